This design comes from an exercise in tuning for small area, a short achievable clock period and few clock cycles per item on the open sky130 flow, not from production work.
RTL that was checked went through simulation tests only; none was proved equivalent to the original.
The runs stand in the order in which they began. Some may have run side by side, so a run need not build on the results above it, and the first need not be the original design.
Not every run is shown, and edits may drop behaviour that the tests do not exercise.
The RTL of runs 3, 4, 8, 19, 20 and 22 was laid out without a check of its function.

File: design.v
module matrix_mul(
    input wire clk,
    input wire reset,
    input wire start,
    input wire [8:0][7:0] matrix_a,
    input wire [8:0][7:0] matrix_b,
    output reg [8:0][15:0] result,
    output reg done
);
reg [3:0] state;
reg [3:0] i, j, k;
reg [15:0] sum;
localparam IDLE = 4'd0, MULTIPLY = 4'd1, DONE = 4'd2;
always @(posedge clk or posedge reset) begin
    if (reset) begin
        state <= IDLE;
        done <= 0;
        i <= 0;
        j <= 0;
        k <= 0;
        sum <= 0;
    end else begin
        case (state)
            IDLE: begin
                if (start) begin
                    state <= MULTIPLY;
                    i <= 0;
                    j <= 0;
                    k <= 0;
                    sum <= 0;
                    done <= 0;
                end
            end
            MULTIPLY: begin
                if (k == 3) begin
                    result[i*3 + j] <= sum;
                    sum <= 0;
                    k <= 0;
                    if (j == 2) begin
                        j <= 0;
                        if (i == 2) begin
                            state <= DONE;
                        end else begin
                            i <= i + 1;
                        end
                    end else begin
                        j <= j + 1;
                    end
                end else begin
                    sum <= sum + matrix_a[i*3 + k] * matrix_b[k*3 + j];
                    k <= k + 1;
                end
            end
            DONE: begin
                done <= 1;
                state <= IDLE;
            end
        endcase
    end
end
endmodule
File: run.sh
#!/bin/bash
# synth_recipe.tcl (not shown) runs the flow's synth.tcl, then flattens the netlist and writes it again
# the make line also repeats each setting of config.mk as NAME=value (left out here)
make -C /OpenROAD-flow-scripts/flow DESIGN_CONFIG=/design/flow/config.mk WORK_HOME=/design/flow/orfs CLKGATE_MAP_FILE= SYNTH_SCRIPT=/design/flow/synth_recipe.tcl finish
File: config.mk
export PLATFORM = sky130hd
export DESIGN_NAME = matrix_mul
export DESIGN_NICKNAME = matrix_mul
export VERILOG_FILES = /design/flow/design.v
export SDC_FILE = /design/flow/constraint.sdc
export NUM_CORES = 4
export LEC_CHECK = 0
export CAP_MARGIN = 20
export CORE_MARGIN = 2
export CORE_UTILIZATION = 40
export PLACE_DENSITY = 0.6
export SLEW_MARGIN = 20
File: constraint.sdc
create_clock -name core_clock -period 10.0 [get_ports {clk}]
set_input_delay 2.0000 -clock core_clock [delete_from_list [all_inputs] [get_ports {clk}]]
set_output_delay 2.0000 -clock core_clock [all_outputs]
set_load 0.01 [all_outputs]
==> results of run 1 <==
registers in the layout, summed over array words and instances (netlist names):
name,cells
result,144
sum,16
i,4
j,4
k,4
state,2
done,1
metrics by stage:
step	worst slack, ns	std cells
final	2.31	1633
after detailed placement	2.24	1601
after CTS	2.29	1633
after global placement	2.42	1601
after floorplan	1.89	960
after global routing	1.72	1633
logic make-up after synthesis:
| family | Yosys count | synth area share, % |
|---|---|---|
| AND/OR/NAND/NOR | 192 | 7.82 |
| multiplexers | 197 | 21.0 |
| adder cells (fa/ha/maj) | 122 | 16.0 |
| flip-flops | 175 | 41.8 |
| XOR/XNOR | 27 | 1.94 |
| buffers and inverters | 142 | 4.62 |
| AO/OA/AOI/OAI | 105 | 6.74 |
metal layers:
metal | routed length, um | track usage, % | up-vias
met5 | 0 | 0 | -
met4 | 868 | 7.22 | 0
met3 | 1700 | 3.24 | 34
met2 | 15600 | 35.4 | 301
met1 | 14200 | 26.9 | 4278
li1 | - | - | 4025
critical path, stage by stage (launching register included):
cell	delay (ns)
dfrtp_1	0.48
inv_1	0.07
ha_1	0.38
fa_1	1.06
nor3b_1	0.81
nand3_1	0.14
o21ai_0	0.19
and2_1	0.32
nand2_1	0.12
fa_1	0.55
inv_1	0.05
fa_1	0.50
fa_1	0.51
fa_1	0.49
ha_1	0.36
a2111oi_0	0.45
o21ai_0	0.22
a41oi_1	0.36
a21oi_1	0.13
xor2_1	0.15
a22o_1	0.20
Yosys cell counts, types with 3 or more instances:
cell | count | area, um2
a22oi_1 | 8 | 60.1
o21ai_0 | 23 | 115
xor2_1 | 6 | 52.6
mux2_1 | 21 | 236
mux2i_1 | 11 | 110
nand2b_1 | 6 | 37.5
and2_0 | 14 | 87.6
edfxtp_1 | 144 | 4320
ha_1 | 65 | 813
nor2b_1 | 6 | 37.5
a21oi_1 | 16 | 80.1
buf_2 | 9 | 45.0
and2_1 | 10 | 62.6
clkbuf_1 | 39 | 146
o211ai_1 | 3 | 22.5
fa_1 | 57 | 1140
nand2_1 | 58 | 218
a22o_1 | 17 | 149
nor2_1 | 33 | 124
inv_1 | 91 | 342
or3_1 | 3 | 18.8
a2111oi_0 | 3 | 26.3
and3_1 | 10 | 62.6
mux4_2 | 32 | 721
o21ai_2 | 4 | 35.0
nor3_1 | 18 | 90.1
mux2_2 | 133 | 1500
o21a_1 | 5 | 37.5
a21o_1 | 8 | 60.1
nand3_1 | 20 | 100
xnor2_1 | 21 | 184
dfrtp_1 | 31 | 776
layout by cell type (no fill, tap or decap), types with 10 or more instances in the layout:
cell	n
nor3_1	18
inv_1	91
dfrtp_1	31
a21oi_1	16
nor2_1	33
ha_1	63
mux2_1	21
fa_1	57
o21ai_0	23
clkbuf_16	17
nand3_1	20
and2_0	14
mux2_2	133
a22o_1	17
and3_1	10
xnor2_1	20
edfxtp_1	144
nand2_1	58
buf_4	11
mux2i_1	11
clkdlybuf4s50_1	291
and2_1	10
mux4_2	32
worst min path at each step:
stage	startpoint	to	slack (ns)
floorplan	state[0]$_DFFE_PP0P_	state[0]$_DFFE_PP0P_	0.50
global placement	state[0]$_DFFE_PP0P_	state[0]$_DFFE_PP0P_	0.53
detailed placement	sum[4]$_DFFE_PP0P_	sum[4]$_DFFE_PP0P_	0.55
CTS	sum[4]$_DFFE_PP0P_	sum[4]$_DFFE_PP0P_	0.57
global route	result[25]$_DFFE_PP_	result[25]$_DFFE_PP_	0.59
finish	sum[4]$_DFFE_PP0P_	sum[4]$_DFFE_PP0P_	0.56
cell type report:
class	instances	area (um2)	share of cell area, %
sequential	175	5100	31.7
inverter	91	342	2.12
clock inverter	15	170	1.06
clock buffer	17	425	2.64
multi-input combinational	643	6570	40.8
timing repair buffer	302	3000	18.6
tap	390	488	3.03
==> results.py, run 1 <==
metrics = {
    "status": {
        "status": "finished clean",
    },
    "critical_path": {
        "reg2reg_setup_slack_ns": 2.31,
        "cp-end-kind": "register",
        "reg2regPathDepth": 20,
        "crit_path_end": "sum[14]$_DFFE_PP0P_",
        "worstSetupPathType": "reg2reg",
        "startpoint_type": "register",
        "setup.worst_path.start": "i[0]$_DFFE_PP0P_",
        "cp.arrival_ns": 8.01,
        "cp_max_fo": 17,
        "worstPathRequired_ns": 10.33,
        "r2r-start": "i[0]$_DFFE_PP0P_",
        "timing.rr.end": "sum[14]$_DFFE_PP0P_",
    },
    "finish": {
        "layout-drive-gt1-share_pct": 18.3,
        "n_fill_cell": 2574,
        "final_nets": 1499,
        "syn_to_final_growth_pct": 31.9,
        "diodes": 0,
        "fin_util_pct": 54.0,
        "stdcell_area_mm2": 0.0161,
    },
    "placed_design": {
        "port_buffers": 291,
        "post-dp-hpwl_mm": 25.9,
        "gp_congestion": 0.888,
        "dpl_cell_area_mm2": 0.0155,
    },
    "drt": {
        "drt-vias-per-instance": 5.29,
        "drt_wl_total_mm": 32.4,
        "first_pass_iters": 5,
        "drt_iter0_drc": 556,
        "wire_per_inst_um": 19.8,
        "drc_errors": 0,
        "ant_nets": 0,
        "vias": 8638,
    },
    "synthesis": {
        "synthFlopType": "edfxtp_1",
        "synth_edf_count": 144,
        "yosysUniqueCellTypes": 56,
        "ys_seq_area_share_pct": 41.8,
        "ys_ff_latch": 175,
        "syn_nets": 1229,
        "synth_cells": 960,
        "yosysWarnings": 1,
        "async_flop_share_pct": 17.7,
        "syn_area_mm2": 0.0122,
        "avgSynthCellArea_um2": 12.7,
    },
    "grt": {
        "antenna_found_initial": 0,
        "grt_pass1_vias": 8792,
        "grt_use_total_pct": 20.8,
        "grt_start_max_net_pins": 84,
        "grt_first_pass_wirelength_mm": 50.0,
        "overflow": 0,
    },
    "floorplanning": {
        "start_util_pct": 40.9,
        "num_rows": 63,
        "num_io_pins": 292,
        "die_area_mm2": 0.0319,
        "fp.dieW_um": 179,
        "die_h_um": 179,
        "core_area_mm2": 0.0298,
    },
    "sta": {
        "slew_headroom_pct": 27.9,
        "fmax_ghz": 0.130,
        "hold_violations": 0,
        "worst_slew_pin_slew_ns": 1.08,
        "holdWs_ns": 0.561,
        "setup_viol": 0,
        "period_needed_ns": 7.69,
        "drv_slew": 0,
        "rsz0062_at_grt": "no",
        "fin_setup_tns_ns": 0,
        "finalClockSkew_ns": 0.0128,
        "fin_crit_sh_pct": 76.9,
    },
    "clock_network": {
        "cts.clk_slew.worst_paths_ns": 0.08,
        "cts_tree": "done",
        "cts_buffer_depth": 2,
        "clock-sinks": 175,
        "cts_setup_buffers": 0,
        "holdBufCountCts": 0,
        "cts_buffers": 17,
        "root_buffer": "clkbuf_16",
        "clock_latency_ns": 0.43,
        "post_cts_resized": 0,
        "htree_levels": 4,
    },
    "run": {
        "drv_cap": 0,
    },
    "min_path": {
        "hp-class": "reg2reg",
        "hold_depth": 1,
    },
}
Testbench counts, summed over its fixed seeds: cycles 19,456, items 512.
Power of run 1 is not shown: default switching activity piles up to over one toggle a cycle in this logic, so the estimate is an artifact.
==> run 2: changes to the inputs <==
==> design.v (replaced) <==
module matrix_mul(
    input wire clk,
    input wire reset,
    input wire start,
    input wire [8:0][7:0] matrix_a,
    input wire [8:0][7:0] matrix_b,
    output reg [8:0][15:0] result,
    output reg done
);
reg phase;
always @(posedge clk or posedge reset) begin
    if (reset) begin
        phase <= 1'b0;
        done  <= 1'b0;
    end else begin
        phase <= start & ~phase;
        if (phase)
            done <= 1'b1;
        else if (start)
            done <= 1'b0;
    end
end
wire [8:0][3:0] nib;
genvar e, i, j;
generate
    for (e = 0; e < 9; e = e + 1) begin : g_nib
        assign nib[e] = phase ? matrix_b[e][3:0] : matrix_b[e][7:4];
    end
    for (i = 0; i < 3; i = i + 1) begin : g_row
        for (j = 0; j < 3; j = j + 1) begin : g_col
            wire [15:0] acc = phase ? {result[i*3+j][11:0], 4'b0} : 16'd0;
            wire [15:0] s = acc
                          + matrix_a[i*3+0] * nib[0*3+j]
                          + matrix_a[i*3+1] * nib[1*3+j]
                          + matrix_a[i*3+2] * nib[2*3+j];
            always @(posedge clk)
                if (phase | start)
                    result[i*3+j] <= s;
        end
    end
endgenerate
endmodule
==> results.py, run 2 <==
metrics = {
    "status": {
        "status": "finished clean",
    },
    "floorplanning": {
        "die_h_um": 302,
        "die_area_mm2": 0.0912,
        "core_area_mm2": 0.0882,
        "fp.dieW_um": 302,
        "num_io_pins": 292,
        "num_rows": 109,
        "start_util_pct": 40.2,
    },
    "drt": {
        "drt_wl_total_mm": 95.0,
        "wire_per_inst_um": 18.7,
        "drt-vias-per-instance": 4.93,
        "drt_iter0_drc": 1139,
        "drc_errors": 0,
        "vias": 25116,
        "ant_nets": 0,
        "first_pass_iters": 5,
    },
    "critical_path": {
        "slowest_delay_ns": 0.55,
        "cp-end-kind": "register",
        "path_common_cell": "fa_1",
        "crit_slowest_cell": "fa_1",
        "worstPathRequired_ns": 10.27,
        "reg2regPathDepth": 19,
        "cp.arrival_ns": 7.47,
        "worstSetupPathType": "in2reg",
        "crit_chain": "clkdlybuf4s50_1, mux2_2, and2_1, fa_1, inv_1, fa_1, inv_1, fa_1, inv_1, fa_1, inv_1, ha_1, fa_1, a211oi_1, o21ai_0, a31oi_1, o21bai_1, a21oi_1, xnor2_1",
        "cp_max_fo": 24,
        "startpoint_type": "primary input",
    },
    "run": {
        "drv_cap": 0,
    },
    "finish": {
        "largest_register": "result",
        "n_fill_cell": 8551,
        "instances_no_fill": 5094,
        "largest_reg_flops": 144,
        "syn_to_final_growth_pct": 12.4,
        "layout-drive-gt1-share_pct": 2.37,
        "stdcell_area_mm2": 0.0399,
        "layout.cells.most_common": "inv_1",
        "final_nets": 5104,
        "reg_top3": "result x144, done x1, phase x1",
        "final_cell_mix": "909 x inv_1, 729 x fa_1, 473 x and2_1, 466 x nand2_1, 315 x ha_1",
    },
    "synthesis": {
        "synth_cells": 3753,
        "syn_nets": 4944,
        "synth_area_leader_cell": "fa_1",
        "synthFlopType": "edfxtp_1",
        "avgSynthCellArea_um2": 9.46,
        "synth_edf_count": 144,
        "synth_top_area_share_pct": 41.1,
        "syn_area_mm2": 0.0355,
        "async_flop_share_pct": 1.37,
        "post-synth-top-count-cell": "inv_1",
        "ys_seq_area_share_pct": 12.3,
        "synth_top_cells_by_count": "909 x inv_1, 729 x fa_1, 473 x and2_1",
        "ys_ff_latch": 146,
        "yosysUniqueCellTypes": 59,
        "synthTopCellsByArea": "fa_1 41%, edfxtp_1 12%, ha_1 11%, inv_1 9.6%, and2_1 8.3%",
        "yosysWarnings": 1,
    },
    "sta": {
        "rsz0062_at_grt": "no",
        "worst_slew_pin_slew_ns": 0.899,
        "setup_viol": 0,
        "fin_ws_ns": 2.80,
        "fmax_ghz": 0.139,
        "hold_violations": 0,
        "finalClockSkew_ns": 0.0293,
        "fin_crit_sh_pct": 72.0,
        "drv_slew": 0,
        "period_needed_ns": 7.20,
        "slew_headroom_pct": 40.1,
        "fin_setup_tns_ns": 0,
    },
    "clock_network": {
        "htree_levels": 4,
        "cts_tree": "done",
        "holdBufCountCts": 0,
        "cts_buffer_depth": 2,
        "clock_latency_ns": 0.55,
        "cts.clk_slew.worst_paths_ns": 0.07,
        "clock-sinks": 146,
        "cts_setup_buffers": 0,
        "root_buffer": "clkbuf_16",
        "post_cts_resized": 0,
        "cts_buffers": 17,
    },
    "min_path": {
        "hold_depth": 1,
        "hp-class": "reg2reg",
    },
    "grt": {
        "grt_use_total_pct": 22.1,
        "grt_pass1_vias": 27492,
        "antenna_found_initial": 10,
        "grt_start_max_net_pins": 59,
        "overflow": 0,
        "grt_first_pass_wirelength_mm": 152,
    },
    "placed_design": {
        "gp_congestion": 0.835,
        "dpl_cell_area_mm2": 0.0393,
        "placed_cells": 5059,
        "post-dp-hpwl_mm": 77.6,
        "port_buffers": 291,
        "pre_cts_slack_ns": 2.28,
    },
}
-- run 2: cell count changes after synthesis, sizes merged, moves of 43 or more --
cell    before  now
fa          57  729
nor2b        6   69
ha          65  315
a21oi       16   59
and2        24  475
inv         91  909
mux2       154   33
xnor2       21   66
clkbuf      39  154
nand2       58  466
-- run 2: logic make-up after synthesis --
family / share of synthesized area (%)
fa+ha+maj: 52.2
xor+xnor: 2.32
compound gates: 4.31
mux: 1.24
buf+inv: 11.4
flops: 12.3
simple gates: 16.2
-- run 2: routing by layer --
metal	GRT usage [%]	wire length (um)	part of all wire [%]	up-vias
li1	-	-	-	11446
met1	27.3	39000	41	13067
met2	39.4	49200	52	449
met3	3.49	3830	4.0	138
met4	7.33	2900	3.0	16
met5	0	97	0.10	-
-- run 2: per-stage QoR --
stage / hold slack (ns) / util (%)
finish: 0.483 / 45.2
global route: 0.518 / 45.2
CTS: 0.487 / 45.2
detailed placement: 0.469 / 44.6
global placement: 0.463 / 44.6
floorplan: 0.518 / -
-- run 2: final timing paths --
kind / start / slack, ns / end
worst max-delay path: matrix_b[42] / 2.80 / result[92]$_DFFE_PP_
worst min-delay path: done$_DFFE_PP0P_ / 0.48 / done$_DFFE_PP0P_
worst max register to register: phase$_DFF_PP0_ / 3.36 / result[62]$_DFFE_PP_
min in group asynchronous: reset / 1.61 / phase$_DFF_PP0_
max in group asynchronous: reset / 8.27 / phase$_DFF_PP0_
worst min register to register: done$_DFFE_PP0P_ / 0.48 / done$_DFFE_PP0P_
-- run 2: worst max-delay path: cells and delay by family --
| family | cells | cell delay (ns) |
|---|---|---|
| buffers and inverters | 5 | 0.62 |
| AND/OR/NAND/NOR | 1 | 0.28 |
| XOR/XNOR | 1 | 0.10 |
| AO/OA/AOI/OAI | 5 | 1.19 |
| adder cells (fa/ha/maj) | 6 | 2.76 |
| multiplexers | 1 | 0.49 |
-- run 2: final cells by class --
type | instances | area, um2 | share of cell area [%]
timing repair buffer | 302 | 3000 | 7.50
clock inverter | 13 | 129 | 0.323
inverter | 909 | 3410 | 8.55
antenna | 3 | 7.51 | 0.0188
clock buffer | 19 | 443 | 1.11
multi-input combinational | 2537 | 27100 | 67.9
tap | 1165 | 1460 | 3.65
sequential | 146 | 4380 | 11.0
Testbench counts for the RTL of run 2, summed over its fixed seeds: cycles 1,024, items 512.
Power of run 2 is not shown: the default activity estimate is doubtful for this run.
--- run 3: outline of the changes from run 2 ---
design.v: 42 -> 1619 lines; modules unchanged: 0
  matrix_mul: edited, 42 -> 1615 lines, shown in part
  fa: new, 4 lines
==> module matrix_mul, changes in run 3, first 70 of 1610 lines <==
@@ -20,23 +20,1596 @@
             done <= 1'b0;
     end
 end
+wire load = start | phase;
 wire [8:0][3:0] nib;
-genvar e, i, j;
+genvar e;
 generate
     for (e = 0; e < 9; e = e + 1) begin : g_nib
         assign nib[e] = phase ? matrix_b[e][3:0] : matrix_b[e][7:4];
     end
-    for (i = 0; i < 3; i = i + 1) begin : g_row
-        for (j = 0; j < 3; j = j + 1) begin : g_col
-            wire [15:0] acc = phase ? {result[i*3+j][11:0], 4'b0} : 16'd0;
-            wire [15:0] s = acc
-                          + matrix_a[i*3+0] * nib[0*3+j]
-                          + matrix_a[i*3+1] * nib[1*3+j]
-                          + matrix_a[i*3+2] * nib[2*3+j];
-            always @(posedge clk)
-                if (phase | start)
-                    result[i*3+j] <= s;
-        end
-    end
 endgenerate
+wire e0_s1, e0_c2;
+wire e0_s3, e0_c4;
+wire e0_s5, e0_c6;
+wire e0_s7, e0_c8;
+wire e0_s9, e0_c10;
+wire e0_s11, e0_c12;
+wire e0_s13, e0_c14;
+wire e0_s15, e0_c16;
+wire e0_s17, e0_c18;
+wire e0_s19, e0_c20;
+wire e0_s21, e0_c22;
+wire e0_s23, e0_c24;
+wire e0_s25, e0_c26;
+wire e0_s27, e0_c28;
+wire e0_s29, e0_c30;
+wire e0_s31, e0_c32;
+wire e0_s33, e0_c34;
+wire e0_s35, e0_c36;
+wire e0_s37, e0_c38;
+wire e0_s39, e0_c40;
+wire e0_s41, e0_c42;
+wire e0_s43, e0_c44;
+wire e0_s45, e0_c46;
+wire e0_s47, e0_c48;
+wire e0_s49, e0_c50;
+wire e0_s51, e0_c52;
+wire e0_s53, e0_c54;
+wire e0_s55, e0_c56;
+wire e0_s57, e0_c58;
+wire e0_s59, e0_c60;
+wire e0_s61, e0_c62;
+wire e0_s63, e0_c64;
+wire e0_s65, e0_c66;
+wire e0_s67, e0_c68;
+wire e0_s69, e0_c70;
+wire e0_s71, e0_c72;
+wire e0_s73, e0_c74;
+wire e0_s75, e0_c76;
+wire e0_s77, e0_c78;
+wire e0_s79, e0_c80;
+wire e0_s81, e0_c82;
+wire e0_s83, e0_c84;
+wire e0_s85, e0_c86;
+wire e0_s87, e0_c88;
+wire e0_s89, e0_c90;
==> module fa as of run 3 <==
module fa(input wire a, input wire b, input wire c, output wire s, output wire co);
    assign s = a ^ b ^ c;
    assign co = (a & b) | (a & c) | (b & c);
endmodule
--- a/config.mk
+++ b/config.mk
@@ -10,3 +10,4 @@
 export CORE_UTILIZATION = 40
 export PLACE_DENSITY = 0.6
 export SLEW_MARGIN = 20
+export SYNTH_HIERARCHICAL = 1
==> results.py, run 3 <==
metrics = {
    "synthesis": {
        "synth_top_area_share_pct": 55.0,
        "synth_cells": 2592,
        "async_flop_share_pct": 1.37,
        "synth_area_leader_cell": "fa_1",
        "synthFlopType": "edfxtp_1",
        "yosysWarnings": 7,
        "synthTopCellsByArea": "fa_1 55%, edfxtp_1 15%, nand2_1 13%, ha_1 2.8%, xnor2_1 2.2%",
        "synth_top_cells_by_count": "1005 x nand2_1, 774 x fa_1, 156 x clkbuf_1",
        "ys_seq_area_share_pct": 15.5,
        "ys_ff_latch": 146,
        "yosysUniqueCellTypes": 40,
        "synth_edf_count": 144,
        "avgSynthCellArea_um2": 10.9,
        "syn_nets": 3576,
        "post-synth-top-count-cell": "nand2_1",
        "syn_area_mm2": 0.0282,
    },
    "finish": {
        "diodes": 0,
        "largest_register": "result",
        "syn_to_final_growth_pct": 14.7,
        "layout-drive-gt1-share_pct": 3.33,
        "largest_reg_flops": 144,
        "reg_top3": "result x144, done x1, phase x1",
        "final_nets": 3734,
        "stdcell_area_mm2": 0.0323,
        "fin_util_pct": 46.3,
        "layout.cells.most_common": "nand2_1",
        "final_cell_mix": "1004 x nand2_1, 774 x fa_1, 291 x clkdlybuf4s50_1, 144 x edfxtp_1, 72 x xnor2_1",
    },
    "placed_design": {
        "gp_congestion": 0.897,
        "dpl_cell_area_mm2": 0.0317,
        "port_buffers": 291,
        "post-dp-hpwl_mm": 70.4,
    },
    "critical_path": {
        "cp-end-kind": "register",
        "worstPathRequired_ns": 10.34,
        "cp_max_fo": 24,
        "worstSetupPathType": "in2reg",
        "cp.arrival_ns": 8.05,
        "reg2reg_setup_slack_ns": 2.97,
        "timing.rr.end": "result[79]$_DFFE_PP_",
        "r2r-start": "phase$_DFF_PP0_",
        "startpoint_type": "primary input",
        "reg2regPathDepth": 15,
    },
    "drt": {
        "drt_iter0_drc": 1809,
        "ant_nets": 0,
        "wire_per_inst_um": 24.8,
        "drc_errors": 0,
        "drt_wl_total_mm": 91.8,
        "first_pass_iters": 5,
        "vias": 21073,
        "drt-vias-per-instance": 5.69,
    },
    "clock_network": {
        "htree_levels": 4,
        "post_cts_resized": 0,
        "holdBufCountCts": 0,
        "cts_buffers": 17,
        "root_buffer": "clkbuf_16",
        "cts.clk_slew.worst_paths_ns": 0.06,
        "clock_latency_ns": 0.50,
        "cts_tree": "done",
        "cts_setup_buffers": 0,
        "cts_buffer_depth": 2,
        "clock-sinks": 146,
    },
    "min_path": {
        "hold_path_startpoint": "done$_DFFE_PP0P_",
        "hold_depth": 1,
        "min_to": "done$_DFFE_PP0P_",
        "hp-class": "reg2reg",
    },
    "sta": {
        "worst_slew_pin_slew_ns": 0.972,
        "rsz0062_at_grt": "no",
        "setup_viol": 0,
        "holdWs_ns": 0.488,
        "fmax_ghz": 0.130,
        "slew_headroom_pct": 35.0,
        "hold_violations": 0,
        "finalClockSkew_ns": 0.0112,
        "fin_setup_tns_ns": 0,
        "drv_slew": 0,
        "fin_crit_sh_pct": 77.1,
        "period_needed_ns": 7.71,
    },
    "grt": {
        "grt_use_total_pct": 26.0,
        "antenna_found_initial": 0,
        "grt_first_pass_wirelength_mm": 144,
        "grt_start_max_net_pins": 62,
        "overflow": 0,
        "grt_pass1_vias": 24136,
    },
    "run": {
        "drv_cap": 0,
    },
    "floorplanning": {
        "die_area_mm2": 0.0726,
        "start_util_pct": 40.3,
        "core_area_mm2": 0.0699,
        "num_rows": 97,
        "fp.dieW_um": 269,
        "num_io_pins": 292,
        "die_h_um": 269,
    },
    "status": {
        "status": "finished clean",
    },
}
-- run 3: kinds of logic (layout without fill, tap and decap cells) --
logic type	Yosys count	in the layout	share of synthesized area, %
AO/OA/AOI/OAI	132	132	3.30
XOR/XNOR	106	106	3.29
adder cells (fa/ha/maj)	837	837	57.8
buffers and inverters	219	390	2.93
flip-flops	146	146	15.5
multiplexers	36	36	1.44
AND/OR/NAND/NOR	1116	1116	15.7
-- run 3: critical path, stage by stage --
cell	delay [ns]
clkdlybuf4s50_1	0.45
mux2_2	0.71
nand2_1	0.19
fa_1	0.57
fa_1	0.45
fa_1	0.45
fa_1	0.48
fa_1	0.40
fa_1	0.43
fa_1	0.41
ha_1	0.25
a211oi_1	0.31
o21ai_0	0.20
or4_1	0.53
a41oi_1	0.16
-- run 3: area by class of cell --
cell class                 count  area (um2)
clock buffer                  20         437
clock inverter                12         159
fill                        6427       37600
inverter                      59         221
multi-input combinational   2227       23000
sequential                   146        4380
tap                          940        1180
timing repair buffer         299        2970
-- run 3: stage by stage --
step                instances  setup WS [ns]
floorplan                2592           2.96
global placement         3671           1.94
detailed placement       3671           1.86
CTS                      3703           2.35
global route             3703           2.04
finish                   3703           2.29
-- run 3: modules after synthesis, one instance, submodules excluded --
module	cells inside	cell area, um2	copies in the design	flip-flops and latches
fa	1	20.0	774	0
matrix_mul	1818	12700	1	146
-- run 3: worst max-delay path by stage --
stage	cells past startpoint	slack (ns)	start	endpoint
5_1_grt	15	2.04	matrix_b[11]	result[79]$_DFFE_PP_
3_3_place_gp	14	1.94	matrix_b[11]	result[31]$_DFFE_PP_
3_5_place_dp	15	1.86	matrix_b[15]	result[79]$_DFFE_PP_
2_1_floorplan	15	2.96	matrix_b[34]	result[79]$_DFFE_PP_
4_1_cts	15	2.35	matrix_b[15]	result[79]$_DFFE_PP_
6_report	15	2.29	matrix_b[15]	result[79]$_DFFE_PP_
-- run 3: metal layers --
| layer | share of wire, % | GRT usage, % | up-vias |
|---|---|---|---|
| met3 | 10 | 7.38 | 220 |
| li1 | - | - | 8446 |
| met5 | 0 | 0 | - |
| met2 | 47 | 41.6 | 1249 |
| met1 | 39 | 34.0 | 11158 |
| met4 | 3.2 | 9.17 | 0 |
Power of run 3 is not shown: the default activity estimate is doubtful for this run.
==> run 4: changes to the inputs <==
--- a/config.mk
+++ b/config.mk
@@ -9,5 +9,6 @@
 export CORE_MARGIN = 2
 export CORE_UTILIZATION = 40
 export PLACE_DENSITY = 0.6
+export SETUP_SLACK_MARGIN = 4
 export SLEW_MARGIN = 20
 export SYNTH_HIERARCHICAL = 1
==> results.py, run 4 <==
metrics = {
    "status": {
        "status": "finished clean",
    },
    "synthesis": {
        "synth_top_area_share_pct": 55.0,
        "synth_top_cells_by_count": "1005 x nand2_1, 774 x fa_1, 156 x clkbuf_1",
        "async_flop_share_pct": 1.37,
        "syn_nets": 3576,
        "avgSynthCellArea_um2": 10.9,
        "synth_area_leader_cell": "fa_1",
        "syn_area_mm2": 0.0282,
        "synthTopCellsByArea": "fa_1 55%, edfxtp_1 15%, nand2_1 13%, ha_1 2.8%, xnor2_1 2.2%",
        "synth_cells": 2592,
        "yosysUniqueCellTypes": 40,
        "synth_edf_count": 144,
        "ys_seq_area_share_pct": 15.5,
        "yosysWarnings": 7,
        "ys_ff_latch": 146,
        "synthFlopType": "edfxtp_1",
        "post-synth-top-count-cell": "nand2_1",
    },
    "clock_network": {
        "cts.clk_slew.worst_paths_ns": 0.08,
        "cts_buffers": 17,
        "cts_tree": "done",
        "root_buffer": "clkbuf_16",
        "cts_buffer_depth": 2,
        "holdBufCountCts": 0,
        "clock_latency_ns": 0.51,
        "clock-sinks": 146,
        "htree_levels": 4,
    },
    "critical_path": {
        "path_common_cell": "fa_2",
        "crit_slowest_cell": "fa_2",
        "cp_max_fo": 12,
        "worstSetupPathType": "in2reg",
        "cp-end-kind": "register",
        "crit_chain": "buf_2, nand2_1, fa_1, fa_2, fa_2, fa_1, fa_2, fa_2, fa_2, or3_4, buf_4, buf_6, o41ai_4, xnor2_1",
        "cp.arrival_ns": 6.83,
        "worstPathRequired_ns": 10.25,
        "reg2reg_setup_slack_ns": 3.77,
        "startpoint_type": "primary input",
        "slowest_delay_ns": 0.56,
    },
    "drt": {
        "drt_iter0_drc": 3148,
        "ant_nets": 0,
        "drt_wl_total_mm": 118,
        "vias": 24036,
        "drt-vias-per-instance": 6.01,
        "drc_errors": 0,
        "wire_per_inst_um": 29.6,
        "first_pass_iters": 8,
    },
    "sta": {
        "worst_slew_pin_slew_ns": 0.965,
        "rsz0062_at_grt": "yes",
        "period_needed_ns": 6.58,
        "hold_violations": 0,
        "fmax_ghz": 0.152,
        "drv_slew": 0,
        "fin_setup_tns_ns": 0,
        "setup_viol": 0,
        "slew_headroom_pct": 35.7,
        "finalClockSkew_ns": 0.00708,
        "fin_crit_sh_pct": 65.8,
    },
    "finish": {
        "layout-drive-gt1-share_pct": 30.8,
        "layout.cells.most_common": "nand2_1",
        "reg_top3": "result x144, done x1, phase x1",
        "final_cell_mix": "906 x nand2_1, 550 x fa_1, 224 x fa_2, 160 x buf_4, 148 x clkdlybuf4s50_1",
        "largest_reg_flops": 144,
        "final_nets": 4020,
        "largest_register": "result",
        "syn_to_final_growth_pct": 33.0,
    },
    "placed_design": {
        "gp_congestion": 0.901,
        "port_buffers": 291,
        "post-dp-hpwl_mm": 69.8,
    },
    "floorplanning": {
        "num_rows": 97,
        "fp.dieW_um": 269,
        "start_util_pct": 40.3,
        "core_area_mm2": 0.0699,
        "die_area_mm2": 0.0726,
        "num_io_pins": 292,
        "die_h_um": 269,
    },
    "grt": {
        "grt_pass1_vias": 26579,
        "grt_use_total_pct": 32.8,
        "grt_first_pass_wirelength_mm": 172,
        "overflow": 0,
        "grt_start_max_net_pins": 80,
        "antenna_found_initial": 14,
    },
    "min_path": {
        "hp-class": "reg2reg",
    },
    "run": {
        "drv_cap": 0,
    },
}
run 4: cell types whose count changed in the layout (fill, tap and decap cells not counted), moves of 43 or more:
cell             previous run  this run
mux2_4                      0        88
buf_6                       0        73
fa_1                      774       550
nand2_2                     0        58
fa_2                        0       224
clkdlybuf4s50_1           291       148
buf_4                       8       160
buf_2                       0        43
nand2_1                  1004       906
run 4: worst paths after layout:
check,to,depth (start not counted),from
min in group asynchronous,phase$_DFF_PP0_,2,reset
worst max register to register,result[12]$_DFFE_PP_,16,phase$_DFF_PP0_
worst min-delay path,done$_DFFE_PP0P_,1,done$_DFFE_PP0P_
worst max-delay path,result[12]$_DFFE_PP_,14,matrix_a[21]
worst min register to register,done$_DFFE_PP0P_,1,done$_DFFE_PP0P_
max in group asynchronous,phase$_DFF_PP0_,2,reset
run 4: layout make-up:
class / instances / area, um2
inverters: 59 / 221
diodes: 11 / 27.5
repair buffers: 527 / 5320
well taps: 940 / 1180
fillers: 5912 / 32400
clock inverters: 15 / 161
multi-input cells: 2285 / 25800
flip-flops and latches: 146 / 4380
clock buffers: 17 / 425
run 4: cell families (layout without fill, tap and decap cells):
logic type	Yosys count	count (layout)	share of synthesized area [%]
and+or+nand+nor	1116	1116	15.7
adders and majority gates	837	837	57.8
buffers and inverters	219	618	2.93
DFF	146	146	15.5
AOI/OAI and AO/OA	132	132	3.30
xor gates and xnor gates	106	106	3.29
muxes	36	94	1.44
other	0	11	0
run 4: modules after synthesis, one instance, submodules excluded:
module	cells inside	flip-flops and latches	copies in the design	cell area (um2)
fa	1	0	774	20.0
matrix_mul	1818	146	1	12700
run 4: through the flow:
step | std cells | util [%] | instance area [um2] | setup slack (ns) | hold WS, ns
global route | 3996 | 53.6 | 37500 | 3.33 | 0.509
global placement | 3669 | 46.4 | 32500 | 2.27 | 0.468
finish | 4000 | 53.6 | 37500 | 3.42 | 0.476
detailed placement | 3669 | 46.4 | 32500 | 2.14 | 0.465
floorplan | 2592 | - | 29500 | 3.16 | 0.518
CTS | 3934 | 52.0 | 36300 | 3.48 | 0.484
run 4: what timing repair did:
item | CTS | global route
cloned | 54 | 4
resized for setup | 956 | 194
pin swaps | 203 | 132
setup endpoints to repair | 91 | 72
buffers inserted | 179 | 51
run 4: worst max-delay path: cells and delay by family:
kind	cells	cell delay (ns)
adder cells (fa/ha/maj)	7	3.12
buffers and inverters	3	0.62
AND/OR/NAND/NOR	2	0.56
AO/OA/AOI/OAI	1	0.37
XOR/XNOR	1	0.13
run 4: layer usage:
metal,vias up,routed length (um),GRT usage [%]
met4,12,7420,18.1
met3,535,18100,15.0
met2,2026,52700,49.7
met5,-,132,0.592
li1,9147,-,-
met1,12316,40000,38.8
Power of run 4 is not shown: default switching activity piles up to over one toggle a cycle in this logic, so the estimate is an artifact.
==> run 5: too many edits to list; what changed since run 4 <==
design.v: 1619 -> 1748 lines; modules unchanged: 1
  matrix_mul: edited, 1615 -> 1741 lines, shown in part
  xnr: new, 3 lines
==> module matrix_mul as of run 5, first 82 of 1741 lines <==
module matrix_mul(
    input wire clk,
    input wire reset,
    input wire start,
    input wire [8:0][7:0] matrix_a,
    input wire [8:0][7:0] matrix_b,
    output reg [8:0][15:0] result,
    output reg done
);
reg phase;
always @(posedge clk or posedge reset) begin
    if (reset) begin
        phase <= 1'b0;
        done  <= 1'b0;
    end else begin
        phase <= start & ~phase;
        if (phase)
            done <= 1'b1;
        else if (start)
            done <= 1'b0;
    end
end
wire load = start | phase;
wire [8:0][3:0] nib;
genvar e;
generate
    for (e = 0; e < 9; e = e + 1) begin : g_nib
        assign nib[e] = phase ? matrix_b[e][3:0] : matrix_b[e][7:4];
    end
endgenerate
wire e0_s1, e0_c2;
wire e0_s3, e0_c4;
wire e0_s5, e0_c6;
wire e0_s7, e0_c8;
wire e0_s9, e0_c10;
wire e0_s11, e0_c12;
wire e0_s13, e0_c14;
wire e0_s15, e0_c16;
wire e0_s17, e0_c18;
wire e0_s19, e0_c20;
wire e0_s21, e0_c22;
wire e0_s23, e0_c24;
wire e0_s25, e0_c26;
wire e0_s27, e0_c28;
wire e0_s29, e0_c30;
wire e0_s31, e0_c32;
wire e0_s33, e0_c34;
wire e0_s35, e0_c36;
wire e0_s37, e0_c38;
wire e0_s39, e0_c40;
wire e0_s41, e0_c42;
wire e0_s43, e0_c44;
wire e0_s45, e0_c46;
wire e0_s47, e0_c48;
wire e0_s49, e0_c50;
wire e0_s51, e0_c52;
wire e0_s53, e0_c54;
wire e0_s55, e0_c56;
wire e0_s57, e0_c58;
wire e0_s59, e0_c60;
wire e0_s61, e0_c62;
wire e0_s63, e0_c64;
wire e0_s65, e0_c66;
wire e0_s67, e0_c68;
wire e0_s69, e0_c70;
wire e0_s71, e0_c72;
wire e0_s73, e0_c74;
wire e0_s75, e0_c76;
wire e0_s77, e0_c78;
wire e0_s79, e0_c80;
wire e0_s81, e0_c82;
wire e0_s83, e0_c84;
wire e0_s85, e0_c86;
wire e0_s87, e0_c88;
wire e0_s89, e0_c90;
wire e0_s91, e0_c92;
wire e0_s93, e0_c94;
wire e0_s95, e0_c96;
wire e0_s97, e0_c98;
wire e0_s99, e0_c100;
wire e0_s101, e0_c102;
wire e0_s103, e0_c104;
==> module xnr as of run 5 <==
module xnr(input wire a, input wire b, output wire y);
    assign y = ~(a ^ b);
endmodule
--- a/config.mk
+++ b/config.mk
@@ -9,6 +9,6 @@
 export CORE_MARGIN = 2
 export CORE_UTILIZATION = 40
 export PLACE_DENSITY = 0.6
-export SETUP_SLACK_MARGIN = 4
+export SETUP_SLACK_MARGIN = 3
 export SLEW_MARGIN = 20
 export SYNTH_HIERARCHICAL = 1
==> results.py, run 5 <==
metrics = {
    "status": {
        "status": "finished clean",
    },
    "synthesis": {
        "yosysWarnings": 7,
        "synth_top_family_by_area": "adder cells",
        "synthAdderAreaFrac_pct": 52.1,
        "synth_top_area_share_pct": 46.9,
        "synth_xor_area_share_pct": 5.77,
        "muxShareOfSynthArea_pct": 1.43,
        "post-synth-top-count-cell": "nand2_1",
        "synthTopCellsByArea": "fa_1 47%, edfxtp_1 14%, nand2_1 12%, ha_1 5.2%, xnor2_1 4.1%",
        "synth_cells": 2998,
        "yosys.area_share.simple_pct": 17.3,
        "syn_area_mm2": 0.0303,
        "synthFlopType": "edfxtp_1",
        "ys_ff_latch": 146,
        "async_flop_share_pct": 1.37,
        "synth_compound_area_share_pct": 5.93,
        "ys_seq_area_share_pct": 14.4,
        "syn_nets": 3982,
        "yosysUniqueCellTypes": 63,
        "synth_top_cells_by_count": "1009 x nand2_1, 711 x fa_1, 148 x clkbuf_1",
        "synth_edf_count": 144,
        "avgSynthCellArea_um2": 10.1,
        "synth_area_leader_cell": "fa_1",
    },
    "drt": {
        "vias": 24349,
        "first_pass_iters": 6,
        "drt_wl_total_mm": 108,
        "drt-vias-per-instance": 5.78,
        "drt_iter0_drc": 2422,
        "wire_per_inst_um": 25.7,
        "drc_errors": 0,
        "ant_nets": 0,
    },
    "finish": {
        "multiInputGateArea_mm2": 0.0255,
        "layout-drive-gt1-share_pct": 6.75,
        "syn_to_final_growth_pct": 17.5,
        "layout.cells.most_common": "nand2_1",
        "n_fill_cell": 7051,
        "seqCellArea_mm2": 0.00438,
        "largest_register": "result",
        "final_nets": 4202,
        "reg_top3": "result x144, done x1, phase x1",
        "final_cell_mix": "1009 x nand2_1, 711 x fa_1, 234 x clkdlybuf4s50_1, 144 x edfxtp_1, 142 x xnor2_1",
        "largest_reg_flops": 144,
    },
    "run": {
        "drv_cap": 0,
    },
    "grt": {
        "overflow": 0,
        "antenna_found_initial": 3,
        "grt_first_pass_wirelength_mm": 156,
        "grt_start_max_net_pins": 60,
        "grt_use_total_pct": 26.9,
        "grt_pass1_vias": 25626,
    },
    "critical_path": {
        "crit_chain": "clkdlybuf4s50_1, mux2_2, nand2_1, fa_1, fa_1, fa_1, fa_1, fa_1, ha_1, nand4_1, o21a_1, o211ai_2, a31oi_2, o311a_1",
        "worstPathRequired_ns": 10.27,
        "worstSetupPathType": "in2reg",
        "r2r-start": "phase$_DFF_PP0_",
        "cp_max_fo": 12,
        "cp-end-kind": "register",
        "crit_slowest_cell": "clkdlybuf4s50_1",
        "timing.rr.end": "result[15]$_DFFE_PP_",
        "cp.arrival_ns": 7.21,
        "reg2reg_setup_slack_ns": 3.33,
        "reg2regPathDepth": 16,
        "startpoint_type": "primary input",
        "path_common_cell": "fa_1",
        "slowest_delay_ns": 0.65,
    },
    "sta": {
        "period_needed_ns": 6.94,
        "fin_setup_tns_ns": 0,
        "slew_headroom_pct": 26.5,
        "setup_viol": 0,
        "fin_crit_sh_pct": 69.4,
        "hold_violations": 0,
        "fmax_ghz": 0.144,
        "finalClockSkew_ns": 0.0172,
        "worst_slew_pin_slew_ns": 1.10,
        "drv_slew": 0,
        "rsz0062_at_grt": "yes",
    },
    "floorplanning": {
        "die_area_mm2": 0.0781,
        "num_io_pins": 292,
        "fp.dieW_um": 279,
        "start_util_pct": 40.2,
        "die_h_um": 279,
        "num_rows": 101,
        "core_area_mm2": 0.0756,
    },
    "min_path": {
        "min_to": "done$_DFFE_PP0P_",
        "hold_path_startpoint": "done$_DFFE_PP0P_",
        "hold_depth": 1,
        "hp-class": "reg2reg",
    },
    "clock_network": {
        "cts_buffers": 17,
        "holdBufCountCts": 0,
        "cts_tree": "done",
        "cts_buffer_depth": 2,
        "cts.clk_slew.worst_paths_ns": 0.07,
        "clock-sinks": 146,
        "htree_levels": 4,
        "root_buffer": "clkbuf_16",
        "clock_latency_ns": 0.52,
    },
    "placed_design": {
        "port_buffers": 291,
        "post-dp-hpwl_mm": 75.1,
        "gp_congestion": 0.865,
    },
}
==> run 5: cell types whose count changed after synthesis, moves of 18 or more <==
cell and change:
xnor2_1 +70, nand4_1 +67, fa_1 -63, ha_1 +63, a21oi_1 +56, buf_1 +26, or2_2 +25, o21a_1 +24
o21ai_1 +24, xor2_1 +24, a21o_1 +23, nand3_1 +18, nor2b_1 +18
==> run 5: worst max path at each step <==
stage                       endpoint  cells after the start  slack (ns)         start
2_1_floorplan  result[126]$_DFFE_PP_                     16        3.33  matrix_b[34]
3_3_place_gp    result[15]$_DFFE_PP_                     16        2.05   matrix_b[3]
3_5_place_dp    result[62]$_DFFE_PP_                     15        1.98   matrix_b[3]
4_1_cts        result[126]$_DFFE_PP_                     15        3.01  matrix_a[51]
5_1_grt         result[61]$_DFFE_PP_                     17        2.91   matrix_b[7]
6_report        result[63]$_DFFE_PP_                     14        3.06   matrix_b[7]
==> run 5: layer usage <==
layer	global-route usage [%]	vias to the layer above	wire, um	part of all wire (%)
met4	9.60	0	4230	3.9
met3	6.01	251	12500	12
met5	0	-	0	0
met2	42.9	1402	49200	45
li1	-	10121	-	-
met1	36.1	12575	42500	39
==> run 5: cell families after synthesis <==
logic type	after synthesis
mux	39
flops	146
fa+ha+maj	837
buf+inv	241
xor+xnor	200
simple gates	1269
compound gates	266
==> run 5: layout make-up <==
| class | count | share of cell area (%) |
|---|---|---|
| antenna | 1 | 0.00702 |
| clock buffer | 19 | 1.21 |
| clock inverter | 13 | 0.246 |
| inverter | 59 | 0.621 |
| multi-input combinational | 2625 | 71.6 |
| sequential | 146 | 12.3 |
| tap | 978 | 3.43 |
| timing repair buffer | 369 | 10.6 |
==> run 5: modules after synthesis, one instance, submodules excluded <==
module      flops+latches  cell area [um2]  times used
fa                      0             20.0         702
xnr                     0             8.76          90
matrix_mul            146            15500           1
==> run 5: timing repair <==
item                       4_1_cts  5_1_grt
setup endpoints to repair       48       32
buffers inserted                 0       53
gates resized for setup         36       85
gates cloned                     3       11
pin swaps                        0        3
==> run 5: critical path: cells and delay by family <==
kind                     cells  cell delay [ns]
AO/OA/AOI/OAI                4             0.98
AND/OR/NAND/NOR              2             0.25
adder cells (fa/ha/maj)      6             2.76
buffers and inverters        1             0.65
multiplexers                 1             0.57
==> run 5: stage by stage <==
step	instances	setup WS, ns	cell area (um2)	hold slack, ns	util [%]
2_1_floorplan	2998	3.33	30300	0.518	-
6_report	4210	3.06	35700	0.484	47.2
3_5_place_dp	4110	1.98	34000	0.471	45.0
4_1_cts	4145	3.01	34700	0.486	45.9
5_1_grt	4209	2.91	35700	0.502	47.2
3_3_place_gp	4110	2.05	34000	0.470	45.0
Testbench counts for the RTL of run 5, summed over its fixed seeds: cycles 1,024, items 512.
Power of run 5 is not shown: the default activity estimate is doubtful for this run.
==> run 6: changes to the inputs <==
==> flow/run.sh (new file) <==
#!/bin/bash
# Standard ORFS layout; the only change: ports are buffered with buf_1 cells
# instead of the default delay buffers. Full tool output goes to standard.log.
bash standard.sh finish "BUFFER_PORTS_ARGS=-buffer_cell sky130_fd_sc_hd__buf_1" > standard.log 2>&1
==> standard.sh (new file) <==
#!/bin/bash
# synth_recipe.tcl (not shown) runs the flow's synth.tcl, then flattens the netlist and writes it again
# the make line also repeats each setting of config.mk as NAME=value (left out here)
make -C /OpenROAD-flow-scripts/flow DESIGN_CONFIG=/design/flow/config.mk WORK_HOME=/design/flow/orfs CLKGATE_MAP_FILE= SYNTH_SCRIPT=/design/flow/synth_recipe.tcl "${@:-finish}"
removed: run.sh
==> results.py, run 6 <==
metrics = {
    "status": {
        "status": "finished clean",
    },
    "finish": {
        "n_fill_cell": 7333,
        "instances_no_fill": 4161,
        "final_nets": 4152,
        "syn_to_final_growth_pct": 8.84,
        "final_cell_mix": "1009 x nand2_1, 711 x fa_1, 288 x buf_1, 144 x edfxtp_1, 142 x xnor2_1",
        "largest_reg_flops": 144,
        "layout.cells.most_common": "nand2_1",
        "largest_register": "result",
        "reg_top3": "result x144, done x1, phase x1",
        "layout-drive-gt1-share_pct": 5.03,
    },
    "critical_path": {
        "r2r-start": "phase$_DFF_PP0_",
        "worstPathRequired_ns": 10.25,
        "timing.rr.end": "result[62]$_DFFE_PP_",
        "crit_slowest_cell": "mux2_2",
        "critPathTopFamily": "adder cells",
        "startpoint_type": "primary input",
        "worstSetupPathType": "in2reg",
        "cp_max_fo": 27,
        "crit_chain": "buf_1, mux2_2, nand2_1, fa_1, fa_1, fa_1, fa_1, fa_1, ha_1, a2111oi_2, o21ai_1, a41o_1, a21oi_2, o21ai_1, a21oi_1, xnor2_1",
        "slowest_delay_ns": 0.76,
        "reg2regPathDepth": 16,
        "cp.arrival_ns": 7.04,
        "cp-end-kind": "register",
        "path_common_cell": "fa_1",
        "path_buf_inv": 1,
        "path_depth": 16,
        "reg2reg_setup_slack_ns": 3.37,
    },
    "synthesis": {
        "synthTopCellsByArea": "fa_1 47%, edfxtp_1 14%, nand2_1 12%, ha_1 5.2%, xnor2_1 4.1%",
        "synth_area_leader_cell": "fa_1",
        "synthFlopType": "edfxtp_1",
        "avgSynthCellArea_um2": 10.1,
        "synth_edf_count": 144,
        "post-synth-top-count-cell": "nand2_1",
        "synth_top_cells_by_count": "1009 x nand2_1, 711 x fa_1, 148 x clkbuf_1",
        "syn_area_mm2": 0.0303,
        "async_flop_share_pct": 1.37,
        "syn_nets": 3982,
        "synth_top_area_share_pct": 46.9,
        "yosysWarnings": 7,
        "yosysUniqueCellTypes": 63,
        "ys_ff_latch": 146,
        "ys_seq_area_share_pct": 14.4,
        "synth_cells": 2998,
    },
    "drt": {
        "ant_nets": 0,
        "first_pass_iters": 5,
        "drc_errors": 0,
        "vias": 23870,
        "drt_wl_total_mm": 102,
        "drt_iter0_drc": 1965,
        "drt-vias-per-instance": 5.74,
        "wire_per_inst_um": 24.5,
    },
    "min_path": {
        "min_to": "done$_DFFE_PP0P_",
        "hp-class": "reg2reg",
        "hold_depth": 1,
        "hold_path_startpoint": "done$_DFFE_PP0P_",
    },
    "sta": {
        "rsz0062_at_grt": "yes",
        "finalClockSkew_ns": 0.0189,
        "slew_headroom_pct": 29.9,
        "fmax_ghz": 0.147,
        "hold_violations": 0,
        "fin_setup_tns_ns": 0,
        "drv_slew": 0,
        "fin_crit_sh_pct": 67.9,
        "setup_viol": 0,
        "period_needed_ns": 6.79,
        "worst_slew_pin_slew_ns": 1.05,
    },
    "floorplanning": {
        "core_area_mm2": 0.0756,
        "num_io_pins": 292,
        "die_h_um": 279,
        "start_util_pct": 40.2,
        "die_area_mm2": 0.0781,
        "num_rows": 101,
        "fp.dieW_um": 279,
    },
    "placed_design": {
        "post-dp-hpwl_mm": 74.6,
        "port_buffers": 291,
        "gp_congestion": 0.878,
        "placed_cells": 4125,
    },
    "grt": {
        "grt_first_pass_wirelength_mm": 155,
        "grt_use_total_pct": 26.6,
        "overflow": 0,
        "grt_pass1_vias": 25048,
        "grt_start_max_net_pins": 145,
        "antenna_found_initial": 2,
    },
    "clock_network": {
        "cts_tree": "done",
        "root_buffer": "clkbuf_16",
        "htree_levels": 4,
        "cts_buffers": 17,
        "holdBufCountCts": 0,
        "clock-sinks": 146,
        "cts.clk_slew.worst_paths_ns": 0.07,
        "clock_latency_ns": 0.52,
        "cts_buffer_depth": 2,
    },
    "run": {
        "drv_cap": 0,
    },
}
## run 6: cell counts after synthesis
No cell type changed its count.
## run 6: per-module statistics from Yosys (local to each module, per instance)
module	cells	flops+latches
xnr	1	0
matrix_mul	2206	146
fa	1	0
## run 6: cell type report
class	count	area, um2	area share, %
repair buffers	331	1420	4.29
clock inverters	14	180	0.545
well taps	978	1220	3.70
diodes	2	5.00	0.0152
flip-flops and latches	146	4380	13.3
multi-input cells	2613	25200	76.2
inverters	59	221	0.670
clock buffers	18	429	1.30
## run 6: worst max path at each step
stage | slack [ns] | endpoint | start
CTS | 3.08 | result[78]$_DFFE_PP_ | matrix_b[11]
detailed placement | 2.34 | result[62]$_DFFE_PP_ | matrix_b[3]
global route | 2.96 | result[94]$_DFFE_PP_ | matrix_b[70]
finish | 3.21 | result[94]$_DFFE_PP_ | matrix_b[65]
floorplan | 3.33 | result[126]$_DFFE_PP_ | matrix_b[34]
global placement | 2.43 | result[78]$_DFFE_PP_ | matrix_b[11]
## run 6: timing repair
action | 4_1_cts | 5_1_grt
resized for setup | 2 | 26
cloned | 0 | 2
endpoints found under the setup margin | 11 | 17
buffers inserted | 0 | 0
## run 6: logic make-up (layout without fill, tap and decap cells)
logic type | after synthesis | count (layout) | synth area share [%]
compound gates | 266 | 266 | 5.93
xor+xnor | 200 | 200 | 5.77
fa+ha+maj | 837 | 837 | 52.1
buf+inv | 241 | 422 | 3.01
flops | 146 | 146 | 14.4
mux | 39 | 41 | 1.43
other cells | 0 | 2 | 0
simple gates | 1269 | 1269 | 17.3
## run 6: worst reg2reg max path: cells and delay by family, from the launching register on
kind                     cells  cell delay [ns]
adder cells (fa/ha/maj)      6             2.72
flip-flops                   1             0.79
AO/OA/AOI/OAI                5             1.24
multiplexers                 1             0.49
AND/OR/NAND/NOR              1             0.12
XOR/XNOR                     1             0.10
buffers and inverters        2             0.91
## run 6: routing by layer
metal	GRT usage, %	share of wire [%]
met5	0	0
met4	8.75	2.8
met3	5.56	9.3
met2	43.2	48
met1	35.6	40
## run 6: per-stage QoR
| stage | instance area, um2 | hold WS, ns | utilization (%) | worst slack (ns) |
|---|---|---|---|---|
| after global routing | 33000 | 0.499 | 43.7 | 2.96 |
| after detailed placement | 32300 | 0.467 | 42.7 | 2.34 |
| final | 33000 | 0.482 | 43.7 | 3.21 |
| after global placement | 32300 | 0.467 | 42.7 | 2.43 |
| after floorplan | 30300 | 0.518 | - | 3.33 |
| after CTS | 32900 | 0.485 | 43.5 | 3.08 |
Power of run 6 is not shown: the default activity estimate is doubtful for this run.
==> run 7: changes to the inputs <==
--- a/config.mk
+++ b/config.mk
@@ -7,8 +7,8 @@
 export LEC_CHECK = 0
 export CAP_MARGIN = 20
 export CORE_MARGIN = 2
-export CORE_UTILIZATION = 40
-export PLACE_DENSITY = 0.6
+export CORE_UTILIZATION = 65
+export PLACE_DENSITY = 0.8
 export SETUP_SLACK_MARGIN = 3
 export SLEW_MARGIN = 20
 export SYNTH_HIERARCHICAL = 1
==> results.py, run 7 <==
metrics = {
    "clock_network": {
        "clock_latency_ns": 0.53,
        "cts_buffers": 17,
        "clock-sinks": 146,
        "root_buffer": "clkbuf_16",
        "cts.clk_slew.worst_paths_ns": 0.06,
        "cts_setup_buffers": 0,
        "cts_buffer_depth": 2,
        "cts_tree": "done",
        "htree_levels": 4,
    },
    "drt": {
        "wire_per_inst_um": 25.2,
        "drt-vias-per-instance": 6.65,
        "drt_wl_total_mm": 94.8,
        "ant_nets": 0,
        "vias": 25047,
        "drt_iter0_drc": 2994,
        "drc_errors": 0,
        "first_pass_iters": 7,
    },
    "finish": {
        "n_fill_cell": 3413,
        "largest_reg_flops": 144,
        "final_nets": 4126,
        "final_cell_mix": "1009 x nand2_1, 711 x fa_1, 289 x buf_1, 144 x edfxtp_1, 142 x xnor2_1",
        "syn_to_final_growth_pct": 6.49,
        "layout.cells.most_common": "nand2_1",
        "multiInputGateArea_mm2": 0.0251,
        "seqCellArea_mm2": 0.00438,
        "reg_top3": "result x144, done x1, phase x1",
        "largest_register": "result",
        "layout-drive-gt1-share_pct": 4.31,
    },
    "grt": {
        "grt_use_total_pct": 40.9,
        "overflow": 0,
        "antenna_found_initial": 6,
        "grt_pass1_vias": 27170,
        "grt_start_max_net_pins": 111,
        "grt_first_pass_wirelength_mm": 147,
    },
    "synthesis": {
        "async_flop_share_pct": 1.37,
        "yosysWarnings": 7,
        "muxShareOfSynthArea_pct": 1.43,
        "synthFlopType": "edfxtp_1",
        "yosysUniqueCellTypes": 63,
        "ys_ff_latch": 146,
        "ys_seq_area_share_pct": 14.4,
        "synthTopCellsByArea": "fa_1 47%, edfxtp_1 14%, nand2_1 12%, ha_1 5.2%, xnor2_1 4.1%",
        "post-synth-top-count-cell": "nand2_1",
        "synth_compound_area_share_pct": 5.93,
        "synth_area_leader_cell": "fa_1",
        "synth_top_area_share_pct": 46.9,
        "synth_cells": 2998,
        "synth_top_family_by_area": "adder cells",
        "synthAdderAreaFrac_pct": 52.1,
        "synth_top_cells_by_count": "1009 x nand2_1, 711 x fa_1, 148 x clkbuf_1",
        "avgSynthCellArea_um2": 10.1,
        "syn_area_mm2": 0.0303,
        "yosys.area_share.simple_pct": 17.3,
        "synth_edf_count": 144,
        "synth_xor_area_share_pct": 5.77,
        "syn_nets": 3982,
    },
    "placed_design": {
        "port_buffers": 291,
        "gp_congestion": 0.974,
        "post-dp-hpwl_mm": 69.4,
    },
    "floorplanning": {
        "core_area_mm2": 0.0464,
        "die_h_um": 220,
        "fp.dieW_um": 220,
        "num_io_pins": 292,
        "die_area_mm2": 0.0484,
        "start_util_pct": 65.5,
        "num_rows": 79,
    },
    "critical_path": {
        "worstPathRequired_ns": 10.27,
        "cp.arrival_ns": 7.13,
        "cp-end-kind": "register",
        "cp_max_fo": 27,
        "reg2regPathDepth": 16,
        "startpoint_type": "primary input",
        "worstSetupPathType": "in2reg",
    },
    "sta": {
        "slew_headroom_pct": 27.3,
        "fmax_ghz": 0.146,
        "rsz0062_at_grt": "yes",
        "period_needed_ns": 6.86,
        "finalClockSkew_ns": 0.0122,
        "worst_slew_pin_slew_ns": 1.09,
        "drv_slew": 0,
        "holdWs_ns": 0.490,
        "hold_violations": 0,
        "fin_setup_tns_ns": 0,
        "fin_crit_sh_pct": 68.6,
        "setup_viol": 0,
    },
    "min_path": {
        "hold_depth": 1,
        "hp-class": "reg2reg",
    },
    "run": {
        "drv_cap": 0,
    },
    "status": {
        "status": "finished clean",
    },
}
[run 7: kinds of logic (layout without fill, tap and decap cells)]
kind of cell | Yosys count | count (layout)
adder cells (fa/ha/maj) | 837 | 837
buffers and inverters | 241 | 397
multiplexers | 39 | 40
AO/OA/AOI/OAI | 266 | 266
other | 0 | 6
flip-flops | 146 | 146
XOR/XNOR | 200 | 200
AND/OR/NAND/NOR | 1269 | 1269
[run 7: what timing repair did]
item                       in CTS  in global routing
gates cloned                    0                  1
hold buffers                    0                  0
pin swaps                       0                  0
setup endpoints to repair      17                 26
resized for setup               3                 15
[run 7: final timing paths]
check / slack, ns / endpoint / from
worst max-delay path: 3.14 / result[126]$_DFFE_PP_ / matrix_b[38]
worst min-delay path: 0.49 / done$_DFFE_PP0P_ / done$_DFFE_PP0P_
worst max register to register: 3.26 / result[126]$_DFFE_PP_ / phase$_DFF_PP0_
worst min register to register: 0.49 / done$_DFFE_PP0P_ / done$_DFFE_PP0P_
max in group asynchronous: 8.58 / phase$_DFF_PP0_ / reset
min in group asynchronous: 1.30 / phase$_DFF_PP0_ / reset
[run 7: cell type report]
cell class                      count  share of cell area, %
Multi-Input combinational cell   2612                   77.8
Sequential cell                   146                   13.5
Timing Repair Buffer              306                   3.77
Tap cell                          607                   2.35
Clock buffer                       17                   1.32
Inverter                           59                  0.685
Clock inverter                     15                  0.496
Antenna cell                        6                 0.0465
[run 7: routing by layer]
metal / part of all wire (%) / vias to the layer above / wire [um] / track usage (%)
met5: 0.043 / - / 41 / 0
met3: 14 / 510 / 13500 / 15.3
li1: - / 9967 / - / -
met1: 34 / 12439 / 32400 / 50.6
met2: 45 / 2125 / 42700 / 61.5
met4: 6.6 / 6 / 6250 / 24.8
[run 7: through the flow]
stage / setup WS [ns] / std cells / cell area (um2) / utilization (%)
floorplan: 3.33 / 2998 / 30300 / -
global placement: 2.41 / 3729 / 31600 / 68.2
detailed placement: 2.26 / 3729 / 31600 / 68.2
CTS: 3.02 / 3761 / 32200 / 69.5
global route: 2.96 / 3762 / 32300 / 69.7
finish: 3.14 / 3768 / 32300 / 69.7
[run 7: Yosys stat by module, one instance, submodules excluded]
module      cells inside  cell area (um2)
xnr                    1             8.76
fa                     1             20.0
matrix_mul          2206            15500
[run 7: worst max-delay path, cell delays in order]
cell,delay (ns)
buf_1,0.06
mux2_2,0.70
nand2_1,0.21
fa_1,0.61
fa_1,0.44
fa_1,0.41
fa_1,0.53
fa_1,0.41
ha_1,0.38
a2111oi_2,0.31
o21ai_1,0.15
a41o_1,0.29
a21oi_1,0.22
o21ai_1,0.12
a21oi_2,0.17
xnor2_1,0.07
Power of run 7 is left out: the tool's default activity adds up to more than one toggle a clock period on the data nets, which glitch-free logic cannot reach.
## Run 8: large edit since run 7, in outline
design.v: 1748 -> 1798 lines; modules unchanged: 2
  matrix_mul: edited, 1741 -> 1788 lines, shown in part
  nmux: new, 3 lines
==> module matrix_mul as of run 8, first 83 of 1788 lines <==
module matrix_mul(
    input wire clk,
    input wire reset,
    input wire start,
    input wire [8:0][7:0] matrix_a,
    input wire [8:0][7:0] matrix_b,
    output reg [8:0][15:0] result,
    output reg done
);
reg phase;
always @(posedge clk or posedge reset) begin
    if (reset) begin
        phase <= 1'b0;
        done  <= 1'b0;
    end else begin
        phase <= start & ~phase;
        if (phase)
            done <= 1'b1;
        else if (start)
            done <= 1'b0;
    end
end
wire load = start | phase;
wire [3:0] e0_n0;
wire [3:0] e0_n1;
wire [3:0] e0_n2;
wire e0_s1, e0_c2;
wire e0_s3, e0_c4;
wire e0_s5, e0_c6;
wire e0_s7, e0_c8;
wire e0_s9, e0_c10;
wire e0_s11, e0_c12;
wire e0_s13, e0_c14;
wire e0_s15, e0_c16;
wire e0_s17, e0_c18;
wire e0_s19, e0_c20;
wire e0_s21, e0_c22;
wire e0_s23, e0_c24;
wire e0_s25, e0_c26;
wire e0_s27, e0_c28;
wire e0_s29, e0_c30;
wire e0_s31, e0_c32;
wire e0_s33, e0_c34;
wire e0_s35, e0_c36;
wire e0_s37, e0_c38;
wire e0_s39, e0_c40;
wire e0_s41, e0_c42;
wire e0_s43, e0_c44;
wire e0_s45, e0_c46;
wire e0_s47, e0_c48;
wire e0_s49, e0_c50;
wire e0_s51, e0_c52;
wire e0_s53, e0_c54;
wire e0_s55, e0_c56;
wire e0_s57, e0_c58;
wire e0_s59, e0_c60;
wire e0_s61, e0_c62;
wire e0_s63, e0_c64;
wire e0_s65, e0_c66;
wire e0_s67, e0_c68;
wire e0_s69, e0_c70;
wire e0_s71, e0_c72;
wire e0_s73, e0_c74;
wire e0_s75, e0_c76;
wire e0_s77, e0_c78;
wire e0_s79, e0_c80;
wire e0_s81, e0_c82;
wire e0_s83, e0_c84;
wire e0_s85, e0_c86;
wire e0_s87, e0_c88;
wire e0_s89, e0_c90;
wire e0_s91, e0_c92;
wire e0_s93, e0_c94;
wire e0_s95, e0_c96;
wire e0_s97, e0_c98;
wire e0_s99, e0_c100;
wire e0_s101, e0_c102;
wire e0_s103, e0_c104;
wire e0_s105, e0_c106;
wire e0_s107, e0_c108;
wire e0_s109, e0_c110;
wire e0_s111, e0_c112;
wire e0_s113, e0_c114;
==> module nmux as of run 8 <==
module nmux(input wire [7:0] b, input wire lo, output wire [3:0] n);
    assign n = lo ? b[3:0] : b[7:4];
endmodule
--- a/config.mk
+++ b/config.mk
@@ -7,8 +7,8 @@
 export LEC_CHECK = 0
 export CAP_MARGIN = 20
 export CORE_MARGIN = 2
-export CORE_UTILIZATION = 65
-export PLACE_DENSITY = 0.8
+export CORE_UTILIZATION = 40
+export PLACE_DENSITY = 0.6
 export SETUP_SLACK_MARGIN = 3
 export SLEW_MARGIN = 20
 export SYNTH_HIERARCHICAL = 1
==> results.py, run 8 <==
metrics = {
    "status": {
        "status": "finished clean",
    },
    "placed_design": {
        "post-dp-hpwl_mm": 82.5,
        "port_buffers": 291,
        "gp_congestion": 0.918,
        "placed_cells": 4274,
    },
    "floorplanning": {
        "die_area_mm2": 0.0807,
        "num_io_pins": 292,
        "num_rows": 102,
        "fp.dieW_um": 284,
        "die_h_um": 284,
        "core_area_mm2": 0.0776,
        "start_util_pct": 40.5,
    },
    "sta": {
        "drv_slew": 0,
        "fin_setup_tns_ns": 0,
        "fmax_ghz": 0.147,
        "fin_crit_sh_pct": 68.2,
        "rsz0062_at_grt": "no",
        "finalClockSkew_ns": 0.0152,
        "period_needed_ns": 6.82,
        "worst_slew_pin_slew_ns": 1.08,
        "slew_headroom_pct": 28.1,
        "hold_violations": 0,
        "setup_viol": 0,
    },
    "grt": {
        "grt_start_max_net_pins": 106,
        "grt_use_total_pct": 26.0,
        "antenna_found_initial": 7,
        "grt_pass1_vias": 25775,
        "overflow": 0,
        "grt_first_pass_wirelength_mm": 158,
    },
    "synthesis": {
        "synthFlopType": "edfxtp_1",
        "synth_top_area_share_pct": 45.3,
        "ys_seq_area_share_pct": 13.9,
        "yosysWarnings": 7,
        "avgSynthCellArea_um2": 10.0,
        "async_flop_share_pct": 1.37,
        "post-synth-top-count-cell": "nand2_1",
        "synth_area_leader_cell": "fa_1",
        "yosysUniqueCellTypes": 62,
        "syn_nets": 4112,
        "synthTopCellsByArea": "fa_1 45%, edfxtp_1 14%, nand2_1 12%, ha_1 5.0%, xnor2_1 4.0%",
        "synth_cells": 3128,
        "syn_area_mm2": 0.0314,
        "synth_edf_count": 144,
        "synth_top_cells_by_count": "1006 x nand2_1, 711 x fa_1, 197 x clkbuf_1",
        "ys_ff_latch": 146,
    },
    "min_path": {
        "hold_depth": 1,
        "hp-class": "reg2reg",
        "min_to": "done$_DFFE_PP0P_",
        "hold_path_startpoint": "done$_DFFE_PP0P_",
    },
    "clock_network": {
        "root_buffer": "clkbuf_16",
        "holdBufCountCts": 0,
        "cts.clk_slew.worst_paths_ns": 0.08,
        "clock-sinks": 146,
        "cts_buffer_depth": 2,
        "cts_buffers": 17,
        "cts_tree": "done",
        "htree_levels": 4,
        "clock_latency_ns": 0.50,
    },
    "drt": {
        "ant_nets": 0,
        "drt-vias-per-instance": 5.66,
        "vias": 24375,
        "drt_wl_total_mm": 103,
        "wire_per_inst_um": 24.0,
        "first_pass_iters": 6,
        "drc_errors": 0,
        "drt_iter0_drc": 2201,
    },
    "critical_path": {
        "startpoint_type": "primary input",
        "worstSetupPathType": "in2reg",
        "path_common_cell": "fa_1",
        "cp-end-kind": "register",
        "timing.rr.end": "result[125]$_DFFE_PP_",
        "worstPathRequired_ns": 10.24,
        "critPathTopFamily": "adder cells",
        "crit_slowest_cell": "buf_1",
        "slowest_delay_ns": 0.77,
        "reg2reg_setup_slack_ns": 3.58,
        "reg2regPathDepth": 15,
        "cp.arrival_ns": 7.06,
        "r2r-start": "phase$_DFF_PP0_",
        "cp_max_fo": 15,
        "path_buf_inv": 1,
        "crit_chain": "buf_1, nand2_1, fa_1, fa_1, fa_1, fa_1, fa_1, ha_1, a211o_1, a211oi_1, a211oi_1, o22ai_1, o21ai_0, xor2_1",
    },
    "run": {
        "drv_cap": 0,
    },
    "finish": {
        "syn_to_final_growth_pct": 7.72,
        "final_nets": 4238,
        "largest_reg_flops": 144,
        "instances_no_fill": 4308,
        "layout.cells.most_common": "nand2_1",
        "n_fill_cell": 7578,
        "reg_top3": "result x144, done x1, phase x1",
        "layout-drive-gt1-share_pct": 6.37,
        "largest_register": "result",
        "fin_util_pct": 43.6,
        "final_cell_mix": "1006 x nand2_1, 711 x fa_1, 290 x buf_1, 144 x xnor2_1, 144 x edfxtp_1",
    },
}
## run 8: through the flow
stage	hold WS [ns]	setup WS, ns	area [um2]
after floorplan	0.518	3.21	31400
after global placement	0.475	2.82	33200
after detailed placement	0.494	2.69	33200
after CTS	0.514	3.26	33800
after global routing	0.533	3.00	33800
final	0.509	3.18	33800
## run 8: worst max path at each step
stage,from,depth (start not counted),to
global placement,matrix_a[4],13,result[31]$_DFFE_PP_
global route,matrix_a[19],14,result[30]$_DFFE_PP_
finish,matrix_a[19],14,result[30]$_DFFE_PP_
CTS,matrix_a[27],14,result[77]$_DFFE_PP_
floorplan,phase$_DFF_PP0_,17,result[123]$_DFFE_PP_
detailed placement,matrix_a[27],14,result[77]$_DFFE_PP_
## run 8: cells by family (layout without fill, tap and decap cells)
| kind of cell | Yosys count | in the layout | share of synthesized area [%] |
|---|---|---|---|
| xor gates and xnor gates | 200 | 200 | 5.58 |
| DFF | 146 | 146 | 13.9 |
| AOI/OAI and AO/OA | 294 | 294 | 6.11 |
| muxes | 110 | 110 | 3.94 |
| buffers and inverters | 271 | 410 | 3.24 |
| other | 0 | 1 | 0 |
| adders and majority gates | 837 | 837 | 50.4 |
| and+or+nand+nor | 1270 | 1270 | 16.8 |
## run 8: cell type report
type                            instances  area, um2  area share (%)
Antenna cell                            1       2.50         0.00740
Clock buffer                           17        425            1.26
Clock inverter                         15        164           0.485
Inverter                               64        240           0.710
Multi-Input combinational cell       2711      26000            76.9
Sequential cell                       146       4380            12.9
Tap cell                             1040       1300            3.85
Timing Repair Buffer                  314       1300            3.83
## run 8: Yosys stat by module (local to each module, per instance)
| module | cell area (um2) | flip-flops and latches | cells inside |
|---|---|---|---|
| matrix_mul | 15300 | 146 | 2228 |
| fa | 20.0 | 0 | 1 |
| xnr | 8.76 | 0 | 1 |
| nmux | 45.0 | 0 | 4 |
## run 8: repair_timing
item | in CTS | in global routing
resized for setup | 0 | 3
endpoints found under the setup margin | 0 | 5
buffers inserted | 0 | 1
## run 8: per-layer routing
metal | track usage (%) | vias to the layer above | wire, um
li1 | - | 10459 | -
met1 | 36.2 | 12632 | 44100
met2 | 40.9 | 1148 | 47900
met3 | 6.09 | 124 | 9160
met4 | 6.82 | 12 | 2040
met5 | 0 | - | 76
Power of run 8 is not shown: the default activity estimate is doubtful for this run.
==> run 9: changes to the inputs <==
==> design.v: back to that of run 5 <==
--- a/config.mk
+++ b/config.mk
@@ -9,6 +9,6 @@
 export CORE_MARGIN = 2
 export CORE_UTILIZATION = 40
 export PLACE_DENSITY = 0.6
-export SETUP_SLACK_MARGIN = 3
+export SETUP_SLACK_MARGIN = 4
 export SLEW_MARGIN = 20
 export SYNTH_HIERARCHICAL = 1
==> results.py, run 9 <==
metrics = {
    "status": {
        "status": "finished clean",
    },
    "drt": {
        "wire_per_inst_um": 29.6,
        "drt-vias-per-instance": 6.01,
        "drc_errors": 0,
        "ant_nets": 0,
        "drt_iter0_drc": 3023,
        "first_pass_iters": 8,
        "drt_wl_total_mm": 132,
        "vias": 26767,
    },
    "critical_path": {
        "crit_chain": "buf_6, buf_8, mux2_4, buf_4, buf_12, nand2_1, fa_1, fa_2, fa_1, fa_1, fa_1, ha_4, nand4_1, o21a_1, o211ai_2, a31oi_4, o311a_1",
        "r2r-start": "phase$_DFF_PP0_",
        "reg2reg_setup_slack_ns": 3.87,
        "timing.rr.end": "result[126]$_DFFE_PP_",
        "worstSetupPathType": "in2reg",
        "startpoint_type": "primary input",
        "reg2regPathDepth": 18,
        "worstPathRequired_ns": 10.26,
        "cp-end-kind": "register",
        "slowest_delay_ns": 0.52,
        "cp_max_fo": 5,
        "path_common_cell": "fa_1",
        "cp.arrival_ns": 6.50,
        "crit_slowest_cell": "fa_1",
    },
    "finish": {
        "n_fill_cell": 6588,
        "layout-drive-gt1-share_pct": 26.5,
        "seqCellArea_mm2": 0.00438,
        "multiInputGateArea_mm2": 0.0279,
        "layout.cells.most_common": "nand2_1",
        "largest_register": "result",
        "final_cell_mix": "910 x nand2_1, 591 x fa_1, 199 x buf_4, 190 x buf_1, 144 x edfxtp_1",
        "largest_reg_flops": 144,
        "stdcell_area_mm2": 0.0392,
        "syn_to_final_growth_pct": 29.3,
        "final_nets": 4442,
        "reg_top3": "result x144, done x1, phase x1",
    },
    "grt": {
        "grt_pass1_vias": 27717,
        "grt_start_max_net_pins": 97,
        "grt_use_total_pct": 33.0,
        "antenna_found_initial": 11,
        "overflow": 0,
        "grt_first_pass_wirelength_mm": 184,
    },
    "synthesis": {
        "ys_seq_area_share_pct": 14.4,
        "synth_edf_count": 144,
        "post-synth-top-count-cell": "nand2_1",
        "syn_area_mm2": 0.0303,
        "yosysWarnings": 7,
        "synth_top_area_share_pct": 46.9,
        "avgSynthCellArea_um2": 10.1,
        "synthFlopType": "edfxtp_1",
        "syn_nets": 3982,
        "async_flop_share_pct": 1.37,
        "ys_ff_latch": 146,
        "synth_area_leader_cell": "fa_1",
        "yosysUniqueCellTypes": 63,
        "synth_cells": 2998,
        "synth_top_cells_by_count": "1009 x nand2_1, 711 x fa_1, 148 x clkbuf_1",
        "synthTopCellsByArea": "fa_1 47%, edfxtp_1 14%, nand2_1 12%, ha_1 5.2%, xnor2_1 4.1%",
    },
    "floorplanning": {
        "core_area_mm2": 0.0756,
        "num_rows": 101,
        "fp.dieW_um": 279,
        "die_area_mm2": 0.0781,
        "start_util_pct": 40.2,
        "num_io_pins": 292,
        "die_h_um": 279,
    },
    "placed_design": {
        "gp_congestion": 0.887,
        "post-dp-hpwl_mm": 74.2,
        "pre_cts_slack_ns": 2.47,
        "dpl_cell_area_mm2": 0.0331,
        "port_buffers": 291,
    },
    "sta": {
        "worst_slew_pin_slew_ns": 1.05,
        "hold_violations": 0,
        "slew_headroom_pct": 30.1,
        "holdWs_ns": 0.497,
        "fin_ws_ns": 3.77,
        "fin_crit_sh_pct": 62.3,
        "drv_slew": 0,
        "setup_viol": 0,
        "finalClockSkew_ns": 0.0127,
        "fin_setup_tns_ns": 0,
        "fmax_ghz": 0.160,
        "period_needed_ns": 6.23,
        "rsz0062_at_grt": "yes",
    },
    "min_path": {
        "hold_path_startpoint": "done$_DFFE_PP0P_",
        "min_to": "done$_DFFE_PP0P_",
        "hp-class": "reg2reg",
        "hold_depth": 1,
    },
    "clock_network": {
        "cts_buffer_depth": 2,
        "clock-sinks": 146,
        "cts_buffers": 17,
        "holdBufCountCts": 0,
        "htree_levels": 4,
        "clock_latency_ns": 0.51,
        "cts_tree": "done",
        "root_buffer": "clkbuf_16",
        "cts.clk_slew.worst_paths_ns": 0.07,
    },
    "run": {
        "drv_cap": 0,
    },
}
-- run 9: changes by cell type after synthesis, sizes merged, moves of 8 or more --
cell,change
a21oi,-16
buf,+24
clkbuf,-49
mux2,-72
nor2b,+8
o211ai,+12
o21a,+11
or3,-9
-- run 9: cell families after synthesis --
family                   synth area share (%)
AO/OA/AOI/OAI                            5.93
XOR/XNOR                                 5.77
adder cells (fa/ha/maj)                  52.1
buffers and inverters                    3.01
flip-flops                               14.4
multiplexers                             1.43
AND/OR/NAND/NOR                          17.3
-- run 9: repair_timing --
| action | 4_1_cts | 5_1_grt |
|---|---|---|
| pin swaps | 154 | 201 |
| setup endpoints to repair | 81 | 61 |
| resized for setup | 383 | 283 |
| cloned | 35 | 6 |
| setup buffers | 164 | 90 |
-- run 9: area by class of cell --
type	count	area share, %
multi-input combinational	2649	71.0
timing repair buffer	585	12.6
sequential	146	11.2
tap	978	3.12
clock buffer	18	1.09
inverter	59	0.571
clock inverter	14	0.386
antenna	8	0.0510
-- run 9: per-stage QoR --
stage               std cells  utilization [%]
finish                   4457             51.9
CTS                      4353             49.4
floorplan                2998                -
detailed placement       4122             43.8
global placement         4122             43.8
global route             4451             51.9
-- run 9: worst max path at each step --
| stage | slack, ns | cells past startpoint | end | start |
|---|---|---|---|---|
| after CTS | 3.86 | 18 | result[126]$_DFFE_PP_ | matrix_b[11] |
| after global routing | 3.67 | 18 | result[63]$_DFFE_PP_ | matrix_b[6] |
| after global placement | 2.49 | 15 | result[62]$_DFFE_PP_ | matrix_b[3] |
| final | 3.77 | 17 | result[79]$_DFFE_PP_ | matrix_b[11] |
| after floorplan | 3.61 | 16 | result[94]$_DFFE_PP_ | matrix_b[69] |
| after detailed placement | 2.47 | 15 | result[62]$_DFFE_PP_ | matrix_b[3] |
-- run 9: per-module statistics from Yosys, one instance, submodules excluded --
module | cell area (um2) | cells
xnr | 8.76 | 1
matrix_mul | 15500 | 2206
fa | 20.0 | 1
-- run 9: worst max-delay path: cells and delay by family --
kind	cells	cell delay (ns)
and+or+nand+nor	2	0.18
buffers and inverters	4	0.50
adders and majority gates	6	2.56
AOI/OAI and AO/OA	4	0.95
muxes	1	0.30
-- run 9: per-layer routing --
layer | routed length (um) | GRT usage (%)
met2 | 55500 | 48.4
met4 | 8890 | 17.8
met5 | 210 | 0
met1 | 47300 | 40.9
met3 | 20000 | 14.4
Testbench counts for the RTL of run 9, summed over its fixed seeds: cycles 1,024, items 512.
Power of run 9 is not shown: the default activity estimate is doubtful for this run.
==> run 10: changes to the inputs <==
--- a/config.mk
+++ b/config.mk
@@ -9,6 +9,7 @@
 export CORE_MARGIN = 2
 export CORE_UTILIZATION = 40
 export PLACE_DENSITY = 0.6
-export SETUP_SLACK_MARGIN = 4
+export SETUP_SLACK_MARGIN = 3.5
 export SLEW_MARGIN = 20
 export SYNTH_HIERARCHICAL = 1
+export TNS_END_PERCENT = 5
==> results.py, run 10 <==
metrics = {
    "sta": {
        "holdWs_ns": 0.489,
        "slew_headroom_pct": 31.0,
        "setup_viol": 0,
        "worst_slew_pin_slew_ns": 1.03,
        "fin_setup_tns_ns": 0,
        "hold_violations": 0,
        "period_needed_ns": 6.49,
        "fmax_ghz": 0.154,
        "drv_slew": 0,
        "rsz0062_at_grt": "yes",
        "finalClockSkew_ns": 0.0128,
        "fin_crit_sh_pct": 64.9,
    },
    "finish": {
        "layout.cells.most_common": "nand2_1",
        "final_cell_mix": "1009 x nand2_1, 710 x fa_1, 242 x buf_1, 144 x edfxtp_1, 142 x xnor2_1",
        "layout-drive-gt1-share_pct": 7.91,
        "fin_util_pct": 44.5,
        "final_nets": 4183,
        "syn_to_final_growth_pct": 10.9,
        "largest_register": "result",
        "reg_top3": "result x144, done x1, phase x1",
        "largest_reg_flops": 144,
    },
    "synthesis": {
        "synth_top_area_share_pct": 46.9,
        "synth_cells": 2998,
        "synth_top_cells_by_count": "1009 x nand2_1, 711 x fa_1, 148 x clkbuf_1",
        "syn_area_mm2": 0.0303,
        "synthFlopType": "edfxtp_1",
        "yosysWarnings": 7,
        "synthAdderAreaFrac_pct": 52.1,
        "avgSynthCellArea_um2": 10.1,
        "yosys.area_share.simple_pct": 17.3,
        "yosysUniqueCellTypes": 63,
        "synthTopCellsByArea": "fa_1 47%, edfxtp_1 14%, nand2_1 12%, ha_1 5.2%, xnor2_1 4.1%",
        "async_flop_share_pct": 1.37,
        "syn_nets": 3982,
        "muxShareOfSynthArea_pct": 1.43,
        "synth_area_leader_cell": "fa_1",
        "synth_xor_area_share_pct": 5.77,
        "post-synth-top-count-cell": "nand2_1",
        "ys_seq_area_share_pct": 14.4,
        "synth_top_family_by_area": "adder cells",
        "synth_compound_area_share_pct": 5.93,
        "ys_ff_latch": 146,
        "synth_edf_count": 144,
    },
    "drt": {
        "drt_iter0_drc": 2447,
        "wire_per_inst_um": 25.1,
        "drt_wl_total_mm": 105,
        "ant_nets": 0,
        "first_pass_iters": 6,
        "drc_errors": 0,
        "vias": 24191,
        "drt-vias-per-instance": 5.77,
    },
    "grt": {
        "grt_start_max_net_pins": 63,
        "overflow": 0,
        "antenna_found_initial": 2,
        "grt_first_pass_wirelength_mm": 155,
        "grt_pass1_vias": 25134,
        "grt_use_total_pct": 26.7,
    },
    "clock_network": {
        "holdBufCountCts": 0,
        "htree_levels": 4,
        "root_buffer": "clkbuf_16",
        "cts_buffers": 17,
        "cts.clk_slew.worst_paths_ns": 0.07,
        "clock-sinks": 146,
        "cts_tree": "done",
        "cts_buffer_depth": 2,
        "clock_latency_ns": 0.51,
    },
    "critical_path": {
        "reg2reg_setup_slack_ns": 3.62,
        "cp-end-kind": "register",
        "cp.arrival_ns": 6.75,
        "timing.rr.end": "result[30]$_DFFE_PP_",
        "r2r-start": "phase$_DFF_PP0_",
        "cp_max_fo": 6,
        "reg2regPathDepth": 17,
        "startpoint_type": "primary input",
        "worstPathRequired_ns": 10.26,
        "worstSetupPathType": "in2reg",
    },
    "run": {
        "drv_cap": 0,
    },
    "min_path": {
        "hp-class": "reg2reg",
        "hold_path_startpoint": "done$_DFFE_PP0P_",
        "min_to": "done$_DFFE_PP0P_",
        "hold_depth": 1,
    },
    "floorplanning": {
        "num_io_pins": 292,
        "start_util_pct": 40.2,
        "fp.dieW_um": 279,
        "die_area_mm2": 0.0781,
        "num_rows": 101,
        "die_h_um": 279,
        "core_area_mm2": 0.0756,
    },
    "placed_design": {
        "port_buffers": 291,
        "post-dp-hpwl_mm": 74.3,
        "gp_congestion": 0.877,
    },
    "status": {
        "status": "finished clean",
    },
}
==> run 10: logic make-up (layout without fill, tap and decap cells) <==
group / Yosys count / in the layout
flops: 146 / 146
xor+xnor: 200 / 200
mux: 39 / 47
compound gates: 266 / 266
fa+ha+maj: 837 / 837
other cells: 0 / 1
buf+inv: 241 / 446
simple gates: 1269 / 1269
==> run 10: modules after synthesis, one instance, submodules excluded <==
module	area, um2	flip-flops and latches	copies in the design
matrix_mul	15500	146	1
fa	20.0	0	702
xnr	8.76	0	90
==> run 10: worst max-delay path, cell delays in order <==
cell and delay [ns]:
clkbuf_4 0.21, mux2_4 0.36, buf_4 0.16, nand2_1 0.08, fa_1 0.46, fa_1 0.51
fa_1 0.40, fa_1 0.52, fa_1 0.41, ha_1 0.35, nand3_1 0.11, o211ai_1 0.10
buf_4 0.16, o41ai_2 0.34, nand2b_1 0.19, nor3_1 0.05, o22ai_1 0.22, xnor2_1 0.11
==> run 10: layer usage <==
| metal | vias up | routed length (um) | track usage (%) |
|---|---|---|---|
| met2 | 1363 | 49400 | 42.7 |
| met5 | - | 113 | 0 |
| met1 | 12547 | 41700 | 35.8 |
| met3 | 187 | 11200 | 6.01 |
| li1 | 10090 | - | - |
| met4 | 4 | 2930 | 9.12 |
==> run 10: layout make-up <==
| type | count | area, um2 |
|---|---|---|
| Timing Repair Buffer | 356 | 1820 |
| Clock inverter | 14 | 115 |
| Sequential cell | 146 | 4380 |
| Fill cell | 7283 | 41900 |
| Antenna cell | 1 | 2.50 |
| Tap cell | 978 | 1220 |
| Multi-Input combinational cell | 2619 | 25500 |
| Inverter | 59 | 221 |
| Clock buffer | 17 | 425 |
==> run 10: how the worst max path moves through the flow <==
stage / from / endpoint / slack (ns)
floorplan: matrix_b[34] / result[78]$_DFFE_PP_ / 3.48
global placement: matrix_b[11] / result[78]$_DFFE_PP_ / 2.20
CTS: matrix_b[43] / result[94]$_DFFE_PP_ / 3.38
finish: matrix_b[11] / result[30]$_DFFE_PP_ / 3.51
detailed placement: matrix_b[11] / result[78]$_DFFE_PP_ / 2.21
global route: matrix_b[11] / result[126]$_DFFE_PP_ / 3.39
==> run 10: timing repair <==
item | in CTS | in global routing
pin swaps | 0 | 10
endpoints found under the setup margin | 64 | 50
gates resized for setup | 45 | 107
setup buffers | 2 | 24
cloned | 2 | 6
==> run 10: metrics by stage <==
step           worst slack (ns)  instances  area, um2
2_1_floorplan              3.48       2998      30400
3_3_place_gp               2.20       4124      32300
3_5_place_dp               2.21       4124      32300
4_1_cts                    3.38       4159      33100
5_1_grt                    3.39       4190      33700
6_report                   3.51       4190      33700
Power of run 10 is not shown: the default activity estimate is doubtful for this run.
==> run 11: changes to the inputs <==
--- a/config.mk
+++ b/config.mk
@@ -9,7 +9,7 @@
 export CORE_MARGIN = 2
 export CORE_UTILIZATION = 40
 export PLACE_DENSITY = 0.6
-export SETUP_SLACK_MARGIN = 3.5
+export SETUP_SLACK_MARGIN = 3
 export SLEW_MARGIN = 20
 export SYNTH_HIERARCHICAL = 1
 export TNS_END_PERCENT = 5
==> results.py, run 11 <==
metrics = {
    "status": {
        "status": "finished clean",
    },
    "clock_network": {
        "htree_levels": 4,
        "cts.clk_slew.worst_paths_ns": 0.08,
        "holdBufCountCts": 0,
        "cts_buffer_depth": 2,
        "clock_latency_ns": 0.52,
        "cts_tree": "done",
        "cts_buffers": 17,
        "clock-sinks": 146,
        "root_buffer": "clkbuf_16",
    },
    "critical_path": {
        "slowest_delay_ns": 0.78,
        "path_common_cell": "fa_1",
        "startpoint_type": "primary input",
        "cp-end-kind": "register",
        "worstSetupPathType": "in2reg",
        "worstPathRequired_ns": 10.26,
        "path_buf_inv": 1,
        "crit_chain": "buf_1, mux2_2, nand2_1, fa_1, fa_1, fa_1, fa_1, fa_1, ha_1, a21oi_1, o211ai_1, a31oi_1, o21ai_1, a211oi_2, xnor2_1",
        "crit_slowest_cell": "mux2_2",
        "cp.arrival_ns": 7.16,
        "critPathTopFamily": "adder cells",
        "cp_max_fo": 27,
    },
    "floorplanning": {
        "num_rows": 101,
        "fp.dieW_um": 279,
        "num_io_pins": 292,
        "start_util_pct": 40.2,
        "die_h_um": 279,
        "core_area_mm2": 0.0756,
        "die_area_mm2": 0.0781,
    },
    "placed_design": {
        "gp_congestion": 0.878,
        "port_buffers": 291,
        "post-dp-hpwl_mm": 74.6,
    },
    "synthesis": {
        "synth_edf_count": 144,
        "synth_cells": 2998,
        "synth_top_area_share_pct": 46.9,
        "yosysUniqueCellTypes": 63,
        "synthTopCellsByArea": "fa_1 47%, edfxtp_1 14%, nand2_1 12%, ha_1 5.2%, xnor2_1 4.1%",
        "post-synth-top-count-cell": "nand2_1",
        "synth_area_leader_cell": "fa_1",
        "synthFlopType": "edfxtp_1",
        "syn_nets": 3982,
        "async_flop_share_pct": 1.37,
        "syn_area_mm2": 0.0303,
        "synth_top_cells_by_count": "1009 x nand2_1, 711 x fa_1, 148 x clkbuf_1",
        "avgSynthCellArea_um2": 10.1,
        "ys_seq_area_share_pct": 14.4,
        "yosysWarnings": 7,
        "ys_ff_latch": 146,
    },
    "drt": {
        "drt-vias-per-instance": 5.73,
        "drt_wl_total_mm": 102,
        "vias": 23824,
        "wire_per_inst_um": 24.6,
        "first_pass_iters": 6,
        "ant_nets": 0,
        "drt_iter0_drc": 2053,
        "drc_errors": 0,
    },
    "sta": {
        "fmax_ghz": 0.145,
        "hold_violations": 0,
        "period_needed_ns": 6.89,
        "rsz0062_at_grt": "yes",
        "worst_slew_pin_slew_ns": 1.05,
        "fin_setup_tns_ns": 0,
        "slew_headroom_pct": 29.8,
        "fin_crit_sh_pct": 68.9,
        "finalClockSkew_ns": 0.0195,
        "drv_slew": 0,
        "setup_viol": 0,
    },
    "grt": {
        "grt_use_total_pct": 26.6,
        "overflow": 0,
        "grt_first_pass_wirelength_mm": 155,
        "grt_start_max_net_pins": 145,
        "antenna_found_initial": 2,
        "grt_pass1_vias": 25048,
    },
    "finish": {
        "n_fill_cell": 7331,
        "final_cell_mix": "1009 x nand2_1, 711 x fa_1, 289 x buf_1, 144 x edfxtp_1, 142 x xnor2_1",
        "final_nets": 4152,
        "layout-drive-gt1-share_pct": 5.03,
        "layout.cells.most_common": "nand2_1",
        "syn_to_final_growth_pct": 8.77,
        "largest_register": "result",
        "reg_top3": "result x144, done x1, phase x1",
        "largest_reg_flops": 144,
        "fin_util_pct": 43.7,
    },
    "run": {
        "drv_cap": 0,
    },
    "min_path": {
        "hp-class": "reg2reg",
    },
}
## run 11: cell counts after synthesis
Identical to the previous run, type by type.
## run 11: final timing paths
path / slack (ns) / startpoint / depth (start not counted) / end
setup reg to reg: 3.38 / phase$_DFF_PP0_ / 16 / result[62]$_DFFE_PP_
hold reg to reg: 0.48 / done$_DFFE_PP0P_ / 1 / done$_DFFE_PP0P_
max in group asynchronous: 8.57 / reset / 2 / phase$_DFF_PP0_
setup / recovery: 3.11 / matrix_b[54] / 15 / result[62]$_DFFE_PP_
min in group asynchronous: 1.30 / reset / 2 / phase$_DFF_PP0_
hold / removal: 0.48 / done$_DFFE_PP0P_ / 1 / done$_DFFE_PP0P_
## run 11: per-layer routing
| metal | GRT usage (%) | vias to the layer above | wire, um | part of all wire, % |
|---|---|---|---|---|
| met5 | 0 | - | 0 | 0 |
| met4 | 8.75 | 0 | 2790 | 2.7 |
| met3 | 5.56 | 162 | 9560 | 9.4 |
| met2 | 43.2 | 1256 | 48600 | 48 |
| met1 | 35.6 | 12390 | 41200 | 40 |
| li1 | - | 10016 | - | - |
## run 11: Yosys stat by module (local to each module, per instance)
module	area (um2)	times used	flip-flops and latches
fa	20.0	702	0
xnr	8.76	90	0
matrix_mul	15500	1	146
## run 11: final cells by class
cell class | count | area, um2 | share of cell area (%)
clock inverters | 14 | 180 | 0.546
inverters | 59 | 221 | 0.671
well taps | 978 | 1220 | 3.71
repair buffers | 331 | 1410 | 4.26
multi-input cells | 2613 | 25200 | 76.2
diodes | 2 | 5.00 | 0.0152
clock buffers | 18 | 429 | 1.30
flip-flops and latches | 146 | 4380 | 13.3
## run 11: timing repair
item,CTS,global route
gates resized for setup,1,22
setup buffers,0,0
cloned,0,2
setup endpoints to repair,11,24
## run 11: cells by family after synthesis
group / synth area share, %
flip-flops: 14.4
XOR/XNOR: 5.77
buffers and inverters: 3.01
AO/OA/AOI/OAI: 5.93
multiplexers: 1.43
adder cells (fa/ha/maj): 52.1
AND/OR/NAND/NOR: 17.3
## run 11: worst reg2reg max path, cell delays in order (launching register included)
cell	delay, ns
dfrtp_4	0.78
buf_4	0.60
mux2_4	0.50
buf_4	0.31
nand2_1	0.11
fa_1	0.48
fa_1	0.51
fa_1	0.42
fa_1	0.54
fa_1	0.41
ha_1	0.35
a21oi_1	0.26
o211ai_1	0.16
a31oi_1	0.42
o21ai_1	0.18
a211oi_2	0.25
xnor2_1	0.10
## run 11: metrics by stage
step	std cells	worst slack [ns]	hold slack [ns]	instance area, um2
finish	4161	3.11	0.482	33000
global route	4161	2.96	0.499	33000
CTS	4157	2.89	0.485	32900
detailed placement	4125	2.34	0.467	32300
global placement	4125	2.43	0.467	32300
floorplan	2998	3.33	0.518	30300
Power of run 11 is not shown: the default activity estimate is doubtful for this run.
==> run 12: changes to the inputs <==
--- a/config.mk
+++ b/config.mk
@@ -9,7 +9,7 @@
 export CORE_MARGIN = 2
 export CORE_UTILIZATION = 40
 export PLACE_DENSITY = 0.6
-export SETUP_SLACK_MARGIN = 3
+export SETUP_SLACK_MARGIN = 4
 export SLEW_MARGIN = 20
 export SYNTH_HIERARCHICAL = 1
 export TNS_END_PERCENT = 5
==> results.py, run 12 <==
metrics = {
    "min_path": {
        "hp-class": "reg2reg",
        "hold_path_startpoint": "done$_DFFE_PP0P_",
        "hold_depth": 1,
    },
    "synthesis": {
        "syn_area_mm2": 0.0303,
        "async_flop_share_pct": 1.37,
        "post-synth-top-count-cell": "nand2_1",
        "ys_ff_latch": 146,
        "synth_top_cells_by_count": "1009 x nand2_1, 711 x fa_1, 148 x clkbuf_1",
        "ys_seq_area_share_pct": 14.4,
        "synth_cells": 2998,
        "synth_area_leader_cell": "fa_1",
        "avgSynthCellArea_um2": 10.1,
        "synth_edf_count": 144,
        "yosysWarnings": 7,
        "synthTopCellsByArea": "fa_1 47%, edfxtp_1 14%, nand2_1 12%, ha_1 5.2%, xnor2_1 4.1%",
        "yosysUniqueCellTypes": 63,
        "synthFlopType": "edfxtp_1",
        "syn_nets": 3982,
        "synth_top_area_share_pct": 46.9,
    },
    "drt": {
        "drt_iter0_drc": 2546,
        "drc_errors": 0,
        "ant_nets": 0,
        "first_pass_iters": 6,
        "drt-vias-per-instance": 5.92,
        "vias": 25424,
        "drt_wl_total_mm": 120,
        "wire_per_inst_um": 27.9,
    },
    "sta": {
        "worst_slew_pin_slew_ns": 1.00,
        "setup_viol": 0,
        "fmax_ghz": 0.159,
        "hold_violations": 0,
        "finalClockSkew_ns": 0.0163,
        "drv_slew": 0,
        "period_needed_ns": 6.30,
        "fin_setup_tns_ns": 0,
        "fin_crit_sh_pct": 63.0,
        "slew_headroom_pct": 33.1,
        "rsz0062_at_grt": "yes",
    },
    "grt": {
        "overflow": 0,
        "met1_usage_pct": 38.0,
        "met3_usage_pct": 10.0,
        "grt_start_max_net_pins": 63,
        "grt_first_pass_wirelength_mm": 173,
        "busiest_layer": "met2",
        "grt_pass1_vias": 26652,
        "grt_use_total_pct": 30.4,
        "antenna_found_initial": 2,
        "use_met2_pct": 47.4,
    },
    "placed_design": {
        "post-dp-hpwl_mm": 74.8,
        "gp_congestion": 0.877,
        "port_buffers": 291,
    },
    "critical_path": {
        "r2r-start": "phase$_DFF_PP0_",
        "critPathTopFamily": "adder cells",
        "worstSetupPathType": "in2reg",
        "cp.arrival_ns": 6.56,
        "crit_slowest_cell": "fa_1",
        "cp-end-kind": "register",
        "cp_max_fo": 7,
        "path_depth": 17,
        "reg2regPathDepth": 17,
        "path_common_cell": "fa_1",
        "reg2reg_setup_slack_ns": 3.87,
        "slowest_delay_ns": 0.53,
        "worstPathRequired_ns": 10.26,
        "crit_chain": "clkbuf_4, mux2_8, buf_12, buf_12, buf_4, nand2_1, fa_1, fa_1, fa_2, fa_1, fa_1, ha_4, nand4_1, o21a_2, o211ai_2, a31oi_2, o311a_1",
        "path_buf_inv": 4,
        "setup.worst_path.start": "matrix_b[30]",
        "crit_path_end": "result[63]$_DFFE_PP_",
        "startpoint_type": "primary input",
        "timing.rr.end": "result[126]$_DFFE_PP_",
    },
    "finish": {
        "final_cell_mix": "1002 x nand2_1, 681 x fa_1, 204 x buf_1, 144 x edfxtp_1, 141 x xnor2_1",
        "final_nets": 4285,
        "largest_register": "result",
        "reg_top3": "result x144, done x1, phase x1",
        "layout-drive-gt1-share_pct": 14.4,
        "syn_to_final_growth_pct": 17.3,
        "layout.cells.most_common": "nand2_1",
        "largest_reg_flops": 144,
    },
    "run": {
        "drv_cap": 0,
    },
    "floorplanning": {
        "die_area_mm2": 0.0781,
        "num_io_pins": 292,
        "start_util_pct": 40.2,
        "die_h_um": 279,
        "core_area_mm2": 0.0756,
        "fp.dieW_um": 279,
        "num_rows": 101,
    },
    "clock_network": {
        "root_buffer": "clkbuf_16",
        "htree_levels": 4,
        "holdBufCountCts": 0,
        "cts.clk_slew.worst_paths_ns": 0.07,
        "clock-sinks": 146,
        "cts_buffers": 17,
        "clock_latency_ns": 0.52,
        "cts_tree": "done",
        "cts_buffer_depth": 2,
    },
    "status": {
        "status": "finished clean",
    },
}
-- run 12: per-layer routing --
layer,vias to the layer above,routed length [um]
li1,10299,-
met1,13053,43500
met2,1691,53400
met3,381,15700
met4,0,7250
met5,-,0
-- run 12: area by class of cell --
type,count,area [um2]
fillers,7032,40000
multi-input cells,2637,26300
flip-flops and latches,146,4380
repair buffers,440,2880
well taps,978,1220
clock buffers,17,425
inverters,59,221
clock inverters,15,171
diodes,2,5.00
-- run 12: kinds of logic (layout without fill, tap and decap cells) --
logic type	count (synthesis)	in the layout	synth area share [%]
AO/OA/AOI/OAI	266	266	5.93
other	0	2	0
flip-flops	146	146	14.4
adder cells (fa/ha/maj)	837	837	52.1
multiplexers	39	65	1.43
buffers and inverters	241	531	3.01
XOR/XNOR	200	200	5.77
AND/OR/NAND/NOR	1269	1269	17.3
-- run 12: worst min-delay path by stage --
| stage | to | slack (ns) |
|---|---|---|
| final | done$_DFFE_PP0P_ | 0.49 |
| after detailed placement | done$_DFFE_PP0P_ | 0.47 |
| after floorplan | done$_DFFE_PP0P_ | 0.52 |
| after CTS | done$_DFFE_PP0P_ | 0.49 |
| after global routing | done$_DFFE_PP0P_ | 0.52 |
| after global placement | done$_DFFE_PP0P_ | 0.47 |
-- run 12: Yosys stat by module, one instance, submodules excluded --
| module | cell area [um2] | copies in the design |
|---|---|---|
| matrix_mul | 15500 | 1 |
| xnr | 8.76 | 90 |
| fa | 20.0 | 702 |
-- run 12: stage by stage --
step | util [%] | setup WS, ns | hold WS (ns) | std cells | area (um2)
after floorplan | - | 3.61 | 0.518 | 2998 | 30600
after global routing | 47.1 | 3.59 | 0.523 | 4292 | 35600
after global placement | 42.8 | 2.11 | 0.468 | 4123 | 32400
final | 47.1 | 3.70 | 0.487 | 4294 | 35600
after CTS | 46.4 | 3.81 | 0.491 | 4269 | 35100
after detailed placement | 42.8 | 2.09 | 0.472 | 4123 | 32400
-- run 12: what timing repair did --
item | CTS | global route
cloned | 24 | 3
setup endpoints to repair | 87 | 66
gates resized for setup | 247 | 56
setup buffers | 90 | 20
pin swaps | 55 | 45
Power of run 12 is not shown: the default activity estimate is doubtful for this run.
==> run 13: changes to the inputs <==
--- a/config.mk
+++ b/config.mk
@@ -9,7 +9,7 @@
 export CORE_MARGIN = 2
 export CORE_UTILIZATION = 40
 export PLACE_DENSITY = 0.6
-export SETUP_SLACK_MARGIN = 4
+export SETUP_SLACK_MARGIN = 4.5
 export SLEW_MARGIN = 20
 export SYNTH_HIERARCHICAL = 1
 export TNS_END_PERCENT = 5
==> results.py, run 13 <==
metrics = {
    "critical_path": {
        "cp.arrival_ns": 6.57,
        "startpoint_type": "primary input",
        "reg2regPathDepth": 16,
        "cp_max_fo": 7,
        "path_common_cell": "fa_1",
        "reg2reg_setup_slack_ns": 3.81,
        "timing.rr.end": "result[31]$_DFFE_PP_",
        "crit_chain": "buf_2, mux2_4, buf_6, nand2_1, fa_1, fa_1, fa_2, fa_2, fa_1, ha_4, nand3_1, nor2_2, inv_1, a211oi_2, o31ai_1, xor2_1, and2_1",
        "worstPathRequired_ns": 10.27,
        "crit_slowest_cell": "fa_2",
        "slowest_delay_ns": 0.55,
        "cp-end-kind": "register",
        "worstSetupPathType": "in2reg",
        "r2r-start": "phase$_DFF_PP0_",
    },
    "sta": {
        "finalClockSkew_ns": 0.0186,
        "drv_slew": 0,
        "rsz0062_at_grt": "yes",
        "setup_viol": 0,
        "period_needed_ns": 6.30,
        "fin_crit_sh_pct": 63.0,
        "fmax_ghz": 0.159,
        "slew_headroom_pct": 28.3,
        "worst_slew_pin_slew_ns": 1.08,
        "fin_setup_tns_ns": 0,
        "hold_violations": 0,
    },
    "synthesis": {
        "synth_cells": 2998,
        "async_flop_share_pct": 1.37,
        "syn_area_mm2": 0.0303,
        "synth_edf_count": 144,
        "syn_nets": 3982,
        "synthFlopType": "edfxtp_1",
        "ys_ff_latch": 146,
        "synthTopCellsByArea": "fa_1 47%, edfxtp_1 14%, nand2_1 12%, ha_1 5.2%, xnor2_1 4.1%",
        "ys_seq_area_share_pct": 14.4,
        "yosysWarnings": 7,
        "synth_top_area_share_pct": 46.9,
        "synth_area_leader_cell": "fa_1",
        "post-synth-top-count-cell": "nand2_1",
        "yosysUniqueCellTypes": 63,
        "avgSynthCellArea_um2": 10.1,
        "synth_top_cells_by_count": "1009 x nand2_1, 711 x fa_1, 148 x clkbuf_1",
    },
    "placed_design": {
        "post-dp-hpwl_mm": 74.7,
        "gp_congestion": 0.869,
        "port_buffers": 291,
    },
    "drt": {
        "drt_iter0_drc": 2803,
        "first_pass_iters": 6,
        "wire_per_inst_um": 28.8,
        "drt_wl_total_mm": 124,
        "ant_nets": 0,
        "drt-vias-per-instance": 5.99,
        "drc_errors": 0,
        "vias": 25788,
    },
    "floorplanning": {
        "die_h_um": 279,
        "core_area_mm2": 0.0756,
        "num_rows": 101,
        "start_util_pct": 40.2,
        "num_io_pins": 292,
        "die_area_mm2": 0.0781,
        "fp.dieW_um": 279,
    },
    "finish": {
        "reg_top3": "result x144, done x1, phase x1",
        "largest_reg_flops": 144,
        "layout-drive-gt1-share_pct": 15.3,
        "largest_register": "result",
        "syn_to_final_growth_pct": 18.4,
        "n_fill_cell": 6971,
        "final_nets": 4296,
        "fin_util_pct": 47.5,
        "layout.cells.most_common": "nand2_1",
        "final_cell_mix": "1001 x nand2_1, 669 x fa_1, 200 x buf_1, 144 x edfxtp_1, 142 x xnor2_1",
    },
    "clock_network": {
        "clock-sinks": 146,
        "cts_buffers": 17,
        "cts_buffer_depth": 2,
        "cts.clk_slew.worst_paths_ns": 0.07,
        "htree_levels": 4,
        "holdBufCountCts": 0,
        "root_buffer": "clkbuf_16",
        "clock_latency_ns": 0.52,
        "cts_tree": "done",
    },
    "grt": {
        "overflow": 0,
        "grt_use_total_pct": 30.9,
        "grt_pass1_vias": 26530,
        "grt_start_max_net_pins": 90,
        "grt_first_pass_wirelength_mm": 174,
        "antenna_found_initial": 7,
    },
    "run": {
        "drv_cap": 0,
    },
    "min_path": {
        "hold_depth": 1,
        "hp-class": "reg2reg",
        "min_to": "done$_DFFE_PP0P_",
        "hold_path_startpoint": "done$_DFFE_PP0P_",
    },
    "status": {
        "status": "finished clean",
    },
}
==> run 13: worst max-delay path by stage <==
stage	from	to	slack, ns	cells past startpoint
after floorplan	matrix_b[69]	result[94]$_DFFE_PP_	3.61	16
after global placement	matrix_b[3]	result[62]$_DFFE_PP_	2.09	15
after detailed placement	matrix_b[3]	result[62]$_DFFE_PP_	2.09	15
after CTS	matrix_b[11]	result[30]$_DFFE_PP_	3.79	17
after global routing	matrix_b[11]	result[79]$_DFFE_PP_	3.62	18
final	matrix_b[42]	result[47]$_DFFE_PP_	3.70	17
==> run 13: per-layer routing <==
| metal | global-route usage (%) | part of all wire, % | up-vias |
|---|---|---|---|
| li1 | - | - | 10346 |
| met1 | 39.1 | 36 | 13182 |
| met4 | 14.0 | 5.7 | 14 |
| met3 | 11.1 | 15 | 391 |
| met5 | 0.813 | 0.17 | - |
| met2 | 47.4 | 43 | 1855 |
==> run 13: stage by stage <==
step	cell area [um2]	setup slack [ns]	instances	hold slack, ns
final	35900	3.70	4303	0.543
after global routing	35900	3.62	4302	0.565
after CTS	35000	3.79	4258	0.487
after detailed placement	32400	2.09	4120	0.473
after global placement	32400	2.09	4120	0.469
after floorplan	30600	3.61	2998	0.518
==> run 13: kinds of logic (layout without fill, tap and decap cells) <==
group / count (synthesis) / in the layout / share of synthesized area, %
AO/OA/AOI/OAI: 266 / 266 / 5.93
AND/OR/NAND/NOR: 1269 / 1269 / 17.3
flip-flops: 146 / 146 / 14.4
other: 0 / 1 / 0
multiplexers: 39 / 66 / 1.43
buffers and inverters: 241 / 540 / 3.01
XOR/XNOR: 200 / 200 / 5.77
adder cells (fa/ha/maj): 837 / 837 / 52.1
==> run 13: worst max-delay path, delay by kind of cell <==
family | cells | cell delay (ns)
buffers and inverters | 3 | 0.47
adders and majority gates | 6 | 2.75
and+or+nand+nor | 4 | 0.57
muxes | 1 | 0.22
AOI/OAI and AO/OA | 2 | 0.38
xor gates and xnor gates | 1 | 0.15
==> run 13: modules after synthesis, one instance, submodules excluded <==
module,cell area [um2],cells inside,times used,flops+latches
xnr,8.76,1,90,0
matrix_mul,15500,2206,1,146
fa,20.0,1,702,0
==> run 13: layout make-up <==
class	instances	area [um2]	share of cell area, %
Multi-Input combinational cell	2638	26300	73.3
Sequential cell	146	4380	12.2
Timing Repair Buffer	450	3190	8.88
Tap cell	978	1220	3.41
Clock buffer	18	429	1.19
Inverter	59	221	0.616
Clock inverter	13	161	0.449
Antenna cell	1	2.50	0.00697
==> run 13: timing repair <==
action                                  in CTS  in global routing
pin swaps                                   38                 55
buffers inserted                            83                 38
gates resized for setup                    226                126
cloned                                      24                  6
endpoints found under the setup margin     104                 96
Power of run 13 is not shown: the default activity estimate is doubtful for this run.
--- run 14: outline of the changes from run 13 ---
design.v: 1748 -> 3917 lines; modules unchanged: 2
  matrix_mul: edited, 1741 -> 3883 lines, shown in part
  g_inv: new, 3 lines
  g_nand: new, 3 lines
  g_nor: new, 3 lines
  g_xor: new, 3 lines
  g_xnor: new, 3 lines
  g_aoi21b: new, 3 lines
  g_oai21b: new, 3 lines
  g_aoi21: new, 3 lines
  g_oai21: new, 3 lines
==> module matrix_mul, changes in run 14, first 117 of 5144 lines <==
@@ -116,6 +116,126 @@
 wire e0_s171, e0_c172;
 wire e0_s173, e0_c174;
 wire e0_s175, e0_c176;
+wire e0_g177;
+wire e0_g178;
+wire e0_g179;
+wire e0_g180;
+wire e0_g181;
+wire e0_g182;
+wire e0_g183;
+wire e0_g184;
+wire e0_g185;
+wire e0_g186;
+wire e0_g187;
+wire e0_g188;
+wire e0_g189;
+wire e0_g190;
+wire e0_g191;
+wire e0_g192;
+wire e0_g193;
+wire e0_g194;
+wire e0_g195;
+wire e0_g196;
+wire e0_g197;
+wire e0_g198;
+wire e0_g199;
+wire e0_g200;
+wire e0_g201;
+wire e0_g202;
+wire e0_g203;
+wire e0_g204;
+wire e0_g205;
+wire e0_g206;
+wire e0_g207;
+wire e0_g208;
+wire e0_g209;
+wire e0_g210;
+wire e0_g211;
+wire e0_g212;
+wire e0_g213;
+wire e0_g214;
+wire e0_g215;
+wire e0_g216;
+wire e0_g217;
+wire e0_g218;
+wire e0_g219;
+wire e0_g220;
+wire e0_g221;
+wire e0_g222;
+wire e0_g223;
+wire e0_g224;
+wire e0_g225;
+wire e0_g226;
+wire e0_g227;
+wire e0_g228;
+wire e0_g229;
+wire e0_g230;
+wire e0_g231;
+wire e0_g232;
+wire e0_g233;
+wire e0_g234;
+wire e0_g235;
+wire e0_g236;
+wire e0_g237;
+wire e0_g238;
+wire e0_g239;
+wire e0_g240;
+wire e0_g241;
+wire e0_g242;
+wire e0_g243;
+wire e0_g244;
+wire e0_g245;
+wire e0_g246;
+wire e0_g247;
+wire e0_g248;
+wire e0_g249;
+wire e0_g250;
+wire e0_g251;
+wire e0_g252;
+wire e0_g253;
+wire e0_g254;
+wire e0_g255;
+wire e0_g256;
+wire e0_g257;
+wire e0_g258;
+wire e0_g259;
+wire e0_g260;
+wire e0_g261;
+wire e0_g262;
+wire e0_g263;
+wire e0_g264;
+wire e0_g265;
+wire e0_g266;
+wire e0_g267;
+wire e0_g268;
+wire e0_g269;
+wire e0_g270;
+wire e0_g271;
+wire e0_g272;
+wire e0_g273;
+wire e0_g274;
+wire e0_g275;
+wire e0_g276;
+wire e0_g277;
+wire e0_g278;
+wire e0_g279;
+wire e0_g280;
+wire e0_g281;
+wire e0_g282;
+wire e0_g283;
+wire e0_g284;
+wire e0_g285;
+wire e0_g286;
+wire e0_g287;
+wire e0_g288;
+wire e0_g289;
==> module g_inv as of run 14 <==
module g_inv(input wire a, output wire y);
    assign y = ~a;
endmodule
==> module g_nand as of run 14 <==
module g_nand(input wire a, input wire b, output wire y);
    assign y = ~(a & b);
endmodule
==> module g_nor as of run 14 <==
module g_nor(input wire a, input wire b, output wire y);
    assign y = ~(a | b);
endmodule
==> module g_xor as of run 14 <==
module g_xor(input wire a, input wire b, output wire y);
    assign y = a ^ b;
endmodule
==> module g_xnor as of run 14 <==
module g_xnor(input wire a, input wire b, output wire y);
    assign y = ~(a ^ b);
endmodule
==> module g_aoi21b as of run 14 <==
module g_aoi21b(input wire a, input wire b, input wire c, output wire y);
    assign y = ~((a & b) | ~c);
endmodule
==> module g_oai21b as of run 14 <==
module g_oai21b(input wire a, input wire b, input wire c, output wire y);
    assign y = ~((a | b) & ~c);
endmodule
==> module g_aoi21 as of run 14 <==
module g_aoi21(input wire a, input wire b, input wire c, output wire y);
    assign y = ~((a & b) | c);
endmodule
==> module g_oai21 as of run 14 <==
module g_oai21(input wire a, input wire b, input wire c, output wire y);
    assign y = ~((a | b) & c);
endmodule
--- a/config.mk
+++ b/config.mk
@@ -9,7 +9,7 @@
 export CORE_MARGIN = 2
 export CORE_UTILIZATION = 40
 export PLACE_DENSITY = 0.6
-export SETUP_SLACK_MARGIN = 4.5
+export SETUP_SLACK_MARGIN = 4
 export SLEW_MARGIN = 20
 export SYNTH_HIERARCHICAL = 1
 export TNS_END_PERCENT = 5
==> results.py, run 14 <==
metrics = {
    "status": {
        "status": "finished clean",
    },
    "sta": {
        "fin_crit_sh_pct": 59.6,
        "fin_setup_tns_ns": 0,
        "drv_slew": 0,
        "fmax_ghz": 0.168,
        "hold_violations": 0,
        "slew_headroom_pct": 28.2,
        "worst_slew_pin_slew_ns": 1.08,
        "finalClockSkew_ns": 0.0152,
        "setup_viol": 0,
        "rsz0062_at_grt": "yes",
        "period_needed_ns": 5.96,
    },
    "synthesis": {
        "synth_area_leader_cell": "fa_1",
        "ys_seq_area_share_pct": 14.2,
        "synth_edf_count": 144,
        "synthFlopType": "edfxtp_1",
        "post-synth-top-count-cell": "nand2_1",
        "synth_top_area_share_pct": 45.8,
        "ys_ff_latch": 146,
        "syn_area_mm2": 0.0307,
        "yosysUniqueCellTypes": 23,
        "yosysWarnings": 7,
        "syn_nets": 4059,
        "synth_cells": 3210,
        "synthTopCellsByArea": "fa_1 46%, nand2_1 15%, edfxtp_1 14%, xor2_1 5.4%, xnor2_1 4.6%",
        "synth_top_cells_by_count": "1188 x nand2_1, 702 x fa_1, 189 x xor2_1",
        "async_flop_share_pct": 1.37,
        "avgSynthCellArea_um2": 9.57,
    },
    "finish": {
        "largest_register": "result",
        "largest_reg_flops": 144,
        "reg_top3": "result x144, done x1, phase x1",
        "final_nets": 4258,
        "syn_to_final_growth_pct": 11.4,
        "fin_util_pct": 45.1,
        "layout-drive-gt1-share_pct": 11.2,
        "final_cell_mix": "1188 x nand2_1, 698 x fa_1, 232 x buf_1, 189 x xor2_1, 162 x xnor2_1",
        "layout.cells.most_common": "nand2_1",
    },
    "critical_path": {
        "crit_slowest_cell": "fa_1",
        "path_common_cell": "fa_1",
        "worstSetupPathType": "in2reg",
        "timing.rr.end": "result[11]$_DFFE_PP_",
        "worstPathRequired_ns": 10.26,
        "cp-end-kind": "register",
        "crit_path_end": "result[75]$_DFFE_PP_",
        "r2r-start": "phase$_DFF_PP0_",
        "path_buf_inv": 2,
        "cp_max_fo": 9,
        "startpoint_type": "primary input",
        "critPathTopFamily": "adder cells",
        "crit_chain": "clkbuf_2, mux2_4, buf_12, nand2_1, fa_1, fa_1, fa_1, fa_1, fa_1, nand2_1, a21oi_2, o21ai_1, a21oi_4, o21ai_1, xor2_1",
        "slowest_delay_ns": 0.58,
        "reg2reg_setup_slack_ns": 4.21,
        "setup.worst_path.start": "matrix_b[13]",
        "reg2regPathDepth": 15,
        "path_depth": 15,
        "cp.arrival_ns": 6.22,
    },
    "clock_network": {
        "cts_tree": "done",
        "cts.clk_slew.worst_paths_ns": 0.07,
        "htree_levels": 4,
        "clock_latency_ns": 0.52,
        "cts_buffers": 17,
        "holdBufCountCts": 0,
        "clock-sinks": 146,
        "cts_buffer_depth": 2,
        "root_buffer": "clkbuf_16",
    },
    "grt": {
        "antenna_found_initial": 14,
        "grt_start_max_net_pins": 93,
        "overflow": 0,
        "grt_first_pass_wirelength_mm": 152,
        "grt_pass1_vias": 24737,
        "grt_use_total_pct": 26.2,
    },
    "placed_design": {
        "gp_congestion": 0.877,
        "port_buffers": 291,
        "post-dp-hpwl_mm": 73.4,
    },
    "floorplanning": {
        "fp.dieW_um": 281,
        "die_h_um": 281,
        "core_area_mm2": 0.0759,
        "num_rows": 101,
        "die_area_mm2": 0.0790,
        "start_util_pct": 40.4,
        "num_io_pins": 292,
    },
    "drt": {
        "drt-vias-per-instance": 5.49,
        "drc_errors": 0,
        "wire_per_inst_um": 24.0,
        "drt_iter0_drc": 2523,
        "vias": 24477,
        "drt_wl_total_mm": 107,
        "ant_nets": 0,
        "first_pass_iters": 7,
    },
    "min_path": {
        "hp-class": "reg2reg",
    },
    "run": {
        "drv_cap": 0,
    },
}
-- run 14: worst min path at each step --
stage	start	end	slack, ns	cells after the start
2_1_floorplan	done$_DFFE_PP0P_	done$_DFFE_PP0P_	0.52	1
3_3_place_gp	done$_DFFE_PP0P_	done$_DFFE_PP0P_	0.46	1
3_5_place_dp	done$_DFFE_PP0P_	done$_DFFE_PP0P_	0.47	1
4_1_cts	done$_DFFE_PP0P_	done$_DFFE_PP0P_	0.49	1
5_1_grt	done$_DFFE_PP0P_	done$_DFFE_PP0P_	0.50	1
6_report	done$_DFFE_PP0P_	done$_DFFE_PP0P_	0.48	1
-- run 14: per-module statistics from Yosys (local to each module, per instance) --
module	flops+latches	cell area [um2]	cells
matrix_mul	146	10000	1437
g_xor	0	8.76	1
xnr	0	8.76	1
g_oai21b	0	7.51	1
g_inv	0	3.75	1
g_oai21	0	5.00	1
g_nor	0	3.75	1
g_nand	0	3.75	1
fa	0	20.0	1
g_xnor	0	8.76	1
g_aoi21	0	8.76	1
-- run 14: kinds of logic (layout without fill, tap and decap cells) --
| logic type | count (synthesis) | in the layout | synth area share [%] |
|---|---|---|---|
| buffers and inverters | 289 | 489 | 4.31 |
| DFF | 146 | 146 | 14.2 |
| AOI/OAI and AO/OA | 244 | 244 | 5.82 |
| adders and majority gates | 702 | 702 | 45.8 |
| xor gates and xnor gates | 351 | 351 | 10.0 |
| other | 0 | 8 | 0 |
| and+or+nand+nor | 1442 | 1442 | 18.4 |
| muxes | 36 | 48 | 1.41 |
-- run 14: area by class of cell --
cell class / count / area (um2)
clock buffer: 19 / 433
multi-input combinational: 2787 / 25600
fill: 7314 / 41700
inverter: 101 / 379
sequential: 146 / 4380
clock inverter: 13 / 151
timing repair buffer: 356 / 1930
antenna: 8 / 20.0
tap: 1030 / 1290
-- run 14: timing repair --
action,in CTS,in global routing
gates cloned,4,8
setup buffers,2,31
endpoints found under the hold margin,0,0
pin swaps,0,12
gates resized for setup,76,115
endpoints found under the setup margin,93,73
-- run 14: through the flow --
| stage | area (um2) | cells | hold slack [ns] | setup WS [ns] |
|---|---|---|---|---|
| finish | 34200 | 4460 | 0.483 | 4.04 |
| floorplan | 30700 | 3210 | 0.518 | 3.96 |
| CTS | 33400 | 4413 | 0.487 | 3.93 |
| global placement | 32400 | 4375 | 0.462 | 2.20 |
| global route | 34200 | 4456 | 0.502 | 3.95 |
| detailed placement | 32400 | 4375 | 0.470 | 2.32 |
-- run 14: layer usage --
metal  global-route usage [%]  up-vias  share of wire, %
met5                        0        -             0.066
met4                     8.62       12               2.6
met3                     7.94      163                12
met2                     40.8     1431                46
met1                     34.9    12503                40
li1                         -    10368                 -
Testbench counts for the RTL of run 14, summed over its fixed seeds: cycles 1,024, items 512.
Power of run 14 is not shown: the default activity estimate is doubtful for this run.
==> run 15: changes to the inputs <==
--- a/config.mk
+++ b/config.mk
@@ -9,7 +9,7 @@
 export CORE_MARGIN = 2
 export CORE_UTILIZATION = 40
 export PLACE_DENSITY = 0.6
-export SETUP_SLACK_MARGIN = 4
+export SETUP_SLACK_MARGIN = 3.5
 export SLEW_MARGIN = 20
 export SYNTH_HIERARCHICAL = 1
 export TNS_END_PERCENT = 5
==> results.py, run 15 <==
metrics = {
    "clock_network": {
        "clock_latency_ns": 0.53,
        "htree_levels": 4,
        "cts_buffer_depth": 2,
        "cts_buffers": 17,
        "cts.clk_slew.worst_paths_ns": 0.09,
        "cts_tree": "done",
        "clock-sinks": 146,
        "root_buffer": "clkbuf_16",
    },
    "drt": {
        "drc_errors": 0,
        "first_pass_iters": 5,
        "drt-vias-per-instance": 5.44,
        "drt_iter0_drc": 2204,
        "drt_wl_total_mm": 101,
        "ant_nets": 0,
        "wire_per_inst_um": 22.9,
        "vias": 23976,
    },
    "placed_design": {
        "port_buffers": 291,
        "post-dp-hpwl_mm": 74.0,
        "dpl_cell_area_mm2": 0.0324,
        "gp_congestion": 0.865,
    },
    "critical_path": {
        "cp_max_fo": 12,
        "path_common_cell": "fa_1",
        "reg2reg_setup_slack_ns": 3.91,
        "cp.arrival_ns": 6.66,
        "crit_slowest_cell": "buf_1",
        "slowest_delay_ns": 0.77,
        "worstPathRequired_ns": 10.28,
        "crit_chain": "buf_1, nand2_1, fa_1, fa_1, fa_1, fa_1, fa_1, nor2_1, a21oi_2, o21ai_1, inv_1, o21ai_1, o21bai_1, xnor2_1",
        "worstSetupPathType": "in2reg",
        "startpoint_type": "primary input",
        "cp-end-kind": "register",
    },
    "synthesis": {
        "ys_ff_latch": 146,
        "syn_nets": 4059,
        "ys_seq_area_share_pct": 14.2,
        "yosysUniqueCellTypes": 23,
        "synth_top_area_share_pct": 45.8,
        "synth_top_cells_by_count": "1188 x nand2_1, 702 x fa_1, 189 x xor2_1",
        "synthTopCellsByArea": "fa_1 46%, nand2_1 15%, edfxtp_1 14%, xor2_1 5.4%, xnor2_1 4.6%",
        "async_flop_share_pct": 1.37,
        "synth_edf_count": 144,
        "synth_area_leader_cell": "fa_1",
        "synth_cells": 3210,
        "post-synth-top-count-cell": "nand2_1",
        "synthFlopType": "edfxtp_1",
        "yosysWarnings": 7,
        "avgSynthCellArea_um2": 9.57,
        "syn_area_mm2": 0.0307,
    },
    "finish": {
        "final_nets": 4213,
        "largest_reg_flops": 144,
        "reg_top3": "result x144, done x1, phase x1",
        "largest_register": "result",
        "fin_util_pct": 43.6,
        "n_fill_cell": 7389,
        "layout.cells.most_common": "nand2_1",
        "stdcell_area_mm2": 0.0331,
        "syn_to_final_growth_pct": 7.89,
        "final_cell_mix": "1188 x nand2_1, 702 x fa_1, 284 x buf_1, 189 x xor2_1, 163 x nor2_1",
        "layout-drive-gt1-share_pct": 7.61,
    },
    "sta": {
        "fin_crit_sh_pct": 63.7,
        "fmax_ghz": 0.157,
        "period_needed_ns": 6.37,
        "fin_setup_tns_ns": 0,
        "finalClockSkew_ns": 0.0317,
        "drv_slew": 0,
        "hold_violations": 0,
        "slew_headroom_pct": 24.9,
        "worst_slew_pin_slew_ns": 1.13,
        "rsz0062_at_grt": "yes",
        "setup_viol": 0,
    },
    "floorplanning": {
        "start_util_pct": 40.4,
        "fp.dieW_um": 281,
        "die_area_mm2": 0.0790,
        "core_area_mm2": 0.0759,
        "num_rows": 101,
        "die_h_um": 281,
        "num_io_pins": 292,
    },
    "grt": {
        "antenna_found_initial": 11,
        "grt_pass1_vias": 24885,
        "grt_use_total_pct": 26.1,
        "grt_start_max_net_pins": 72,
        "overflow": 0,
        "grt_first_pass_wirelength_mm": 153,
    },
    "min_path": {
        "hp-class": "reg2reg",
    },
    "run": {
        "drv_cap": 0,
    },
    "status": {
        "status": "finished clean",
    },
}
==> run 15: cell counts after synthesis <==
No cell type changed its count.
==> run 15: repair_timing <==
action	in CTS	in global routing
hold endpoints to repair	0	0
setup endpoints to repair	24	65
gates resized for setup	1	31
buffers inserted	0	2
cloned	0	1
hold buffers	0	0
==> run 15: worst max-delay path: cells and delay by family <==
family / cells / cell delay (ns)
buffers and inverters: 2 / 0.85
and+or+nand+nor: 2 / 0.42
xor gates and xnor gates: 1 / 0.10
adders and majority gates: 5 / 2.51
AOI/OAI and AO/OA: 4 / 0.76
==> run 15: path summary, 6_finish.rpt <==
kind | from | end | cells after the start
worst min register to register | done$_DFFE_PP0P_ | done$_DFFE_PP0P_ | 1
worst max-delay path | matrix_a[20] | result[30]$_DFFE_PP_ | 14
max in group asynchronous | reset | phase$_DFF_PP0_ | 2
min in group asynchronous | reset | phase$_DFF_PP0_ | 2
worst min-delay path | done$_DFFE_PP0P_ | done$_DFFE_PP0P_ | 1
worst max register to register | phase$_DFF_PP0_ | result[78]$_DFFE_PP_ | 15
==> run 15: cell type report <==
type	instances	area [um2]	share of cell area, %
multi-input cells	2776	25100	75.8
well taps	1030	1290	3.89
diodes	1	2.50	0.00755
clock buffers	17	425	1.28
flip-flops and latches	146	4380	13.2
repair buffers	322	1380	4.15
clock inverters	15	180	0.544
inverters	101	379	1.14
==> run 15: cell families (layout without fill, tap and decap cells) <==
kind of cell    Yosys count  after routing  share of synthesized area (%)
other cells               0              1                              0
simple gates           1442           1442                           18.4
buf+inv                 289            455                           4.31
compound gates          244            244                           5.82
xor+xnor                351            351                           10.0
fa+ha+maj               702            702                           45.8
mux                      36             37                           1.41
flops                   146            146                           14.2
==> run 15: per-module statistics from Yosys, one instance, submodules excluded, excerpt <==
module / flops+latches / cells inside / copies in the design / area [um2]
g_nor: 0 / 1 / 162 / 3.75
g_aoi21: 0 / 1 / 144 / 8.76
g_oai21b: 0 / 1 / 9 / 7.51
g_xor: 0 / 1 / 189 / 8.76
g_oai21: 0 / 1 / 90 / 5.00
g_xnor: 0 / 1 / 72 / 8.76
g_nand: 0 / 1 / 216 / 3.75
matrix_mul: 146 / 1437 / 1 / 10000
g_inv: 0 / 1 / 99 / 3.75
==> run 15: per-stage QoR <==
step / worst slack, ns / hold WS, ns / cells
finish: 3.63 / 0.484 / 4408
global route: 3.45 / 0.509 / 4408
CTS: 3.48 / 0.491 / 4403
detailed placement: 2.77 / 0.475 / 4371
global placement: 2.85 / 0.462 / 4371
floorplan: 3.81 / 0.518 / 3210
==> run 15: per-layer routing <==
| layer | vias up | global-route usage (%) | share of wire, % |
|---|---|---|---|
| met5 | - | 0 | 0.12 |
| met4 | 18 | 7.56 | 2.5 |
| met3 | 163 | 7.52 | 10 |
| met2 | 1236 | 40.7 | 46 |
| met1 | 12286 | 35.5 | 41 |
| li1 | 10273 | - | - |
Power of run 15 is not shown: the default activity estimate is doubtful for this run.
==> run 16: changes to the inputs <==
==> flow/run.sh (replaced) <==
#!/bin/bash
# The standard ORFS layout (standard.sh, unchanged synthesis); the one
# change: ports are buffered with buf_1 cells instead of the default delay
# buffers. The full tool output goes to standard.log in this folder.
bash standard.sh finish "BUFFER_PORTS_ARGS=-buffer_cell sky130_fd_sc_hd__buf_1" > standard.log 2>&1
--- a/config.mk
+++ b/config.mk
@@ -9,7 +9,7 @@
 export CORE_MARGIN = 2
 export CORE_UTILIZATION = 40
 export PLACE_DENSITY = 0.6
-export SETUP_SLACK_MARGIN = 3.5
+export SETUP_SLACK_MARGIN = 4
 export SLEW_MARGIN = 20
 export SYNTH_HIERARCHICAL = 1
 export TNS_END_PERCENT = 5
==> results.py, run 16 <==
metrics = {
    "finish": {
        "final_nets": 4258,
        "reg_top3": "result x144, done x1, phase x1",
        "largest_reg_flops": 144,
        "final_cell_mix": "1188 x nand2_1, 698 x fa_1, 232 x buf_1, 189 x xor2_1, 162 x xnor2_1",
        "n_fill_cell": 7314,
        "layout.cells.most_common": "nand2_1",
        "syn_to_final_growth_pct": 11.4,
        "largest_register": "result",
        "fin_util_pct": 45.1,
        "layout-drive-gt1-share_pct": 11.2,
    },
    "placed_design": {
        "port_buffers": 291,
        "gp_congestion": 0.877,
        "post-dp-hpwl_mm": 73.4,
    },
    "floorplanning": {
        "core_area_mm2": 0.0759,
        "num_io_pins": 292,
        "fp.dieW_um": 281,
        "num_rows": 101,
        "start_util_pct": 40.4,
        "die_h_um": 281,
        "die_area_mm2": 0.0790,
    },
    "synthesis": {
        "synth_top_area_share_pct": 45.8,
        "syn_nets": 4059,
        "synth_top_cells_by_count": "1188 x nand2_1, 702 x fa_1, 189 x xor2_1",
        "yosysWarnings": 7,
        "post-synth-top-count-cell": "nand2_1",
        "syn_area_mm2": 0.0307,
        "ys_ff_latch": 146,
        "avgSynthCellArea_um2": 9.57,
        "synthFlopType": "edfxtp_1",
        "yosysUniqueCellTypes": 23,
        "synth_area_leader_cell": "fa_1",
        "synth_cells": 3210,
        "synthTopCellsByArea": "fa_1 46%, nand2_1 15%, edfxtp_1 14%, xor2_1 5.4%, xnor2_1 4.6%",
        "async_flop_share_pct": 1.37,
        "ys_seq_area_share_pct": 14.2,
        "synth_edf_count": 144,
    },
    "drt": {
        "drt-vias-per-instance": 5.49,
        "first_pass_iters": 7,
        "ant_nets": 0,
        "drt_wl_total_mm": 107,
        "drt_iter0_drc": 2523,
        "drc_errors": 0,
        "wire_per_inst_um": 24.0,
        "vias": 24477,
    },
    "min_path": {
        "hold_path_startpoint": "done$_DFFE_PP0P_",
        "hold_depth": 1,
        "min_to": "done$_DFFE_PP0P_",
        "hp-class": "reg2reg",
    },
    "grt": {
        "grt_start_max_net_pins": 93,
        "grt_use_total_pct": 26.2,
        "grt_first_pass_wirelength_mm": 152,
        "overflow": 0,
        "antenna_found_initial": 14,
        "grt_pass1_vias": 24737,
    },
    "sta": {
        "period_needed_ns": 5.96,
        "fin_crit_sh_pct": 59.6,
        "rsz0062_at_grt": "yes",
        "drv_slew": 0,
        "fin_setup_tns_ns": 0,
        "slew_headroom_pct": 28.2,
        "finalClockSkew_ns": 0.0152,
        "setup_viol": 0,
        "hold_violations": 0,
        "worst_slew_pin_slew_ns": 1.08,
        "fmax_ghz": 0.168,
    },
    "critical_path": {
        "cp_max_fo": 9,
        "cp-end-kind": "register",
        "worstSetupPathType": "in2reg",
        "reg2regPathDepth": 15,
        "timing.rr.end": "result[11]$_DFFE_PP_",
        "reg2reg_setup_slack_ns": 4.21,
        "cp.arrival_ns": 6.22,
        "worstPathRequired_ns": 10.26,
        "r2r-start": "phase$_DFF_PP0_",
        "startpoint_type": "primary input",
        "setup.worst_path.start": "matrix_b[13]",
    },
    "clock_network": {
        "cts_buffer_depth": 2,
        "cts_tree": "done",
        "root_buffer": "clkbuf_16",
        "clock-sinks": 146,
        "htree_levels": 4,
        "cts_buffers": 17,
        "holdBufCountCts": 0,
        "clock_latency_ns": 0.52,
        "cts.clk_slew.worst_paths_ns": 0.07,
    },
    "status": {
        "status": "finished clean",
    },
    "run": {
        "drv_cap": 0,
    },
}
## run 16: final cells by class
type	count	area, um2	share of cell area, %
flip-flops and latches	146	4380	12.8
well taps	1030	1290	3.77
clock buffers	19	433	1.27
repair buffers	356	1930	5.64
multi-input cells	2787	25600	74.9
diodes	8	20.0	0.0585
clock inverters	13	151	0.442
inverters	101	379	1.11
## run 16: through the flow
stage / hold slack (ns) / instances / instance area, um2 / setup WS (ns)
floorplan: 0.518 / 3210 / 30700 / 3.96
global placement: 0.462 / 4375 / 32400 / 2.20
detailed placement: 0.470 / 4375 / 32400 / 2.32
CTS: 0.487 / 4413 / 33400 / 3.93
global route: 0.502 / 4456 / 34200 / 3.95
finish: 0.483 / 4460 / 34200 / 4.04
## run 16: kinds of logic (layout without fill, tap and decap cells)
family | after synthesis | count (layout) | share of synthesized area (%)
other | 0 | 8 | 0
AND/OR/NAND/NOR | 1442 | 1442 | 18.4
flip-flops | 146 | 146 | 14.2
AO/OA/AOI/OAI | 244 | 244 | 5.82
adder cells (fa/ha/maj) | 702 | 702 | 45.8
multiplexers | 36 | 48 | 1.41
XOR/XNOR | 351 | 351 | 10.0
buffers and inverters | 289 | 489 | 4.31
## run 16: how the worst max path moves through the flow
stage                       endpoint  slack [ns]  depth (start not counted)
2_1_floorplan   result[10]$_DFFE_PP_        3.96                         14
3_3_place_gp    result[11]$_DFFE_PP_        2.20                         14
3_5_place_dp    result[13]$_DFFE_PP_        2.32                         14
4_1_cts         result[30]$_DFFE_PP_        3.93                         14
5_1_grt        result[137]$_DFFE_PP_        3.95                         15
6_report        result[75]$_DFFE_PP_        4.04                         15
## run 16: per-module statistics from Yosys, one instance, submodules excluded
module / copies in the design / area, um2 / cells
g_nand: 216 / 3.75 / 1
g_oai21: 90 / 5.00 / 1
g_inv: 99 / 3.75 / 1
g_xnor: 72 / 8.76 / 1
g_xor: 189 / 8.76 / 1
g_aoi21: 144 / 8.76 / 1
g_oai21b: 9 / 7.51 / 1
xnr: 90 / 8.76 / 1
matrix_mul: 1 / 10000 / 1437
fa: 702 / 20.0 / 1
g_nor: 162 / 3.75 / 1
## run 16: critical path, stage by stage
cell	delay [ns]
clkbuf_2	0.18
mux2_4	0.27
buf_12	0.17
nand2_1	0.08
fa_1	0.58
fa_1	0.46
fa_1	0.40
fa_1	0.46
fa_1	0.55
nand2_1	0.10
a21oi_2	0.19
o21ai_1	0.12
a21oi_4	0.31
o21ai_1	0.15
xor2_1	0.18
## run 16: repair_timing
action / in CTS / in global routing
gates cloned: 4 / 8
buffers inserted: 2 / 31
hold endpoints to repair: 0 / 0
setup endpoints to repair: 93 / 73
gates resized for setup: 76 / 115
pin swaps: 0 / 12
## run 16: layer usage
metal	GRT usage, %	vias to the layer above	wire, um	part of all wire [%]
li1	-	10368	-	-
met1	34.9	12503	42300	40
met2	40.8	1431	48900	46
met3	7.94	163	12800	12
met4	8.62	12	2790	2.6
met5	0	-	71	0.066
Power of run 16 is not shown: the default activity estimate is doubtful for this run.
==> run 17: changes to the inputs <==
==> flow/run.sh (replaced) <==
#!/bin/bash
# Standard ORFS layout; the only change: ports are buffered with buf_1 cells
# instead of the default delay buffers. Full tool output goes to standard.log.
bash standard.sh finish "BUFFER_PORTS_ARGS=-buffer_cell sky130_fd_sc_hd__buf_1" > standard.log 2>&1
--- a/config.mk
+++ b/config.mk
@@ -9,7 +9,7 @@
 export CORE_MARGIN = 2
 export CORE_UTILIZATION = 40
 export PLACE_DENSITY = 0.6
-export SETUP_SLACK_MARGIN = 4
+export SETUP_SLACK_MARGIN = 4.5
 export SLEW_MARGIN = 20
 export SYNTH_HIERARCHICAL = 1
 export TNS_END_PERCENT = 5
==> results.py, run 17 <==
metrics = {
    "finish": {
        "largest_reg_flops": 144,
        "largest_register": "result",
        "multiInputGateArea_mm2": 0.0263,
        "reg_top3": "result x144, done x1, phase x1",
        "fin_util_pct": 48.1,
        "layout-drive-gt1-share_pct": 20.3,
        "syn_to_final_growth_pct": 19.1,
        "layout.cells.most_common": "nand2_1",
        "final_cell_mix": "1143 x nand2_1, 613 x fa_1, 209 x buf_1, 189 x xor2_1, 162 x xnor2_1",
        "n_fill_cell": 7068,
        "seqCellArea_mm2": 0.00438,
        "final_nets": 4410,
    },
    "synthesis": {
        "async_flop_share_pct": 1.37,
        "post-synth-top-count-cell": "nand2_1",
        "synth_cells": 3210,
        "muxShareOfSynthArea_pct": 1.41,
        "ys_seq_area_share_pct": 14.2,
        "synth_top_cells_by_count": "1188 x nand2_1, 702 x fa_1, 189 x xor2_1",
        "syn_area_mm2": 0.0307,
        "synthTopCellsByArea": "fa_1 46%, nand2_1 15%, edfxtp_1 14%, xor2_1 5.4%, xnor2_1 4.6%",
        "synthAdderAreaFrac_pct": 45.8,
        "yosysUniqueCellTypes": 23,
        "synth_top_family_by_area": "adder cells",
        "synth_edf_count": 144,
        "synth_area_leader_cell": "fa_1",
        "ys_ff_latch": 146,
        "synthFlopType": "edfxtp_1",
        "yosys.area_share.simple_pct": 18.4,
        "avgSynthCellArea_um2": 9.57,
        "yosysWarnings": 7,
        "synth_top_area_share_pct": 45.8,
        "syn_nets": 4059,
        "synth_compound_area_share_pct": 5.82,
        "synth_xor_area_share_pct": 10.0,
    },
    "floorplanning": {
        "die_area_mm2": 0.0790,
        "fp.dieW_um": 281,
        "num_io_pins": 292,
        "die_h_um": 281,
        "num_rows": 101,
        "core_area_mm2": 0.0759,
        "start_util_pct": 40.4,
    },
    "critical_path": {
        "worstSetupPathType": "in2reg",
        "crit_chain": "buf_2, mux2_4, nand2_1, fa_1, fa_1, fa_1, fa_1, fa_1, nand2_1, a21oi_2, o21ai_2, a21oi_4, buf_12, o21ai_1, xor2_1",
        "slowest_delay_ns": 0.55,
        "reg2reg_setup_slack_ns": 4.26,
        "path_common_cell": "fa_1",
        "worstPathRequired_ns": 10.26,
        "r2r-start": "phase$_DFF_PP0_",
        "cp.arrival_ns": 6.09,
        "cp_max_fo": 12,
        "reg2regPathDepth": 16,
        "cp-end-kind": "register",
        "startpoint_type": "primary input",
        "crit_slowest_cell": "fa_1",
        "timing.rr.end": "result[77]$_DFFE_PP_",
    },
    "drt": {
        "drt_iter0_drc": 2830,
        "drt_wl_total_mm": 123,
        "drt-vias-per-instance": 5.69,
        "first_pass_iters": 6,
        "ant_nets": 0,
        "drc_errors": 0,
        "vias": 26243,
        "wire_per_inst_um": 26.7,
    },
    "clock_network": {
        "holdBufCountCts": 0,
        "clock_latency_ns": 0.51,
        "cts_buffer_depth": 2,
        "cts_tree": "done",
        "clock-sinks": 146,
        "cts_buffers": 17,
        "cts.clk_slew.worst_paths_ns": 0.07,
        "root_buffer": "clkbuf_16",
        "htree_levels": 4,
    },
    "sta": {
        "fin_crit_sh_pct": 58.3,
        "rsz0062_at_grt": "yes",
        "drv_slew": 0,
        "finalClockSkew_ns": 0.0165,
        "period_needed_ns": 5.83,
        "holdWs_ns": 0.486,
        "fmax_ghz": 0.172,
        "setup_viol": 0,
        "slew_headroom_pct": 38.3,
        "fin_setup_tns_ns": 0,
        "worst_slew_pin_slew_ns": 0.925,
        "fin_ws_ns": 4.17,
        "hold_violations": 0,
    },
    "grt": {
        "grt_use_total_pct": 30.8,
        "overflow": 0,
        "antenna_found_initial": 13,
        "grt_first_pass_wirelength_mm": 174,
        "grt_start_max_net_pins": 71,
        "grt_pass1_vias": 26829,
    },
    "min_path": {
        "min_to": "done$_DFFE_PP0P_",
        "hp-class": "reg2reg",
        "hold_path_startpoint": "done$_DFFE_PP0P_",
        "hold_depth": 1,
    },
    "run": {
        "drv_cap": 0,
    },
    "placed_design": {
        "post-dp-hpwl_mm": 74.1,
        "port_buffers": 291,
        "gp_congestion": 0.878,
        "pre_cts_slack_ns": 2.64,
    },
    "status": {
        "status": "finished clean",
    },
}
[run 17: cell counts after synthesis]
Identical to the previous run, type by type.
[run 17: cell type report]
type / count / share of cell area (%)
clock inverter: 13 / 0.308
multi-input combinational: 2805 / 72.0
sequential: 146 / 12.0
timing repair buffer: 490 / 9.87
inverter: 101 / 1.05
tap: 1030 / 3.52
clock buffer: 19 / 1.18
antenna: 8 / 0.0547
[run 17: metal layers]
| metal | part of all wire, % | up-vias | track usage (%) |
|---|---|---|---|
| met5 | 0.21 | - | 1.38 |
| met4 | 6.0 | 20 | 15.5 |
| met1 | 37 | 13208 | 39.6 |
| met2 | 42 | 1855 | 44.8 |
| li1 | - | 10744 | - |
| met3 | 15 | 416 | 12.2 |
[run 17: through the flow]
stage | cell area, um2 | std cells
6_report | 36600 | 4612
5_1_grt | 36600 | 4607
4_1_cts | 35800 | 4570
3_5_place_dp | 32600 | 4385
3_3_place_gp | 32600 | 4384
2_1_floorplan | 31100 | 3210
[run 17: how the worst max path moves through the flow]
| stage | startpoint | end | cells after the start |
|---|---|---|---|
| final | matrix_b[9] | result[77]$_DFFE_PP_ | 15 |
| after global routing | matrix_b[9] | result[78]$_DFFE_PP_ | 15 |
| after CTS | matrix_b[39] | result[30]$_DFFE_PP_ | 17 |
| after detailed placement | matrix_b[3] | result[105]$_DFFE_PP_ | 15 |
| after global placement | matrix_b[3] | result[111]$_DFFE_PP_ | 14 |
| after floorplan | matrix_b[24] | result[105]$_DFFE_PP_ | 15 |
[run 17: worst max-delay path, delay by kind of cell]
kind | cells | cell delay, ns
AND/OR/NAND/NOR | 2 | 0.23
XOR/XNOR | 1 | 0.16
buffers and inverters | 2 | 0.33
AO/OA/AOI/OAI | 4 | 0.56
adder cells (fa/ha/maj) | 5 | 2.40
multiplexers | 1 | 0.39
[run 17: per-module statistics from Yosys (local to each module, per instance), a selection]
module      flip-flops and latches  copies in the design  area, um2  cells inside
g_xnor                           0                    72       8.76             1
g_oai21                          0                    90       5.00             1
g_xor                            0                   189       8.76             1
g_nand                           0                   216       3.75             1
matrix_mul                     146                     1      10000          1437
xnr                              0                    90       8.76             1
[run 17: what timing repair did]
action | in CTS | in global routing
pin swaps | 135 | 72
gates cloned | 31 | 8
setup endpoints to repair | 98 | 100
gates resized for setup | 307 | 115
setup buffers | 122 | 25
[run 17: cells by family after synthesis]
kind of cell    Yosys count
mux                      36
simple gates           1442
fa+ha+maj               702
compound gates          244
flops                   146
xor+xnor                351
buf+inv                 289
Power of run 17 is not shown: the default activity estimate is doubtful for this run.
==> run 18: changes to the inputs <==
--- a/config.mk
+++ b/config.mk
@@ -7,9 +7,9 @@
 export LEC_CHECK = 0
 export CAP_MARGIN = 20
 export CORE_MARGIN = 2
-export CORE_UTILIZATION = 40
-export PLACE_DENSITY = 0.6
-export SETUP_SLACK_MARGIN = 4.5
+export CORE_UTILIZATION = 55
+export PLACE_DENSITY = 0.7
+export SETUP_SLACK_MARGIN = 4
 export SLEW_MARGIN = 20
 export SYNTH_HIERARCHICAL = 1
 export TNS_END_PERCENT = 5
==> results.py, run 18 <==
metrics = {
    "sta": {
        "drv_slew": 0,
        "hold_violations": 0,
        "rsz0062_at_grt": "yes",
        "slew_headroom_pct": 32.1,
        "fin_setup_tns_ns": 0,
        "fmax_ghz": 0.165,
        "period_needed_ns": 6.06,
        "setup_viol": 0,
        "fin_crit_sh_pct": 60.6,
        "worst_slew_pin_slew_ns": 1.02,
        "finalClockSkew_ns": 0.0241,
    },
    "min_path": {
        "min_to": "done$_DFFE_PP0P_",
        "hold_path_startpoint": "done$_DFFE_PP0P_",
        "hp-class": "reg2reg",
        "hold_depth": 1,
    },
    "drt": {
        "wire_per_inst_um": 26.5,
        "first_pass_iters": 6,
        "drc_errors": 0,
        "drt_wl_total_mm": 111,
        "drt-vias-per-instance": 6.23,
        "ant_nets": 0,
        "drt_iter0_drc": 3348,
        "vias": 26168,
    },
    "synthesis": {
        "post-synth-top-count-cell": "nand2_1",
        "async_flop_share_pct": 1.37,
        "avgSynthCellArea_um2": 9.57,
        "synth_top_cells_by_count": "1188 x nand2_1, 702 x fa_1, 189 x xor2_1",
        "yosysUniqueCellTypes": 23,
        "ys_ff_latch": 146,
        "ys_seq_area_share_pct": 14.2,
        "syn_area_mm2": 0.0307,
        "synth_cells": 3210,
        "synthTopCellsByArea": "fa_1 46%, nand2_1 15%, edfxtp_1 14%, xor2_1 5.4%, xnor2_1 4.6%",
        "syn_nets": 4059,
        "yosysWarnings": 7,
        "synth_edf_count": 144,
        "synth_top_area_share_pct": 45.8,
        "synthFlopType": "edfxtp_1",
        "synth_area_leader_cell": "fa_1",
    },
    "clock_network": {
        "cts_buffers": 17,
        "root_buffer": "clkbuf_16",
        "clock_latency_ns": 0.53,
        "htree_levels": 4,
        "cts_tree": "done",
        "cts_buffer_depth": 2,
        "clock-sinks": 146,
        "holdBufCountCts": 0,
        "cts.clk_slew.worst_paths_ns": 0.07,
    },
    "finish": {
        "largest_register": "result",
        "n_fill_cell": 4533,
        "layout.cells.most_common": "nand2_1",
        "syn_to_final_growth_pct": 11.3,
        "reg_top3": "result x144, done x1, phase x1",
        "layout-drive-gt1-share_pct": 12.6,
        "final_nets": 4287,
        "largest_reg_flops": 144,
        "final_cell_mix": "1187 x nand2_1, 695 x fa_1, 210 x buf_1, 189 x xor2_1, 161 x xnor2_1",
    },
    "floorplanning": {
        "die_area_mm2": 0.0577,
        "core_area_mm2": 0.0552,
        "num_rows": 86,
        "num_io_pins": 292,
        "die_h_um": 240,
        "start_util_pct": 55.6,
        "fp.dieW_um": 240,
    },
    "run": {
        "drv_cap": 0,
    },
    "grt": {
        "overflow": 0,
        "grt_pass1_vias": 26891,
        "grt_first_pass_wirelength_mm": 152,
        "grt_start_max_net_pins": 95,
        "grt_use_total_pct": 35.5,
        "antenna_found_initial": 7,
    },
    "critical_path": {
        "cp.arrival_ns": 6.32,
        "reg2reg_setup_slack_ns": 4.20,
        "worstSetupPathType": "in2reg",
        "cp-end-kind": "register",
        "startpoint_type": "primary input",
        "reg2regPathDepth": 15,
        "worstPathRequired_ns": 10.26,
        "r2r-start": "phase$_DFF_PP0_",
        "cp_max_fo": 13,
        "timing.rr.end": "result[12]$_DFFE_PP_",
    },
    "placed_design": {
        "port_buffers": 291,
        "post-dp-hpwl_mm": 71.0,
        "gp_congestion": 0.902,
    },
    "status": {
        "status": "finished clean",
    },
}
run 18: cell count changes in the layout (fill, tap and decap cells not counted), sizes merged, moves of 2 or more:
cell / previous run / this run
buf: 462 / 300
bufbuf: 2 / 0
bufinv: 1 / 3
clkbuf: 32 / 82
clkdlybuf4s15: 11 / 9
clkinvlp: 2 / 0
diode: 8 / 1
mux2: 66 / 61
run 18: through the flow:
stage | cells | worst slack [ns] | hold slack (ns) | area (um2) | util, %
2_1_floorplan | 3210 | 3.96 | 0.518 | 30700 | -
3_5_place_dp | 4080 | 2.32 | 0.493 | 32000 | 57.9
5_1_grt | 4199 | 3.89 | 0.528 | 34200 | 61.9
6_report | 4200 | 3.94 | 0.499 | 34200 | 61.9
4_1_cts | 4116 | 3.92 | 0.507 | 32900 | 59.5
3_3_place_gp | 4080 | 2.38 | 0.482 | 32000 | 57.9
run 18: final cells by class:
cell class	count	area, um2	area share (%)
Clock inverter	12	140	0.410
Timing Repair Buffer	372	2090	6.12
Tap cell	748	936	2.74
Sequential cell	146	4380	12.8
Clock buffer	20	437	1.28
Multi-Input combinational cell	2800	25800	75.5
Inverter	101	379	1.11
Antenna cell	1	2.50	0.00733
run 18: worst max-delay path by stage:
stage / start / end / slack, ns
5_1_grt: matrix_b[5] / result[12]$_DFFE_PP_ / 3.89
6_report: matrix_b[34] / result[26]$_DFFE_PP_ / 3.94
3_5_place_dp: matrix_b[19] / result[45]$_DFFE_PP_ / 2.32
2_1_floorplan: matrix_a[9] / result[10]$_DFFE_PP_ / 3.96
4_1_cts: matrix_a[15] / result[14]$_DFFE_PP_ / 3.92
3_3_place_gp: matrix_b[19] / result[44]$_DFFE_PP_ / 2.38
run 18: Yosys stat by module, one instance, submodules excluded:
module,cells,flip-flops and latches
g_nand,1,0
g_xnor,1,0
g_xor,1,0
g_oai21,1,0
g_inv,1,0
g_aoi21,1,0
xnr,1,0
fa,1,0
g_nor,1,0
g_oai21b,1,0
matrix_mul,1437,146
run 18: repair_timing:
action	CTS	global route
resized for setup	68	159
setup endpoints to repair	92	73
cloned	4	21
pin swaps	0	20
setup buffers	0	62
run 18: critical path: stages:
cell and delay, ns:
clkbuf_2 0.17, mux2_2 0.58, nand2_1 0.19, fa_1 0.59, fa_1 0.44, fa_1 0.53
fa_1 0.48, nand2_1 0.17, nand2_1 0.08, o21ai_1 0.55, a21oi_4 0.21, o21ai_1 0.23
xor2_1 0.09
run 18: cells by family after synthesis:
kind of cell    after synthesis  share of synthesized area (%)
flops                       146                           14.2
fa+ha+maj                   702                           45.8
compound gates              244                           5.82
buf+inv                     289                           4.31
mux                          36                           1.41
xor+xnor                    351                           10.0
simple gates               1442                           18.4
run 18: routing by layer:
metal,wire (um),GRT usage [%],part of all wire [%],vias up
met5,70,0,0.063,-
met4,6730,16.0,6.0,10
met3,17800,10.8,16,433
met2,48400,55.0,44,2150
met1,38300,46.3,34,13106
li1,-,-,-,10469
Power of run 18 is not shown: the default activity estimate is doubtful for this run.
--- run 19: outline of the changes from run 18 ---
design.v: 3917 -> 3845 lines; modules unchanged: 11
  matrix_mul: edited, 3883 -> 3811 lines, shown in part
==> module matrix_mul, changes in run 19, first 32 of 4149 lines <==
@@ -232,10 +232,6 @@
 wire e0_g290;
 wire e0_g291;
 wire e0_g292;
-wire e0_g293;
-wire e0_g294;
-wire e0_g295;
-wire e0_g296;
 fa u_e0_s1 (.a(~(matrix_a[0][0] & nib[0][3])), .b(~(matrix_a[0][1] & nib[0][2])), .c(~(matrix_a[0][2] & nib[0][1])), .s(e0_s1), .co(e0_c2));
 xnr u_e0_s3 (.a(~(matrix_a[0][3] & nib[0][0])), .b(~(matrix_a[1][0] & nib[3][3])), .y(e0_s3));
 assign e0_c4 = ~(matrix_a[0][3] & nib[0][0]) | ~(matrix_a[1][0] & nib[3][3]);
@@ -414,48 +410,46 @@
 g_aoi21 u_e0_g254 (.a(e0_g195), .b(e0_g235), .c(e0_g181), .y(e0_g254));
 g_inv u_e0_g255 (.a(e0_g235), .y(e0_g255));
 g_oai21 u_e0_g256 (.a(e0_g227), .b(e0_g255), .c(e0_g221), .y(e0_g256));
-g_inv u_e0_g257 (.a(e0_g235), .y(e0_g257));
-g_oai21 u_e0_g258 (.a(e0_g246), .b(e0_g257), .c(e0_g237), .y(e0_g258));
-g_aoi21 u_e0_g259 (.a(e0_g247), .b(e0_g235), .c(e0_g238), .y(e0_g259));
-g_aoi21 u_e0_g260 (.a(e0_g203), .b(e0_g241), .c(e0_g189), .y(e0_g260));
-g_inv u_e0_g261 (.a(e0_g241), .y(e0_g261));
-g_oai21 u_e0_g262 (.a(e0_g231), .b(e0_g261), .c(e0_g225), .y(e0_g262));
-g_aoi21 u_e0_g263 (.a(e0_g251), .b(e0_g241), .c(e0_g242), .y(e0_g263));
-g_inv u_e0_g264 (.a(e0_g241), .y(e0_g264));
-g_oai21 u_e0_g265 (.a(e0_g253), .b(e0_g264), .c(e0_g244), .y(e0_g265));
-g_nand u_e0_g266 (.a(e0_g203), .b(e0_g250), .y(e0_g266));
-g_inv u_e0_g267 (.a(e0_g231), .y(e0_g267));
+g_oai21 u_e0_g257 (.a(e0_g246), .b(e0_g255), .c(e0_g237), .y(e0_g257));
+g_aoi21 u_e0_g258 (.a(e0_g247), .b(e0_g235), .c(e0_g238), .y(e0_g258));
+g_aoi21 u_e0_g259 (.a(e0_g203), .b(e0_g241), .c(e0_g189), .y(e0_g259));
+g_inv u_e0_g260 (.a(e0_g241), .y(e0_g260));
+g_oai21 u_e0_g261 (.a(e0_g231), .b(e0_g260), .c(e0_g225), .y(e0_g261));
+g_aoi21 u_e0_g262 (.a(e0_g251), .b(e0_g241), .c(e0_g242), .y(e0_g262));
--- a/config.mk
+++ b/config.mk
@@ -7,8 +7,8 @@
 export LEC_CHECK = 0
 export CAP_MARGIN = 20
 export CORE_MARGIN = 2
-export CORE_UTILIZATION = 55
-export PLACE_DENSITY = 0.7
+export CORE_UTILIZATION = 40
+export PLACE_DENSITY = 0.6
 export SETUP_SLACK_MARGIN = 4
 export SLEW_MARGIN = 20
 export SYNTH_HIERARCHICAL = 1
==> results.py, run 19 <==
metrics = {
    "status": {
        "status": "finished clean",
    },
    "clock_network": {
        "cts_buffer_depth": 2,
        "clock-sinks": 146,
        "cts.clk_slew.worst_paths_ns": 0.07,
        "htree_levels": 4,
        "clock_latency_ns": 0.51,
        "cts_buffers": 17,
        "holdBufCountCts": 0,
        "cts_tree": "done",
        "root_buffer": "clkbuf_16",
    },
    "sta": {
        "period_needed_ns": 5.98,
        "slew_headroom_pct": 35.5,
        "finalClockSkew_ns": 0.0229,
        "fin_crit_sh_pct": 59.8,
        "setup_viol": 0,
        "rsz0062_at_grt": "yes",
        "hold_violations": 0,
        "holdWs_ns": 0.487,
        "worst_slew_pin_slew_ns": 0.968,
        "fmax_ghz": 0.167,
        "fin_setup_tns_ns": 0,
        "drv_slew": 0,
    },
    "placed_design": {
        "gp_congestion": 0.876,
        "port_buffers": 291,
        "dpl_cell_area_mm2": 0.0324,
        "post-dp-hpwl_mm": 74.1,
    },
    "critical_path": {
        "cp.arrival_ns": 6.24,
        "r2r-start": "phase$_DFF_PP0_",
        "cp_max_fo": 12,
        "path_common_cell": "fa_1",
        "crit_slowest_cell": "fa_1",
        "setup.worst_path.start": "matrix_a[35]",
        "startpoint_type": "primary input",
        "worstSetupPathType": "in2reg",
        "worstPathRequired_ns": 10.26,
        "slowest_delay_ns": 0.61,
        "reg2regPathDepth": 15,
        "critPathTopFamily": "adder cells",
        "cp-end-kind": "register",
        "crit_chain": "clkdlybuf4s15_2, nand2_1, fa_1, fa_2, fa_1, fa_1, fa_1, nand2_2, a21oi_2, o21ai_2, a21oi_4, buf_6, o21ai_1, xnor2_1",
        "path_buf_inv": 2,
        "reg2reg_setup_slack_ns": 4.12,
        "path_depth": 14,
    },
    "synthesis": {
        "post-synth-top-count-cell": "nand2_1",
        "yosysWarnings": 7,
        "syn_area_mm2": 0.0306,
        "avgSynthCellArea_um2": 9.60,
        "synth_edf_count": 144,
        "async_flop_share_pct": 1.37,
        "ys_seq_area_share_pct": 14.3,
        "syn_nets": 4041,
        "synth_cells": 3192,
        "synthFlopType": "edfxtp_1",
        "synthTopCellsByArea": "fa_1 46%, nand2_1 15%, edfxtp_1 14%, xor2_1 5.4%, xnor2_1 4.6%",
        "ys_ff_latch": 146,
        "yosysUniqueCellTypes": 23,
        "synth_top_area_share_pct": 45.9,
        "synth_area_leader_cell": "fa_1",
        "synth_top_cells_by_count": "1188 x nand2_1, 702 x fa_1, 189 x xor2_1",
    },
    "finish": {
        "syn_to_final_growth_pct": 12.7,
        "n_fill_cell": 7227,
        "multiInputGateArea_mm2": 0.0257,
        "largest_register": "result",
        "seqCellArea_mm2": 0.00438,
        "final_nets": 4260,
        "largest_reg_flops": 144,
        "final_cell_mix": "1185 x nand2_1, 694 x fa_1, 225 x buf_1, 189 x xor2_1, 162 x xnor2_1",
        "layout.cells.most_common": "nand2_1",
        "stdcell_area_mm2": 0.0345,
        "layout-drive-gt1-share_pct": 12.3,
        "reg_top3": "result x144, done x1, phase x1",
    },
    "drt": {
        "drc_errors": 0,
        "drt_iter0_drc": 2750,
        "ant_nets": 0,
        "drt_wl_total_mm": 111,
        "first_pass_iters": 9,
        "drt-vias-per-instance": 5.56,
        "vias": 24795,
        "wire_per_inst_um": 24.8,
    },
    "floorplanning": {
        "num_rows": 101,
        "core_area_mm2": 0.0759,
        "fp.dieW_um": 281,
        "start_util_pct": 40.3,
        "num_io_pins": 292,
        "die_area_mm2": 0.0788,
        "die_h_um": 281,
    },
    "grt": {
        "overflow": 0,
        "grt_pass1_vias": 25433,
        "grt_start_max_net_pins": 83,
        "antenna_found_initial": 12,
        "grt_use_total_pct": 26.6,
        "grt_first_pass_wirelength_mm": 154,
    },
    "min_path": {
        "hold_path_startpoint": "done$_DFFE_PP0P_",
        "hold_depth": 1,
        "hp-class": "reg2reg",
    },
    "run": {
        "drv_cap": 0,
    },
}
==> run 19: changes by cell type in the layout (fill, tap and decap cells not counted), moves of 8 or more <==
| cell | before | now |
|---|---|---|
| clkbuf_2 | 62 | 32 |
| inv_1 | 99 | 78 |
| mux2_4 | 43 | 26 |
| buf_1 | 210 | 225 |
| clkdlybuf4s15_2 | 9 | 17 |
| mux2_8 | 8 | 16 |
==> run 19: path summary, 6_finish.rpt <==
| path | endpoint |
|---|---|
| worst max-delay path | result[79]$_DFFE_PP_ |
| worst min-delay path | done$_DFFE_PP0P_ |
| worst max register to register | result[57]$_DFFE_PP_ |
| worst min register to register | done$_DFFE_PP0P_ |
| max in group asynchronous | phase$_DFF_PP0_ |
| min in group asynchronous | phase$_DFF_PP0_ |
==> run 19: metrics by stage <==
stage | cells | setup slack (ns) | utilization [%]
2_1_floorplan | 3192 | 3.95 | -
3_3_place_gp | 4358 | 2.44 | 42.6
3_5_place_dp | 4358 | 2.40 | 42.6
4_1_cts | 4399 | 3.94 | 44.0
5_1_grt | 4456 | 3.95 | 45.5
6_report | 4459 | 4.02 | 45.5
==> run 19: routing by layer <==
| layer | share of wire (%) | GRT usage [%] |
|---|---|---|
| met4 | 3.9 | 10.8 |
| met3 | 12 | 6.33 |
| met2 | 45 | 41.7 |
| met5 | 0.14 | 0 |
| met1 | 39 | 35.4 |
==> run 19: Yosys stat by module, one instance, submodules excluded, a selection <==
module,times used,cells,area [um2]
fa,702,1,20.0
g_inv,81,1,3.75
g_nor,162,1,3.75
g_oai21,90,1,5.00
g_oai21b,9,1,7.51
g_xnor,72,1,8.76
g_xor,189,1,8.76
xnr,90,1,8.76
==> run 19: kinds of logic after synthesis <==
group	share of synthesized area, %
AND/OR/NAND/NOR	18.5
multiplexers	1.41
AO/OA/AOI/OAI	5.83
flip-flops	14.3
adder cells (fa/ha/maj)	45.9
buffers and inverters	4.10
XOR/XNOR	10.0
==> run 19: final cells by class <==
| type | count | area share [%] |
|---|---|---|
| clock buffers | 22 | 1.37 |
| clock inverters | 10 | 0.424 |
| multi-input cells | 2790 | 74.4 |
| well taps | 1030 | 3.73 |
| inverters | 83 | 0.902 |
| diodes | 5 | 0.0362 |
| flip-flops and latches | 146 | 12.7 |
| repair buffers | 373 | 6.41 |
==> run 19: timing repair <==
| item | 4_1_cts | 5_1_grt |
|---|---|---|
| pin swaps | 0 | 20 |
| endpoints found under the setup margin | 84 | 64 |
| buffers inserted | 5 | 43 |
| gates resized for setup | 87 | 141 |
| gates cloned | 4 | 11 |
Power of run 19 is not shown: the default activity estimate is doubtful for this run.
==> run 20: changes to the inputs <==
--- a/config.mk
+++ b/config.mk
@@ -7,8 +7,8 @@
 export LEC_CHECK = 0
 export CAP_MARGIN = 20
 export CORE_MARGIN = 2
-export CORE_UTILIZATION = 40
-export PLACE_DENSITY = 0.6
+export CORE_UTILIZATION = 30
+export PLACE_DENSITY = 0.5
 export SETUP_SLACK_MARGIN = 4
 export SLEW_MARGIN = 20
 export SYNTH_HIERARCHICAL = 1
==> results.py, run 20 <==
metrics = {
    "status": {
        "status": "finished clean",
    },
    "min_path": {
        "hp-class": "reg2reg",
    },
    "finish": {
        "largest_register": "result",
        "syn_to_final_growth_pct": 13.4,
        "multiInputGateArea_mm2": 0.0256,
        "stdcell_area_mm2": 0.0347,
        "n_fill_cell": 10518,
        "layout-drive-gt1-share_pct": 11.2,
        "seqCellArea_mm2": 0.00438,
        "largest_reg_flops": 144,
        "layout.cells.most_common": "nand2_1",
        "final_nets": 4255,
        "reg_top3": "result x144, done x1, phase x1",
        "final_cell_mix": "1188 x nand2_1, 695 x fa_1, 245 x buf_1, 189 x xor2_1, 161 x xnor2_1",
    },
    "sta": {
        "slew_headroom_pct": 35.4,
        "fin_crit_sh_pct": 59.3,
        "setup_viol": 0,
        "period_needed_ns": 5.93,
        "hold_violations": 0,
        "rsz0062_at_grt": "yes",
        "fmax_ghz": 0.169,
        "fin_setup_tns_ns": 0,
        "drv_slew": 0,
        "worst_slew_pin_slew_ns": 0.968,
        "finalClockSkew_ns": 0.0154,
        "holdWs_ns": 0.479,
    },
    "grt": {
        "grt_first_pass_wirelength_mm": 167,
        "grt_pass1_vias": 25472,
        "grt_start_max_net_pins": 77,
        "antenna_found_initial": 15,
        "grt_use_total_pct": 21.8,
        "overflow": 0,
    },
    "synthesis": {
        "ys_seq_area_share_pct": 14.3,
        "syn_area_mm2": 0.0306,
        "ys_ff_latch": 146,
        "synth_top_cells_by_count": "1188 x nand2_1, 702 x fa_1, 189 x xor2_1",
        "synthTopCellsByArea": "fa_1 46%, nand2_1 15%, edfxtp_1 14%, xor2_1 5.4%, xnor2_1 4.6%",
        "yosysWarnings": 7,
        "synth_area_leader_cell": "fa_1",
        "synth_edf_count": 144,
        "syn_nets": 4041,
        "synthFlopType": "edfxtp_1",
        "post-synth-top-count-cell": "nand2_1",
        "async_flop_share_pct": 1.37,
        "synth_top_area_share_pct": 45.9,
        "avgSynthCellArea_um2": 9.60,
        "synth_cells": 3192,
        "yosysUniqueCellTypes": 23,
    },
    "drt": {
        "drt_wl_total_mm": 115,
        "drc_errors": 0,
        "ant_nets": 0,
        "drt_iter0_drc": 1822,
        "vias": 24419,
        "wire_per_inst_um": 24.0,
        "first_pass_iters": 8,
        "drt-vias-per-instance": 5.10,
    },
    "critical_path": {
        "worstPathRequired_ns": 10.28,
        "cp_max_fo": 30,
        "startpoint_type": "primary input",
        "worstSetupPathType": "in2reg",
        "cp.arrival_ns": 6.21,
        "cp-end-kind": "register",
    },
    "run": {
        "drv_cap": 0,
    },
    "clock_network": {
        "htree_levels": 4,
        "root_buffer": "clkbuf_16",
        "clock-sinks": 146,
        "clock_latency_ns": 0.53,
        "cts_buffer_depth": 2,
        "cts.clk_slew.worst_paths_ns": 0.07,
        "cts_tree": "done",
        "cts_buffers": 17,
    },
    "floorplanning": {
        "core_area_mm2": 0.102,
        "start_util_pct": 30.2,
        "num_rows": 117,
        "num_io_pins": 292,
        "die_area_mm2": 0.105,
        "fp.dieW_um": 324,
        "die_h_um": 324,
    },
    "placed_design": {
        "dpl_cell_area_mm2": 0.0329,
        "gp_congestion": 0.851,
        "port_buffers": 291,
        "post-dp-hpwl_mm": 81.5,
    },
}
[run 20: changes by cell type in the layout (fill, tap and decap cells not counted), moves of 4 or more]
| cell | change |
|---|---|
| buf_1 | +20 |
| clkbuf_2 | -14 |
| buf_12 | -7 |
| buf_2 | -7 |
| buf_4 | +6 |
| mux2_4 | -6 |
| clkbuf_8 | -4 |
| o21ai_2 | -4 |
[run 20: path summary, 6_finish.rpt]
check	slack (ns)	start	endpoint	depth (start not counted)
max	4.07	matrix_b[33]	result[78]$_DFFE_PP_	16
max reg2reg	4.16	phase$_DFF_PP0_	result[91]$_DFFE_PP_	16
min in group asynchronous	1.30	reset	phase$_DFF_PP0_	2
min reg2reg	0.48	done$_DFFE_PP0P_	done$_DFFE_PP0P_	1
min	0.48	done$_DFFE_PP0P_	done$_DFFE_PP0P_	1
max in group asynchronous	8.57	reset	phase$_DFF_PP0_	2
[run 20: timing repair]
item / 4_1_cts / 5_1_grt
gates resized for setup: 84 / 104
gates cloned: 3 / 7
hold buffers: 0 / 0
endpoints found under the setup margin: 87 / 68
setup buffers: 7 / 28
pin swaps: 0 / 12
[run 20: per-module statistics from Yosys, one instance, submodules excluded]
module | copies in the design | cells inside | flops+latches | cell area [um2]
g_inv | 81 | 1 | 0 | 3.75
xnr | 90 | 1 | 0 | 8.76
g_xor | 189 | 1 | 0 | 8.76
g_nor | 162 | 1 | 0 | 3.75
g_oai21b | 9 | 1 | 0 | 7.51
fa | 702 | 1 | 0 | 20.0
g_oai21 | 90 | 1 | 0 | 5.00
matrix_mul | 1 | 1437 | 146 | 10000
g_xnor | 72 | 1 | 0 | 8.76
g_nand | 216 | 1 | 0 | 3.75
g_aoi21 | 144 | 1 | 0 | 8.76
[run 20: logic make-up (layout without fill, tap and decap cells)]
group | count (synthesis) | after routing | share of synthesized area, %
compound gates | 244 | 244 | 5.83
other cells | 0 | 2 | 0
flops | 146 | 146 | 14.3
buf+inv | 271 | 488 | 4.10
xor+xnor | 351 | 351 | 10.0
mux | 36 | 46 | 1.41
simple gates | 1442 | 1442 | 18.5
fa+ha+maj | 702 | 702 | 45.9
[run 20: critical path, stage by stage]
cell and delay [ns]:
buf_1 0.06, mux2_2 0.26, clkbuf_8 0.25, nand2_1 0.16, fa_1 0.45, fa_1 0.51, fa_1 0.41, fa_1 0.56
fa_1 0.49, nor2_1 0.23, a21oi_2 0.11, o21ai_2 0.28, inv_1 0.07, o21ai_1 0.12, o21bai_1 0.13, xnor2_1 0.09
[run 20: through the flow]
step | util, % | cells | setup WS (ns)
2_1_floorplan | - | 3192 | 3.95
5_1_grt | 34.2 | 4787 | 3.95
6_report | 34.2 | 4789 | 4.07
3_5_place_dp | 32.4 | 4710 | 2.27
4_1_cts | 33.5 | 4752 | 3.92
3_3_place_gp | 32.4 | 4709 | 2.32
[run 20: area by class of cell]
type	instances	area share, %
Multi-Input combinational cell	2785	73.7
Sequential cell	146	12.6
Timing Repair Buffer	373	6.06
Tap cell	1368	4.93
Clock buffer	20	1.26
Inverter	83	0.897
Clock inverter	12	0.522
Antenna cell	2	0.0144
[run 20: routing by layer]
layer / share of wire (%) / global-route usage, %
met1: 42 / 29.6
met4: 2.2 / 5.84
met3: 9.2 / 5.19
met5: 0.15 / 0
met2: 47 / 34.8
Power of run 20 is not shown: the default activity estimate is doubtful for this run.
--- run 21: outline of the changes from run 20 ---
design.v: 3845 -> 4238 lines; modules unchanged: 11
  matrix_mul: edited, 3811 -> 4201 lines, shown in part
  g_a222oi: new, 3 lines
==> module matrix_mul as of run 21, first 94 of 4201 lines <==
module matrix_mul(
    input wire clk,
    input wire reset,
    input wire start,
    input wire [8:0][7:0] matrix_a,
    input wire [8:0][7:0] matrix_b,
    output reg [8:0][15:0] result,
    output reg done
);
reg phase;
always @(posedge clk or posedge reset) begin
    if (reset) begin
        phase <= 1'b0;
        done  <= 1'b0;
    end else begin
        phase <= start & ~phase;
        if (phase)
            done <= 1'b1;
        else if (start)
            done <= 1'b0;
    end
end
wire load = start | phase;
wire [8:0][3:0] nib;
genvar e;
generate
    for (e = 0; e < 9; e = e + 1) begin : g_nib
        assign nib[e] = phase ? matrix_b[e][3:0] : matrix_b[e][7:4];
    end
endgenerate
wire r0_g1;
wire r0_g2;
wire r0_g3;
wire r0_g4;
wire r0_g5;
wire r0_g6;
wire r0_g7;
wire r0_g8;
wire r0_g9;
wire r0_g10;
wire r0_g11;
wire r0_g12;
wire r0_g13;
wire r0_g14;
wire r0_g15;
wire r0_g16;
wire r0_g17;
wire r0_g18;
wire r0_g19;
wire r0_g20;
wire r0_g21;
wire r0_g22;
wire r0_g23;
wire r0_g24;
wire r0_g25;
wire r0_g26;
wire r0_g27;
wire r0_g28;
wire r0_g29;
wire r0_g30;
wire r0_g31;
wire r0_g32;
wire r0_g33;
wire r0_g34;
wire r0_g35;
wire r0_g36;
wire r0_g37;
wire r0_g38;
wire r0_g39;
wire r0_g40;
wire r0_g41;
wire r0_g42;
wire r0_g43;
wire r0_g44;
wire r0_g45;
wire r0_g46;
wire r0_g47;
wire r0_g48;
wire r0_g49;
wire r0_g50;
wire r0_g51;
wire r0_g52;
wire r0_g53;
wire r0_g54;
wire r0_g55;
wire r0_g56;
wire r0_g57;
wire r0_g58;
wire r0_g59;
wire r0_g60;
g_nand u_r0_g1 (.a(matrix_a[0][0]), .b(matrix_a[1][0]), .y(r0_g1));
g_nand u_r0_g2 (.a(matrix_a[0][1]), .b(matrix_a[1][1]), .y(r0_g2));
g_nand u_r0_g3 (.a(matrix_a[0][2]), .b(matrix_a[1][2]), .y(r0_g3));
g_nand u_r0_g4 (.a(matrix_a[0][3]), .b(matrix_a[1][3]), .y(r0_g4));
==> module g_a222oi as of run 21 <==
module g_a222oi(input wire a, input wire b, input wire c, input wire d, input wire e, input wire f, output wire y);
    assign y = ~((a & b) | (c & d) | (e & f));
endmodule
--- a/config.mk
+++ b/config.mk
@@ -6,9 +6,11 @@
 export NUM_CORES = 4
 export LEC_CHECK = 0
 export CAP_MARGIN = 20
+export CELL_PAD_IN_SITES_DETAIL_PLACEMENT = 1
+export CELL_PAD_IN_SITES_GLOBAL_PLACEMENT = 1
 export CORE_MARGIN = 2
-export CORE_UTILIZATION = 30
-export PLACE_DENSITY = 0.5
+export CORE_UTILIZATION = 40
+export PLACE_DENSITY = 0.6
 export SETUP_SLACK_MARGIN = 4
 export SLEW_MARGIN = 20
 export SYNTH_HIERARCHICAL = 1
==> results.py, run 21 <==
metrics = {
    "sta": {
        "fmax_ghz": 0.161,
        "rsz0062_at_grt": "yes",
        "slew_headroom_pct": 21.9,
        "fin_crit_sh_pct": 62.2,
        "fin_setup_tns_ns": 0,
        "hold_violations": 0,
        "worst_slew_pin_slew_ns": 1.17,
        "setup_viol": 0,
        "drv_slew": 0,
        "period_needed_ns": 6.22,
        "holdWs_ns": 0.482,
        "finalClockSkew_ns": 0.0204,
    },
    "finish": {
        "layout.cells.most_common": "nand2_1",
        "fin_util_pct": 49.2,
        "final_cell_mix": "640 x nand2_1, 408 x fa_1, 288 x a222oi_1, 252 x buf_1, 205 x xor2_1",
        "n_fill_cell": 7548,
        "final_nets": 3808,
        "stdcell_area_mm2": 0.0331,
        "layout-drive-gt1-share_pct": 22.3,
        "reg_top3": "result x144, done x1, phase x1",
        "syn_to_final_growth_pct": 21.8,
        "seqCellArea_mm2": 0.00438,
        "largest_reg_flops": 144,
        "multiInputGateArea_mm2": 0.0237,
        "largest_register": "result",
    },
    "critical_path": {
        "path_depth": 19,
        "worstPathRequired_ns": 10.27,
        "critPathTopFamily": "adder cells",
        "crit_slowest_cell": "fa_2",
        "crit_chain": "buf_1, buf_6, nor2_4, o21ai_4, a21oi_4, o21ai_4, xor2_4, a222oi_1, fa_1, fa_2, fa_1, fa_2, nand2_2, a21oi_4, o21ai_4, buf_6, buf_4, a21oi_2, xnor2_1",
        "cp.arrival_ns": 6.49,
        "cp_max_fo": 6,
        "slowest_delay_ns": 0.62,
        "cp-end-kind": "register",
        "path_common_cell": "o21ai_4",
        "reg2regPathDepth": 15,
        "worstSetupPathType": "in2reg",
        "path_buf_inv": 4,
        "startpoint_type": "primary input",
    },
    "drt": {
        "drt_iter0_drc": 4197,
        "drt_wl_total_mm": 124,
        "drt-vias-per-instance": 6.41,
        "ant_nets": 0,
        "wire_per_inst_um": 30.4,
        "drc_errors": 0,
        "vias": 26283,
        "first_pass_iters": 15,
    },
    "grt": {
        "grt_first_pass_wirelength_mm": 181,
        "grt_start_max_net_pins": 62,
        "grt_use_total_pct": 34.8,
        "grt_pass1_vias": 28452,
        "overflow": 0,
        "antenna_found_initial": 3,
    },
    "placed_design": {
        "dpl_cell_area_mm2": 0.0297,
        "port_buffers": 291,
        "post-dp-hpwl_mm": 88.1,
        "gp_congestion": 0.893,
    },
    "synthesis": {
        "synthFlopType": "edfxtp_1",
        "post-synth-top-count-cell": "nand2_1",
        "synth_top_cells_by_count": "660 x nand2_1, 450 x fa_1, 288 x a222oi_1",
        "synth_top_area_share_pct": 33.1,
        "synth_cells": 2789,
        "syn_nets": 3386,
        "yosysWarnings": 7,
        "synthTopCellsByArea": "fa_1 33%, edfxtp_1 16%, a222oi_1 11%, nand2_1 9.1%, xor2_1 7.2%",
        "ys_ff_latch": 146,
        "async_flop_share_pct": 1.37,
        "avgSynthCellArea_um2": 9.75,
        "ys_seq_area_share_pct": 16.1,
        "yosysUniqueCellTypes": 28,
        "synth_edf_count": 144,
        "synth_area_leader_cell": "fa_1",
        "syn_area_mm2": 0.0272,
    },
    "floorplanning": {
        "die_area_mm2": 0.0701,
        "start_util_pct": 40.4,
        "die_h_um": 265,
        "num_io_pins": 292,
        "num_rows": 95,
        "core_area_mm2": 0.0673,
        "fp.dieW_um": 265,
    },
    "clock_network": {
        "holdBufCountCts": 0,
        "cts_buffers": 17,
        "htree_levels": 4,
        "cts_tree": "done",
        "cts_buffer_depth": 2,
        "clock-sinks": 146,
        "cts.clk_slew.worst_paths_ns": 0.08,
        "clock_latency_ns": 0.51,
        "root_buffer": "clkbuf_16",
    },
    "min_path": {
        "hp-class": "reg2reg",
        "hold_depth": 1,
    },
    "run": {
        "drv_cap": 0,
    },
    "status": {
        "status": "finished clean",
    },
}
run 21: per-stage QoR:
stage	worst slack [ns]	instances
after floorplan	3.99	2789
after global placement	2.54	3928
after detailed placement	2.40	3928
after CTS	3.93	4040
after global routing	3.61	4099
final	3.78	4099
run 21: modules after synthesis, one instance, submodules excluded:
module / flops+latches / copies in the design / cells
g_oai21b: 0 / 9 / 1
fa: 0 / 450 / 1
g_nor: 0 / 201 / 1
g_a222oi: 0 / 288 / 1
g_nand: 0 / 252 / 1
xnr: 0 / 63 / 1
g_inv: 0 / 87 / 1
matrix_mul: 146 / 1 / 848
g_aoi21: 0 / 162 / 1
g_oai21: 0 / 123 / 1
g_xnor: 0 / 81 / 1
g_xor: 0 / 225 / 1
run 21: kinds of logic after synthesis:
logic type	after synthesis	synth area share [%]
XOR/XNOR	369	11.9
adder cells (fa/ha/maj)	450	33.1
AO/OA/AOI/OAI	652	20.4
buffers and inverters	186	3.44
multiplexers	12	0.621
AND/OR/NAND/NOR	974	14.5
flip-flops	146	16.1
run 21: metal layers:
metal  vias up  global-route usage [%]  part of all wire (%)
met5         -                       0                 0.013
met4         2                    14.9                   4.2
met3       308                    8.35                   9.7
met2      1567                    56.6                    47
met1     13552                    44.4                    39
li1      10854                       -                     -
run 21: layout make-up:
cell class	instances	share of cell area (%)
inverters	113	1.28
diodes	2	0.0151
clock buffers	19	1.31
flip-flops and latches	146	13.2
well taps	873	3.30
multi-input cells	2468	71.5
repair buffers	465	8.94
clock inverters	13	0.453
run 21: final timing paths:
path,start,endpoint,slack (ns)
worst min-delay path,done$_DFFE_PP0P_,done$_DFFE_PP0P_,0.48
worst max register to register,phase$_DFF_PP0_,result[94]$_DFFE_PP_,3.98
worst min register to register,done$_DFFE_PP0P_,done$_DFFE_PP0P_,0.48
max in group asynchronous,reset,phase$_DFF_PP0_,8.56
worst max-delay path,matrix_a[58],result[108]$_DFFE_PP_,3.78
min in group asynchronous,reset,done$_DFFE_PP0P_,1.31
run 21: worst reg2reg max path, delay by kind of cell, from the launching register on:
| family | cells | cell delay, ns |
|---|---|---|
| XOR/XNOR | 1 | 0.13 |
| AO/OA/AOI/OAI | 5 | 1.03 |
| adder cells (fa/ha/maj) | 4 | 2.11 |
| flip-flops | 1 | 0.88 |
| buffers and inverters | 2 | 0.60 |
| AND/OR/NAND/NOR | 3 | 1.05 |
run 21: what timing repair did:
| action | CTS | global route |
|---|---|---|
| setup endpoints to repair | 99 | 79 |
| resized for setup | 312 | 151 |
| buffers inserted | 73 | 53 |
| pin swaps | 117 | 130 |
| gates cloned | 7 | 4 |
Testbench counts for the RTL of run 21, summed over its fixed seeds: cycles 1,024, items 512.
Power of run 21 is not shown: the default activity estimate is doubtful for this run.
==> run 22: changes to the inputs <==
==> design.v: back to that of run 19 <==
==> config.mk (replaced) <==
export PLATFORM = sky130hd
export DESIGN_NAME = matrix_mul
export DESIGN_NICKNAME = matrix_mul
export VERILOG_FILES = /design/flow/design.v
export SDC_FILE = /design/flow/constraint.sdc
export NUM_CORES = 4
export LEC_CHECK = 0
export CAP_MARGIN = 20
export CORE_MARGIN = 2
export CORE_UTILIZATION = 30
export PLACE_DENSITY = 0.5
export SETUP_SLACK_MARGIN = 4.2
export SLEW_MARGIN = 20
export SYNTH_HIERARCHICAL = 1
export TNS_END_PERCENT = 5
==> results.py, run 22 <==
metrics = {
    "floorplanning": {
        "fp.dieW_um": 324,
        "num_rows": 117,
        "die_area_mm2": 0.105,
        "start_util_pct": 30.2,
        "num_io_pins": 292,
        "die_h_um": 324,
        "core_area_mm2": 0.102,
    },
    "critical_path": {
        "reg2reg_setup_slack_ns": 4.26,
        "worstPathRequired_ns": 10.26,
        "cp.arrival_ns": 6.13,
        "startpoint_type": "primary input",
        "r2r-start": "phase$_DFF_PP0_",
        "timing.rr.end": "result[61]$_DFFE_PP_",
        "cp_max_fo": 7,
        "cp-end-kind": "register",
        "worstSetupPathType": "in2reg",
        "reg2regPathDepth": 16,
    },
    "synthesis": {
        "synth_area_leader_cell": "fa_1",
        "post-synth-top-count-cell": "nand2_1",
        "ys_ff_latch": 146,
        "synthFlopType": "edfxtp_1",
        "yosysWarnings": 7,
        "synth_top_area_share_pct": 45.9,
        "synthTopCellsByArea": "fa_1 46%, nand2_1 15%, edfxtp_1 14%, xor2_1 5.4%, xnor2_1 4.6%",
        "async_flop_share_pct": 1.37,
        "syn_area_mm2": 0.0306,
        "yosysUniqueCellTypes": 23,
        "synth_edf_count": 144,
        "synth_cells": 3192,
        "ys_seq_area_share_pct": 14.3,
        "synth_top_cells_by_count": "1188 x nand2_1, 702 x fa_1, 189 x xor2_1",
        "avgSynthCellArea_um2": 9.60,
        "syn_nets": 4041,
    },
    "placed_design": {
        "post-dp-hpwl_mm": 81.2,
        "port_buffers": 291,
        "gp_congestion": 0.836,
    },
    "clock_network": {
        "cts_tree": "done",
        "clock-sinks": 146,
        "clock_latency_ns": 0.53,
        "cts_buffer_depth": 2,
        "cts.clk_slew.worst_paths_ns": 0.07,
        "htree_levels": 4,
        "cts_buffers": 17,
        "root_buffer": "clkbuf_16",
    },
    "drt": {
        "wire_per_inst_um": 24.3,
        "ant_nets": 0,
        "drt-vias-per-instance": 5.08,
        "drt_wl_total_mm": 117,
        "drt_iter0_drc": 1883,
        "drc_errors": 0,
        "first_pass_iters": 5,
        "vias": 24546,
    },
    "finish": {
        "syn_to_final_growth_pct": 16.3,
        "layout.cells.most_common": "nand2_1",
        "reg_top3": "result x144, done x1, phase x1",
        "layout-drive-gt1-share_pct": 15.5,
        "final_cell_mix": "1171 x nand2_1, 645 x fa_1, 239 x buf_1, 189 x xor2_1, 162 x xnor2_1",
        "largest_register": "result",
        "largest_reg_flops": 144,
        "final_nets": 4293,
    },
    "run": {
        "drv_cap": 0,
    },
    "sta": {
        "worst_slew_pin_slew_ns": 1.03,
        "slew_headroom_pct": 31.4,
        "hold_violations": 0,
        "drv_slew": 0,
        "fmax_ghz": 0.170,
        "rsz0062_at_grt": "yes",
        "fin_setup_tns_ns": 0,
        "fin_crit_sh_pct": 58.7,
        "setup_viol": 0,
        "period_needed_ns": 5.87,
        "finalClockSkew_ns": 0.0220,
    },
    "grt": {
        "overflow": 0,
        "grt_first_pass_wirelength_mm": 168,
        "grt_pass1_vias": 25530,
        "grt_start_max_net_pins": 70,
        "antenna_found_initial": 17,
        "grt_use_total_pct": 22.0,
    },
    "min_path": {
        "hold_path_startpoint": "done$_DFFE_PP0P_",
        "hold_depth": 1,
        "hp-class": "reg2reg",
        "min_to": "done$_DFFE_PP0P_",
    },
    "status": {
        "status": "finished clean",
    },
}
==> run 22: changes by cell type after synthesis, moves of 26 or more <==
cell / change
clkbuf_1: +47
or2_2: -42
a222oi_1: -288
o21ai_0: -45
nand4_1: +54
mux2_2: +26
nand2_1: +528
o21ai_1: -33
buf_2: +76
xor2_1: -36
fa_1: +252
inv_1: -30
nor2_1: -51
==> run 22: what timing repair did <==
action                     in CTS  in global routing
cloned                          6                  6
gates resized for setup       146                167
hold buffers                    0                  0
pin swaps                       6                 75
setup buffers                  29                 41
setup endpoints to repair      94                 73
==> run 22: through the flow <==
stage | hold slack, ns | utilization (%) | instances | worst slack (ns) | cell area [um2]
after global routing | 0.534 | 35.1 | 4826 | 4.03 | 35600
after floorplan | 0.518 | - | 3192 | 4.04 | 30800
after detailed placement | 0.472 | 32.5 | 4711 | 2.37 | 33000
after CTS | 0.489 | 34.1 | 4778 | 4.16 | 34600
final | 0.485 | 35.1 | 4828 | 4.13 | 35600
after global placement | 0.469 | 32.5 | 4711 | 2.43 | 33000
==> run 22: how the worst max path moves through the flow <==
| stage | startpoint | end | depth (start not counted) | slack (ns) |
|---|---|---|---|---|
| after detailed placement | matrix_b[3] | result[108]$_DFFE_PP_ | 15 | 2.37 |
| after global placement | matrix_b[3] | result[108]$_DFFE_PP_ | 15 | 2.43 |
| after floorplan | matrix_b[30] | result[108]$_DFFE_PP_ | 15 | 4.04 |
| after global routing | matrix_b[19] | result[89]$_DFFE_PP_ | 18 | 4.03 |
| final | matrix_b[46] | result[45]$_DFFE_PP_ | 15 | 4.13 |
| after CTS | matrix_b[32] | result[124]$_DFFE_PP_ | 16 | 4.16 |
==> run 22: per-layer routing <==
metal	vias to the layer above	wire, um	track usage [%]
met4	22	3510	6.65
met1	12795	50300	30.8
met5	-	142	0
met2	1125	52900	34.2
met3	169	10300	4.53
li1	10435	-	-
==> run 22: logic make-up (layout without fill, tap and decap cells) <==
family / Yosys count / count (layout) / share of synthesized area (%)
fa+ha+maj: 702 / 702 / 45.9
flops: 146 / 146 / 14.3
other cells: 0 / 3 / 0
simple gates: 1442 / 1442 / 18.5
compound gates: 244 / 244 / 5.83
buf+inv: 271 / 525 / 4.10
mux: 36 / 47 / 1.41
xor+xnor: 351 / 351 / 10.0
==> run 22: worst max-delay path, cell delays in order <==
cell,delay (ns)
clkbuf_4,0.20
mux2_8,0.31
nand2_1,0.12
fa_1,0.56
fa_2,0.41
fa_2,0.54
fa_1,0.45
fa_2,0.63
nor2_2,0.07
a21oi_2,0.14
o21ai_2,0.08
a21oi_4,0.21
buf_6,0.14
o21ai_1,0.08
xor2_1,0.16
==> run 22: area by class of cell <==
cell class | count | area [um2]
Inverter | 83 | 312
Clock inverter | 12 | 181
Antenna cell | 3 | 7.51
Clock buffer | 20 | 447
Fill cell | 10402 | 66000
Timing Repair Buffer | 410 | 2570
Sequential cell | 146 | 4380
Tap cell | 1368 | 1710
Multi-Input combinational cell | 2786 | 26000
==> run 22: Yosys stat by module (local to each module, per instance) <==
module      flip-flops and latches  copies in the design
g_nand                           0                   216
g_nor                            0                   162
g_xnor                           0                    72
g_inv                            0                    81
g_aoi21                          0                   144
fa                               0                   702
g_xor                            0                   189
g_oai21                          0                    90
matrix_mul                     146                     1
xnr                              0                    90
g_oai21b                         0                     9
Power of run 22 is not shown: the default activity estimate is doubtful for this run.
==> run 23: changes to the inputs <==
==> design.v: back to that of run 21 <==
--- a/config.mk
+++ b/config.mk
@@ -7,9 +7,9 @@
 export LEC_CHECK = 0
 export CAP_MARGIN = 20
 export CORE_MARGIN = 2
-export CORE_UTILIZATION = 30
-export PLACE_DENSITY = 0.5
-export SETUP_SLACK_MARGIN = 4.2
+export CORE_UTILIZATION = 35
+export PLACE_DENSITY = 0.45
+export SETUP_SLACK_MARGIN = 3.5
 export SLEW_MARGIN = 20
 export SYNTH_HIERARCHICAL = 1
 export TNS_END_PERCENT = 5
==> results.py, run 23 <==
metrics = {
    "min_path": {
        "hp-class": "reg2reg",
    },
    "floorplanning": {
        "core_area_mm2": 0.0772,
        "num_rows": 102,
        "fp.dieW_um": 283,
        "die_area_mm2": 0.0799,
        "start_util_pct": 35.2,
        "die_h_um": 283,
        "num_io_pins": 292,
    },
    "clock_network": {
        "clock-sinks": 146,
        "htree_levels": 4,
        "cts.clk_slew.worst_paths_ns": 0.08,
        "root_buffer": "clkbuf_16",
        "cts_tree": "done",
        "clock_latency_ns": 0.51,
        "cts_buffers": 17,
        "cts_buffer_depth": 2,
    },
    "finish": {
        "largest_reg_flops": 144,
        "final_cell_mix": "657 x nand2_1, 449 x fa_1, 288 x a222oi_1, 262 x buf_1, 215 x xor2_1",
        "layout.cells.most_common": "nand2_1",
        "largest_register": "result",
        "layout-drive-gt1-share_pct": 14.0,
        "syn_to_final_growth_pct": 13.9,
        "final_nets": 3698,
        "seqCellArea_mm2": 0.00438,
        "n_fill_cell": 7614,
        "reg_top3": "result x144, done x1, phase x1",
        "multiInputGateArea_mm2": 0.0225,
    },
    "drt": {
        "drt_wl_total_mm": 110,
        "drc_errors": 0,
        "ant_nets": 0,
        "first_pass_iters": 17,
        "vias": 24553,
        "wire_per_inst_um": 26.4,
        "drt_iter0_drc": 4000,
        "drt-vias-per-instance": 5.90,
    },
    "synthesis": {
        "synth_top_family_by_area": "adder cells",
        "synth_edf_count": 144,
        "synth_top_area_share_pct": 33.1,
        "synthFlopType": "edfxtp_1",
        "post-synth-top-count-cell": "nand2_1",
        "ys_seq_area_share_pct": 16.1,
        "synth_compound_area_share_pct": 20.4,
        "syn_nets": 3386,
        "synth_xor_area_share_pct": 11.9,
        "yosys.area_share.simple_pct": 14.5,
        "avgSynthCellArea_um2": 9.75,
        "synth_cells": 2789,
        "synthTopCellsByArea": "fa_1 33%, edfxtp_1 16%, a222oi_1 11%, nand2_1 9.1%, xor2_1 7.2%",
        "muxShareOfSynthArea_pct": 0.621,
        "synth_area_leader_cell": "fa_1",
        "yosysWarnings": 7,
        "synthAdderAreaFrac_pct": 33.1,
        "async_flop_share_pct": 1.37,
        "ys_ff_latch": 146,
        "synth_top_cells_by_count": "660 x nand2_1, 450 x fa_1, 288 x a222oi_1",
        "syn_area_mm2": 0.0272,
        "yosysUniqueCellTypes": 28,
    },
    "sta": {
        "fmax_ghz": 0.155,
        "hold_violations": 0,
        "worst_slew_pin_slew_ns": 1.24,
        "rsz0062_at_grt": "yes",
        "setup_viol": 0,
        "fin_crit_sh_pct": 64.6,
        "finalClockSkew_ns": 0.0175,
        "drv_slew": 0,
        "period_needed_ns": 6.46,
        "fin_setup_tns_ns": 0,
        "slew_headroom_pct": 16.8,
    },
    "critical_path": {
        "slowest_delay_ns": 0.72,
        "cp_max_fo": 17,
        "crit_chain": "buf_1, inv_1, o32ai_2, buf_4, a222oi_1, fa_1, fa_1, fa_1, fa_1, nand2_1, a21oi_2, o21ai_1, a21oi_4, inv_1, a21oi_2, xnor2_1",
        "cp-end-kind": "register",
        "worstPathRequired_ns": 10.25,
        "cp.arrival_ns": 6.71,
        "path_common_cell": "fa_1",
        "startpoint_type": "primary input",
        "crit_slowest_cell": "o32ai_2",
        "worstSetupPathType": "in2reg",
    },
    "status": {
        "status": "finished clean",
    },
    "placed_design": {
        "post-dp-hpwl_mm": 83.9,
        "gp_congestion": 0.908,
        "port_buffers": 291,
    },
    "grt": {
        "busiest_layer": "met2",
        "overflow": 0,
        "grt_start_max_net_pins": 66,
        "grt_first_pass_wirelength_mm": 160,
        "met3_usage_pct": 6.83,
        "use_met2_pct": 41.7,
        "antenna_found_initial": 13,
        "grt_use_total_pct": 27.2,
        "grt_pass1_vias": 25161,
        "met1_usage_pct": 37.3,
    },
    "run": {
        "drv_cap": 0,
    },
}
[run 23: stage by stage]
stage               setup slack (ns)  cell area (um2)  hold slack (ns)  cells  util (%)
floorplan                       3.65            27200            0.518   2789         -
global placement                2.04            29600            0.469   4107      38.3
detailed placement              2.03            29600            0.474   4108      38.3
CTS                             3.42            30400            0.494   4143      39.4
global route                    3.42            31000            0.512   4155      40.1
finish                          3.54            31000            0.487   4160      40.1
[run 23: logic make-up (layout without fill, tap and decap cells)]
family,Yosys count,after routing
compound gates,652,652
flops,146,146
fa+ha+maj,450,450
xor+xnor,369,371
buf+inv,186,509
mux,12,12
simple gates,974,974
other cells,0,6
[run 23: per-layer routing]
layer  routed length, um  vias to the layer above
li1                    -                    10629
met1               47300                    12478
met2               48600                     1252
met3               10200                      178
met4                3400                       16
met5                 113                        -
[run 23: worst paths after layout]
kind                                  start                    to  slack [ns]  depth (start not counted)
setup / recovery               matrix_b[14]  result[28]$_DFFE_PP_        3.54                         16
min in group asynchronous             reset       phase$_DFF_PP0_        1.31                          2
setup reg to reg            phase$_DFF_PP0_  result[92]$_DFFE_PP_        3.86                         16
hold / removal             done$_DFFE_PP0P_      done$_DFFE_PP0P_        0.49                          1
max in group asynchronous             reset       phase$_DFF_PP0_        8.57                          2
hold reg to reg            done$_DFFE_PP0P_      done$_DFFE_PP0P_        0.49                          1
[run 23: worst max-delay path, delay by kind of cell]
family / cells / cell delay (ns)
adders and majority gates: 4 / 1.94
buffers and inverters: 4 / 0.95
AOI/OAI and AO/OA: 6 / 1.62
and+or+nand+nor: 1 / 0.10
xor gates and xnor gates: 1 / 0.09
[run 23: cell type report]
class                      instances  share of cell area (%)
inverter                         113                    1.37
multi-input combinational       2459                    72.7
clock buffer                      20                    1.41
sequential                       146                    14.1
timing repair buffer             364                    5.67
clock inverter                    12                   0.428
antenna                            6                  0.0485
tap                             1040                    4.20
[run 23: modules after synthesis, one instance, submodules excluded, excerpt]
module	copies in the design	flip-flops and latches	cell area [um2]	cells inside
matrix_mul	1	146	7940	848
g_a222oi	288	0	10.0	1
g_xnor	81	0	8.76	1
xnr	63	0	8.76	1
g_xor	225	0	8.76	1
g_oai21b	9	0	7.51	1
g_nor	201	0	3.75	1
g_nand	252	0	3.75	1
[run 23: timing repair]
action / CTS / global route
setup buffers: 3 / 9
endpoints found under the hold margin: 0 / 0
setup endpoints to repair: 79 / 72
gates cloned: 0 / 2
hold buffers: 0 / 0
resized for setup: 63 / 89
pin swaps: 8 / 25
Testbench counts for the RTL of run 23, summed over its fixed seeds: cycles 1,024, items 512.
Power of run 23 is not shown: the default activity estimate is doubtful for this run.
==> run 24: changes to the inputs <==
==> flow/run.sh (replaced) <==
#!/bin/bash
# The standard ORFS layout (standard.sh, unchanged synthesis); the one
# change: ports are buffered with buf_1 cells instead of the default delay
# buffers. The full tool output goes to standard.log in this folder.
bash standard.sh finish "BUFFER_PORTS_ARGS=-buffer_cell sky130_fd_sc_hd__buf_1" > standard.log 2>&1
==> results.py, run 24 <==
metrics = {
    "synthesis": {
        "async_flop_share_pct": 1.37,
        "synth_top_cells_by_count": "660 x nand2_1, 450 x fa_1, 288 x a222oi_1",
        "ys_seq_area_share_pct": 16.1,
        "synthFlopType": "edfxtp_1",
        "synth_cells": 2789,
        "syn_nets": 3386,
        "post-synth-top-count-cell": "nand2_1",
        "yosysUniqueCellTypes": 28,
        "synth_edf_count": 144,
        "syn_area_mm2": 0.0272,
        "synth_top_area_share_pct": 33.1,
        "yosysWarnings": 7,
        "avgSynthCellArea_um2": 9.75,
        "synth_area_leader_cell": "fa_1",
        "ys_ff_latch": 146,
        "synthTopCellsByArea": "fa_1 33%, edfxtp_1 16%, a222oi_1 11%, nand2_1 9.1%, xor2_1 7.2%",
    },
    "sta": {
        "fmax_ghz": 0.155,
        "fin_ws_ns": 3.54,
        "period_needed_ns": 6.46,
        "setup_viol": 0,
        "slew_headroom_pct": 16.8,
        "drv_slew": 0,
        "fin_crit_sh_pct": 64.6,
        "rsz0062_at_grt": "yes",
        "worst_slew_pin_slew_ns": 1.24,
        "hold_violations": 0,
        "fin_setup_tns_ns": 0,
        "finalClockSkew_ns": 0.0175,
    },
    "finish": {
        "n_fill_cell": 7614,
        "layout.cells.most_common": "nand2_1",
        "largest_reg_flops": 144,
        "reg_top3": "result x144, done x1, phase x1",
        "layout-drive-gt1-share_pct": 14.0,
        "syn_to_final_growth_pct": 13.9,
        "largest_register": "result",
        "final_cell_mix": "657 x nand2_1, 449 x fa_1, 288 x a222oi_1, 262 x buf_1, 215 x xor2_1",
        "final_nets": 3698,
        "stdcell_area_mm2": 0.0310,
    },
    "clock_network": {
        "clock-sinks": 146,
        "root_buffer": "clkbuf_16",
        "cts_buffers": 17,
        "holdBufCountCts": 0,
        "cts.clk_slew.worst_paths_ns": 0.08,
        "cts_tree": "done",
        "clock_latency_ns": 0.51,
        "cts_buffer_depth": 2,
        "htree_levels": 4,
    },
    "drt": {
        "drt_wl_total_mm": 110,
        "drc_errors": 0,
        "vias": 24553,
        "drt_iter0_drc": 4000,
        "wire_per_inst_um": 26.4,
        "ant_nets": 0,
        "first_pass_iters": 17,
        "drt-vias-per-instance": 5.90,
    },
    "critical_path": {
        "cp-end-kind": "register",
        "worstPathRequired_ns": 10.25,
        "cp_max_fo": 17,
        "cp.arrival_ns": 6.71,
        "worstSetupPathType": "in2reg",
        "reg2reg_setup_slack_ns": 3.86,
        "setup.worst_path.start": "matrix_b[14]",
        "startpoint_type": "primary input",
        "r2r-start": "phase$_DFF_PP0_",
    },
    "placed_design": {
        "port_buffers": 291,
        "gp_congestion": 0.908,
        "post-dp-hpwl_mm": 83.9,
        "dpl_cell_area_mm2": 0.0296,
        "pre_cts_slack_ns": 2.03,
    },
    "min_path": {
        "hp-class": "reg2reg",
        "hold_path_startpoint": "done$_DFFE_PP0P_",
    },
    "floorplanning": {
        "fp.dieW_um": 283,
        "start_util_pct": 35.2,
        "num_rows": 102,
        "core_area_mm2": 0.0772,
        "die_h_um": 283,
        "die_area_mm2": 0.0799,
        "num_io_pins": 292,
    },
    "status": {
        "status": "finished clean",
    },
    "grt": {
        "grt_start_max_net_pins": 66,
        "grt_first_pass_wirelength_mm": 160,
        "grt_pass1_vias": 25161,
        "overflow": 0,
        "grt_use_total_pct": 27.2,
        "antenna_found_initial": 13,
    },
    "run": {
        "drv_cap": 0,
    },
}
run 24: Yosys stat by module, one instance, submodules excluded, a selection:
module / flip-flops and latches / cell area, um2 / copies in the design
g_xor: 0 / 8.76 / 225
g_nand: 0 / 3.75 / 252
g_xnor: 0 / 8.76 / 81
g_oai21: 0 / 5.00 / 123
g_inv: 0 / 3.75 / 87
matrix_mul: 146 / 7940 / 1
g_aoi21: 0 / 8.76 / 162
g_oai21b: 0 / 7.51 / 9
g_a222oi: 0 / 10.0 / 288
run 24: cell type report:
cell class                      count  area, um2  area share [%]
Timing Repair Buffer              364       1760            5.67
Clock inverter                     12        133           0.428
Sequential cell                   146       4380            14.1
Inverter                          113        424            1.37
Antenna cell                        6       15.0          0.0485
Multi-Input combinational cell   2459      22500            72.7
Clock buffer                       20        437            1.41
Tap cell                         1040       1300            4.20
run 24: path summary, 6_finish.rpt:
| kind | depth (start not counted) | end |
|---|---|---|
| worst max-delay path | 16 | result[28]$_DFFE_PP_ |
| worst min-delay path | 1 | done$_DFFE_PP0P_ |
| worst max register to register | 16 | result[92]$_DFFE_PP_ |
| worst min register to register | 1 | done$_DFFE_PP0P_ |
| max in group asynchronous | 2 | phase$_DFF_PP0_ |
| min in group asynchronous | 2 | phase$_DFF_PP0_ |
run 24: cell families (layout without fill, tap and decap cells):
logic type | count (synthesis) | count (layout) | share of synthesized area (%)
XOR/XNOR | 369 | 371 | 11.9
other | 0 | 6 | 0
buffers and inverters | 186 | 509 | 3.44
AO/OA/AOI/OAI | 652 | 652 | 20.4
AND/OR/NAND/NOR | 974 | 974 | 14.5
multiplexers | 12 | 12 | 0.621
adder cells (fa/ha/maj) | 450 | 450 | 33.1
flip-flops | 146 | 146 | 16.1
run 24: repair_timing:
action,in CTS,in global routing
pin swaps,8,25
cloned,0,2
hold endpoints to repair,0,0
setup buffers,3,9
resized for setup,63,89
setup endpoints to repair,79,72
run 24: critical path, cell delays in order:
cell,delay (ns)
buf_1,0.26
inv_1,0.10
o32ai_2,0.72
buf_4,0.45
a222oi_1,0.20
fa_1,0.50
fa_1,0.41
fa_1,0.48
fa_1,0.55
nand2_1,0.10
a21oi_2,0.13
o21ai_1,0.11
a21oi_4,0.30
inv_1,0.14
a21oi_2,0.16
xnor2_1,0.09
run 24: per-layer routing:
| metal | vias to the layer above | share of wire (%) | routed length (um) | GRT usage, % |
|---|---|---|---|---|
| met5 | - | 0.10 | 113 | 0 |
| met4 | 16 | 3.1 | 3400 | 9.47 |
| met3 | 178 | 9.3 | 10200 | 6.83 |
| met2 | 1252 | 44 | 48600 | 41.7 |
| met1 | 12478 | 43 | 47300 | 37.3 |
| li1 | 10629 | - | - | - |
run 24: through the flow:
step           utilization (%)  std cells  hold WS [ns]
6_report                  40.1       4160         0.487
5_1_grt                   40.1       4155         0.512
4_1_cts                   39.4       4143         0.494
3_5_place_dp              38.3       4108         0.474
3_3_place_gp              38.3       4107         0.469
2_1_floorplan                -       2789         0.518
Power of run 24 is not shown: the default activity estimate is doubtful for this run.

[what the ideal ports hide]
No port has a modelled driver above. Below, the same layouts with a new extraction and two added sets of constraints. Step 1, drivers: a clkbuf_16 drives clk and a buf_2 each remaining input, both assumed. Step 2, shift: input delay + t, output delay - t, t = (earliest + latest rising clock arrival at the registers) / 2. This alone moves slack from input paths to output paths. a / b / c = ideal / step 1 / step 2; a / b = the first two.
| run | t (ns) | setup slack, ns | worst hold slack (ns) |
|---|---|---|---|
| run 1 | 0.475 | 2.315 / 2.315 / 2.192 | 0.561 / 0.561 / 0.561 |
| run 2 | 0.603 | 2.798 / 2.843 / 2.240 | 0.483 / 0.483 / 0.483 |
| run 3 | 0.557 | 2.288 / 2.325 / 1.767 | 0.488 / 0.488 / 0.488 |
| run 4 | 0.571 | 3.421 / 3.453 / 2.882 | 0.476 / 0.476 / 0.476 |
| run 5 | 0.569 | 3.056 / 3.091 / 2.522 | 0.484 / 0.484 / 0.484 |
| run 6 | 0.570 | 3.209 / 3.231 / 2.661 | 0.482 / 0.482 / 0.482 |
| run 7 | 0.579 | 3.143 / 3.178 / 2.598 | 0.490 / 0.490 / 0.490 |
| run 8 | 0.558 | 3.179 / 3.212 / 2.654 | 0.509 / 0.509 / 0.509 |
| run 9 | 0.570 | 3.767 / 3.784 / 3.214 | 0.497 / 0.497 / 0.497 |
| run 10 | 0.572 | 3.507 / 3.556 / 2.984 | 0.489 / 0.489 / 0.489 |
| run 11 | 0.570 | 3.109 / 3.150 / 2.580 | 0.482 / 0.482 / 0.482 |
| run 12 | 0.574 | 3.698 / 3.730 / 3.156 | 0.487 / 0.487 / 0.487 |
| run 13 | 0.578 | 3.700 / 3.743 / 3.165 | 0.543 / 0.543 / 0.543 |
| run 14 | 0.577 | 4.038 / 4.026 / 3.448 | 0.483 / 0.483 / 0.483 |
| run 15 | 0.573 | 3.627 / 3.641 / 3.068 | 0.484 / 0.484 / 0.484 |
| run 16 | 0.577 | 4.038 / 4.026 / 3.448 | 0.483 / 0.483 / 0.483 |
| run 17 | 0.568 | 4.171 / 4.203 / 3.635 | 0.486 / 0.486 / 0.486 |
| run 18 | 0.581 | 3.940 / 3.978 / 3.397 | 0.499 / 0.499 / 0.499 |
| run 19 | 0.567 | 4.016 / 4.060 / 3.494 | 0.487 / 0.487 / 0.487 |
| run 20 | 0.595 | 4.066 / 4.017 / 3.422 | 0.479 / 0.479 / 0.479 |
| run 21 | 0.570 | 3.779 / 3.755 / 3.186 | 0.482 / 0.482 / 0.482 |
| run 22 | 0.579 | 4.132 / 4.140 / 3.561 | 0.485 / 0.485 / 0.485 |
| run 23 | 0.566 | 3.541 / 3.570 / 3.004 | 0.487 / 0.487 / 0.487 |
| run 24 | 0.566 | 3.541 / 3.570 / 3.004 | 0.487 / 0.487 / 0.487 |
After both steps every run listed still meets setup and hold. For run 20, which loses most, drivers alone change the setup slack by -0.049 ns; drivers and shift together by -0.644 ns.
